This is an optimization exercise on Yosys and OpenROAD, whose aim is small area and a short achievable clock period, not a production implementation. RTL that was checked went through simulation tests only; none was proved equivalent to the original. Runs are listed by start time; runs that overlapped did not see each other's results, and the first one shown may already differ from the original design. Some runs may be left out. An edit can pass the tests and still lose a function that they never use. Only the layout flow was run in runs 3 to 6; the RTL was not checked for function there.

===== config.mk =====
export PLATFORM = sky130hd
export DESIGN_NAME = rvs192_core
export DESIGN_NICKNAME = rvs192_core
export VERILOG_FILES = /design/flow/design.v
export SDC_FILE = /design/flow/constraint.sdc
export NUM_CORES = 4
export LEC_CHECK = 0
export CAP_MARGIN = 20
export CORE_MARGIN = 2
export CORE_UTILIZATION = 40
export PLACE_DENSITY = 0.6
export SLEW_MARGIN = 20

===== constraint.sdc =====
create_clock -name core_clock -period 12.0 [get_ports {clk}]
set_input_delay 2.4000 -clock core_clock [delete_from_list [all_inputs] [get_ports {clk}]]
set_output_delay 2.4000 -clock core_clock [all_outputs]
set_load 0.01 [all_outputs]

===== design.v =====
package	RVS192_user_parameters;
	parameter	ICACHE_LINE = 128;				 
	parameter	ICACHE_WAY = 2;
	parameter	DCACHE_LINE = 32;				 
	parameter	DCACHE_WAY = 4;
	parameter 	DCACHE_WB_DEPTH = 10;
	parameter	L2_CACHE_LINE = 64;
	parameter 	L2_CACHE_WAY = 8;
	parameter 	L2_CACHE_WB_DEPTH = 16;
	parameter	GSHARE_GPT_INDEX = 5;
	parameter 	LOCAL_LPT_INDEX = 5;
	parameter 	LOCAL_LHT_INDEX = 5;
	parameter 	BTB_INDEX = 3;
	parameter 	BTB_TAG_LENGTH = 30-BTB_INDEX;
endpackage
package	RVS192_package;
	parameter	CACHE_BLOCK_SIZE = 64;
	parameter	GSHARE_HISTORY_LENGTH = 5;
	parameter 	LOCAL_HISTORY_LENGTH = 5;
	parameter 	PC_LENGTH = 32;
	parameter 	INST_LENGTH = 32;	
	parameter	DATA_LENGTH = 32;
	parameter 	CONTROL_LENGTH = 21;
	parameter 	CONTROL_ADDR_LENGTH = 9;
	parameter 	BYTE_OFFSET = 2;
	parameter	WORD_OFFSET = $clog2(CACHE_BLOCK_SIZE/4);
	parameter	MEM_LINE = 2**11;		 
	parameter 	REGISTER_FILE_DEPTH = 32;
endpackage
import RVS192_package::*;
	typedef	enum logic [3:0]	{
		ADD = 4'b0000,
		SUB = 4'b0001,
		LUI = 4'b0010,
		SLL = 4'b0100,
		SRL = 4'b0101,
		SRA = 4'b0110,
		OR = 4'b1000,
		AND = 4'b1001,
		XOR = 4'b1010,
		USC = 4'b1100,
		SC = 4'b1101	
	}	alu_op_type;
	typedef enum logic [1:0]	{
		EQUAL = 2'b00,
		N_EQUAL = 2'b01,
		LT = 2'b10,
		GE = 2'b11
	}	branch_kind_type;
	typedef enum logic [2:0]	{
		B = 3'b000,
		H = 3'b001,
		W = 3'b010,
		BU = 3'b011,
		HU = 3'b100
	}	mem_type;
	typedef enum logic [4:0]	{
		LUI_TYPE = 5'b01101,
		AUIPC_TYPE = 5'b00101,
		JAL_TYPE = 5'b11011,
		JALR_TYPE = 5'b11001,
		B_TYPE = 5'b11000,
		L_TYPE = 5'b00000,
		S_TYPE = 5'b01000,
		I_TYPE = 5'b00100,
		R_TYPE = 5'b01100
	}	op_type;
	typedef struct packed	{
		logic 	[6:0]		imm_op;
		logic 	[4:0]		s2_reg;		
		logic 	[4:0]		s1_reg;
		logic 	[2:0]		op3;
		logic 	[4:0]		des_reg;
		op_type				op5;
		logic 	[1:0]		redundant;
	}	i_extract_type;
	typedef struct packed	{
		logic										wb_sel;
		logic										reg_wen;
	}	control_type_wb;
	typedef struct packed	{
		logic 										cpu_write;
		logic 										cpu_read;	
		mem_type									mem_gen;
		control_type_wb								control_wb;
	}	control_type_mem;
	typedef struct packed	{
		alu_op_type									alu_op;
		logic 										jal;
		logic 										jalr;
		logic 										alu_in1_sel;
		logic 										alu_in2_sel;
		logic 										branch_capture;
		branch_kind_type							branch_kind;
		logic 	[DATA_LENGTH-1:0]					imm_dec;
		control_type_mem							control_mem;
	}	control_type_ex;
		typedef struct packed	{
			logic	[1:0]								GBP_predict;
			logic 	[1:0] 								LBP_predict;
			logic	[1:0]								CPT_predict;
			logic 	[GSHARE_HISTORY_LENGTH-1:0]			GBHR;
			logic 	[LOCAL_HISTORY_LENGTH-1:0]			LBHR;
			logic 										branch_take;
			logic 	[PC_LENGTH-1:0]						target;		 
		}	br_check_type;
		typedef struct packed	{
			logic	[1:0]								GBP_predict_update;
			logic 	[1:0] 								LBP_predict_update;
			logic 	[1:0]								CPT_predict_update;
			logic 	[GSHARE_HISTORY_LENGTH-1:0]			GBHR_old;
			logic 	[LOCAL_HISTORY_LENGTH-1:0]			LBHR_old;	
			logic 										update;
			logic 										wrong;
			logic 										actual;			
		}	br_update_type;
	typedef	struct packed	{
		logic 										update;
		logic 	[INST_LENGTH-1:0]					w1_update;
		logic 	[INST_LENGTH-1:0]					w2_update;
		logic	[ $clog2(CACHE_BLOCK_SIZE/4)-2:0]	addr_update;
	}	cache_update_type;
	typedef struct packed	{
		logic	[PC_LENGTH-1:0]		pc;
		br_check_type 				br_check;
		logic 	[INST_LENGTH-1:0]	inst;
	}	pp_fetch_dec_type;
	typedef struct packed	{
		logic	[PC_LENGTH-1:0]		pc;
		br_check_type 				br_check;	
		logic 	[4:0]				rs1;
		logic 	[4:0]				rs2;	
		logic 	[4:0]				rd;
		logic 	[DATA_LENGTH-1:0]	rs1_out;
		logic 	[DATA_LENGTH-1:0]	rs2_out;
		control_type_ex				control_signals;		
	}	pp_dec_ex_type;
	typedef	struct packed	{
		logic	[4:0]				rd;
		logic 	[DATA_LENGTH-1:0]	alu_out;
		logic 	[DATA_LENGTH-1:0]	rs2_out_fix;
		control_type_mem			control_signals;
	}	pp_ex_mem_type;
	typedef struct packed	{
		logic 	[4:0]				rd;
		logic 	[DATA_LENGTH-1:0]	alu_out;
		logic 	[DATA_LENGTH-1:0]	mem_out;
		control_type_wb				control_signals;
	}	pp_mem_wb_type;
import 	RVS192_package::*;
import	RVS192_user_parameters::*;
module	ALU_RVS192
(
	output	logic	[DATA_LENGTH-1:0]	alu_out,
										add_result,
										target_pc,
	output 	logic						ge,
										eq,
	input 	[DATA_LENGTH-1:0]			branch_cal_out,
										imm_ex,
										pc_ex,
										alu_in1,
										alu_in2,
	input 	alu_op_type					alu_op,
	input 								jal,
										jalr,
										branch_capture
);	
	logic 					 	operate,
								shift_swap,
								sub,
								g_raw;
	logic 	[DATA_LENGTH-1:0]	comp_result,
								shift_result,
								logic_result,
								alu_cal,
								alu_in1_buf,
								alu_in2_buf,
								shift_in,
								shift_out;
	always_comb begin
		sub = 1'b0;
		alu_in1_buf = alu_in1;
		alu_in2_buf = alu_in2;
		if(alu_op == SUB)
		begin
			sub = 1'b1;
			alu_in2_buf = ~alu_in2;
		end
		else if(jalr)
			alu_in2_buf = imm_ex;
		else if(branch_capture || jal)
		begin
			alu_in1_buf = pc_ex;
			alu_in2_buf = imm_ex;
		end		
	end
	assign 	add_result = alu_in1_buf + alu_in2_buf + sub;
	assign 	target_pc = add_result;
	assign 	g_raw = $signed(alu_in1) > $signed(alu_in2) ? 1'b1 : 1'b0; 	 
	assign 	eq = (alu_in1 == alu_in2) ? 1'b1 : 1'b0;
	always_comb begin
		ge = g_raw | eq;
		if(alu_op == USC)
		begin
			if(alu_in1[DATA_LENGTH-1] || alu_in2[DATA_LENGTH-1])
				ge = !g_raw | eq;
		end
	end
	assign	comp_result = (ge||eq) ? '0 : 32'h1;
	always_comb begin
		logic_result = '0;
		case(alu_op)
		OR:		logic_result = alu_in1 | alu_in2;
		AND:	logic_result = alu_in1 & alu_in2;
		XOR:	logic_result = alu_in1 ^ alu_in2;	
		endcase
	end
	assign shift_swap = (alu_op == SLL)	? 1'b1 : 1'b0;
	genvar a;
	generate 
		for(a = 0; a < DATA_LENGTH; a++)
		begin: swap_gen
			assign	shift_in[a] = shift_swap ? alu_in1[DATA_LENGTH-1-a] : alu_in1[a];
			assign 	shift_result[a] = shift_swap ? shift_out[DATA_LENGTH-1-a]: shift_out[a];
		end
	endgenerate	
	always_comb begin
		if(alu_op == SRA)
			shift_out = shift_in >>> alu_in2;
		else 
			shift_out = shift_in >> alu_in2;
	end
	always_comb begin
		case(alu_op[3:2])
		2'b00:	
		begin	
			alu_cal = add_result;
			if(alu_op[1:0] == 2'b10)
				alu_cal = alu_in2;
		end
		2'b01:	alu_cal = shift_result;
		2'b10:	alu_cal = logic_result;
		2'b11:	alu_cal = comp_result;
		endcase
	end
	assign 	alu_out = (jal || jalr) ? branch_cal_out : alu_cal;
endmodule 
import 	RVS192_package::*;
import	RVS192_user_parameters::*;
module	Decoder
(
	output	control_type_ex			control_dec,
	output 	[4:0]					rs1,
									rs2,
									rd,
	input	[INST_LENGTH-1:0]		inst_raw
);
	i_extract_type					inst_union;
	assign 	inst_union = inst_raw;
	always_comb begin
		control_dec.alu_op = ADD;
		control_dec.jal = 1'b0;
		control_dec.jalr = 1'b0;
		control_dec.alu_in1_sel = 1'b0;
		control_dec.alu_in2_sel = 1'b0;
		control_dec.branch_capture = 1'b0;
		control_dec.branch_kind = EQUAL;
		control_dec.imm_dec = 1'b0;
		control_dec.control_mem.cpu_read = 1'b0;
		control_dec.control_mem.cpu_write = 1'b0;
		control_dec.control_mem.mem_gen = W;
		control_dec.control_mem.control_wb.wb_sel = 1'b0;
		control_dec.control_mem.control_wb.reg_wen = 1'b0;
		case (inst_union.op5)
		LUI_TYPE:
		begin	
			control_dec.alu_op = LUI;
			control_dec.alu_in2_sel = 1'b1;
			control_dec.control_mem.control_wb.wb_sel = 1'b1;
			control_dec.control_mem.control_wb.reg_wen = 1'b1;
		end
		AUIPC_TYPE:
		begin
			control_dec.alu_op = ADD;
			control_dec.alu_in1_sel = 1'b1;
			control_dec.alu_in2_sel = 1'b1;
			control_dec.control_mem.control_wb.wb_sel = 1'b1;
			control_dec.control_mem.control_wb.reg_wen = 1'b1;		
		end
		JAL_TYPE:
		begin
			control_dec.alu_op = ADD;
			control_dec.jal = 1'b1;
			control_dec.branch_capture = 1'b1;
			control_dec.alu_in1_sel = 1'b1;
			control_dec.alu_in2_sel = 1'b1;
			control_dec.control_mem.control_wb.wb_sel = 1'b1;
			control_dec.control_mem.control_wb.reg_wen = 1'b1;			
		end
		JALR_TYPE:
		begin
			control_dec.alu_op = ADD;
			control_dec.jalr = 1'b1;
			control_dec.branch_capture = 1'b1;			
			control_dec.alu_in2_sel = 1'b1;
			control_dec.control_mem.control_wb.wb_sel = 1'b1;
			control_dec.control_mem.control_wb.reg_wen = 1'b1;	
		end
		B_TYPE:
		begin
			control_dec.branch_capture = 1'b1;
			control_dec.alu_op = SC;
			case(inst_union.op3)
			3'b000:	control_dec.branch_kind = EQUAL;
			3'b001:	control_dec.branch_kind = N_EQUAL;
			3'b100:	control_dec.branch_kind = LT;
			3'b101:	control_dec.branch_kind = GE;
			3'b110:	
			begin
				control_dec.branch_kind = EQUAL;
				control_dec.alu_op = USC;
			end	
			3'b111:
			begin
				control_dec.branch_kind = EQUAL;
				control_dec.alu_op = USC;
			end
			endcase
		end
		L_TYPE:
		begin
			control_dec.control_mem.cpu_read = 1'b1;
			control_dec.alu_in2_sel = 1'b1;
			control_dec.control_mem.control_wb.reg_wen = 1'b1;
			case(inst_union.op3)
			3'b000:	control_dec.control_mem.mem_gen = B;
			3'b001:	control_dec.control_mem.mem_gen = H;
			3'b010:	control_dec.control_mem.mem_gen = W;
			3'b100:	control_dec.control_mem.mem_gen = BU;
			3'b101:	control_dec.control_mem.mem_gen = HU;
			endcase
		end
		S_TYPE:
		begin
			control_dec.control_mem.cpu_write = 1'b1;
			control_dec.alu_in2_sel = 1'b1;		
			case(inst_union.op3)
			3'b000:	control_dec.control_mem.mem_gen = B;
			3'b001:	control_dec.control_mem.mem_gen = H;
			3'b010:	control_dec.control_mem.mem_gen = W;		
			endcase
		end
		I_TYPE:
		begin
			control_dec.alu_in2_sel = 1'b1;
			control_dec.control_mem.control_wb.wb_sel = 1'b1;
			control_dec.control_mem.control_wb.reg_wen = 1'b1;
			case(inst_union.op3)			
			3'b000:	control_dec.alu_op = ADD;
			3'b010:	control_dec.alu_op = SC;
			3'b011:	control_dec.alu_op = USC;
			3'b100:	control_dec.alu_op = XOR;
			3'b110:	control_dec.alu_op = OR;
			3'b111:	control_dec.alu_op = AND;
			3'b001: control_dec.alu_op = SLL;
			3'b101:
			begin
				if({inst_union.imm_op, inst_union.s2_reg}== 7'b000_0000)
					control_dec.alu_op = SRL;
				else if({inst_union.imm_op, inst_union.s2_reg} == 7'b010_0000)
					control_dec.alu_op = SRA;
			end
			endcase
		end
		R_TYPE:
		begin
			control_dec.control_mem.control_wb.wb_sel = 1'b1;
			control_dec.control_mem.control_wb.reg_wen = 1'b1;
			case(inst_union.op3)
			3'b000:	
			begin
				if({inst_union.imm_op, inst_union.s2_reg} == 7'b010_0000)
					control_dec.alu_op = SUB;
			end
			3'b010:	control_dec.alu_op = SC;
			3'b011:	control_dec.alu_op = USC;
			3'b100:	control_dec.alu_op = XOR;
			3'b110:	control_dec.alu_op = OR;
			3'b111:	control_dec.alu_op = AND;
			3'b001: control_dec.alu_op = SLL;
			3'b101:
			begin
				if({inst_union.imm_op, inst_union.s2_reg}== 7'b000_0000)
					control_dec.alu_op = SRL;
				else if({inst_union.imm_op, inst_union.s2_reg} == 7'b010_0000)
					control_dec.alu_op = SRA;
			end			
			endcase
		end
		endcase
		casez (inst_union.op5)
		I_TYPE, L_TYPE, JALR_TYPE: control_dec.imm_dec = {{20{inst_union[31]}}, inst_union[31:20]};
		S_TYPE:	control_dec.imm_dec = {{20{inst_union[31]}}, inst_union[31:25], inst_union[11:7]};
		B_TYPE: control_dec.imm_dec = {{20{inst_union[31]}}, inst_union[7], inst_union[30:25], inst_union[11:8], 1'b0};
		LUI_TYPE, AUIPC_TYPE: control_dec.imm_dec = {inst_union[31:12], 12'b0};
		JAL_TYPE: control_dec.imm_dec = {{12{inst_union[31]}}, inst_union[19:12], inst_union[20], inst_union[30:21] ,1'b0};
		default: control_dec.imm_dec = '0;
		endcase
	end
	assign 	rs1 = inst_union.s1_reg;
	assign 	rs2 = inst_union.s2_reg;
	assign 	rd = inst_union.des_reg;
endmodule
import 	RVS192_package::*;
import	RVS192_user_parameters::*;
module Forwarding_Unit 
(
	output	logic 	[1:0]	fw_sel_1,
							fw_sel_2,
							mem_fix,
	output					FW_halt,
	input 	[4:0]			rs1_ex,
							rs2_ex,
							rd_mem,
							rd_wb,
	input 					reg_wen_mem,
							reg_wen_wb,
							alu_in1_sel,
							alu_in2_sel,
							wb_mem,
							cpu_write
);
	logic 	halt_op1,
			halt_op2,
			halt_mem;
	always_comb begin															 
		halt_op1 = 1'b0;														 
		fw_sel_1 = {1'b0, alu_in1_sel};											 
		if((rd_mem == rs1_ex) && (rd_mem != '0) && reg_wen_mem && !alu_in1_sel && !wb_mem) 	 
			halt_op1 = 1'b1;
		else if((rd_mem == rs1_ex) && (rd_mem != '0) && reg_wen_mem && !alu_in1_sel && wb_mem)  
			fw_sel_1 = 2'b10;
		else if((rd_wb == rs1_ex) && (rd_wb != '0) && reg_wen_wb && !alu_in1_sel)			 
			fw_sel_1 = 2'b11;
	end
	always_comb begin
		halt_op2 = 1'b0;
		fw_sel_2 = {1'b0, alu_in2_sel};
		if((rd_mem == rs2_ex) && (rd_mem != '0) && reg_wen_mem && !alu_in2_sel && !wb_mem)	 
			halt_op2 = 1'b1;
		else if((rd_mem == rs2_ex) && (rd_mem != '0) && reg_wen_mem && !alu_in2_sel && wb_mem)	 
			fw_sel_2 = 2'b10;
		else if((rd_wb == rs2_ex) && (rd_wb != '0) && reg_wen_wb && !alu_in2_sel)			 
			fw_sel_2 = 2'b11;
	end
	always_comb begin
		mem_fix = 2'b0;	
		halt_mem = 1'b0;
		if(cpu_write && (rd_mem == rs2_ex) && (rd_mem != '0) && reg_wen_mem && !wb_mem)		 
			halt_mem = 1'b1;	
		else if (cpu_write && (rd_mem == rs2_ex) && (rd_mem != '0) && reg_wen_mem && wb_mem)
			mem_fix = 2'b10;																 
		else if(cpu_write && (rd_wb == rs2_ex) && (rd_wb != '0) && reg_wen_wb)
			mem_fix = 2'b01;																 
	end
	assign 	FW_halt = halt_op1 || halt_op2 || halt_mem;
endmodule
import 	RVS192_package::*;
import	RVS192_user_parameters::*;
module DataGen
(
  input  	mem_type					data_type,
  input 	[DATA_LENGTH-1:0]			data_in,
  output 	logic 	[DATA_LENGTH-1:0]	data_out
 );
	always_comb begin
		data_out = '0;
		case(data_type)
        B:  data_out = {{24{data_in[7]}}, data_in[7:0]}; 
        H:  data_out = {{16{data_in[15]}}, data_in[15:0]};
        W:  data_out = data_in;
        BU: data_out = {24'b0, data_in[7:0]};
        HU: data_out = {16'b0, data_in[15:0]};
		endcase
	end
endmodule
import 	RVS192_package::*;
import	RVS192_user_parameters::*;
module Branch_Handling
(
	output 	br_update_type		br_update_ex,
	output 	[PC_LENGTH-1:0]		branch_cal_out,
								actual_pc,
	input 	br_check_type 		br_check_ex,
	input 						ge,
								eq,
								branch_capture,
								non_condition,
	input 	branch_kind_type	branch_kind,							
	input	[DATA_LENGTH-1:0]	imm_ex,
								add_result,
	input 	[PC_LENGTH-1:0]		pc_ex
);
	logic 	condition_check;
	logic 	[1:0]	CPT_check;
	logic 	[PC_LENGTH-1:0]		operand_2;
		assign 	br_update_ex.LBHR_old = br_check_ex.LBHR;	
		assign 	br_update_ex.GBHR_old = br_check_ex.GBHR;
		always_comb begin
			br_update_ex.LBP_predict_update = br_check_ex.LBP_predict;
			if(branch_capture)
			begin
				if(non_condition) 	
					br_update_ex.LBP_predict_update = 2'b11;
				else begin				 
					if((br_check_ex.LBP_predict != 2'b11) && br_update_ex.actual)
						br_update_ex.LBP_predict_update = br_check_ex.LBP_predict + 2'b01;			
					else if((br_check_ex.LBP_predict != 2'b00) && !br_update_ex.actual)				
						br_update_ex.LBP_predict_update = br_check_ex.LBP_predict - 2'b01;
				end		
			end
		end
		always_comb begin
			br_update_ex.GBP_predict_update = br_check_ex.GBP_predict;
			if(branch_capture)
			begin
				if(non_condition)	 
					br_update_ex.GBP_predict_update = 2'b11;		
				else 
				begin       		 
					if((br_check_ex.GBP_predict != 2'b11) && br_update_ex.actual)
						br_update_ex.GBP_predict_update = br_check_ex.GBP_predict + 2'b01;			
					else if((br_check_ex.GBP_predict != 2'b00) && !br_update_ex.actual)				
						br_update_ex.GBP_predict_update = br_check_ex.GBP_predict - 2'b01;
				end
			end
		end		
		always_comb begin
			br_update_ex.CPT_predict_update = br_check_ex.CPT_predict;	
			begin
				if((br_check_ex.CPT_predict != 2'b00)&&(CPT_check == 2'b01))	
					br_update_ex.CPT_predict_update = br_check_ex.CPT_predict - 2'b01;
				else if((br_check_ex.CPT_predict != 2'b11)&&(CPT_check == 2'b10))
					br_update_ex.CPT_predict_update = br_check_ex.CPT_predict + 2'b01;
			end
		end		
	always_comb begin	
		condition_check = 1'b0;
		if(branch_capture && !non_condition)
		begin
			case(branch_kind)
			EQUAL:		condition_check = eq;			
			N_EQUAL:	condition_check = !eq;
			LT:			condition_check = !ge;
			GE:			condition_check = ge;
			endcase  
		end	
	end
	assign 	CPT_check = br_check_ex.CPT_predict ~^ {br_update_ex.actual, br_update_ex.actual};
	assign 	operand_2 = ((br_update_ex.actual)&& ~non_condition) ?	imm_ex : 32'h4;
	assign 	branch_cal_out = pc_ex + operand_2;
	assign 	actual_pc = non_condition ? add_result : branch_cal_out; 
	always_comb begin
		br_update_ex.wrong = 1'b0;
		if(((non_condition || condition_check) ^ br_check_ex.branch_take) && branch_capture)
				br_update_ex.wrong = 1'b1;
		if(br_check_ex.branch_take && br_update_ex.actual && (br_check_ex.target != actual_pc) && branch_capture)
				br_update_ex.wrong = 1'b1;
	end
	assign 	br_update_ex.update = branch_capture;
	assign 	br_update_ex.actual = non_condition || condition_check;
endmodule
import 	RVS192_package::*;
import	RVS192_user_parameters::*;
module	BPU
(
	output	br_check_type	br_check_fetch,
	output 	logic			pc_sel,
							pc_fix,
	output	[PC_LENGTH-1:0]	target_predict,
	input 	br_update_type	br_update_ex,
	input 	[PC_LENGTH-1:0]	pc_ex,
							pc_in,
							target_pc,
	input 					clk,
							rst_n
);
	logic 	[1:0]	byte_index_mem;
	logic 	[PC_LENGTH+BTB_TAG_LENGTH-1:0]	BTB [2**BTB_INDEX-1:0];
	logic 	[2**BTB_INDEX-1:0]	VALID;
	logic 	valid_bit;
	logic 	avail_bit;
	logic 	BTB_hit;
	logic 	[GSHARE_HISTORY_LENGTH-1:0]	GBHR;
	logic	[2**GSHARE_GPT_INDEX-1:0][1:0]	GPT;
	logic 	[GSHARE_GPT_INDEX-1:0]	GPT_index;
	logic 	[GSHARE_GPT_INDEX-1:0]	GPT_index_update;	
	logic	[2**LOCAL_LHT_INDEX-1:0][LOCAL_HISTORY_LENGTH-1:0]	LHT;
	logic 	[2**LOCAL_LPT_INDEX-1:0][1:0]	LPT;
	logic 	[LOCAL_LHT_INDEX-1:0]	LHT_index_update;	
	logic 	[LOCAL_LPT_INDEX-1:0]	LPT_index;	
	logic 	[LOCAL_LPT_INDEX-1:0]	LPT_index_update;
	logic	[2**GSHARE_GPT_INDEX-1:0][1:0]	CPT;
	logic 	[1:0] 	CPT_predict;
	logic 	[GSHARE_GPT_INDEX-1:0]	CPT_index;	
	assign 	byte_index_mem = pc_ex[1:0];
	assign 	GPT_index = pc_in[GSHARE_GPT_INDEX+1:2] ^ GBHR;
	assign	br_check_fetch.GBHR = GBHR;
	assign 	GPT_index_update = pc_ex[GSHARE_GPT_INDEX+1:2] ^ br_update_ex.GBHR_old;
	always_ff @(posedge clk or negedge rst_n)
	begin
		if(!rst_n)
			GPT <= '0;
		else if((byte_index_mem == 2'b0)&&(br_update_ex.update))
			GPT[GPT_index_update] <= br_update_ex.GBP_predict_update;
	end
	assign 	br_check_fetch.GBP_predict = GPT[GPT_index];
	always_ff @(posedge clk or negedge rst_n)
	begin
		if(!rst_n)
			GBHR <= '0;	
		else if((byte_index_mem == 2'b0)&&(br_update_ex.update))
			GBHR <= {br_update_ex.GBHR_old[GSHARE_HISTORY_LENGTH-1:1], br_update_ex.actual};
		else 
			GBHR <= GBHR;
	end
	assign 	LHT_index_update = pc_ex[LOCAL_LHT_INDEX+1:2];	
	assign 	LPT_index = pc_in[LOCAL_LPT_INDEX+1:2] ^ br_check_fetch.LBHR;						 
	assign 	LPT_index_update = pc_ex[LOCAL_LPT_INDEX+1:2] ^ br_update_ex.LBHR_old; 
	always_ff @(posedge clk or negedge rst_n)
	begin
		if(!rst_n)
			LHT <= '0;
		else if((byte_index_mem == 2'b0)&&(br_update_ex.update))
			LHT[LHT_index_update] <= {br_update_ex.LBHR_old[LOCAL_HISTORY_LENGTH-1:1], br_update_ex.actual};
	end
	always_ff @(posedge clk or negedge rst_n)
	begin
		if(!rst_n)
			LPT <= '0;
		else if((byte_index_mem == 2'b00)&&(br_update_ex.update))
			LPT[LPT_index_update] <= br_update_ex.LBP_predict_update;
	end
	assign	br_check_fetch.LBP_predict = LPT[LPT_index];	 
	assign 	br_check_fetch.LBHR = LHT[pc_in[LOCAL_LPT_INDEX+1:2]];
	always_ff @(posedge clk)
	begin
		if((byte_index_mem == 2'b00)&&(br_update_ex.update))
			BTB[pc_ex[BTB_INDEX+1:2]] <= {pc_ex[PC_LENGTH-1:BTB_INDEX+2], target_pc};
	end
	always_ff @(posedge clk or negedge rst_n)
	begin
		if(!rst_n)
			VALID <= '0;
		else if((byte_index_mem == 2'b00)&&(br_update_ex.update))
			VALID[pc_ex[BTB_INDEX+1:2]] <= 1'b1;  
	end
	assign 	target_predict = BTB[pc_in[BTB_INDEX+1:2]][PC_LENGTH-1:0];
	assign 	br_check_fetch.target = target_predict;
	assign	avail_bit = ~|(BTB[pc_in[BTB_INDEX+1:2]][PC_LENGTH+BTB_TAG_LENGTH-1:PC_LENGTH] ^ pc_in[PC_LENGTH-1:BTB_INDEX+2]);
	assign 	valid_bit = VALID[pc_in[BTB_INDEX+1:2]];
	assign	BTB_hit = valid_bit && avail_bit;	
	always_ff @(posedge clk or negedge rst_n)
	begin
		if(!rst_n)
			CPT <= '0;
		else if((byte_index_mem == 2'b0)&&(br_update_ex.update))
			CPT[GPT_index_update] <= br_update_ex.CPT_predict_update;
	end	
	assign 	CPT_index = GPT_index;
	assign 	br_check_fetch.CPT_predict = CPT[CPT_index];
	always_comb begin
		br_check_fetch.branch_take = 1'b0;
		if(BTB_hit)
			br_check_fetch.branch_take = (br_check_fetch.CPT_predict[1]) ? br_check_fetch.GBP_predict[1] : br_check_fetch.LBP_predict[1];
	end
	always_comb begin
		pc_sel = 1'b1;
		if(BTB_hit && br_check_fetch.branch_take)
			pc_sel = 1'b0;
	end
	always_comb begin
		pc_fix = 1'b0;
		if(br_update_ex.wrong)
			pc_fix = 1'b1;
	end
endmodule
import 	RVS192_package::*;
import	RVS192_user_parameters::*;
module	Register_File
(
	output	logic	[DATA_LENGTH-1:0]	rs1_out,
										rs2_out,
	input 	[DATA_LENGTH-1:0]			data_wb,
	input 	[4:0]						rs1,
										rs2,
										rd,
	input		 						reg_wen,
										clk
);
	logic 	[DATA_LENGTH-1:0] register [0:REGISTER_FILE_DEPTH-1];
	always_ff @(posedge clk) begin
		if((reg_wen == 1'b1)&&(rd != 0))
			register[rd] <= data_wb;
		else 
			register[0] <= 32'b0;
	end	
	always_comb begin
		rs1_out = register[rs1];
		rs2_out = register[rs2];
		if((reg_wen == 1'b1)&&(rd != 0)&&(rd == rs1))
			rs1_out = data_wb;
		if((reg_wen == 1'b1)&&(rd != 0)&&(rd == rs2))
			rs2_out = data_wb;
	end
endmodule
import 	RVS192_package::*;
import	RVS192_user_parameters::*;
module 	rvs192_core
(
	input 							clk,
									rst_n,
	output	logic	[PC_LENGTH-1:0]	imem_addr,
	input 			[INST_LENGTH-1:0]	imem_rdata,
	input 							imem_stall,
	output	logic	[DATA_LENGTH-1:0]	dmem_addr,
									dmem_wdata,
	output	logic	[2:0]			dmem_size,
	output	logic					dmem_read,
									dmem_write,
	input 			[DATA_LENGTH-1:0]	dmem_rdata,
	input 							dmem_stall
);
	logic 	[PC_LENGTH-1:0]			pc_in,
									pc_fetch,
									target_predict,
									target_pc,
									actual_pc;
	logic							pc_sel,
									pc_fix,
									FW_halt,
									ICC_halt,
									DCC_halt;
	control_type_ex					raw_control_signals;
	br_update_type					br_update_ex;
	logic	[DATA_LENGTH-1:0]		data_wb;
	logic 	[INST_LENGTH-1:0]		inst;
	logic	[DATA_LENGTH-1:0]		add_result;
	logic							ge,
									eq;
	logic 	[DATA_LENGTH-1:0]		branch_cal_out,
									alu_in1,
									alu_in2,
									data_r,
									data_in;
	logic 	[1:0]					fw_sel_1,
									fw_sel_2,
									mem_fix;
	pp_fetch_dec_type				i_pp_fetch_dec,
									o_pp_fetch_dec;
	pp_dec_ex_type					i_pp_dec_ex,
									o_pp_dec_ex;
	pp_ex_mem_type					i_pp_ex_mem,
									o_pp_ex_mem;
	pp_mem_wb_type					i_pp_mem_wb,
									o_pp_mem_wb;
	logic 							back_halt,
									wrong_dl;
	assign 	imem_addr = pc_fetch;
	assign 	inst = imem_rdata;
	assign 	ICC_halt = imem_stall;
	assign 	dmem_addr = o_pp_ex_mem.alu_out;
	assign 	dmem_wdata = i_pp_mem_wb.mem_out;
	assign 	dmem_size = o_pp_ex_mem.control_signals.mem_gen;
	assign 	dmem_read = o_pp_ex_mem.control_signals.cpu_read;
	assign 	dmem_write = o_pp_ex_mem.control_signals.cpu_write;
	assign 	data_r = dmem_rdata;
	assign 	DCC_halt = dmem_stall && (dmem_read || dmem_write);
	assign 	back_halt = FW_halt || DCC_halt;
	always_ff @(posedge clk or negedge rst_n)
	begin
		if(!rst_n)
			wrong_dl <= 1'b0;
		else if(br_update_ex.wrong && !back_halt)
			wrong_dl <= 1'b1;
		else
			wrong_dl <= 1'b0;
	end
	always_ff @(posedge clk or negedge rst_n)
	begin
		if(!rst_n)
			o_pp_fetch_dec <= '0;
		else if(back_halt)
			o_pp_fetch_dec <= o_pp_fetch_dec;
		else
			o_pp_fetch_dec <= i_pp_fetch_dec;
	end
	always_ff @(posedge clk or negedge rst_n)
	begin
		if(!rst_n)
			o_pp_dec_ex <= '0;
		else if(back_halt)
		begin
			if(o_pp_mem_wb.control_signals.reg_wen && (o_pp_mem_wb.rd != '0) && (o_pp_mem_wb.rd == o_pp_dec_ex.rs1))
				o_pp_dec_ex.rs1_out <= data_wb;
			if(o_pp_mem_wb.control_signals.reg_wen && (o_pp_mem_wb.rd != '0) && (o_pp_mem_wb.rd == o_pp_dec_ex.rs2))
				o_pp_dec_ex.rs2_out <= data_wb;
		end
		else
			o_pp_dec_ex <= i_pp_dec_ex;
	end
	always_ff @(posedge clk or negedge rst_n)
	begin
		if(!rst_n)
			o_pp_ex_mem <= '0;
		else if(DCC_halt)
			o_pp_ex_mem <= o_pp_ex_mem;
		else if(FW_halt)
			o_pp_ex_mem <= '0;
		else
			o_pp_ex_mem <= i_pp_ex_mem;
	end
	always_ff @(posedge clk or negedge rst_n)
	begin
		if(!rst_n)
			o_pp_mem_wb <= '0;
		else
			o_pp_mem_wb <= i_pp_mem_wb;
	end
	BPU	BPU_U
	(
	.br_check_fetch(i_pp_fetch_dec.br_check),
	.pc_sel(pc_sel),
	.pc_fix(pc_fix),
	.target_predict(target_predict),
	.br_update_ex(br_update_ex),
	.pc_ex(o_pp_dec_ex.pc),
	.pc_in(pc_fetch),
	.target_pc(target_pc),
	.clk(clk),
	.rst_n(rst_n)
	);
	always_ff @(posedge clk or negedge rst_n)
	begin
		if(rst_n == 1'b0)
			pc_fetch <= 32'h0000_0ffc;
		else if(back_halt)
			pc_fetch <= pc_fetch;
		else if(pc_fix)
			pc_fetch <= actual_pc;
		else if(ICC_halt)
			pc_fetch <= pc_fetch;
		else
			pc_fetch <= pc_in;
	end
	assign	pc_in = pc_sel ? (pc_fetch + 32'h4) : target_predict;
	assign	i_pp_fetch_dec.pc = pc_fetch;
	assign 	i_pp_fetch_dec.inst = (br_update_ex.wrong || ICC_halt) ? 32'h00007033 : inst;
	assign 	i_pp_dec_ex.pc = o_pp_fetch_dec.pc;
	assign 	i_pp_dec_ex.br_check = o_pp_fetch_dec.br_check;
	Register_File	REG_FILE
	(
	.rs1_out(i_pp_dec_ex.rs1_out),
	.rs2_out(i_pp_dec_ex.rs2_out),
	.data_wb(data_wb),
	.rs1(i_pp_dec_ex.rs1),
	.rs2(i_pp_dec_ex.rs2),
	.rd(o_pp_mem_wb.rd),
	.reg_wen(o_pp_mem_wb.control_signals.reg_wen),
	.clk(clk)
	);
	Decoder	DEC_U
	(
	.control_dec(raw_control_signals),
	.rs1(i_pp_dec_ex.rs1),
	.rs2(i_pp_dec_ex.rs2),
	.rd(i_pp_dec_ex.rd),
	.inst_raw(o_pp_fetch_dec.inst)
	);
	assign 	i_pp_dec_ex.control_signals = (br_update_ex.wrong || wrong_dl) ? '0 : raw_control_signals;
	assign 	i_pp_ex_mem.control_signals = o_pp_dec_ex.control_signals.control_mem;
	assign 	i_pp_ex_mem.rd = o_pp_dec_ex.rd;
	ALU_RVS192	ALU_U
	(
	.alu_out(i_pp_ex_mem.alu_out),
	.add_result(add_result),
	.target_pc(target_pc),
	.ge(ge),
	.eq(eq),
	.branch_cal_out(branch_cal_out),
	.imm_ex(o_pp_dec_ex.control_signals.imm_dec),
	.pc_ex(o_pp_dec_ex.pc),
	.alu_in1(alu_in1),
	.alu_in2(alu_in2),
	.alu_op(o_pp_dec_ex.control_signals.alu_op),
	.jal(o_pp_dec_ex.control_signals.jal),
	.jalr(o_pp_dec_ex.control_signals.jalr),
	.branch_capture(o_pp_dec_ex.control_signals.branch_capture)
	);
	Branch_Handling	BRH_U
	(
	.br_update_ex(br_update_ex),
	.branch_cal_out(branch_cal_out),
	.actual_pc(actual_pc),
	.br_check_ex(o_pp_dec_ex.br_check),
	.ge(ge),
	.eq(eq),
	.branch_capture(o_pp_dec_ex.control_signals.branch_capture),
	.non_condition(o_pp_dec_ex.control_signals.jal || o_pp_dec_ex.control_signals.jalr),
	.branch_kind(o_pp_dec_ex.control_signals.branch_kind),
	.imm_ex(o_pp_dec_ex.control_signals.imm_dec),
	.add_result(add_result),
	.pc_ex(o_pp_dec_ex.pc)
	);
	Forwarding_Unit FW_U
	(
	.fw_sel_1(fw_sel_1),
	.fw_sel_2(fw_sel_2),
	.mem_fix(mem_fix),
	.FW_halt(FW_halt),
	.rs1_ex(o_pp_dec_ex.rs1),
	.rs2_ex(o_pp_dec_ex.rs2),
	.rd_mem(o_pp_ex_mem.rd),
	.rd_wb(o_pp_mem_wb.rd),
	.reg_wen_mem(o_pp_ex_mem.control_signals.control_wb.reg_wen),
	.reg_wen_wb(o_pp_mem_wb.control_signals.reg_wen),
	.alu_in1_sel(o_pp_dec_ex.control_signals.alu_in1_sel),
	.alu_in2_sel(o_pp_dec_ex.control_signals.alu_in2_sel),
	.wb_mem(o_pp_ex_mem.control_signals.control_wb.wb_sel),
	.cpu_write(o_pp_dec_ex.control_signals.control_mem.cpu_write)
	);
	always_comb begin
		alu_in1 = '0;
		case(fw_sel_1)
			2'b00:	alu_in1	= o_pp_dec_ex.rs1_out;
			2'b01:	alu_in1 = o_pp_dec_ex.pc;
			2'b10:	alu_in1 = o_pp_ex_mem.alu_out;
			2'b11:	alu_in1 = data_wb;
		endcase
	end
	always_comb begin
		alu_in2 = '0;
		case(fw_sel_2)
		2'b00:	alu_in2 = o_pp_dec_ex.rs2_out;
		2'b01:	alu_in2 = o_pp_dec_ex.control_signals.imm_dec;
		2'b10:	alu_in2 = o_pp_ex_mem.alu_out;
		2'b11:	alu_in2 = data_wb;
		endcase
	end
	always_comb begin
		i_pp_ex_mem.rs2_out_fix = o_pp_dec_ex.rs2_out;
		if(mem_fix == 2'b01)
			i_pp_ex_mem.rs2_out_fix = data_wb;
		else if(mem_fix == 2'b10)
			i_pp_ex_mem.rs2_out_fix = o_pp_ex_mem.alu_out;
	end
	assign 	i_pp_mem_wb.control_signals = o_pp_ex_mem.control_signals.control_wb;
	assign	i_pp_mem_wb.rd = o_pp_ex_mem.rd;
	assign 	i_pp_mem_wb.alu_out = o_pp_ex_mem.alu_out;
	DataGen	DG_U
	(
	.data_type(o_pp_ex_mem.control_signals.mem_gen),
	.data_in(data_in),
	.data_out(i_pp_mem_wb.mem_out)
	);
	assign 	data_in = o_pp_ex_mem.control_signals.cpu_read ? data_r : o_pp_ex_mem.rs2_out_fix;
	assign data_wb = o_pp_mem_wb.control_signals.wb_sel ? o_pp_mem_wb.alu_out : o_pp_mem_wb.mem_out;
endmodule

===== run.sh =====
#!/bin/bash
# synth_recipe.tcl (not shown) runs the flow's synth.tcl, then flattens the netlist and writes it again
# the make line also repeats each setting of config.mk as NAME=value (left out here)
make -C /OpenROAD-flow-scripts/flow DESIGN_CONFIG=/design/flow/config.mk WORK_HOME=/design/flow/orfs CLKGATE_MAP_FILE= SYNTH_SCRIPT=/design/flow/synth_recipe.tcl finish

==> out/metrics.csv, run 1 <==
stage;metric;value;unit
run_status;status;complete, no violations;
placement;gp_congestion;0.997;
clock_network;clk_pin_slew_worst_paths;0.06;ns
synth;ys_top_cells_by_area;edfxtp_1 38%, dfrtp_1 18%, mux4_2 16%;
global_routing;grt_pass1_vias;81100;
finish;fin_nets;9118;
finish;syn2layout_area_growth;13.2;%
die;die-area;303000;um^2
run;drv_cap;0;
die;core_area;297000;um^2
finish;num-fill-cells;26100;
min_path;hp-start;o_pp_fetch_dec[44]$_DFFE_PN0P_;
clock_network;hold_buffers;0;
clock_network;cts_tree;yes;
global_routing;grt_pass1_wl;613;mm
routing;drt_wl_total;435;mm
sta;tightest_slew;1.26;ns
critical_path;worst_ep_required_time;12.81;ns
sta;finalHoldViolations;0;
die;boundaryPins;169;
clock_network;clock_latency;0.91;ns
synth;async_flop_share;36.7;%
min_path;hold_class;reg2reg;
critical_path;cpPeakStageDelay;0.70;ns
sta;report.final.slew_viol_count;0;
critical_path;cp_max_fo;35;
sta;max_freq;0.0894;GHz
sta;period_share;93.2;%
clock_network;ctsResizeCount;0;
synth;ys_warn_count;10;
finish;final_cell_mix;1496 x edfxtp_1, 1167 x nand2_1, 842 x dfrtp_1;
finish;regArea;66700;um^2
global_routing;grtUsageTotal;28.4;%
critical_path;startpoint;o_pp_ex_mem[72]$_DFFE_PN0N_;
clock_network;cts_sinks;2362;
critical_path;startpoint_type;register;
synth;synth_edf_count;1496;
routing;drt-pass1-iter-count;7;
critical_path;arrival;11.99;ns
sta;period_needed;11.18;ns
global_routing;grt_max_degree;184;
synth;avgSynthCellArea;13.6;um^2
sta;hold_slack;0.438;ns
synth;synth_top_area_share;37.6;%
routing;viasPerCell;6.27;
routing;dr_total_vias;81700;
synth;ys_ff_latch;2362;
critical_path;cpMaxStageDelayCell;or4_1;
synth;synth_nets;9039;
clock_network;cts_buffer_depth;4;
routing;drt_iter0_markers;10400;
clock_network;root_buffer;clkbuf_16;
sta;setup_viol;0;
placement;dp_hpwl;292;mm
die;start_util;40.2;%
global_routing;grt_overflow_total;0;
die;die_h;550;um
synth;netlist_instances;8798;
routing;drc;0;
sta;clock_skew;0.0598;ns
synth;ys_seq_area_share;55.8;%
clock_network;htreeDepth;5;
synth;synth_area_leader_cell;edfxtp_1;
finish;multi_input_area;49700;um^2
finish;mostFrequentLayoutCell;edfxtp_1;
synth;synth_flop_cell;edfxtp_1;
routing;wl_per_cell;33.4;um
synth;syn_area;119000;um^2
die;num_rows;200;
die;fp.dieW;550;um
global_routing;antenna_found_initial;20;
routing;final_antenna_net_count;0;
sta;rsz0062_at_grt;no;
clock_network;cts_buffers;264;
sta;slew-limit-headroom;15.5;%
sta;setup_tns;0;ns
critical_path;critPathKind;reg2reg;
critical_path;endpoint_kind;register;
synth;synth.distinct_cells;100;
clock_network;cts_setup_buffers;0;
placement;port_buffers;166;
finish;layout-drive-gt1-share;21.5;%
critical_path;r2r-start;o_pp_ex_mem[72]$_DFFE_PN0N_;
-- stage by stage --
step | cells | cell area (um^2) | setup slack, ns | util (%)
after floorplan | 8798 | 119000 | 2.30 | -
after global placement | 12500 | 126000 | 0.715 | 42.6
after detailed placement | 12500 | 126000 | 0.687 | 42.6
after CTS | 13000 | 135000 | 0.651 | 45.5
after global routing | 13000 | 135000 | 0.348 | 45.5
final | 13000 | 135000 | 0.816 | 45.5
-- cells in the mapped netlist, drive strengths merged, types with 131 or more instances --
| master | count |
|---|---|
| mux2 | 204 |
| clkbuf | 486 |
| ha | 170 |
| mux4 | 830 |
| nor2 | 357 |
| buf | 238 |
| dfrtp | 856 |
| mux2i | 324 |
| xnor2 | 131 |
| nand2 | 1167 |
| edfxtp | 1496 |
| inv | 163 |
| a21oi | 364 |
| o21ai | 454 |
| a211oi | 183 |
-- path summary, 6_finish.rpt --
path	to	slack, ns	depth (start not counted)
setup / recovery	o_pp_dec_ex[26]$_DFFE_PN0P_	0.82	34
hold / removal	o_pp_dec_ex[141]$_DFFE_PN0P_	0.44	2
setup reg to reg	o_pp_dec_ex[26]$_DFFE_PN0P_	0.82	34
hold reg to reg	o_pp_dec_ex[141]$_DFFE_PN0P_	0.44	2
max in group asynchronous	o_pp_fetch_dec[17]$_DFFE_PN0P_	8.04	4
min in group asynchronous	BPU_U.LHT[53]$_DFFE_PN0P_	1.56	1
-- registers in the layout (all words and copies together), names as in the netlist --
| name | count |
|---|---|
| o_pp_dec_ex | 210 |
| o_pp_ex_mem | 76 |
| BPU_U.LPT | 64 |
| BPU_U.GBHR | 5 |
| pc_fetch | 32 |
| wrong_dl | 1 |
| BPU_U.GPT | 64 |
| REG_FILE.register | 1024 |
| BPU_U.VALID | 8 |
| o_pp_mem_wb | 71 |
| BPU_U.CPT | 64 |
| o_pp_fetch_dec | 111 |
| BPU_U.LHT | 160 |
| BPU_U.BTB | 472 |
-- final cells by class --
cell class                      count  area share (%)
Antenna cell                       11          0.0204
Clock buffer                      351            5.39
Clock inverter                    116           0.965
Inverter                          167           0.465
Multi-Input combinational cell   5545            36.7
Sequential cell                  2362            49.3
Tap cell                         3939            3.64
Timing Repair Buffer              537            3.50
-- critical path: cells and delay by family (launching register included) --
kind                       cells  cell delay [ns]
buffers and inverters          6             1.22
DFF                            1             0.44
adders and majority gates      3             1.02
AOI/OAI and AO/OA             11             3.43
and+or+nand+nor               13             4.76
xor gates and xnor gates       1             0.16
-- cells by family (layout without fill, tap and decap cells) --
logic type | after synthesis | after routing | share of synthesized area (%)
xor+xnor | 211 | 211 | 1.71
compound gates | 1683 | 1683 | 9.31
mux | 1358 | 1358 | 20.3
flops | 2362 | 2362 | 55.8
other cells | 0 | 11 | 0
simple gates | 2120 | 2120 | 7.88
fa+ha+maj | 173 | 173 | 1.83
buf+inv | 891 | 1171 | 3.23
-- per-layer routing --
metal | vias to the layer above | part of all wire [%] | track usage, %
met5 | - | 0.0044 | 0
met4 | 2 | 5.6 | 13.8
met3 | 868 | 7.8 | 4.36
met2 | 3959 | 47 | 45.6
met1 | 42800 | 39 | 37.6
li1 | 34100 | - | -
Power of run 1 is not shown: the default activity estimate is doubtful for this run.
==> run 2: changes to the inputs <==
==> design.v (replaced) <==
package	RVS192_user_parameters;
	parameter	ICACHE_LINE = 128;				 
	parameter	ICACHE_WAY = 2;
	parameter	DCACHE_LINE = 32;				 
	parameter	DCACHE_WAY = 4;
	parameter 	DCACHE_WB_DEPTH = 10;
	parameter	L2_CACHE_LINE = 64;
	parameter 	L2_CACHE_WAY = 8;
	parameter 	L2_CACHE_WB_DEPTH = 16;
	parameter	GSHARE_GPT_INDEX = 5;
	parameter 	LOCAL_LPT_INDEX = 5;
	parameter 	LOCAL_LHT_INDEX = 5;
	parameter 	BTB_INDEX = 3;
	parameter 	BTB_TAG_LENGTH = 30-BTB_INDEX;
endpackage
package	RVS192_package;
	parameter	CACHE_BLOCK_SIZE = 64;
	parameter	GSHARE_HISTORY_LENGTH = 5;
	parameter 	LOCAL_HISTORY_LENGTH = 5;
	parameter 	PC_LENGTH = 32;
	parameter 	INST_LENGTH = 32;	
	parameter	DATA_LENGTH = 32;
	parameter 	CONTROL_LENGTH = 21;
	parameter 	CONTROL_ADDR_LENGTH = 9;
	parameter 	BYTE_OFFSET = 2;
	parameter	WORD_OFFSET = $clog2(CACHE_BLOCK_SIZE/4);
	parameter	MEM_LINE = 2**11;		 
	parameter 	REGISTER_FILE_DEPTH = 32;
endpackage
import RVS192_package::*;
	typedef	enum logic [3:0]	{
		ADD = 4'b0000,
		SUB = 4'b0001,
		LUI = 4'b0010,
		SLL = 4'b0100,
		SRL = 4'b0101,
		SRA = 4'b0110,
		OR = 4'b1000,
		AND = 4'b1001,
		XOR = 4'b1010,
		USC = 4'b1100,
		SC = 4'b1101	
	}	alu_op_type;
	typedef enum logic [1:0]	{
		EQUAL = 2'b00,
		N_EQUAL = 2'b01,
		LT = 2'b10,
		GE = 2'b11
	}	branch_kind_type;
	typedef enum logic [2:0]	{
		B = 3'b000,
		H = 3'b001,
		W = 3'b010,
		BU = 3'b011,
		HU = 3'b100
	}	mem_type;
	typedef enum logic [4:0]	{
		LUI_TYPE = 5'b01101,
		AUIPC_TYPE = 5'b00101,
		JAL_TYPE = 5'b11011,
		JALR_TYPE = 5'b11001,
		B_TYPE = 5'b11000,
		L_TYPE = 5'b00000,
		S_TYPE = 5'b01000,
		I_TYPE = 5'b00100,
		R_TYPE = 5'b01100
	}	op_type;
	typedef struct packed	{
		logic 	[6:0]		imm_op;
		logic 	[4:0]		s2_reg;		
		logic 	[4:0]		s1_reg;
		logic 	[2:0]		op3;
		logic 	[4:0]		des_reg;
		op_type				op5;
		logic 	[1:0]		redundant;
	}	i_extract_type;
	typedef struct packed	{
		logic										wb_sel;
		logic										reg_wen;
	}	control_type_wb;
	typedef struct packed	{
		logic 										cpu_write;
		logic 										cpu_read;	
		mem_type									mem_gen;
		control_type_wb								control_wb;
	}	control_type_mem;
	typedef struct packed	{
		alu_op_type									alu_op;
		logic 										jal;
		logic 										jalr;
		logic 										alu_in1_sel;
		logic 										alu_in2_sel;
		logic 										branch_capture;
		branch_kind_type							branch_kind;
		logic 	[DATA_LENGTH-1:0]					imm_dec;
		control_type_mem							control_mem;
	}	control_type_ex;
		typedef struct packed	{
			logic	[1:0]								GBP_predict;
			logic 	[1:0] 								LBP_predict;
			logic	[1:0]								CPT_predict;
			logic 	[GSHARE_HISTORY_LENGTH-1:0]			GBHR;
			logic 	[LOCAL_HISTORY_LENGTH-1:0]			LBHR;
			logic 										branch_take;
			logic 	[PC_LENGTH-1:0]						target;		 
		}	br_check_type;
		typedef struct packed	{
			logic	[1:0]								GBP_predict_update;
			logic 	[1:0] 								LBP_predict_update;
			logic 	[1:0]								CPT_predict_update;
			logic 	[GSHARE_HISTORY_LENGTH-1:0]			GBHR_old;
			logic 	[LOCAL_HISTORY_LENGTH-1:0]			LBHR_old;	
			logic 										update;
			logic 										wrong;
			logic 										actual;			
		}	br_update_type;
	typedef	struct packed	{
		logic 										update;
		logic 	[INST_LENGTH-1:0]					w1_update;
		logic 	[INST_LENGTH-1:0]					w2_update;
		logic	[ $clog2(CACHE_BLOCK_SIZE/4)-2:0]	addr_update;
	}	cache_update_type;
	typedef struct packed	{
		logic	[PC_LENGTH-1:0]		pc;
		br_check_type 				br_check;
		logic 	[INST_LENGTH-1:0]	inst;
	}	pp_fetch_dec_type;
	typedef struct packed	{
		logic	[PC_LENGTH-1:0]		pc;
		br_check_type 				br_check;	
		logic 	[4:0]				rs1;
		logic 	[4:0]				rs2;	
		logic 	[4:0]				rd;
		logic 	[DATA_LENGTH-1:0]	rs1_out;
		logic 	[DATA_LENGTH-1:0]	rs2_out;
		control_type_ex				control_signals;		
	}	pp_dec_ex_type;
	typedef	struct packed	{
		logic	[4:0]				rd;
		logic 	[DATA_LENGTH-1:0]	alu_out;
		logic 	[DATA_LENGTH-1:0]	rs2_out_fix;
		control_type_mem			control_signals;
	}	pp_ex_mem_type;
	typedef struct packed	{
		logic 	[4:0]				rd;
		logic 	[DATA_LENGTH-1:0]	alu_out;
		logic 	[DATA_LENGTH-1:0]	mem_out;
		control_type_wb				control_signals;
	}	pp_mem_wb_type;
module 	rvs192_core
(
	input 					clk,
							rst_n,
	output	logic	[31:0]	imem_addr,
	input 			[31:0]	imem_rdata,
	input 					imem_stall,
	output	logic	[31:0]	dmem_addr,
							dmem_wdata,
	output	logic	[2:0]	dmem_size,
	output	logic			dmem_read,
							dmem_write,
	input 			[31:0]	dmem_rdata,
	input 					dmem_stall
);
	localparam	[1:0]	S_F = 2'd0, S_E1 = 2'd1, S_M = 2'd2, S_E2 = 2'd3;
	logic	[4:0]	cnt;
	logic	[1:0]	st;
	logic	[31:2]	ir;
	logic	[31:0]	pc, A, D;
	logic			ok, cX, cY, eqf, cond, sgn, rd_f, wr_f;
	logic	[4:0]	shamt;
	logic	[2:0]	sz;
	wire	k0 = (cnt == 5'd0);
	wire	k31 = (cnt == 5'd31);
	wire	k2 = (cnt == 5'd2);
	wire	inF = (st == S_F);
	wire	inE1 = (st == S_E1);
	wire	inM = (st == S_M);
	wire	inE2 = (st == S_E2);
	wire	[4:0]	op = ir[6:2];
	wire	[2:0]	f3 = ir[14:12];
	wire	isLUI = (op == 5'b01101);
	wire	isAUIPC = (op == 5'b00101);
	wire	isJAL = (op == 5'b11011);
	wire	isJALR = (op == 5'b11001);
	wire	isBR = (op == 5'b11000);
	wire	isLD = (op == 5'b00000);
	wire	isST = (op == 5'b01000);
	wire	isOPI = (op == 5'b00100);
	wire	isOP = (op == 5'b01100);
	wire	isALU = isOP || isOPI;
	wire	isSLT = isALU && (f3[2:1] == 2'b01);
	wire	isSLL = isALU && (f3 == 3'b001);
	wire	isCMP = isBR || isSLT;
	wire	imm32 = (ir[31:20] == 12'h020);		 
	logic	[31:0]	imm;
	always_comb begin
		if(isST)
			imm = {{20{ir[31]}}, ir[31:25], ir[11:7]};
		else if(isBR)
			imm = {{20{ir[31]}}, ir[7], ir[30:25], ir[11:8], 1'b0};
		else if(isLUI || isAUIPC)
			imm = {ir[31:12], 12'b0};
		else if(isJAL)
			imm = {{12{ir[31]}}, ir[19:12], ir[20], ir[30:21], 1'b0};
		else
			imm = {{20{ir[31]}}, ir[31:20]};
	end
	wire	immb = imm[cnt];
	logic	[31:0]	q0;
	logic			wbit, rf_we;
	assign	q0[0] = 1'b0;
	genvar g;
	generate
		for(g = 1; g < 32; g++)
		begin: rf
			logic	[31:0]	r;
			always_ff @(posedge clk)
				r <= {(rf_we && (ir[11:7] == g)) ? wbit : r[0], r[31:1]};
			assign	q0[g] = r[0];
		end
	endgenerate
	wire	rs1b = q0[ir[19:15]];
	wire	rs2b = q0[ir[24:20]];
	wire	abit = (isJAL || isAUIPC) ? pc[0] : rs1b;
	wire	bsrc = (isOP || isBR) ? rs2b : immb;
	wire	bx = bsrc ^ isCMP;
	wire	xcin = k0 ? isCMP : cX;
	wire	xs = abit ^ bx ^ xcin;
	wire	xc = (abit & bx) | (abit & xcin) | (bx & xcin);
	wire	eq_all = eqf && (abit == bsrc);
	wire	lt_u = !xc;
	wire	lt_s = !((!abit & bsrc) | (!abit & xcin) | (bsrc & xcin));
	logic	cmpres;
	always_comb begin
		if(isBR)
			case(f3)
			3'b001:	cmpres = !eq_all;
			3'b100:	cmpres = lt_s;
			3'b101:	cmpres = !lt_s;
			default: cmpres = eq_all;
			endcase
		else if(!f3[0])
			cmpres = lt_s;
		else
			cmpres = (abit && bsrc) ? (!lt_u && !eq_all) : lt_u;
	end
	wire	yb = (inE2 && cond) ? immb : k2;
	wire	ycin = k0 ? 1'b0 : cY;
	wire	ys = pc[0] ^ yb ^ ycin;
	wire	yc = (pc[0] & yb) | (pc[0] & ycin) | (yb & ycin);
	logic	alub;
	always_comb begin
		case(f3)
		3'b100:	alub = abit ^ bsrc;
		3'b110:	alub = abit | bsrc;
		3'b111:	alub = abit & bsrc;
		3'b101:	alub = (isOPI && imm32) ? 1'b0 : xs;
		default: alub = xs;
		endcase
	end
	wire	lim8 = (f3[1:0] == 2'b00) && (isLD || !f3[2]);
	wire	lim16 = (f3[1:0] == 2'b01) && (isLD || !f3[2]);
	wire	sgnd = !(isLD && f3[2]);
	wire	ebit = isLD ? D[0] : rs2b;
	wire	hi = (lim8 && (cnt[4:3] != 2'b00)) || (lim16 && cnt[4]);
	wire	extb = hi ? (sgnd && sgn) : ebit;
	logic	[31:0]	drev;
	always_comb begin
		drev[0] = D[0];
		for(int j = 1; j < 32; j++)
			drev[j] = D[32-j];
	end
	wire	sllb = (cnt >= shamt) && !cond && drev[shamt];
	always_comb begin
		rf_we = 1'b0;
		wbit = 1'b0;
		if(inE1)
		begin
			rf_we = isLUI || isAUIPC || isJAL || isJALR || (isALU && !isSLT && !isSLL);
			if(isLUI)
				wbit = immb;
			else if(isAUIPC)
				wbit = xs;
			else if(isJAL || isJALR)
				wbit = ys;
			else
				wbit = alub;
		end
		else if(inE2)
		begin
			rf_we = isLD || isSLT || isSLL;
			if(isLD)
				wbit = extb;
			else if(isSLT)
				wbit = k0 && cond;
			else
				wbit = sllb;
		end
	end
	wire	mdone = k0 ? !dmem_stall : ok;
	wire	mem_next = (inE1 && (isLD || isST)) || (inM && !mdone);
	always_ff @(posedge clk or negedge rst_n)
	begin
		if(!rst_n)
		begin
			cnt <= 5'd0;
			st <= S_F;
			rd_f <= 1'b0;
			wr_f <= 1'b0;
		end
		else
		begin
			cnt <= cnt + 5'd1;
			if(k31)
			begin
				rd_f <= mem_next && isLD;
				wr_f <= mem_next && isST;
				case(st)
				S_F:	st <= ok ? S_E1 : S_F;
				S_E1:	st <= (isLD || isST) ? S_M : ((isBR || isSLT || isSLL) ? S_E2 : S_F);
				S_M:	st <= ok ? (isLD ? S_E2 : S_F) : S_M;
				default: st <= S_F;
				endcase
			end
			else if(k0)
			begin
				rd_f <= 1'b0;
				wr_f <= 1'b0;
			end
		end
	end
	always_ff @(posedge clk)
	begin
		if(k0)
			ok <= inF ? !imem_stall : !dmem_stall;
		if(inF && k0)
			ir <= imem_rdata[31:2];
		cX <= xc;
		cY <= yc;
		eqf <= (k0 || eqf) && (abit == bsrc);
		if(inE1 && isSLL)
			cond <= (!k0 && cond) || ((cnt >= 5'd5) && bsrc);
		else if(inE1 && k31)
			cond <= cmpres;
		if(inE1 && isSLL && (cnt < 5'd5))
			shamt <= {bsrc, shamt[4:1]};
		if((lim8 && cnt == 5'd7) || (lim16 && cnt == 5'd15))
			sgn <= ebit;
		if(inM && k0 && isLD)
			D <= {dmem_rdata[0], dmem_rdata[31:1]};
		else
			D <= {inE1 ? (isST ? extb : rs1b) : D[0], D[31:1]};
		if(f3 == 3'b000)
			sz <= 3'd0;
		else if(f3 == 3'b001)
			sz <= 3'd1;
		else if(isLD && f3 == 3'b100)
			sz <= 3'd3;
		else if(isLD && f3 == 3'b101)
			sz <= 3'd4;
		else
			sz <= 3'd2;
	end
	logic	pcn, an;
	always_comb begin
		pcn = pc[0];
		an = A[0];
		if(inE1)
		begin
			pcn = (isJAL || isJALR) ? xs : (isBR ? pc[0] : ys);
			an = (isLD || isST || isJAL || isJALR) ? xs : ys;
		end
		else if(inM)
			an = mdone ? pc[0] : A[0];
		else if(inE2 && isBR)
		begin
			pcn = ys;
			an = ys;
		end
	end
	always_ff @(posedge clk or negedge rst_n)
	begin
		if(!rst_n)
		begin
			pc <= 32'h0000_0ffc;
			A <= 32'h0000_0ffc;
		end
		else
		begin
			pc <= {pcn, pc[31:1]};
			A <= {an, A[31:1]};
		end
	end
	assign	imem_addr = A;
	assign	dmem_addr = A;
	assign	dmem_wdata = D;
	assign	dmem_size = sz;
	assign	dmem_read = rd_f;
	assign	dmem_write = wr_f;
endmodule
==> run 2 against run 1 <==
  * Hold slack lost 0.12 ns
  * Sequential share of layout area grew 22 points
  * First-iteration DRC count shrank 94%
  * Global-route usage shrank 16 points
  * Via count shrank 85%
  * Register-to-register slack gained 6.1 ns
  * Synthesized area shrank 77%
  * Critical endpoint is now rf[13].r[31]$_DFF_P_
  * Largest cell class unchanged
  * Highest routed layer unchanged
==> out/metrics.csv, run 2 <==
stage;metric;value;unit;change
clock_network;cts_buffer_depth;3;;-1
clock_network;cts_buffers;100;;-62%
routing;drc;0;;unchanged
clock_network;htreeDepth;3;;-2
critical_path;arrival;5.51;ns;-6.48 ns
sta;setup_tns;0;ns;unchanged
global_routing;grt_max_degree;74;;-60%
synth;avgSynthCellArea;16.5;um^2;+22%
routing;wl_per_cell;15.2;um;-55%
synth;syn_area;27600;um^2;-77%
die;start_util;40.3;%;+0.11 points
synth;synth_edf_count;38;;-97%
clock_network;cts_sinks;1141;;-52%
sta;report.final.slew_viol_count;0;;unchanged
sta;clock_skew;0.0220;ns;-0.0378 ns
synth;ys_ff_latch;1141;;-52%
finish;largest_reg_flops;992;;-3.1%
critical_path;endpoint_kind;register;;
die;die_h;266;um;-52%
synth;synth_flop_cell;dfxtp_1;;
clock_network;ctsResizeCount;0;;unchanged
placement;dp_hpwl;27.1;mm;-91%
synth;synth_top_cells_by_count;1030 x dfxtp_1, 81 x nor2_1, 53 x dfrtp_1;;
placement;port_buffers;166;;unchanged
clock_network;cts_setup_buffers;0;;unchanged
routing;final_antenna_net_count;0;;unchanged
sta;max_freq;0.199;GHz;+120%
sta;setup_viol;0;;unchanged
finish;num-fill-cells;5743;;-78%
global_routing;grt_pass1_wl;67.1;mm;-89%
run_status;status;complete, no violations;;
clock_network;cts_tree;yes;;
critical_path;worst_ep_required_time;12.47;ns;-0.34 ns
finish;syn2layout_area_growth;20.5;%;
critical_path;startpoint_type;register;;
routing;viasPerCell;4.30;;-31%
sta;slew-limit-headroom;33.6;%;+18 points
finish;final_cell_mix;1030 x dfxtp_1, 165 x clkdlybuf4s50_1, 101 x clkbuf_16;;
global_routing;grt_overflow_total;0;;unchanged
die;die-area;71000;um^2;-77%
sta;rsz0062_at_grt;no;;
synth;synth_top_area_share;74.8;%;+37 points
synth;synth_area_leader_cell;dfxtp_1;;
run;drv_cap;0;;unchanged
global_routing;antenna_found_initial;3;;-85%
clock_network;clk_pin_slew_worst_paths;0.06;ns;about the same
synth;yosysMostFrequentCell;dfxtp_1;;
routing;drt-pass1-iter-count;5;;-2
synth;ys_warn_count;1;;-9
synth;netlist_instances;1667;;-81%
sta;finalHoldViolations;0;;unchanged
finish;layout-drive-gt1-share;13.5;%;-8.1 points
sta;period_share;42.0;%;-51 points
sta;tightest_slew;0.995;ns;-0.263 ns
critical_path;cp_max_fo;31;;-11%
min_path;hold_class;reg2reg;;
die;num_rows;96;;-52%
routing;dr_total_vias;12200;;-85%
finish;largest_register;rf.r;;
finish;fin_nets;1950;;-79%
placement;gp_congestion;0.797;;-20%
routing;drt_iter0_markers;595;;-94%
routing;drt_wl_total;42.9;mm;-90%
synth;ys_seq_area_share;85.7;%;+30 points
clock_network;root_buffer;clkbuf_16;;
sta;period_needed;5.04;ns;-6.15 ns
global_routing;grtUsageTotal;12.2;%;-16 points
clock_network;clock_latency;0.64;ns;-0.27 ns
clock_network;hold_buffers;0;;unchanged
synth;synth_nets;1751;;-81%
finish;mostFrequentLayoutCell;dfxtp_1;;
synth;synth.distinct_cells;73;;-27%
critical_path;critPathKind;reg2reg;;
die;core_area;68300;um^2;-77%
global_routing;grt_pass1_vias;12300;;-85%
synth;async_flop_share;6.40;%;-30 points
synth;ys_top_cells_by_area;dfxtp_1 75%, dfrtp_1 4.8%, edfxtp_1 4.1%;;
die;fp.dieW;266;um;-52%
die;boundaryPins;169;;unchanged
[run 2: cell types whose count changed in the layout (fill, tap and decap cells not counted), sizes merged, moves of 365 or more]
cell,before,now
edfxtp,1496,38
nand2,1167,38
dfxtp,0,1030
dfrtp,856,53
mux4,830,29
o21ai,454,28
buf,372,7
[run 2: logic make-up (layout without fill, tap and decap cells)]
| logic type | after synthesis | in the layout | share of synthesized area (%) |
|---|---|---|---|
| flip-flops | 1141 | 1141 | 85.7 |
| AND/OR/NAND/NOR | 193 | 193 | 3.60 |
| AO/OA/AOI/OAI | 133 | 133 | 3.33 |
| buffers and inverters | 98 | 377 | 2.02 |
| multiplexers | 83 | 83 | 4.49 |
| adder cells (fa/ha/maj) | 16 | 16 | 0.781 |
| XOR/XNOR | 3 | 3 | 0.0954 |
| other | 0 | 2 | 0 |
[run 2: cell type report]
| cell class | instances | area [um^2] | share of cell area, % |
|---|---|---|---|
| Clock buffer | 146 | 2910 | 8.75 |
| Inverter | 23 | 86.3 | 0.260 |
| Sequential cell | 1141 | 23600 | 71.1 |
| Clock inverter | 36 | 399 | 1.20 |
| Antenna cell | 2 | 5.00 | 0.0151 |
| Tap cell | 882 | 1100 | 3.32 |
| Multi-Input combinational cell | 428 | 3400 | 10.2 |
| Timing Repair Buffer | 172 | 1700 | 5.12 |
[run 2: metal layers]
layer	global-route usage [%]	vias up	part of all wire, %
met5	0	-	0.019
met4	4.28	2	2.3
met3	3.15	77	4.7
met2	18.4	265	43
met1	16.9	5901	50
li1	-	5922	-
[run 2: worst max-delay path, stage by stage, from the launching register on]
cell and delay [ns]:
edfxtp_1 0.68, nand4bb_1 0.70, a211oi_2 0.53, o221ai_1 0.20
o22ai_1 0.38, or3b_1 0.25, nand2_1 0.17, xnor2_1 0.26
fa_1 0.54, o221ai_1 0.23, o211ai_1 0.17, o311ai_4 0.15
buf_4 0.39, a41oi_1 0.18
[run 2: worst paths after layout]
path / from / end / slack [ns] / depth (start not counted)
setup / recovery: ir[2]$_DFFE_PP_ / rf[13].r[31]$_DFF_P_ / 6.96 / 13
hold / removal: rf[28].r[1]$_DFF_P_ / rf[28].r[0]$_DFF_P_ / 0.31 / 0
setup reg to reg: ir[2]$_DFFE_PP_ / rf[13].r[31]$_DFF_P_ / 6.96 / 13
hold reg to reg: rf[28].r[1]$_DFF_P_ / rf[28].r[0]$_DFF_P_ / 0.31 / 0
max in group asynchronous: rst_n / cnt[1]$_DFF_PN0_ / 9.44 / 2
min in group asynchronous: rst_n / A[27]$_DFF_PN0_ / 1.93 / 2
[run 2: per-stage QoR]
step	cell area, um^2	cells	utilization, %	worst slack [ns]	hold WS (ns)
4_1_cts	33200	2828	48.6	6.95	0.314
5_1_grt	33200	2828	48.6	6.67	0.324
3_5_place_dp	29900	2646	43.8	6.99	0.312
6_report	33200	2830	48.6	6.96	0.314
2_1_floorplan	27600	1667	-	8.20	0.310
3_3_place_gp	29900	2646	43.8	6.99	0.310
Power of run 2 is not shown: the default activity estimate is doubtful for this run.
==> run 3: changes to the inputs <==
--- a/design.v
+++ b/design.v
@@ -208,6 +208,8 @@
 	end
-	wire	immb = imm[cnt];
-	logic	[31:0]	q0;
-	logic			wbit, rf_we;
-	assign	q0[0] = 1'b0;
+	logic	immb;
+	always_ff @(posedge clk)
+		immb <= imm[cnt + 5'd1];
+	logic	[31:0]	q1;
+	logic			wbit, rf_we, wbit_d, we_d, rs1b, rs2b;
+	assign	q1[0] = 1'b0;
 	genvar g;
@@ -218,8 +220,13 @@
 			always_ff @(posedge clk)
-				r <= {(rf_we && (ir[11:7] == g)) ? wbit : r[0], r[31:1]};
-			assign	q0[g] = r[0];
+				r <= {r[0], (we_d && (ir[11:7] == g)) ? wbit_d : r[31], r[30:1]};
+			assign	q1[g] = r[1];
 		end
 	endgenerate
-	wire	rs1b = q0[ir[19:15]];
-	wire	rs2b = q0[ir[24:20]];
+	always_ff @(posedge clk)
+	begin
+		rs1b <= q1[ir[19:15]];
+		rs2b <= q1[ir[24:20]];
+		wbit_d <= wbit;
+		we_d <= rf_we;
+	end
 	wire	abit = (isJAL || isAUIPC) ? pc[0] : rs1b;
==> run 3 against run 2 <==
  * Synthesized area shrank 0.16%
  * Sequential cell count grew 5
  * Largest cell class unchanged
  * Non-clock buffer count shrank 2
  * Still clean on timing, DRC and antenna
==> out/metrics.csv, run 3 <==
stage;metric;value;unit;change
run_status;status;complete, no violations;;
synth;synth_top_cells_by_count;1035 x dfxtp_1, 70 x mux2_2, 53 x dfrtp_1;;
sta;slew-limit-headroom;38.6;%;+5.0 points
global_routing;grt_max_degree;74;;unchanged
clock_network;cts_sinks;1146;;+0.44%
finish;largest_register;rf.r;;
die;boundaryPins;169;;unchanged
clock_network;cts_tree;yes;;
global_routing;antenna_found_initial;2;;-1
synth;synth-xor-area-share;0.127;%;+0.032 points
critical_path;reg2reg_slack;8.03;ns;+1.07 ns
synth;synth_area_leader_cell;dfxtp_1;;
clock_network;ctsResizeCount;0;;unchanged
sta;tightest_slew;0.922;ns;-0.0736 ns
synth;avgSynthCellArea;16.8;um^2;+1.8%
synth;ys_top_cells_by_area;dfxtp_1 75%, dfrtp_1 4.8%, edfxtp_1 4.1%;;
synth;synth.distinct_cells;68;;-6.8%
finish;syn2layout_area_growth;21.4;%;
synth;yosysMostFrequentCell;dfxtp_1;;
die;start_util;40.3;%;-0.064 points
sta;period_share;34.7;%;-7.3 points
critical_path;cp_max_fo;5;;-84%
sta;setup_viol;0;;unchanged
clock_network;clock_latency;0.65;ns;about the same
critical_path;worst_ep_required_time;9.60;ns;-2.87 ns
synth;syn_area;27500;um^2;-0.16%
global_routing;grt_overflow_total;0;;unchanged
routing;dr_total_vias;12000;;-1.3%
routing;drc;0;;unchanged
critical_path;worst-path-buf-inv;1;;unchanged
critical_path;endpoint_kind;output port;;
sta;rsz0062_at_grt;no;;
synth;synth_top_area_share;75.3;%;+0.48 points
synth;synth_top_family_by_area;multiplexers;;
synth;yosys.area_share.adder;0.782;%;+0.0012 points
clock_network;clk_pin_slew_worst_paths;0.06;ns;about the same
clock_network;htreeDepth;3;;unchanged
clock_network;hold_buffers;0;;unchanged
sta;report.final.slew_viol_count;0;;unchanged
synth;synth_nets;1719;;-1.8%
die;core_area;68300;um^2;unchanged
critical_path;cpPeakStageDelay;0.61;ns;-0.09 ns
routing;drt-pass1-iter-count;5;;unchanged
global_routing;grt_pass1_vias;12100;;-1.6%
synth;ys_ff_latch;1146;;+0.44%
placement;dp_hpwl;27.1;mm;+0.25%
synth;synthMuxAreaShare;5.66;%;+1.2 points
routing;viasPerCell;4.27;;-0.65%
sta;max_freq;0.240;GHz;+21%
clock_network;cts_buffer_depth;3;;unchanged
finish;layout-drive-gt1-share;15.4;%;+2.0 points
min_path;hold_class;reg2reg;;
synth;ys_warn_count;1;;unchanged
placement;port_buffers;166;;unchanged
sta;finalHoldViolations;0;;unchanged
critical_path;startpoint_type;register;;
finish;largest_reg_flops;992;;unchanged
die;die_h;266;um;about the same
synth;synth_simple_gate_area_share;3.05;%;-0.55 points
die;die-area;70900;um^2;-0.16%
routing;drt_iter0_markers;604;;+1.5%
synth;synth_flop_cell;dfxtp_1;;
global_routing;grtUsageTotal;12.4;%;+0.25 points
critical_path;path_delay_family;buffers and inverters;;
clock_network;root_buffer;clkbuf_16;;
die;num_rows;96;;unchanged
sta;period_needed;4.16;ns;-0.873 ns
finish;fin_nets;1924;;-1.3%
run;drv_cap;0;;unchanged
critical_path;critPathKind;reg2out;;
synth;ys_seq_area_share;86.2;%;+0.50 points
routing;drt_wl_total;43.4;mm;+1.2%
synth;synth_compound_area_share;2.41;%;-0.92 points
routing;wl_per_cell;15.5;um;+2.0%
sta;clock_skew;0.0189;ns;-0.00310 ns
die;fp.dieW;266;um;about the same
critical_path;arrival;1.76;ns;-3.75 ns
clock_network;cts_buffers;102;;+2.0%
critical_path;worstPathCellList;clkdlybuf4s50_1;;
routing;final_antenna_net_count;0;;unchanged
synth;netlist_instances;1635;;-1.9%
finish;mostFrequentLayoutCell;dfxtp_1;;
finish;final_cell_mix;1034 x dfxtp_1, 165 x clkdlybuf4s50_1, 105 x clkbuf_16;;
critical_path;cpMaxStageDelayCell;clkdlybuf4s50_1;;
sta;setup_tns;0;ns;unchanged
global_routing;grt_pass1_wl;67.7;mm;+0.87%
placement;gp_congestion;0.822;;+3.2%
synth;synth_edf_count;38;;unchanged
clock_network;cts_setup_buffers;0;;unchanged
synth;async_flop_share;6.37;%;-0.028 points
[run 3: cell types whose count changed after synthesis, sizes merged, moves of 6 or more]
cell	change
nor2	-42
a31oi	-37
mux2	+36
nor3	+11
buf	-9
nand2	+6
o21ai	-6
[run 3: metal layers]
layer	vias up	global-route usage (%)	part of all wire, %
li1	5820	-	-
met1	5766	17.2	48
met2	316	18.5	43
met3	101	3.14	5.8
met4	0	5.09	3.1
met5	-	0	0
[run 3: through the flow]
stage / hold slack, ns / area [um^2] / util [%] / worst slack [ns] / std cells
global placement: 0.310 / 29900 / 43.8 / 8.05 / 2618
finish: 0.308 / 33400 / 48.9 / 7.84 / 2810
global route: 0.311 / 33400 / 48.8 / 7.69 / 2808
CTS: 0.310 / 33400 / 48.8 / 7.78 / 2808
floorplan: 0.310 / 27500 / - / 8.32 / 1635
detailed placement: 0.312 / 29900 / 43.8 / 8.05 / 2618
[run 3: kinds of logic after synthesis]
family,Yosys count
compound gates,98
xor+xnor,4
fa+ha+maj,16
buf+inv,91
flops,1146
mux,113
simple gates,167
[run 3: final cells by class]
cell class	count	area, um^2
Sequential cell	1146	23700
Clock buffer	149	3030
Inverter	22	82.6
Timing Repair Buffer	170	1690
Clock inverter	41	447
Multi-Input combinational cell	398	3320
Antenna cell	2	5.00
Fill cell	5642	35000
Tap cell	882	1100
[run 3: worst register-to-register path, cell delays in order, from the launching register on]
cell      delay [ns]
dfrtp_1         0.85
inv_1           0.28
ha_1            0.29
nand2_1         0.23
clkinv_1        0.35
a31oi_1         0.29
inv_1           0.10
fa_1            0.47
inv_1           0.09
o21ai_0         0.08
o21ai_0         0.28
o22ai_1         0.12
nor3_1          0.16
o21ai_0         0.12
[run 3: path summary, 6_finish.rpt]
check | cells after the start | endpoint | start
min reg2reg | 0 | rf[13].r[14]$_DFF_P_ | rf[13].r[15]$_DFF_P_
min | 0 | rf[13].r[14]$_DFF_P_ | rf[13].r[15]$_DFF_P_
max in group asynchronous | 2 | pc[1]$_DFF_PN0_ | rst_n
max | 1 | dmem_wdata[0] | D[0]$_DFF_P_
min in group asynchronous | 2 | cnt[0]$_DFF_PN0_ | rst_n
max reg2reg | 13 | cond$_DFFE_PP_ | cnt[0]$_DFF_PN0_
Power of run 3 is not shown: the default activity estimate is doubtful for this run.
==> run 4: changes to the inputs <==
--- a/config.mk
+++ b/config.mk
@@ -10,2 +10,4 @@
 export CORE_UTILIZATION = 40
+export CTS_BUF_LIST = sky130_fd_sc_hd__clkbuf_4 sky130_fd_sc_hd__clkbuf_8
+export CTS_CLUSTER_SIZE = 30
 export PLACE_DENSITY = 0.6
==> run 4 against run 3 <==
  * Hold slack got worse by 0.0053 ns
  * Final cell count rose by 3.2%
  * Fmax is 3.3% lower
  * Still clean
  * Non-clock buffer count unchanged
  * Sequential share of layout area rose by 0.14 points
  * Via count grew 2.4%
  * Count of clock-buffer cells in the layout rose by 103
==> out/metrics.csv, run 4 <==
stage;metric;value;unit;change
global_routing;grt_pass1_wl;68.7;mm;+1.5%
sta;hold_slack;0.303;ns;-0.00534 ns
synth;ys_ff_latch;1146;;unchanged
routing;drt_wl_total;43.9;mm;+1.2%
finish;fin_nets;1985;;+3.2%
routing;viasPerCell;4.24;;-0.70%
critical_path;worstRegToRegCells;13;;unchanged
critical_path;cpPeakStageDelay;0.61;ns;about the same
routing;drt-pass1-iter-count;5;;unchanged
critical_path;r2r-end;cond$_DFFE_PP_;;
critical_path;cp.depth;1;;unchanged
clock_network;cts_tree;yes;;
sta;report.final.slew_viol_count;0;;unchanged
synth;syn_area;27500;um^2;unchanged
clock_network;cts_setup_buffers;0;;unchanged
clock_network;clock_latency;0.79;ns;+0.14 ns
finish;largest_register;rf.r;;
global_routing;grt_max_degree;74;;unchanged
placement;port_buffers;166;;unchanged
synth;synth_area_leader_cell;dfxtp_1;;
die;num_rows;96;;unchanged
die;die_h;266;um;unchanged
critical_path;arrival;1.91;ns;+0.15 ns
finish;largest_reg_flops;992;;unchanged
clock_network;cts_buffer_depth;3;;unchanged
run_status;status;complete, no violations;;
sta;period_needed;4.31;ns;+0.144 ns
clock_network;cts_sinks;1146;;unchanged
finish;fin_util;48.8;%;-0.097 points
sta;max_freq;0.232;GHz;-3.3%
finish;final_cell_mix;1034 x dfxtp_1, 196 x clkbuf_8, 165 x clkdlybuf4s50_1;;
critical_path;startpoint;D[0]$_DFF_P_;;
sta;setup_viol;0;;unchanged
finish;fin_cells;2899;;+3.2%
synth;netlist_instances;1635;;unchanged
synth;ys_top_cells_by_area;dfxtp_1 75%, dfrtp_1 4.8%, edfxtp_1 4.1%;;
synth;ys_seq_area_share;86.2;%;unchanged
critical_path;endpoint_kind;output port;;
critical_path;r2r-start;cnt[0]$_DFF_PN0_;;
critical_path;worstPathCellList;clkdlybuf4s50_1;;
min_path;hold_class;reg2reg;;
routing;drc;0;;unchanged
finish;num-fill-cells;5679;;+0.66%
critical_path;cp_max_fo;5;;unchanged
synth;avgSynthCellArea;16.8;um^2;unchanged
synth;synth_nets;1719;;unchanged
synth;async_flop_share;6.37;%;unchanged
run;drv_cap;0;;unchanged
synth;synth_flop_cell;dfxtp_1;;
global_routing;grtUsageTotal;12.7;%;+0.31 points
clock_network;clk_pin_slew_worst_paths;0.06;ns;about the same
synth;yosysMostFrequentCell;dfxtp_1;;
clock_network;hold_buffers;0;;unchanged
placement;place_inst;2618;;unchanged
sta;tightest_slew;0.924;ns;+0.00180 ns
sta;period_share;35.9;%;+1.2 points
clock_network;cts_buffers;163;;+60%
clock_network;root_buffer;clkbuf_8;;
synth;synth_edf_count;38;;unchanged
finish;mostFrequentLayoutCell;dfxtp_1;;
die;start_util;40.3;%;unchanged
die;die-area;70900;um^2;unchanged
finish;syn2layout_area_growth;21.1;%;
routing;wl_per_cell;15.2;um;-1.9%
synth;ys_warn_count;1;;unchanged
critical_path;critPathKind;reg2out;;
sta;slew-limit-headroom;38.4;%;-0.12 points
synth;synth_top_area_share;75.3;%;unchanged
routing;drt_iter0_markers;553;;-8.4%
sta;setup_tns;0;ns;unchanged
critical_path;cpMaxStageDelayCell;clkdlybuf4s50_1;;
routing;final_antenna_net_count;0;;unchanged
sta;rsz0062_at_grt;no;;
global_routing;grt_pass1_vias;12500;;+3.6%
die;core_area;68300;um^2;unchanged
routing;dr_total_vias;12300;;+2.4%
clock_network;htreeDepth;4;;+1
critical_path;worst-path-buf-inv;1;;unchanged
die;boundaryPins;169;;unchanged
synth;synth.distinct_cells;68;;unchanged
clock_network;ctsResizeCount;0;;unchanged
placement;dp_hpwl;27.1;mm;unchanged
critical_path;reg2reg_slack;7.98;ns;-0.05 ns
critical_path;startpoint_type;register;;
sta;clock_skew;0.0322;ns;+0.0133 ns
finish;layout-drive-gt1-share;20.3;%;+4.9 points
critical_path;crit_end;dmem_wdata[0];;
synth;synth_top_cells_by_count;1035 x dfxtp_1, 70 x mux2_2, 53 x dfrtp_1;;
global_routing;antenna_found_initial;2;;unchanged
global_routing;grt_overflow_total;0;;unchanged
critical_path;worst_ep_required_time;9.60;ns;about the same
sta;finalHoldViolations;0;;unchanged
critical_path;path_delay_family;buffers and inverters;;
die;fp.dieW;266;um;unchanged
placement;gp_congestion;0.822;;unchanged
run 4: cell counts after synthesis:
Identical to the previous run, type by type.
run 4: worst min path at each step:
stage	from	end	slack [ns]	cells past startpoint
CTS	rf[3].r[13]$_DFF_P_	rf[3].r[12]$_DFF_P_	0.29	0
finish	rf[5].r[6]$_DFF_P_	rf[5].r[5]$_DFF_P_	0.30	0
global placement	rf[11].r[4]$_DFF_P_	rf[11].r[3]$_DFF_P_	0.31	0
global route	rf[31].r[12]$_DFF_P_	rf[31].r[11]$_DFF_P_	0.31	0
floorplan	rf[10].r[11]$_DFF_P_	rf[10].r[10]$_DFF_P_	0.31	0
detailed placement	rf[21].r[23]$_DFF_P_	rf[21].r[22]$_DFF_P_	0.31	0
run 4: cells by family (layout without fill, tap and decap cells):
kind of cell,count (synthesis),in the layout,share of synthesized area (%)
muxes,113,113,5.66
AOI/OAI and AO/OA,98,98,2.41
other,0,2,0
adders and majority gates,16,16,0.782
xor gates and xnor gates,4,4,0.127
DFF,1146,1146,86.2
buffers and inverters,91,471,1.79
and+or+nand+nor,167,167,3.05
run 4: final cells by class:
type | instances | area, um^2 | share of cell area, %
Multi-Input combinational cell | 398 | 3320 | 9.96
Timing Repair Buffer | 170 | 1690 | 5.06
Antenna cell | 2 | 5.00 | 0.0150
Clock buffer | 252 | 3120 | 9.36
Sequential cell | 1146 | 23700 | 71.2
Inverter | 22 | 82.6 | 0.248
Tap cell | 882 | 1100 | 3.31
Clock inverter | 27 | 295 | 0.886
run 4: per-layer routing:
metal	up-vias	wire [um]	share of wire (%)	GRT usage, %
met2	339	18900	43	18.5
met1	5892	21200	48	17.1
li1	5962	-	-	-
met5	-	0	0	0
met3	103	2520	5.7	3.71
met4	0	1320	3.0	7.06
run 4: worst register-to-register path, delay by kind of cell, from the launching register on:
family	cells	cell delay (ns)
AO/OA/AOI/OAI	5	0.92
adder cells (fa/ha/maj)	2	0.76
buffers and inverters	4	0.83
flip-flops	1	0.87
AND/OR/NAND/NOR	2	0.39
run 4: through the flow:
stage	cell area, um^2	worst slack (ns)
global placement	29900	8.05
floorplan	27500	8.32
detailed placement	29900	8.05
CTS	33300	7.57
global route	33300	7.62
finish	33300	7.69
Power of run 4 is not shown: the default activity estimate is doubtful for this run.
==> run 5: changes to the inputs <==
--- a/design.v
+++ b/design.v
@@ -172,5 +172,22 @@
 	logic	[2:0]	sz;
-	wire	k0 = (cnt == 5'd0);
-	wire	k31 = (cnt == 5'd31);
-	wire	k2 = (cnt == 5'd2);
+	logic	k0, k31, k2, k7, k15, ge5, ge8, ge16;
+	always_ff @(posedge clk or negedge rst_n)
+	begin
+		if(!rst_n)
+		begin
+			k0 <= 1'b1;
+			{k31, k2, k7, k15, ge5, ge8, ge16} <= '0;
+		end
+		else
+		begin
+			k0 <= (cnt == 5'd31);
+			k31 <= (cnt == 5'd30);
+			k2 <= (cnt == 5'd1);
+			k7 <= (cnt == 5'd6);
+			k15 <= (cnt == 5'd14);
+			ge5 <= (cnt >= 5'd4) && (cnt != 5'd31);
+			ge8 <= (cnt >= 5'd7) && (cnt != 5'd31);
+			ge16 <= (cnt >= 5'd15) && (cnt != 5'd31);
+		end
+	end
 	wire	inF = (st == S_F);
@@ -272,3 +289,3 @@
 	wire	ebit = isLD ? D[0] : rs2b;
-	wire	hi = (lim8 && (cnt[4:3] != 2'b00)) || (lim16 && cnt[4]);
+	wire	hi = (lim8 && ge8) || (lim16 && ge16);
 	wire	extb = hi ? (sgnd && sgn) : ebit;
@@ -349,8 +366,8 @@
 		if(inE1 && isSLL)
-			cond <= (!k0 && cond) || ((cnt >= 5'd5) && bsrc);
+			cond <= (!k0 && cond) || (ge5 && bsrc);
 		else if(inE1 && k31)
 			cond <= cmpres;
-		if(inE1 && isSLL && (cnt < 5'd5))
+		if(inE1 && isSLL && !ge5)
 			shamt <= {bsrc, shamt[4:1]};
-		if((lim8 && cnt == 5'd7) || (lim16 && cnt == 5'd15))
+		if((lim8 && k7) || (lim16 && k15))
 			sgn <= ebit;
@@ -373,3 +390,3 @@
 	always_comb begin
-		pcn = pc[0];
+		pcn = inF ? A[0] : pc[0];
 		an = A[0];
@@ -391,12 +408,8 @@
 		if(!rst_n)
-		begin
-			pc <= 32'h0000_0ffc;
 			A <= 32'h0000_0ffc;
-		end
 		else
-		begin
-			pc <= {pcn, pc[31:1]};
 			A <= {an, A[31:1]};
-		end
 	end
+	always_ff @(posedge clk)
+		pc <= {pcn, pc[31:1]};
 	assign	imem_addr = A;
==> flow/run.sh (new file) <==
#!/bin/bash
# Standard layout (standard.sh: standard synthesis, floorplan, power grid,
# placement, CTS, routing) with two changes:
#  - port buffers are buf_2 cells instead of the default delay buffer;
#  - timing repair aims for setup slack of SETUP_MARGIN ns at the design's
#    clock period, so the repair steps work on the paths that set the achieved
#    period (the constraints themselves are unchanged).
set -euo pipefail
SETUP_MARGIN=${SETUP_MARGIN:-8.5}
bash standard.sh "SETUP_SLACK_MARGIN=${SETUP_MARGIN}" \
  "BUFFER_PORTS_ARGS=-buffer_cell sky130_fd_sc_hd__buf_2" \
  finish > make_finish.log 2>&1
==> standard.sh (new file) <==
#!/bin/bash
# synth_recipe.tcl (not shown) runs the flow's synth.tcl, then flattens the netlist and writes it again
# the make line also repeats each setting of config.mk as NAME=value (left out here)
make -C /OpenROAD-flow-scripts/flow DESIGN_CONFIG=/design/flow/config.mk WORK_HOME=/design/flow/orfs CLKGATE_MAP_FILE= SYNTH_SCRIPT=/design/flow/synth_recipe.tcl "${@:-finish}"
--- a/config.mk
+++ b/config.mk
@@ -10,4 +10,2 @@
 export CORE_UTILIZATION = 40
-export CTS_BUF_LIST = sky130_fd_sc_hd__clkbuf_4 sky130_fd_sc_hd__clkbuf_8
-export CTS_CLUSTER_SIZE = 30
 export PLACE_DENSITY = 0.6
removed: run.sh
==> run 5 against run 4 <==
  * Critical path depth is the same
  * Fmax up 16%
  * Sequential cell count increased by 8
  * Non-clock buffer count increased by 62
  * Register-to-register slack improved by 0.76 ns
  * Wire length fell by 0.69%
  * Via count grew 0.32%
  * Final cell count is 0.93% lower
  * Critical endpoint is now dmem_addr[9]
==> out/metrics.csv, run 5 <==
stage;metric;value;unit;change
run_status;status;complete, no violations;;
synth;async_flop_share;4.25;%;-2.1 points
finish;largest_reg_flops;992;;unchanged
routing;drt_iter0_markers;731;;+32%
routing;drc;0;;unchanged
placement;gp_congestion;0.814;;-1.1%
die;die-area;71000;um^2;about the same
die;fp.dieW;266;um;about the same
sta;slew-limit-headroom;32.0;%;-6.4 points
die;start_util;40.3;%;about the same
critical_path;path_delay_family;flip-flops;;
placement;port_buffers;166;;unchanged
sta;period_share;31.0;%;-4.9 points
sta;finalHoldViolations;0;;unchanged
die;core_area;68300;um^2;unchanged
synth;synth_flop_cell;dfxtp_1;;
clock_network;cts_tree;yes;;
die;num_rows;96;;unchanged
finish;layout-drive-gt1-share;28.3;%;+8.0 points
synth;ys_ff_latch;1154;;+0.70%
routing;dr_total_vias;12300;;+0.32%
clock_network;hold_buffers;0;;unchanged
clock_network;cts_sinks;1154;;+0.70%
placement;dp_hpwl;25.9;mm;-4.7%
clock_network;cts_buffers;103;;-37%
routing;final_antenna_net_count;0;;unchanged
die;boundaryPins;169;;unchanged
routing;drt-pass1-iter-count;5;;unchanged
critical_path;endpoint_kind;output port;;
sta;tightest_slew;1.01;ns;+0.0907 ns
routing;viasPerCell;4.29;;+1.3%
min_path;hold_class;reg2reg;;
critical_path;critPathKind;reg2out;;
synth;ys_top_cells_by_area;dfxtp_1 78%, edfxtp_1 4.1%, dfrtp_1 3.5%;;
finish;mostFrequentLayoutCell;dfxtp_1;;
synth;synth_top_area_share;77.6;%;+2.3 points
critical_path;worst_ep_required_time;9.60;ns;about the same
global_routing;grt_max_degree;50;;-32%
run;drv_cap;0;;unchanged
critical_path;worstPathCellList;buf_6;;
critical_path;cp_max_fo;3;;-2
finish;num-fill-cells;5558;;-2.1%
synth;yosysMostFrequentCell;dfxtp_1;;
clock_network;root_buffer;clkbuf_16;;
sta;max_freq;0.269;GHz;+16%
global_routing;antenna_found_initial;3;;+1
sta;period_needed;3.72;ns;-0.588 ns
synth;ys_seq_area_share;86.2;%;about the same
synth;synth.distinct_cells;61;;-10%
clock_network;htreeDepth;3;;-1
synth;netlist_instances;1630;;-0.31%
critical_path;cpMaxStageDelayCell;dfstp_2;;
global_routing;grt_pass1_vias;12600;;+0.89%
sta;setup_viol;0;;unchanged
synth;synth_area_leader_cell;dfxtp_1;;
routing;drt_wl_total;43.6;mm;-0.69%
critical_path;worst-path-buf-inv;1;;unchanged
sta;clock_skew;0.0602;ns;+0.0280 ns
synth;synth_top_cells_by_count;1067 x dfxtp_1, 70 x mux2_2, 47 x nor2_1;;
synth;synth_nets;1713;;-0.35%
finish;syn2layout_area_growth;22.5;%;
sta;rsz0062_at_grt;yes;;
sta;setup_tns;0;ns;unchanged
synth;ys_warn_count;1;;unchanged
finish;fin_nets;1984;;-0.050%
routing;wl_per_cell;15.2;um;+0.24%
clock_network;clock_latency;0.67;ns;-0.12 ns
global_routing;grt_pass1_wl;68.3;mm;-0.55%
clock_network;cts_buffer_depth;3;;unchanged
finish;largest_register;rf.r;;
global_routing;grtUsageTotal;12.3;%;-0.37 points
synth;syn_area;27500;um^2;about the same
global_routing;grt_overflow_total;0;;unchanged
critical_path;startpoint_type;register;;
finish;final_cell_mix;1032 x dfxtp_1, 104 x clkbuf_16, 100 x buf_2;;
clock_network;clk_pin_slew_worst_paths;0.06;ns;about the same
synth;synth_edf_count;38;;unchanged
synth;avgSynthCellArea;16.9;um^2;+0.39%
critical_path;arrival;1.32;ns;-0.59 ns
sta;report.final.slew_viol_count;0;;unchanged
critical_path;cpPeakStageDelay;0.59;ns;-0.02 ns
die;die_h;266;um;about the same
## run 5: changes by cell type in the layout (fill, tap and decap cells not counted), moves of 11 or more
cell and change:
dfrtp_1 -16, dfxtp_2 +33, clkdlybuf4s50_1 -165, buf_6 +65, bufinv_16 +11, clkbuf_1 +18, clkbuf_16 +104, buf_4 +63
clkbuf_4 -56, clkbuf_8 -181, buf_2 +99
## run 5: final cells by class
class / instances / area, um^2 / share of cell area [%]
inverter: 19 / 71.3 / 0.212
sequential: 1154 / 23800 / 70.6
clock inverter: 55 / 792 / 2.35
tap: 882 / 1100 / 3.27
timing repair buffer: 232 / 1740 / 5.15
antenna: 2 / 5.00 / 0.0148
multi-input combinational: 391 / 3350 / 9.92
clock buffer: 137 / 2880 / 8.53
## run 5: cells by family (layout without fill, tap and decap cells)
logic type	after synthesis	in the layout	share of synthesized area, %
multiplexers	116	116	6.03
AO/OA/AOI/OAI	88	88	2.10
other	0	2	0
buffers and inverters	85	443	1.72
flip-flops	1154	1154	86.2
adder cells (fa/ha/maj)	15	15	0.736
XOR/XNOR	6	6	0.191
AND/OR/NAND/NOR	166	166	3.00
## run 5: metrics by stage
| stage | hold slack, ns | instance area, um^2 | instances | utilization [%] | setup slack, ns |
|---|---|---|---|---|---|
| 2_1_floorplan | 0.310 | 27500 | 1630 | - | 8.77 |
| 3_3_place_gp | 0.310 | 29100 | 2616 | 42.6 | 8.34 |
| 3_5_place_dp | 0.312 | 29100 | 2616 | 42.6 | 8.46 |
| 4_1_cts | 0.278 | 33500 | 2859 | 49.1 | 8.27 |
| 5_1_grt | 0.282 | 33700 | 2870 | 49.3 | 8.25 |
| 6_report | 0.280 | 33700 | 2872 | 49.3 | 8.28 |
## run 5: worst reg2reg max path, delay by kind of cell, from the launching register on
kind	cells	cell delay, ns
buffers and inverters	1	0.20
AND/OR/NAND/NOR	4	0.79
AO/OA/AOI/OAI	3	0.89
adder cells (fa/ha/maj)	1	0.56
flip-flops	1	0.61
## run 5: worst paths after layout
path | start | end | slack [ns] | depth (start not counted)
worst min register to register | rf[14].r[4]$_DFF_P_ | rf[14].r[3]$_DFF_P_ | 0.28 | 0
worst max register to register | ir[6]$_DFFE_PP_ | pc[31]$_DFF_P_ | 8.74 | 9
worst max-delay path | A[9]$_DFF_PN1_ | dmem_addr[9] | 8.28 | 1
max in group asynchronous | rst_n | A[0]$_DFF_PN0_ | 9.73 | 1
worst min-delay path | rf[14].r[4]$_DFF_P_ | rf[14].r[3]$_DFF_P_ | 0.28 | 0
min in group asynchronous | rst_n | A[29]$_DFF_PN0_ | 1.77 | 1
## run 5: routing by layer
metal / vias up / routed length (um) / track usage (%)
met5: - / 0 / 0
met3: 82 / 2510 / 3.02
li1: 5936 / - / -
met4: 0 / 930 / 4.60
met1: 5967 / 20500 / 16.8
met2: 350 / 19700 / 19.2
## run 5: timing repair
action                     in CTS  in global routing
pin swaps                       0                  0
setup endpoints to repair     101                103
gates resized for setup        88                 17
setup buffers                  51                 11
Power of run 5 is not shown: the default activity estimate is doubtful for this run.
==> run 6: changes to the inputs <==
==> run.sh (new file) <==
#!/bin/bash
# synth_recipe.tcl (not shown) runs the flow's synth.tcl, then flattens the netlist and writes it again
# the make line also repeats each setting of config.mk as NAME=value (left out here)
make -C /OpenROAD-flow-scripts/flow DESIGN_CONFIG=/design/flow/config.mk WORK_HOME=/design/flow/orfs CLKGATE_MAP_FILE= SYNTH_SCRIPT=/design/flow/synth_recipe.tcl finish
removed: flow/run.sh
removed: standard.sh
==> run 6 against run 5 <==
  * Still clean
  * Sequential cell count unchanged
  * Register-to-register slack worse by 0.32 ns
  * Wire length decreased by 1.1%
  * Via count fell by 3.0%
  * Die area unchanged
  * Count of clock-buffer cells in the layout up 17
  * Critical path depth is the same
  * First-iteration DRC count decreased by 28%
  * Critical path type unchanged
==> out/metrics.csv, run 6 <==
stage;metric;value;unit;change
min_path;holdPathEnd;rf[18].r[18]$_DFF_P_;;
synth;netlist_instances;1630;;unchanged
sta;rsz0062_at_grt;no;;
sta;slew-limit-headroom;42.5;%;+11 points
min_path;hold_class;reg2reg;;
run_status;status;complete, no violations;;
global_routing;grt_overflow_total;0;;unchanged
critical_path;cp_max_fo;3;;unchanged
routing;drt_wl_total;43.2;mm;-1.1%
die;die-area;71000;um^2;unchanged
finish;largest_reg_flops;992;;unchanged
sta;finalHoldViolations;0;;unchanged
global_routing;antenna_found_initial;3;;unchanged
global_routing;grt_max_degree;50;;unchanged
die;die_h;266;um;unchanged
critical_path;critPathKind;reg2out;;
min_path;hold_depth;0;;unchanged
synth;avgSynthCellArea;16.9;um^2;unchanged
critical_path;worstPathCellList;clkdlybuf4s50_1;;
critical_path;worstRegToRegCells;7;;-2
synth;synth_flop_cell;dfxtp_1;;
synth;synth_nets;1713;;unchanged
global_routing;grt_pass1_vias;12200;;-3.7%
routing;drc;0;;unchanged
finish;layout-drive-gt1-share;15.0;%;-13 points
synth;syn_area;27500;um^2;unchanged
placement;dp_hpwl;26.9;mm;+3.9%
critical_path;cpPeakStageDelay;0.55;ns;-0.04 ns
clock_network;cts_sinks;1154;;unchanged
die;core_area;68300;um^2;unchanged
routing;wl_per_cell;15.4;um;+1.1%
clock_network;hold_buffers;0;;unchanged
sta;report.final.slew_viol_count;0;;unchanged
die;boundaryPins;169;;unchanged
critical_path;worst-path-buf-inv;1;;unchanged
die;num_rows;96;;unchanged
critical_path;reg2reg_slack;8.42;ns;-0.32 ns
run;drv_cap;0;;unchanged
routing;dr_total_vias;12000;;-3.0%
synth;synth_edf_count;38;;unchanged
critical_path;r2r-start;ir[5]$_DFFE_PP_;;
synth;synth_top_cells_by_count;1067 x dfxtp_1, 70 x mux2_2, 47 x nor2_1;;
clock_network;cts_setup_buffers;0;;-100%
sta;setup_viol;0;;unchanged
finish;syn2layout_area_growth;21.3;%;
die;start_util;40.3;%;unchanged
finish;fin_nets;1922;;-3.1%
synth;ys_ff_latch;1154;;unchanged
global_routing;grtUsageTotal;12.2;%;-0.12 points
critical_path;worst_ep_required_time;9.60;ns;about the same
routing;final_antenna_net_count;0;;unchanged
clock_network;clock_latency;0.67;ns;about the same
synth;async_flop_share;4.25;%;unchanged
synth;ys_top_cells_by_area;dfxtp_1 78%, edfxtp_1 4.1%, dfrtp_1 3.5%;;
placement;gp_congestion;0.807;;-0.81%
critical_path;path_delay_family;flip-flops;;
clock_network;clk_pin_slew_worst_paths;0.07;ns;about the same
synth;yosysMostFrequentCell;dfxtp_1;;
sta;setup_tns;0;ns;unchanged
critical_path;arrival;1.75;ns;+0.43 ns
synth;synth_top_area_share;77.6;%;unchanged
clock_network;cts_buffer_depth;3;;unchanged
finish;mostFrequentLayoutCell;dfxtp_1;;
sta;max_freq;0.241;GHz;-10%
clock_network;root_buffer;clkbuf_16;;
die;fp.dieW;266;um;unchanged
finish;largest_register;rf.r;;
sta;tightest_slew;0.850;ns;-0.164 ns
sta;period_needed;4.15;ns;+0.428 ns
routing;drt_iter0_markers;525;;-28%
clock_network;cts_tree;yes;;
sta;clock_skew;0.0434;ns;-0.0169 ns
critical_path;startpoint_type;register;;
min_path;hp-start;rf[18].r[19]$_DFF_P_;;
routing;viasPerCell;4.26;;-0.82%
clock_network;cts_buffers;102;;-0.97%
critical_path;endpoint_kind;output port;;
synth;synth_area_leader_cell;dfxtp_1;;
synth;synth.distinct_cells;61;;unchanged
sta;period_share;34.6;%;+3.6 points
synth;ys_warn_count;1;;unchanged
clock_network;ctsResizeCount;0;;-100%
critical_path;r2r-end;pc[31]$_DFF_P_;;
placement;port_buffers;166;;unchanged
finish;final_cell_mix;1066 x dfxtp_1, 165 x clkdlybuf4s50_1, 103 x clkbuf_16;;
routing;drt-pass1-iter-count;4;;-1
synth;ys_seq_area_share;86.2;%;unchanged
critical_path;cpMaxStageDelayCell;dfstp_2;;
global_routing;grt_pass1_wl;67.3;mm;-1.5%
clock_network;htreeDepth;3;;unchanged
## run 6: worst max-delay path by stage
stage / cells past startpoint / from / end / slack, ns
floorplan: 2 / k0$_DFF_PN1_ / ir[10]$_DFFE_PP_ / 8.77
detailed placement: 11 / ir[5]$_DFFE_PP_ / wbit_d$_DFF_P_ / 8.43
global placement: 11 / ir[5]$_DFFE_PP_ / wbit_d$_DFF_P_ / 8.33
CTS: 1 / A[2]$_DFF_PN1_ / dmem_addr[2] / 7.79
global route: 1 / A[2]$_DFF_PN1_ / dmem_addr[2] / 7.78
finish: 1 / A[2]$_DFF_PN1_ / dmem_addr[2] / 7.85
## run 6: cell families (layout without fill, tap and decap cells)
kind of cell	after synthesis	count (layout)	share of synthesized area, %
buf+inv	85	380	1.72
flops	1154	1154	86.2
fa+ha+maj	15	15	0.736
xor+xnor	6	6	0.191
simple gates	166	166	3.00
mux	116	116	6.03
other cells	0	2	0
compound gates	88	88	2.10
## run 6: through the flow
step                      std cells  area (um^2)  hold slack (ns)  setup slack [ns]  utilization [%]
final                          2809        33400            0.285              7.85             48.9
after global routing           2807        33400            0.293              7.78             48.9
after CTS                      2806        33400            0.292              7.79             48.9
after detailed placement       2616        29900            0.312              8.43             43.8
after global placement         2616        29900            0.310              8.33             43.8
after floorplan                1630        27500            0.310              8.77                -
## run 6: cell type report
type	count	area, um^2
Clock buffer	154	3010
Tap cell	882	1100
Antenna cell	2	5.00
Multi-Input combinational cell	391	3330
Fill cell	5643	34900
Timing Repair Buffer	171	1700
Sequential cell	1154	23700
Inverter	19	71.3
Clock inverter	36	449
## run 6: metal layers
metal / part of all wire [%] / global-route usage, % / up-vias / routed length [um]
met4: 2.7 / 4.78 / 2 / 1160
met2: 44 / 18.5 / 325 / 18900
li1: - / - / 5795 / -
met5: 0.030 / 0 / - / 13
met3: 6.1 / 3.57 / 101 / 2640
met1: 47 / 16.5 / 5742 / 20400
Power of run 6 is not shown: the default activity estimate is doubtful for this run.
==> run 7: changes to the inputs <==
--- a/design.v
+++ b/design.v
@@ -405,3 +405,3 @@
 	end
-	always_ff @(posedge clk or negedge rst_n)
+	always_ff @(posedge clk)
 	begin
==> flow/run.sh (new file) <==
#!/bin/bash
# Standard layout (standard.sh: standard synthesis, floorplan, power grid,
# placement, CTS, routing) with two changes:
#  - port buffers are buf_2 cells instead of the default delay buffer;
#  - timing repair aims for setup slack of SETUP_MARGIN ns at the design's
#    clock period, so the repair steps work on the paths that set the achieved
#    period (the constraints themselves are unchanged).
set -euo pipefail
SETUP_MARGIN=${SETUP_MARGIN:-8.6}
bash standard.sh "SETUP_SLACK_MARGIN=${SETUP_MARGIN}" \
  "BUFFER_PORTS_ARGS=-buffer_cell sky130_fd_sc_hd__buf_2" \
  finish > make_finish.log 2>&1
==> standard.sh (new file) <==
#!/bin/bash
# synth_recipe.tcl (not shown) runs the flow's synth.tcl, then flattens the netlist and writes it again
# the make line also repeats each setting of config.mk as NAME=value (left out here)
make -C /OpenROAD-flow-scripts/flow DESIGN_CONFIG=/design/flow/config.mk WORK_HOME=/design/flow/orfs CLKGATE_MAP_FILE= SYNTH_SCRIPT=/design/flow/synth_recipe.tcl "${@:-finish}"
--- a/config.mk
+++ b/config.mk
@@ -9,4 +9,6 @@
 export CORE_MARGIN = 2
-export CORE_UTILIZATION = 40
-export PLACE_DENSITY = 0.6
+export CORE_UTILIZATION = 70
+export CTS_CLUSTER_DIAMETER = 60
+export CTS_CLUSTER_SIZE = 25
+export PLACE_DENSITY = 0.8
 export SLEW_MARGIN = 20
removed: run.sh
==> run 7 against run 6 <==
  * Still clean on timing, DRC and antenna
  * Die area down 42%
  * Non-clock buffer count is 50 higher
  * Fmax up 16%
  * Sequential cell count unchanged
  * Highest routed layer unchanged
==> out/metrics.csv, run 7 <==
stage;metric;value;unit;change
critical_path;reg2reg_slack;8.74;ns;+0.32 ns
global_routing;antenna_found_initial;3;;unchanged
critical_path;endpoint_kind;output port;;
critical_path;startpoint_type;register;;
finish;syn2layout_area_growth;13.6;%;
synth;ys_top_cells_by_area;dfxtp_1 80%, edfxtp_1 4.1%, mux2_2 3.0%;;
critical_path;cpMaxStageDelayCell;dfrtp_1;;
routing;dr_total_vias;12600;;+5.0%
sta;finalHoldViolations;0;;unchanged
finish;largest_reg_flops;992;;unchanged
finish;fin_nets;1957;;+1.8%
finish;largest_register;rf.r;;
min_path;hp-start;rf[12].r[16]$_DFF_P_;;
critical_path;arrival;1.18;ns;-0.57 ns
sta;fin_ws;8.42;ns;+0.565 ns
critical_path;worstPathCellList;buf_2;;
synth;netlist_instances;1672;;+2.6%
die;die-area;41100;um^2;-42%
routing;viasPerCell;5.22;;+23%
sta;setup_viol;0;;unchanged
die;die_h;203;um;-24%
routing;drt-pass1-iter-count;6;;+2
placement;dp_hpwl;27.6;mm;+2.9%
routing;drc;0;;unchanged
routing;final_antenna_net_count;0;;unchanged
routing;wl_per_cell;21.5;um;+40%
clock_network;clock_latency;0.63;ns;-0.04 ns
placement;gp_congestion;0.865;;+7.2%
finish;num-fill-cells;1862;;-67%
synth;ys_ff_latch;1154;;unchanged
critical_path;worst-path-buf-inv;1;;unchanged
critical_path;r2r-end;wbit_d$_DFF_P_;;
sta;tightest_slew;0.922;ns;+0.0719 ns
run_status;status;complete, no violations;;
synth;synth_top_area_share;79.6;%;+2.1 points
synth;synth_flop_cell;dfxtp_1;;
min_path;hold_depth;0;;unchanged
sta;clock_skew;0.0166;ns;-0.0267 ns
synth;synth_top_cells_by_count;1099 x dfxtp_1, 73 x mux2_2, 42 x nand2_1;;
critical_path;path_delay_family;flip-flops;;
synth;avgSynthCellArea;16.5;um^2;-2.2%
sta;rsz0062_at_grt;yes;;
critical_path;r2r-start;ir[5]$_DFFE_PP_;;
synth;ys_seq_area_share;85.3;%;-0.89 points
min_path;holdPathEnd;rf[12].r[15]$_DFF_P_;;
synth;synth_edf_count;38;;unchanged
global_routing;grt_pass1_wl;77.8;mm;+16%
synth;yosysMostFrequentCell;dfxtp_1;;
finish;layout-drive-gt1-share;24.7;%;+9.7 points
sta;slew-limit-headroom;38.5;%;-4.0 points
clock_network;cts_sinks;1154;;unchanged
synth;async_flop_share;1.47;%;-2.8 points
routing;drt_wl_total;51.8;mm;+20%
clock_network;clk_pin_slew_worst_paths;0.10;ns;+0.03 ns
sta;setup_tns;0;ns;unchanged
clock_network;cts_tree;yes;;
clock_network;cts_buffers;54;;-47%
critical_path;worst_ep_required_time;9.60;ns;about the same
placement;place_ws;8.47;ns;+0.0468 ns
clock_network;htreeDepth;2;;-1
placement;port_buffers;166;;unchanged
global_routing;grt_pass1_vias;13100;;+7.8%
die;boundaryPins;169;;unchanged
sta;max_freq;0.279;GHz;+16%
critical_path;worstRegToRegCells;10;;+3
sta;period_share;29.9;%;-4.7 points
die;core_area;38800;um^2;-43%
min_path;hold_class;reg2reg;;
critical_path;critPathKind;reg2out;;
routing;drt_iter0_markers;797;;+52%
die;fp.dieW;203;um;-24%
synth;synth.distinct_cells;69;;+13%
synth;syn_area;27600;um^2;+0.31%
run;drv_cap;0;;unchanged
critical_path;cp_max_fo;2;;-1
global_routing;grtUsageTotal;25.3;%;+13 points
finish;final_cell_mix;1033 x dfxtp_1, 97 x buf_6, 73 x mux2_2;;
global_routing;grt_overflow_total;0;;unchanged
critical_path;cpPeakStageDelay;0.41;ns;-0.14 ns
die;start_util;71.1;%;+31 points
global_routing;grt_max_degree;50;;unchanged
clock_network;root_buffer;clkbuf_16;;
sta;report.final.slew_viol_count;0;;unchanged
finish;mostFrequentLayoutCell;dfxtp_1;;
die;num_rows;72;;-25%
clock_network;cts_buffer_depth;3;;unchanged
synth;ys_warn_count;1;;unchanged
synth;synth_area_leader_cell;dfxtp_1;;
sta;period_needed;3.58;ns;-0.565 ns
synth;synth_nets;1755;;+2.5%
-- run 7: timing repair --
action / in CTS / in global routing
hold buffers: 0 / 0
endpoints found under the setup margin: 103 / 103
pin swaps: 0 / 0
gates resized for setup: 172 / 20
buffers inserted: 37 / 16
-- run 7: layout make-up --
class	count	area, um^2	share of cell area [%]
sequential	1154	23700	75.6
multi-input combinational	427	3570	11.4
timing repair buffer	221	1860	5.94
clock buffer	61	1400	4.46
tap	518	648	2.07
clock inverter	9	116	0.371
inverter	16	60.1	0.191
antenna	1	2.50	0.00798
-- run 7: how the worst max path moves through the flow --
| stage | start | end | slack [ns] | cells past startpoint |
|---|---|---|---|---|
| floorplan | dmem_stall | A[31]$_SDFF_PN0_ | 8.81 | 5 |
| global placement | ir[6]$_DFFE_PP_ | wbit_d$_DFF_P_ | 8.50 | 10 |
| detailed placement | rst_n | A[31]$_SDFF_PN0_ | 8.47 | 3 |
| CTS | rd_f$_DFFE_PN0P_ | dmem_read | 8.42 | 1 |
| global route | wr_f$_DFFE_PN0P_ | dmem_write | 8.38 | 1 |
| finish | wr_f$_DFFE_PN0P_ | dmem_write | 8.42 | 1 |
-- run 7: kinds of logic after synthesis --
group           after synthesis  synth area share, %
compound gates               94                 2.23
xor+xnor                      4                0.127
fa+ha+maj                    15                0.734
buf+inv                      91                 1.80
flops                      1154                 85.3
mux                         112                 5.75
simple gates                202                 4.04
-- run 7: worst reg2reg max path: stages, from the launching register on --
cell      delay, ns
edfxtp_1       0.68
and3b_1        0.38
nand2_1        0.21
a31oi_1        0.34
inv_1          0.09
fa_1           0.60
nor2b_1        0.21
o221ai_1       0.13
a21oi_1        0.15
a221oi_1       0.09
a41o_1         0.26
-- run 7: layer usage --
| metal | track usage, % | part of all wire [%] | wire length, um | up-vias |
|---|---|---|---|---|
| met5 | 0 | 0.035 | 18 | - |
| met4 | 7.35 | 2.5 | 1290 | 2 |
| met3 | 4.83 | 6.5 | 3350 | 112 |
| met2 | 44.4 | 51 | 26400 | 515 |
| met1 | 32.2 | 40 | 20700 | 6078 |
| li1 | - | - | - | 5862 |
-- run 7: through the flow --
step / hold WS, ns / instances / cell area, um^2 / utilization, %
after detailed placement: 0.312 / 2283 / 28700 / 73.9
final: 0.325 / 2407 / 31400 / 80.8
after global placement: 0.310 / 2283 / 28700 / 73.9
after global routing: 0.332 / 2406 / 31400 / 80.8
after floorplan: 0.310 / 1672 / 27600 / -
after CTS: 0.326 / 2390 / 31200 / 80.3
Power of run 7 is not shown: the default activity estimate is doubtful for this run.
==> run 8: changes to the inputs <==
--- a/config.mk
+++ b/config.mk
@@ -10,4 +10,2 @@
 export CORE_UTILIZATION = 70
-export CTS_CLUSTER_DIAMETER = 60
-export CTS_CLUSTER_SIZE = 25
 export PLACE_DENSITY = 0.8
==> run 8 against run 7 <==
  * Core utilization is 5.7 points higher
  * Sequential share of layout area is 5.0 points lower
  * Non-clock buffer count is 4 higher
  * Critical path type unchanged
  * Register-to-register slack worse by 0.02 ns
  * First-iteration DRC count is 52% higher
  * Final area is 7.1% higher
  * Global-route usage is 4.5 points higher
  * Wire length is 19% higher
  * Sequential cell count stayed put
  * Count of clock-buffer cells in the layout is 76 higher
  * Critical path depth stayed put
==> out/metrics.csv, run 8 <==
stage;metric;value;unit;change
die;boundaryPins;169;;unchanged
routing;final_antenna_net_count;0;;unchanged
synth;synth_nets;1755;;unchanged
placement;port_buffers;166;;unchanged
min_path;hold_class;reg2reg;;
global_routing;grt_max_degree;50;;unchanged
clock_network;root_buffer;clkbuf_16;;
routing;drt_wl_total;61.5;mm;+19%
critical_path;endpoint_kind;output port;;
synth;netlist_instances;1672;;unchanged
synth;ys_seq_area_share;85.3;%;unchanged
die;die-area;41100;um^2;unchanged
finish;fin_nets;2004;;+2.4%
finish;syn2layout_area_growth;21.6;%;
routing;viasPerCell;5.43;;+3.9%
synth;async_flop_share;1.47;%;unchanged
critical_path;cpPeakStageDelay;0.42;ns;about the same
clock_network;cts_buffers;97;;+80%
run;drv_cap;0;;unchanged
routing;dr_total_vias;13700;;+8.9%
clock_network;clk_pin_slew_worst_paths;0.09;ns;about the same
die;fp.dieW;203;um;unchanged
die;num_rows;72;;unchanged
synth;avgSynthCellArea;16.5;um^2;unchanged
die;die_h;203;um;unchanged
clock_network;cts_tree;yes;;
finish;layout-drive-gt1-share;28.7;%;+4.0 points
critical_path;worst-path-buf-inv;1;;unchanged
critical_path;cpMaxStageDelayCell;dfrtp_1;;
sta;period_needed;3.59;ns;+0.00664 ns
synth;synth.distinct_cells;69;;unchanged
global_routing;antenna_found_initial;6;;+3
synth;ys_ff_latch;1154;;unchanged
routing;drc;0;;unchanged
run_status;status;complete, no violations;;
min_path;hold_depth;0;;unchanged
routing;wl_per_cell;24.4;um;+13%
sta;max_freq;0.279;GHz;-0.19%
global_routing;grtUsageTotal;29.8;%;+4.5 points
clock_network;htreeDepth;3;;+1
clock_network;clock_latency;0.64;ns;about the same
synth;synth_flop_cell;dfxtp_1;;
sta;clock_skew;0.0288;ns;+0.0122 ns
synth;yosysMostFrequentCell;dfxtp_1;;
sta;period_share;29.9;%;+0.055 points
finish;largest_reg_flops;992;;unchanged
sta;tightest_slew;1.13;ns;+0.213 ns
sta;setup_viol;0;;unchanged
die;start_util;71.1;%;unchanged
sta;report.final.slew_viol_count;0;;unchanged
finish;largest_register;rf.r;;
synth;synth_edf_count;38;;unchanged
sta;rsz0062_at_grt;yes;;
critical_path;worstPathCellList;buf_2;;
synth;synth_area_leader_cell;dfxtp_1;;
critical_path;path_delay_family;flip-flops;;
placement;gp_congestion;0.865;;unchanged
die;core_area;38800;um^2;unchanged
critical_path;startpoint_type;register;;
critical_path;critPathKind;reg2out;;
critical_path;worst_ep_required_time;9.60;ns;about the same
global_routing;grt_pass1_vias;14500;;+10%
critical_path;arrival;1.19;ns;about the same
finish;mostFrequentLayoutCell;dfxtp_1;;
routing;drt-pass1-iter-count;8;;+2
sta;setup_tns;0;ns;unchanged
synth;ys_top_cells_by_area;dfxtp_1 80%, edfxtp_1 4.1%, mux2_2 3.0%;;
global_routing;grt_overflow_total;0;;unchanged
critical_path;worstRegToRegCells;11;;+1
synth;synth_top_area_share;79.6;%;unchanged
clock_network;cts_sinks;1154;;unchanged
critical_path;cp.depth;1;;unchanged
global_routing;grt_pass1_wl;90.4;mm;+16%
finish;final_cell_mix;1033 x dfxtp_1, 102 x clkbuf_16, 98 x buf_6;;
synth;ys_warn_count;1;;unchanged
synth;syn_area;27600;um^2;unchanged
finish;num-fill-cells;1408;;-24%
placement;dp_hpwl;27.6;mm;unchanged
clock_network;cts_buffer_depth;3;;unchanged
synth;synth_top_cells_by_count;1099 x dfxtp_1, 73 x mux2_2, 42 x nand2_1;;
critical_path;cp_max_fo;2;;unchanged
sta;slew-limit-headroom;24.2;%;-14 points
routing;drt_iter0_markers;1214;;+52%
sta;finalHoldViolations;0;;unchanged
## run 8: area by class of cell
cell class              instances  area, um^2  area share [%]
flip-flops and latches       1154       23700            70.6
multi-input cells             427        3570            10.6
clock buffers                 137        2920            8.70
repair buffers                225        1890            5.62
clock inverters                44         798            2.38
well taps                     518         648            1.93
inverters                      16        60.1           0.179
diodes                          1        2.50         0.00745
## run 8: worst paths after layout
| check | slack [ns] | from | endpoint |
|---|---|---|---|
| worst max-delay path | 8.41 | rd_f$_DFFE_PN0P_ | dmem_read |
| worst min-delay path | 0.31 | rf[6].r[21]$_DFF_P_ | rf[6].r[20]$_DFF_P_ |
| worst max register to register | 8.72 | ir[2]$_DFFE_PP_ | wbit_d$_DFF_P_ |
| worst min register to register | 0.31 | rf[6].r[21]$_DFF_P_ | rf[6].r[20]$_DFF_P_ |
| max in group asynchronous | 9.49 | rst_n | wr_f$_DFFE_PN0P_ |
| min in group asynchronous | 1.92 | rst_n | k2$_DFF_PN0_ |
## run 8: repair_timing
item	in CTS	in global routing
setup endpoints to repair	103	103
hold buffers	0	0
gates resized for setup	172	20
buffers inserted	39	18
## run 8: cell families (layout without fill, tap and decap cells)
family / after synthesis / after routing / synth area share, %
AO/OA/AOI/OAI: 94 / 94 / 2.23
XOR/XNOR: 4 / 4 / 0.127
adder cells (fa/ha/maj): 15 / 15 / 0.734
buffers and inverters: 91 / 422 / 1.80
flip-flops: 1154 / 1154 / 85.3
multiplexers: 112 / 112 / 5.75
other: 0 / 1 / 0
AND/OR/NAND/NOR: 202 / 202 / 4.04
## run 8: routing by layer
| metal | vias to the layer above | global-route usage (%) | wire, um | part of all wire, % |
|---|---|---|---|---|
| met3 | 250 | 6.24 | 4750 | 7.7 |
| met4 | 4 | 11.9 | 2930 | 4.8 |
| li1 | 6016 | - | - | - |
| met2 | 793 | 52.1 | 31300 | 51 |
| met5 | - | 0 | 14 | 0.023 |
| met1 | 6623 | 36.3 | 22500 | 37 |
## run 8: stage by stage
| stage | util (%) | instances | hold WS (ns) | cell area (um^2) | worst slack, ns |
|---|---|---|---|---|---|
| after global placement | 73.9 | 2283 | 0.310 | 28700 | 8.50 |
| after global routing | 86.5 | 2521 | 0.316 | 33600 | 8.39 |
| after CTS | 86.0 | 2503 | 0.308 | 33400 | 8.43 |
| after floorplan | - | 1672 | 0.310 | 27600 | 8.81 |
| final | 86.5 | 2522 | 0.308 | 33600 | 8.41 |
| after detailed placement | 73.9 | 2283 | 0.312 | 28700 | 8.47 |
Power of run 8 is not shown: the default activity estimate is doubtful for this run.
==> run 9: changes to the inputs <==
--- a/flow/run.sh
+++ b/flow/run.sh
@@ -8,5 +8,5 @@
 set -euo pipefail
-SETUP_MARGIN=${SETUP_MARGIN:-8.6}
+SETUP_MARGIN=${SETUP_MARGIN:-8.45}
 bash standard.sh "SETUP_SLACK_MARGIN=${SETUP_MARGIN}" \
-  "BUFFER_PORTS_ARGS=-buffer_cell sky130_fd_sc_hd__buf_2" \
+  "BUFFER_PORTS_ARGS=-buffer_cell sky130_fd_sc_hd__buf_1" \
   finish > make_finish.log 2>&1
--- a/config.mk
+++ b/config.mk
@@ -10,2 +10,4 @@
 export CORE_UTILIZATION = 70
+export CTS_CLUSTER_DIAMETER = 60
+export CTS_CLUSTER_SIZE = 25
 export PLACE_DENSITY = 0.8
==> run 9 against run 8 <==
  * Synthesized area unchanged
  * Final cell count down 5.8%
  * Register-to-register slack worse by 0.18 ns
  * Clock skew down 0.0063 ns
  * Critical path depth unchanged
  * Non-clock buffer count down 38
  * Fmax down 0.11%
  * Still clean
  * Critical path type unchanged
  * Synthesized cell count unchanged
  * Worst setup slack worse by 0.0039 ns
  * Die area unchanged
  * Core utilization down 7.7 points
==> out/metrics.csv, run 9 <==
stage;metric;value;unit;change
routing;drt_iter0_markers;772;;-36%
die;num_rows;72;;unchanged
sta;tightest_slew;1.06;ns;-0.0773 ns
sta;slew-limit-headroom;29.4;%;+5.2 points
synth;syn_area;27600;um^2;unchanged
critical_path;arrival;1.19;ns;about the same
min_path;holdPathEnd;pc[27]$_DFF_P_;;
die;die-area;41100;um^2;unchanged
finish;fin_nets;1923;;-4.0%
routing;dr_total_vias;12100;;-11%
critical_path;critPathKind;reg2out;;
routing;drt_wl_total;48.7;mm;-21%
synth;async_flop_share;1.47;%;unchanged
global_routing;grtUsageTotal;24.0;%;-5.8 points
synth;ys_top_cells_by_area;dfxtp_1 80%, edfxtp_1 4.1%, mux2_2 3.0%;;
sta;period_share;29.9;%;+0.033 points
clock_network;cts_sinks;1154;;unchanged
sta;finalHoldViolations;0;;unchanged
critical_path;startpoint;wr_f$_DFFE_PN0P_;;
clock_network;htreeDepth;2;;-1
global_routing;grt_pass1_wl;74.1;mm;-18%
synth;ys_ff_latch;1154;;unchanged
sta;clock_skew;0.0225;ns;-0.00629 ns
synth;netlist_instances;1672;;unchanged
synth;avgSynthCellArea;16.5;um^2;unchanged
global_routing;grt_max_degree;50;;unchanged
clock_network;clk_pin_slew_worst_paths;0.10;ns;about the same
sta;report.final.slew_viol_count;0;;unchanged
placement;gp_congestion;0.862;;-0.40%
sta;max_freq;0.278;GHz;-0.11%
finish;layout-drive-gt1-share;19.2;%;-9.5 points
routing;drc;0;;unchanged
min_path;hold_depth;0;;unchanged
routing;viasPerCell;5.11;;-5.9%
synth;ys_seq_area_share;85.3;%;unchanged
critical_path;worstPathCellList;buf_2;;
global_routing;antenna_found_initial;3;;-3
die;die_h;203;um;unchanged
clock_network;cts_tree;yes;;
global_routing;grt_pass1_vias;12700;;-12%
critical_path;worst-path-buf-inv;1;;unchanged
finish;largest_reg_flops;992;;unchanged
clock_network;clock_latency;0.63;ns;about the same
critical_path;r2r-end;wbit_d$_DFF_P_;;
critical_path;endpoint_kind;output port;;
routing;wl_per_cell;20.5;um;-16%
synth;synth_edf_count;38;;unchanged
sta;period_needed;3.59;ns;+0.00395 ns
sta;setup_tns;0;ns;unchanged
synth;synth_top_area_share;79.6;%;unchanged
synth;synth_flop_cell;dfxtp_1;;
synth;synth.distinct_cells;69;;unchanged
routing;drt-pass1-iter-count;5;;-3
synth;synth_area_leader_cell;dfxtp_1;;
run_status;status;complete, no violations;;
clock_network;root_buffer;clkbuf_16;;
placement;port_buffers;166;;unchanged
finish;mostFrequentLayoutCell;dfxtp_1;;
placement;dp_hpwl;27.4;mm;-0.89%
die;fp.dieW;203;um;unchanged
critical_path;cp_max_fo;2;;unchanged
routing;final_antenna_net_count;0;;unchanged
run;drv_cap;0;;unchanged
finish;final_cell_mix;1041 x dfxtp_1, 73 x mux2_2, 67 x buf_1;;
clock_network;cts_buffers;54;;-44%
synth;yosysMostFrequentCell;dfxtp_1;;
die;start_util;71.1;%;unchanged
sta;rsz0062_at_grt;yes;;
critical_path;r2r-start;ir[2]$_DFFE_PP_;;
min_path;hp-start;pc[28]$_DFF_P_;;
critical_path;worstRegToRegCells;10;;-1
synth;ys_warn_count;1;;unchanged
synth;synth_nets;1755;;unchanged
critical_path;reg2reg_slack;8.54;ns;-0.18 ns
synth;synth_top_cells_by_count;1099 x dfxtp_1, 73 x mux2_2, 42 x nand2_1;;
die;boundaryPins;169;;unchanged
sta;setup_viol;0;;unchanged
critical_path;cp.depth;1;;unchanged
critical_path;worst_ep_required_time;9.60;ns;about the same
die;core_area;38800;um^2;unchanged
finish;largest_register;rf.r;;
critical_path;path_delay_family;flip-flops;;
critical_path;cpPeakStageDelay;0.41;ns;about the same
critical_path;startpoint_type;register;;
min_path;hold_class;reg2reg;;
clock_network;cts_buffer_depth;3;;unchanged
finish;syn2layout_area_growth;10.8;%;
global_routing;grt_overflow_total;0;;unchanged
critical_path;cpMaxStageDelayCell;dfrtp_1;;
## run 9: changes by cell type in the layout (fill, tap and decap cells not counted), moves of 19 or more
cell,delta
buf_6,-68
buf_1,+67
buf_4,-36
clkbuf_8,-24
bufinv_16,-19
clkbuf_16,-46
## run 9: cells by family after synthesis
group	synth area share, %
flip-flops	85.3
AND/OR/NAND/NOR	4.04
multiplexers	5.75
AO/OA/AOI/OAI	2.23
buffers and inverters	1.80
adder cells (fa/ha/maj)	0.734
XOR/XNOR	0.127
## run 9: how the worst max path moves through the flow
stage | to | slack (ns)
finish | dmem_write | 8.41
global route | dmem_write | 8.38
CTS | dmem_write | 8.41
detailed placement | A[31]$_SDFF_PN0_ | 8.37
global placement | A[31]$_SDFF_PN0_ | 8.44
floorplan | A[31]$_SDFF_PN0_ | 8.81
## run 9: per-stage QoR
stage	cell area [um^2]	worst slack (ns)	util [%]	std cells	hold WS (ns)
2_1_floorplan	27600	8.81	-	1672	0.310
3_3_place_gp	28500	8.44	73.3	2283	0.310
3_5_place_dp	28500	8.37	73.3	2283	0.312
4_1_cts	30400	8.41	78.3	2364	0.326
5_1_grt	30600	8.38	78.8	2373	0.329
6_report	30600	8.41	78.8	2376	0.321
## run 9: cell type report
class | instances | area, um^2
Sequential cell | 1154 | 23700
Multi-Input combinational cell | 427 | 3560
Clock buffer | 64 | 1430
Clock inverter | 7 | 136
Antenna cell | 3 | 7.51
Fill cell | 2021 | 8220
Tap cell | 518 | 648
Timing Repair Buffer | 187 | 1100
Inverter | 16 | 60.1
## run 9: what timing repair did
action / in CTS / in global routing
gates resized for setup: 165 / 39
setup buffers: 10 / 9
endpoints found under the setup margin: 98 / 45
hold buffers: 0 / 0
## run 9: per-layer routing
| layer | part of all wire (%) | wire length, um | track usage [%] |
|---|---|---|---|
| met1 | 42 | 20500 | 31.5 |
| met2 | 50 | 24200 | 41.0 |
| met3 | 5.3 | 2570 | 3.80 |
| met4 | 2.9 | 1410 | 8.39 |
| met5 | 0.023 | 11 | 0 |
Power of run 9 is not shown: the default activity estimate is doubtful for this run.
==> run 10: changes to the inputs <==
--- a/design.v
+++ b/design.v
@@ -172,3 +172,3 @@
 	logic	[2:0]	sz;
-	logic	k0, k31, k2, k7, k15, ge5, ge8, ge16;
+	logic	k0, k31, k2;
 	always_ff @(posedge clk or negedge rst_n)
@@ -178,3 +178,3 @@
 			k0 <= 1'b1;
-			{k31, k2, k7, k15, ge5, ge8, ge16} <= '0;
+			{k31, k2} <= '0;
 		end
@@ -185,9 +185,9 @@
 			k2 <= (cnt == 5'd1);
-			k7 <= (cnt == 5'd6);
-			k15 <= (cnt == 5'd14);
-			ge5 <= (cnt >= 5'd4) && (cnt != 5'd31);
-			ge8 <= (cnt >= 5'd7) && (cnt != 5'd31);
-			ge16 <= (cnt >= 5'd15) && (cnt != 5'd31);
 		end
 	end
+	wire	k7 = (cnt == 5'd7);
+	wire	k15 = (cnt == 5'd15);
+	wire	ge5 = (cnt >= 5'd5);
+	wire	ge8 = cnt[4] || cnt[3];
+	wire	ge16 = cnt[4];
 	wire	inF = (st == S_F);
==> run 10 against run 9 <==
  * First-iteration DRC count grew 18%
  * Critical path depth stayed put
  * Sequential share of layout area about the same
  * Sequential cell count down 5
  * Global-route usage up 0.62 points
  * Synthesized cell count is 0.36% lower
  * Hold slack gained 0.00079 ns
  * Synthesized area down 0.24%
  * Register-to-register slack about the same
==> out/metrics.csv, run 10 <==
stage;metric;value;unit;change
run_status;status;complete, no violations;;
synth;async_flop_share;1.04;%;-0.43 points
synth;synth_flop_cell;dfxtp_1;;
min_path;hold_class;reg2reg;;
sta;setup_tns;0;ns;unchanged
routing;dr_total_vias;12300;;+1.1%
routing;drt-pass1-iter-count;7;;+2
clock_network;htreeDepth;2;;unchanged
sta;slew-limit-headroom;25.9;%;-3.5 points
routing;wl_met2;24.3;mm;+0.51%
sta;report.final.slew_viol_count;0;;unchanged
synth;synth_edf_count;38;;unchanged
synth;synth_top_family_by_area;multiplexers;;
global_routing;grt_overflow_total;0;;unchanged
critical_path;cpPeakStageDelay;0.38;ns;-0.03 ns
synth;synth_top_area_share;79.8;%;+0.19 points
critical_path;worstRegToRegCells;10;;unchanged
critical_path;startpoint_type;register;;
finish;num-fill-cells;1963;;-2.9%
synth;yosysMostFrequentCell;dfxtp_1;;
synth;synthMuxAreaShare;6.20;%;+0.45 points
clock_network;hold_buffers;0;;unchanged
finish;regArea;23500;um^2;-0.55%
synth;ys_top_cells_by_area;dfxtp_1 80%, edfxtp_1 4.1%, mux4_2 2.5%;;
critical_path;path_delay_family;flip-flops;;
sta;clock_skew;0.0249;ns;+0.00238 ns
die;fp.dieW;202;um;-0.12%
critical_path;startpoint;A[19]$_SDFF_PN0_;;
clock_network;cts_buffer_depth;3;;unchanged
routing;viasPerCell;5.17;;+1.2%
routing;top_layer_used;met4;;
synth;ys_ff_latch;1149;;-0.43%
synth;netlist_instances;1666;;-0.36%
critical_path;critPathKind;reg2out;;
run;drv_cap;0;;unchanged
placement;gp_congestion;0.830;;-3.6%
die;die_h;202;um;-0.12%
placement;dp_hpwl;28.4;mm;+3.8%
finish;layout-drive-gt1-share;18.6;%;-0.55 points
critical_path;worst-path-buf-inv;1;;unchanged
synth;synth_simple_gate_area_share;3.90;%;-0.14 points
clock_network;cts_sinks;1149;;-0.43%
synth;syn_area;27600;um^2;-0.24%
global_routing;grtUsageTotal;24.6;%;+0.62 points
clock_network;root_buffer;clkbuf_16;;
die;die-area;41000;um^2;-0.23%
die;core_area;38700;um^2;-0.23%
synth;yosys.area_share.adder;0.736;%;+0.0017 points
synth;synth_nets;1749;;-0.34%
critical_path;cp.depth;1;;unchanged
critical_path;cpMaxStageDelayCell;dfxtp_2;;
synth;avgSynthCellArea;16.5;um^2;+0.12%
synth;synth.distinct_cells;64;;-7.2%
routing;wirelength_met1;20.7;mm;+0.70%
critical_path;endpoint_kind;output port;;
finish;largest_reg_flops;992;;unchanged
finish;final_cell_mix;1040 x dfxtp_1, 68 x buf_1, 68 x buf_2;;
critical_path;reg2reg_slack;8.55;ns;about the same
critical_path;cp_max_fo;3;;+1
clock_network;clk_pin_slew_worst_paths;0.09;ns;about the same
sta;period_needed;3.56;ns;-0.0369 ns
critical_path;worst_ep_required_time;9.60;ns;about the same
finish;fin_nets;1920;;-0.16%
synth;ys_warn_count;1;;unchanged
critical_path;r2r-start;ir[6]$_DFFE_PP_;;
sta;tightest_slew;1.11;ns;+0.0532 ns
routing;drt_iter0_markers;909;;+18%
sta;rsz0062_at_grt;yes;;
synth;synth_area_leader_cell;dfxtp_1;;
clock_network;clock_latency;0.63;ns;about the same
routing;dr_wl_met3;2.82;mm;+9.7%
die;boundaryPins;169;;unchanged
critical_path;arrival;1.16;ns;-0.03 ns
routing;final_antenna_net_count;0;;unchanged
sta;max_freq;0.281;GHz;+1.0%
sta;finalHoldViolations;0;;unchanged
synth;synth_top_cells_by_count;1099 x dfxtp_1, 45 x nand2_1, 39 x mux2_2;;
critical_path;crit_end;dmem_addr[19];;
critical_path;worstPathCellList;buf_2;;
finish;multi_input_area;3640;um^2;+2.2%
global_routing;grt_max_degree;45;;-10%
finish;mostFrequentLayoutCell;dfxtp_1;;
finish;largest_register;rf.r;;
synth;synth_compound_area_share;2.11;%;-0.12 points
die;num_rows;72;;unchanged
placement;port_buffers;166;;unchanged
sta;period_share;29.6;%;-0.31 points
die;start_util;71.1;%;about the same
global_routing;grt_pass1_vias;12800;;+0.92%
synth;ys_seq_area_share;85.1;%;-0.25 points
sta;setup_viol;0;;unchanged
routing;drc;0;;unchanged
clock_network;cts_buffers;53;;-1.9%
critical_path;r2r-end;wbit_d$_DFF_P_;;
global_routing;grt_pass1_wl;75.6;mm;+2.0%
global_routing;antenna_found_initial;1;;-2
routing;drt_wl_total;49.7;mm;+2.2%
synth;synth-xor-area-share;0.159;%;+0.032 points
finish;syn2layout_area_growth;10.5;%;
routing;wl_per_cell;21.0;um;+2.3%
clock_network;cts_tree;yes;;
run 10: layer usage:
metal  vias to the layer above  GRT usage (%)
li1                       5767              -
met4                         0           9.85
met3                       129           4.14
met1                      5939           32.0
met2                       434           41.5
met5                         -              0
run 10: worst min path at each step:
stage	endpoint	start	cells after the start	slack (ns)
final	rf[6].r[28]$_DFF_P_	rf[6].r[29]$_DFF_P_	0	0.32
after global routing	rf[11].r[31]$_DFF_P_	rf[11].r[0]$_DFF_P_	0	0.32
after CTS	rf[11].r[31]$_DFF_P_	rf[11].r[0]$_DFF_P_	0	0.32
after detailed placement	pc[15]$_DFF_P_	pc[16]$_DFF_P_	0	0.31
after global placement	rf[20].r[31]$_DFF_P_	rf[20].r[0]$_DFF_P_	0	0.31
after floorplan	pc[0]$_DFF_P_	pc[1]$_DFF_P_	0	0.31
run 10: through the flow:
| stage | util [%] | hold WS, ns | worst slack (ns) | std cells | instance area, um^2 |
|---|---|---|---|---|---|
| finish | 78.6 | 0.322 | 8.44 | 2373 | 30500 |
| global route | 78.6 | 0.315 | 8.41 | 2369 | 30500 |
| CTS | 78.1 | 0.318 | 8.36 | 2357 | 30300 |
| detailed placement | 73.4 | 0.312 | 8.28 | 2283 | 28400 |
| global placement | 73.4 | 0.310 | 8.26 | 2283 | 28400 |
| floorplan | - | 0.310 | 8.59 | 1666 | 27600 |
run 10: final cells by class:
cell class              count  area share [%]
clock inverters             8           0.476
well taps                 518            2.13
inverters                  23           0.283
repair buffers            185            3.41
diodes                      4          0.0329
flip-flops and latches   1149            77.3
clock buffers              61            4.45
multi-input cells         425            11.9
run 10: cell families after synthesis:
family	count (synthesis)
DFF	1149
and+or+nand+nor	203
adders and majority gates	15
AOI/OAI and AO/OA	89
buffers and inverters	92
muxes	113
xor gates and xnor gates	5
run 10: timing repair:
item | CTS | global route
pin swaps | 0 | 0
setup endpoints to repair | 99 | 51
resized for setup | 158 | 40
setup buffers | 5 | 12
Power of run 10 is not shown: the default activity estimate is doubtful for this run.
==> run 11: changes to the inputs <==
--- a/config.mk
+++ b/config.mk
@@ -7,2 +7,3 @@
 export LEC_CHECK = 0
+export ABC_AREA = 1
 export CAP_MARGIN = 20
==> run 11 against run 10 <==
  * Wire length increased by 20%
  * Via count increased by 17%
  * Still clean
  * First-iteration DRC count grew 57%
  * Non-clock buffer count rose by 12
  * Worst setup slack worse by 0.030 ns
==> out/metrics.csv, run 11 <==
stage;metric;value;unit;change
placement;gp_congestion;0.926;;+12%
critical_path;startpoint_type;register;;
sta;max_freq;0.279;GHz;-0.83%
routing;drt_iter0_markers;1427;;+57%
sta;rsz0062_at_grt;yes;;
finish;largest_reg_flops;992;;unchanged
synth;netlist_instances;1913;;+15%
clock_network;cts_sinks;1149;;unchanged
synth;syn_area;27500;um^2;-0.21%
clock_network;cts_tree;yes;;
synth;synth_area_leader_cell;dfxtp_1;;
sta;period_needed;3.59;ns;+0.0297 ns
clock_network;cts_buffer_depth;3;;unchanged
synth;yosysMostFrequentCell;dfxtp_1;;
sta;setup_viol;0;;unchanged
sta;tightest_slew;0.915;ns;-0.195 ns
routing;dr_total_vias;14300;;+17%
routing;drc;0;;unchanged
clock_network;hold_buffers;0;;unchanged
sta;period_share;29.9;%;+0.25 points
synth;ys_top_cells_by_area;dfxtp_1 80%, edfxtp_1 4.1%, nand2_1 2.8%;;
finish;layout-drive-gt1-share;14.8;%;-3.8 points
synth;ys_warn_count;1;;unchanged
die;boundaryPins;169;;unchanged
finish;syn2layout_area_growth;11.5;%;
global_routing;grt_pass1_vias;14700;;+15%
routing;drt-pass1-iter-count;8;;+1
critical_path;cp_max_fo;2;;-1
critical_path;arrival;1.19;ns;+0.03 ns
finish;mostFrequentLayoutCell;dfxtp_1;;
global_routing;grtUsageTotal;29.4;%;+4.8 points
die;die_h;202;um;-0.10%
clock_network;clk_pin_slew_worst_paths;0.11;ns;+0.02 ns
synth;ys_seq_area_share;85.2;%;+0.18 points
clock_network;cts_buffers;55;;+3.8%
sta;setup_tns;0;ns;unchanged
synth;synth_top_cells_by_count;1099 x dfxtp_1, 203 x nand2_1, 102 x inv_1;;
die;start_util;71.0;%;-0.15 points
synth;synth_top_area_share;80.0;%;+0.17 points
global_routing;grt_max_degree;35;;-22%
synth;avgSynthCellArea;14.4;um^2;-13%
critical_path;worst_ep_required_time;9.60;ns;about the same
critical_path;worstPathCellList;buf_2;;
global_routing;grt_pass1_wl;89.3;mm;+18%
die;core_area;38700;um^2;unchanged
synth;synth.distinct_cells;46;;-28%
critical_path;cpMaxStageDelayCell;dfrtp_1;;
placement;dp_hpwl;33.7;mm;+19%
finish;final_cell_mix;1036 x dfxtp_1, 203 x nand2_1, 102 x inv_1;;
global_routing;grt_overflow_total;0;;unchanged
run;drv_cap;0;;unchanged
critical_path;worst-path-buf-inv;1;;unchanged
routing;drt_wl_total;59.6;mm;+20%
die;num_rows;72;;unchanged
routing;viasPerCell;5.40;;+4.4%
critical_path;path_delay_family;flip-flops;;
sta;clock_skew;0.0403;ns;+0.0154 ns
critical_path;critPathKind;reg2out;;
routing;wl_per_cell;22.5;um;+7.4%
critical_path;cpPeakStageDelay;0.40;ns;+0.02 ns
finish;largest_register;rf.r;;
die;die-area;40900;um^2;-0.21%
sta;finalHoldViolations;0;;unchanged
synth;synth_flop_cell;dfxtp_1;;
global_routing;antenna_found_initial;9;;+8
clock_network;root_buffer;clkbuf_16;;
run_status;status;complete, no violations;;
synth;synth_nets;1996;;+14%
die;fp.dieW;202;um;-0.10%
synth;async_flop_share;1.04;%;unchanged
synth;synth_edf_count;38;;unchanged
clock_network;htreeDepth;2;;unchanged
sta;report.final.slew_viol_count;0;;unchanged
critical_path;endpoint_kind;output port;;
sta;slew-limit-headroom;38.9;%;+13 points
finish;fin_nets;2195;;+14%
routing;final_antenna_net_count;0;;unchanged
placement;port_buffers;166;;unchanged
synth;ys_ff_latch;1149;;unchanged
clock_network;clock_latency;0.66;ns;+0.03 ns
min_path;hold_class;reg2reg;;
-- run 11: cell type report --
cell class                      instances  area [um^2]
Antenna cell                            2         5.00
Clock buffer                           61         1400
Clock inverter                         13          176
Fill cell                            1922         8080
Inverter                              106          398
Multi-Input combinational cell        603         3310
Sequential cell                      1149        23500
Tap cell                              518          648
Timing Repair Buffer                  197         1180
-- run 11: stage by stage --
stage | std cells | hold WS, ns | instance area, um^2 | setup WS [ns] | utilization (%)
6_report | 2649 | 0.314 | 30700 | 8.41 | 79.2
5_1_grt | 2647 | 0.314 | 30700 | 8.38 | 79.1
4_1_cts | 2635 | 0.317 | 30400 | 8.40 | 78.5
3_5_place_dp | 2545 | 0.312 | 28400 | 8.46 | 73.4
3_3_place_gp | 2545 | 0.310 | 28400 | 8.49 | 73.4
2_1_floorplan | 1913 | 0.310 | 27500 | 8.70 | -
-- run 11: logic make-up (layout without fill, tap and decap cells) --
family,count (synthesis),in the layout,share of synthesized area (%)
compound gates,160,160,3.36
xor+xnor,2,2,0.0637
fa+ha+maj,15,15,0.737
buf+inv,161,377,2.76
flops,1149,1149,85.2
mux,34,34,1.76
other cells,0,2,0
simple gates,392,392,6.07
-- run 11: path summary, 6_finish.rpt --
path	startpoint	to	slack (ns)	cells after the start
max reg2reg	ir[20]$_DFFE_PP_	rs2b$_DFF_P_	9.10	7
min in group asynchronous	rst_n	cnt[3]$_DFF_PN0_	1.81	2
max	wr_f$_DFFE_PN0P_	dmem_write	8.41	1
max in group asynchronous	rst_n	k0$_DFF_PN1_	9.85	2
min	rf[12].r[14]$_DFF_P_	rf[12].r[13]$_DFF_P_	0.31	0
min reg2reg	rf[12].r[14]$_DFF_P_	rf[12].r[13]$_DFF_P_	0.31	0
-- run 11: repair_timing --
action | 4_1_cts | 5_1_grt
endpoints found under the setup margin | 98 | 50
resized for setup | 175 | 38
setup buffers | 16 | 12
-- run 11: metal layers --
metal  share of wire, %  up-vias  global-route usage (%)
met4                5.3        6                    13.2
li1                   -     6430                       -
met5              0.069        -                       0
met2                 48      800                    49.2
met1                 39     6799                    36.8
met3                7.7      259                    6.71
Power of run 11 is not shown: the default activity estimate is doubtful for this run.
==> run 12: changes to the inputs <==
--- a/config.mk
+++ b/config.mk
@@ -7,9 +7,8 @@
 export LEC_CHECK = 0
-export ABC_AREA = 1
 export CAP_MARGIN = 20
 export CORE_MARGIN = 2
-export CORE_UTILIZATION = 70
+export CORE_UTILIZATION = 85
 export CTS_CLUSTER_DIAMETER = 60
 export CTS_CLUSTER_SIZE = 25
-export PLACE_DENSITY = 0.8
+export PLACE_DENSITY = 0.9
 export SLEW_MARGIN = 20
==> run 12 against run 11 <==
  * The run now fails in 3_5_place_dp
  * Synthesized area rose by 0.21%
  * Synthesized cell count fell by 13%
==> out/metrics.csv, run 12 <==
stage;metric;value;unit;change
synth;synth.distinct_cells;64;;+39%
synth;avgSynthCellArea;16.5;um^2;+15%
synth;synth_top_area_share;79.8;%;-0.17 points
die;start_util;86.9;%;+16 points
synth;async_flop_share;1.04;%;unchanged
synth;yosysMostFrequentCell;dfxtp_1;;
synth;ys_ff_latch;1149;;unchanged
synth;synth_edf_count;38;;unchanged
synth;ys_warn_count;1;;unchanged
placement;gp_congestion;0.882;;-4.7%
synth;ys_seq_area_share;85.1;%;-0.18 points
synth;netlist_instances;1666;;-13%
run_status;stop_stage;3_5_place_dp;;
synth;synth_flop_cell;dfxtp_1;;
synth;ys_top_cells_by_area;dfxtp_1 80%, edfxtp_1 4.1%, mux4_2 2.5%;;
synth;syn_area;27600;um^2;+0.21%
synth;synth_top_cells_by_count;1099 x dfxtp_1, 45 x nand2_1, 39 x mux2_2;;
die;die_h;184;um;-9.0%
die;fp.dieW;184;um;-9.0%
run_status;status;aborted with a tool error;;
die;num_rows;65;;-9.7%
synth;synth_area_leader_cell;dfxtp_1;;
placement;dp_hpwl;44.8;mm;+33%
run_status;firstError;[ERROR DPL-0033] detailed placement checks failed during check placement.;;
synth;synth_nets;1749;;-12%
die;boundaryPins;169;;unchanged
placement;port_buffers;166;;unchanged
[run 12: changes by cell type after synthesis, sizes merged, moves of 14 or more]
cell / delta
clkbuf: +14
nand3: -50
and2: +21
a21oi: -14
mux4: +31
mux2: +36
nor2: -54
o21ai: -57
nand2b: +21
inv: -80
nand2: -162
[run 12: logic make-up after synthesis]
logic type / Yosys count / share of synthesized area [%]
xor+xnor: 5 / 0.159
buf+inv: 92 / 1.83
simple gates: 203 / 3.90
flops: 1149 / 85.1
fa+ha+maj: 15 / 0.736
compound gates: 89 / 2.11
mux: 113 / 6.20
[run 12: worst max-delay path by stage]
| stage | startpoint | end | slack, ns |
|---|---|---|---|
| floorplan | k0$_DFF_PN1_ | ir[10]$_DFFE_PP_ | 8.59 |
| global placement | ir[4]$_DFFE_PP_ | wbit_d$_DFF_P_ | 7.97 |
[run 12: through the flow]
step	cells	setup slack (ns)	area [um^2]	hold slack (ns)
2_1_floorplan	1666	8.59	27600	0.310
3_3_place_gp	2167	7.97	28300	0.310
==> run 13: changes to the inputs <==
==> flow/run.sh (replaced) <==
#!/bin/bash
# Standard layout (standard.sh: standard synthesis, floorplan, power grid,
# placement, CTS, routing) with these changes:
#  - port buffers are buf_1 cells instead of the default delay buffer;
#  - timing repair aims for setup slack of SETUP_MARGIN ns at the design's
#    clock period, so the repair steps work on the paths that set the achieved
#    period (the constraints themselves are unchanged);
#  - clock tree: clustered sinks, clkbuf_8 sink buffers, no dummy loads.
set -euo pipefail
SETUP_MARGIN=${SETUP_MARGIN:-8.45}
CTS="-sink_clustering_enable -repair_clock_nets -sink_clustering_size 20 -sink_clustering_max_diameter 50"
CTS="$CTS -dont_use_dummy_load -root_buf sky130_fd_sc_hd__clkbuf_16 -sink_clustering_buffer sky130_fd_sc_hd__clkbuf_8"
CTS="$CTS -buf_list {sky130_fd_sc_hd__clkbuf_8 sky130_fd_sc_hd__clkbuf_16}"
bash standard.sh "SETUP_SLACK_MARGIN=${SETUP_MARGIN}" \
  "BUFFER_PORTS_ARGS=-buffer_cell sky130_fd_sc_hd__buf_1" \
  "CTS_ARGS=${CTS}" \
  finish > make_finish.log 2>&1
--- a/config.mk
+++ b/config.mk
@@ -9,6 +9,6 @@
 export CORE_MARGIN = 2
-export CORE_UTILIZATION = 85
+export CORE_UTILIZATION = 70
 export CTS_CLUSTER_DIAMETER = 60
 export CTS_CLUSTER_SIZE = 25
-export PLACE_DENSITY = 0.9
+export PLACE_DENSITY = 0.8
 export SLEW_MARGIN = 20
==> run 13 against run 12 <==
  * The run now finishes clean
  * Synthesized cell count stayed put
  * Synthesized area did not move
==> out/metrics.csv, run 13 <==
stage;metric;value;unit;change
synth;synth_nets;1749;;unchanged
synth;yosysMostFrequentCell;dfxtp_1;;
finish;fin_cells;2363;;
finish;largest_register;rf.r;;
routing;drt-pass1-iter-count;5;;
sta;finalHoldViolations;0;;
placement;port_buffers;166;;unchanged
synth;synth.distinct_cells;64;;unchanged
critical_path;cpPeakStageDelay;0.39;ns;
global_routing;grt_pass1_vias;12200;;
clock_network;cts_buffers;70;;
synth;ys_seq_area_share;85.1;%;unchanged
die;num_rows;72;;+11%
critical_path;critPathKind;reg2out;;
sta;setup_tns;0;ns;
sta;period_needed;3.51;ns;
routing;drt_iter0_markers;739;;
critical_path;worst-path-buf-inv;1;;
synth;avgSynthCellArea;16.5;um^2;unchanged
clock_network;htreeDepth;3;;
synth;synth_top_cells_by_count;1099 x dfxtp_1, 45 x nand2_1, 39 x mux2_2;;
synth;synth_area_leader_cell;dfxtp_1;;
finish;layout-drive-gt1-share;14.3;%;
synth;ys_ff_latch;1149;;unchanged
routing;final_antenna_net_count;0;;
sta;period_share;29.2;%;
critical_path;startpoint_type;register;;
synth;syn_area;27600;um^2;unchanged
global_routing;grt_max_degree;45;;
synth;ys_warn_count;1;;unchanged
clock_network;cts_sinks;1149;;
sta;max_freq;0.285;GHz;
min_path;hold_class;reg2reg;;
placement;place_inst;2283;;
critical_path;path_delay_family;flip-flops;;
clock_network;cts_buffer_depth;3;;
critical_path;worstRegToRegCells;9;;
sta;setup_viol;0;;
global_routing;use_met1;28.6;%;
critical_path;cp_max_fo;3;;
critical_path;startpoint;A[13]$_SDFF_PN0_;;
run;drv_cap;0;;
global_routing;antenna_found_initial;1;;
placement;gp_congestion;0.830;;-5.9%
critical_path;cpMaxStageDelayCell;dfxtp_2;;
clock_network;clk_pin_slew_worst_paths;0.11;ns;
sta;tightest_slew;1.05;ns;
min_path;hp-start;rf[11].r[0]$_DFF_P_;;
global_routing;grtUsageTotal;21.8;%;
die;die_h;202;um;+10%
finish;fin_util;76.7;%;
synth;synth_flop_cell;dfxtp_1;;
synth;synth_top_area_share;79.8;%;unchanged
die;core_area;38700;um^2;
clock_network;cts_tree;yes;;
critical_path;arrival;1.11;ns;
die;boundaryPins;169;;unchanged
routing;wl_per_cell;18.5;um;
sta;rsz0062_at_grt;yes;;
critical_path;endpoint_kind;output port;;
finish;num-fill-cells;2123;;
critical_path;worst_ep_required_time;9.60;ns;
synth;netlist_instances;1666;;unchanged
synth;async_flop_share;1.04;%;unchanged
finish;syn2layout_area_growth;7.80;%;
finish;final_cell_mix;1077 x dfxtp_1, 109 x buf_1, 61 x clkbuf_8;;
die;start_util;71.1;%;-16 points
placement;dp_hpwl;28.4;mm;-37%
routing;drc;0;;
finish;fin_nets;1925;;
routing;drt_wl_total;43.7;mm;
clock_network;clock_latency;0.58;ns;
clock_network;hold_buffers;0;;
routing;dr_total_vias;11900;;
global_routing;met3_usage;5.14;%;
min_path;hold_depth;0;;
global_routing;top_usage_layer;met2;;
finish;largest_reg_flops;992;;
global_routing;grt_overflow_total;0;;
die;die-area;41000;um^2;
global_routing;grt_pass1_wl;67.4;mm;
sta;slew-limit-headroom;30.0;%;
critical_path;worstPathCellList;buf_2;;
min_path;holdPathEnd;rf[11].r[31]$_DFF_P_;;
global_routing;gr-usage-met2;35.1;%;
synth;synth_edf_count;38;;unchanged
clock_network;root_buffer;clkbuf_16;;
finish;mostFrequentLayoutCell;dfxtp_1;;
synth;ys_top_cells_by_area;dfxtp_1 80%, edfxtp_1 4.1%, mux4_2 2.5%;;
critical_path;reg2reg_slack;8.54;ns;
routing;viasPerCell;5.02;;
die;fp.dieW;202;um;+10%
sta;clock_skew;0.0723;ns;
critical_path;r2r-start;ir[3]$_DFFE_PP_;;
critical_path;r2r-end;wbit_d$_DFF_P_;;
sta;report.final.slew_viol_count;0;;
run_status;status;complete, no violations;;
-- run 13: cell counts after synthesis --
No cell type changed its count.
-- run 13: metal layers --
layer | share of wire [%] | vias to the layer above
li1 | - | 5745
met1 | 44 | 5607
met2 | 46 | 378
met5 | 0 | -
met4 | 4.4 | 0
met3 | 5.7 | 122
-- run 13: final cells by class --
class / instances / area [um^2] / area share [%]
Multi-Input combinational cell: 425 / 3640 / 12.2
Timing Repair Buffer: 173 / 774 / 2.61
Inverter: 23 / 86.3 / 0.291
Tap cell: 518 / 648 / 2.18
Sequential cell: 1149 / 23500 / 79.0
Clock buffer: 70 / 1060 / 3.58
Antenna cell: 5 / 12.5 / 0.0421
-- run 13: stage by stage --
| stage | setup WS, ns | cell area, um^2 | hold WS [ns] |
|---|---|---|---|
| after floorplan | 8.59 | 27600 | 0.310 |
| after global placement | 8.26 | 28400 | 0.310 |
| after detailed placement | 8.28 | 28400 | 0.312 |
| after CTS | 8.40 | 29600 | 0.267 |
| after global routing | 8.43 | 29700 | 0.271 |
| final | 8.49 | 29700 | 0.276 |
-- run 13: worst max-delay path by stage --
stage	end	slack, ns	cells past startpoint
2_1_floorplan	ir[10]$_DFFE_PP_	8.59	3
3_3_place_gp	wbit_d$_DFF_P_	8.26	10
3_5_place_dp	wbit_d$_DFF_P_	8.28	10
4_1_cts	imem_addr[0]	8.40	1
5_1_grt	wbit_d$_DFF_P_	8.43	10
6_report	imem_addr[13]	8.49	1
-- run 13: cell families after synthesis --
logic type,share of synthesized area [%]
AOI/OAI and AO/OA,2.11
xor gates and xnor gates,0.159
adders and majority gates,0.736
buffers and inverters,1.83
DFF,85.1
muxes,6.20
and+or+nand+nor,3.90
-- run 13: what timing repair did --
| item | 4_1_cts | 5_1_grt |
|---|---|---|
| gates resized for setup | 39 | 54 |
| setup buffers | 1 | 4 |
| endpoints found under the setup margin | 34 | 49 |
Power of run 13 is not shown: the default activity estimate is doubtful for this run.
==> run 14: changes to the inputs <==
--- a/flow/run.sh
+++ b/flow/run.sh
@@ -15,3 +15,3 @@
   "BUFFER_PORTS_ARGS=-buffer_cell sky130_fd_sc_hd__buf_1" \
-  "CTS_ARGS=${CTS}" \
+  "CTS_ARGS=${CTS}" "RECOVER_POWER=100" \
   finish > make_finish.log 2>&1
==> run 14 against run 13 <==
  * Now fails the layout checks on max-capacitance violations, max-slew violations
  * Core utilization shrank 0.61 points
  * Hold slack got worse by 0.0023 ns
  * Final cell count is essentially flat
  * Worst setup slack lost 0.27 ns
  * Global-route usage did not move
  * Clock skew is 0.0038 ns higher
  * Sequential cell count unchanged
  * First-iteration DRC count down 7.6%
  * Die area unchanged
  * Register-to-register slack got worse by 0.27 ns
  * Critical endpoint is now A[31]$_SDFF_PN0_
  * Largest cell class unchanged
==> out/metrics.csv, run 14 <==
stage;metric;value;unit;change
run_status;status;finished with violations;;
run_status;so.violations;max-capacitance violations, max-slew violations;;
clock_network;root_buffer;clkbuf_16;;
critical_path;critPathKind;in2reg;;
die;core_area;38700;um^2;unchanged
finish;syn2layout_area_growth;6.94;%;
clock_network;htreeDepth;3;;unchanged
routing;final_antenna_net_count;0;;unchanged
synth;ys_seq_area_share;85.1;%;unchanged
global_routing;grt_pass1_vias;12200;;unchanged
sta;max_freq;0.265;GHz;-7.1%
routing;drc;0;;unchanged
die;fp.dieW;202;um;unchanged
synth;syn_area;27600;um^2;unchanged
placement;gp_congestion;0.830;;unchanged
synth;netlist_instances;1666;;unchanged
placement;port_buffers;166;;unchanged
finish;layout-drive-gt1-share;7.72;%;-6.6 points
synth;synth.distinct_cells;64;;unchanged
sta;rsz0062_at_grt;yes;;
critical_path;worst_ep_required_time;12.48;ns;+2.88 ns
sta;setup_viol;0;;unchanged
clock_network;hold_buffers;0;;unchanged
routing;wl_per_cell;18.5;um;about the same
die;boundaryPins;169;;unchanged
finish;largest_reg_flops;992;;unchanged
routing;drt_wl_total;43.7;mm;about the same
clock_network;clock_latency;0.59;ns;about the same
placement;place_area;28400;um^2;unchanged
clock_network;cts_sinks;1149;;unchanged
run;drv_cap;2;;+2
finish;mostFrequentLayoutCell;dfxtp_1;;
synth;yosysMostFrequentCell;dfxtp_1;;
global_routing;grt_overflow_total;0;;unchanged
routing;drt_iter0_markers;683;;-7.6%
critical_path;worstPathCellList;buf_1 -> clkbuf_1 -> o21ai_0 -> a31oi_1;;
die;start_util;71.1;%;unchanged
global_routing;grt_max_degree;45;;unchanged
critical_path;cpMaxStageDelayCell;clkbuf_1;;
clock_network;clk_pin_slew_worst_paths;0.11;ns;about the same
sta;slew-limit-headroom;-36.4;%;-66 points
critical_path;path_delay_family;buffers and inverters;;
critical_path;cp_max_fo;44;;+41
sta;report.final.slew_viol_count;59;;+59
finish;fin_area;29500;um^2;-0.79%
die;num_rows;72;;unchanged
finish;fin_nets;1925;;unchanged
sta;tightest_slew;2.03;ns;+0.982 ns
critical_path;endpoint_kind;register;;
sta;period_share;31.5;%;+2.2 points
critical_path;cpPeakStageDelay;1.26;ns;+0.87 ns
routing;viasPerCell;5.03;;+0.35%
synth;synth_flop_cell;dfxtp_1;;
finish;largest_register;rf.r;;
sta;period_needed;3.78;ns;+0.267 ns
sta;clock_skew;0.0762;ns;+0.00385 ns
synth;synth_nets;1749;;unchanged
min_path;hold_class;reg2reg;;
synth;synth_area_leader_cell;dfxtp_1;;
sta;setup_tns;0;ns;unchanged
synth;avgSynthCellArea;16.5;um^2;unchanged
synth;synth_top_area_share;79.8;%;unchanged
clock_network;cts_tree;yes;;
sta;fin_ws;8.22;ns;-0.267 ns
critical_path;startpoint_type;input pin;;
global_routing;grtUsageTotal;21.8;%;unchanged
routing;drt-pass1-iter-count;8;;+3
synth;synth_top_cells_by_count;1099 x dfxtp_1, 45 x nand2_1, 39 x mux2_2;;
sta;finalHoldViolations;0;;unchanged
global_routing;antenna_found_initial;1;;unchanged
clock_network;cts_buffers;70;;unchanged
critical_path;worst-path-buf-inv;2;;+1
finish;final_cell_mix;1099 x dfxtp_1, 109 x buf_1, 61 x clkbuf_8;;
placement;place_ws;8.28;ns;unchanged
placement;dp_hpwl;28.4;mm;unchanged
synth;ys_top_cells_by_area;dfxtp_1 80%, edfxtp_1 4.1%, mux4_2 2.5%;;
global_routing;grt_pass1_wl;67.4;mm;unchanged
clock_network;cts_buffer_depth;3;;unchanged
routing;dr_total_vias;11900;;+0.27%
synth;ys_ff_latch;1149;;unchanged
synth;async_flop_share;1.04;%;unchanged
die;die_h;202;um;unchanged
critical_path;arrival;4.25;ns;+3.14 ns
synth;ys_warn_count;1;;unchanged
synth;synth_edf_count;38;;unchanged
die;die-area;41000;um^2;unchanged
run 14: cell types whose count changed in the layout (fill, tap and decap cells not counted), moves of 18 or more:
cell,change
dfxtp_1,+22
mux2_2,-25
dfxtp_2,-18
clkbuf_2,-20
mux2_4,-28
clkbuf_1,+40
mux2_1,+53
run 14: cell families (layout without fill, tap and decap cells):
family | count (synthesis) | after routing | synth area share (%)
DFF | 1149 | 1149 | 85.1
and+or+nand+nor | 203 | 203 | 3.90
muxes | 113 | 113 | 6.20
buffers and inverters | 92 | 266 | 1.83
AOI/OAI and AO/OA | 89 | 89 | 2.11
adders and majority gates | 15 | 15 | 0.736
xor gates and xnor gates | 5 | 5 | 0.159
other | 0 | 3 | 0
run 14: worst register-to-register path, cell delays in order, from the launching register on:
cell and delay, ns:
dfstp_1 0.76, inv_1 0.22, nor3_1 1.56, clkbuf_1 0.85
run 14: area by class of cell:
type | instances | area, um^2
fill | 2209 | 9270
tap | 518 | 648
antenna | 3 | 7.51
sequential | 1149 | 23400
inverter | 23 | 86.3
timing repair buffer | 173 | 711
clock buffer | 70 | 1060
multi-input combinational | 425 | 3510
run 14: path summary, 6_finish.rpt:
kind / start / end / slack, ns / cells past startpoint
max in group asynchronous: rst_n / cnt[4]$_DFF_PN0_ / 8.54 / 2
worst max-delay path: rst_n / A[31]$_SDFF_PN0_ / 8.22 / 4
worst max register to register: k0$_DFF_PN1_ / ir[21]$_DFFE_PP_ / 8.27 / 3
worst min-delay path: rf[11].r[0]$_DFF_P_ / rf[11].r[31]$_DFF_P_ / 0.27 / 0
worst min register to register: rf[11].r[0]$_DFF_P_ / rf[11].r[31]$_DFF_P_ / 0.27 / 0
min in group asynchronous: rst_n / k2$_DFF_PN0_ / 2.38 / 2
run 14: metal layers:
layer	up-vias	GRT usage (%)	part of all wire, %
met5	-	0	0
met1	5639	28.6	44
li1	5742	-	-
met4	0	9.28	4.2
met3	118	5.14	5.8
met2	385	35.1	46
run 14: what timing repair did:
action / 4_1_cts / 5_1_grt
setup endpoints to repair: 34 / 49
resized for setup: 39 / 54
buffers inserted: 1 / 4
run 14: per-stage QoR:
stage	utilization, %	hold slack, ns	std cells
global route	76.1	0.271	2358
floorplan	-	0.310	1666
finish	76.1	0.273	2361
CTS	76.3	0.267	2354
global placement	73.4	0.310	2283
detailed placement	73.4	0.312	2283
Power of run 14 is not shown: the default activity estimate is doubtful for this run.
==> run 15: changes to the inputs <==
--- a/design.v
+++ b/design.v
@@ -291,9 +291,5 @@
 	wire	extb = hi ? (sgnd && sgn) : ebit;
-	logic	[31:0]	drev;
-	always_comb begin
-		drev[0] = D[0];
-		for(int j = 1; j < 32; j++)
-			drev[j] = D[32-j];
-	end
-	wire	sllb = (cnt >= shamt) && !cond && drev[shamt];
+	logic	pb;
+	wire	shiftnow = (shamt != 5'd0);
+	wire	sllb = shiftnow ? (!k0 && pb) : D[0];
 	always_comb begin
@@ -321,3 +317,3 @@
 			else
-				wbit = sllb;
+				wbit = !cond && sllb;
 		end
@@ -346,3 +342,3 @@
 				S_M:	st <= ok ? (isLD ? S_E2 : S_F) : S_M;
-				default: st <= S_F;
+				default: st <= (isSLL && !cond && (shamt > 5'd1)) ? S_E2 : S_F;
 				endcase
@@ -371,2 +367,5 @@
 			shamt <= {bsrc, shamt[4:1]};
+		else if(inE2 && isSLL && k31)
+			shamt <= shamt - 5'd1;
+		pb <= D[0];
 		if((lim8 && k7) || (lim16 && k15))
@@ -376,3 +375,3 @@
 		else
-			D <= {inE1 ? (isST ? extb : rs1b) : D[0], D[31:1]};
+			D <= {inE1 ? (isST ? extb : rs1b) : ((inE2 && isSLL) ? sllb : D[0]), D[31:1]};
 		if(f3 == 3'b000)
--- a/flow/run.sh
+++ b/flow/run.sh
@@ -15,3 +15,3 @@
   "BUFFER_PORTS_ARGS=-buffer_cell sky130_fd_sc_hd__buf_1" \
-  "CTS_ARGS=${CTS}" "RECOVER_POWER=100" \
+  "CTS_ARGS=${CTS}" \
   finish > make_finish.log 2>&1
==> run 15 against run 14 <==
  * The run now finishes clean
  * Synthesized area shrank 0.92%
  * Non-clock buffer count down 3
  * Hold slack better by 0.0075 ns
  * Synthesized cell count fell by 1.0%
  * Via count fell by 2.2%
  * Sequential share of layout area rose by 0.52 points
  * Sequential cell count rose by 1
  * Wire length fell by 4.3%
  * Final area decreased by 0.48%
  * Critical path depth down 3
  * Die area down 0.91%
  * Count of clock-buffer cells in the layout stayed put
==> out/metrics.csv, run 15 <==
stage;metric;value;unit;change
run_status;status;complete, no violations;;
global_routing;met3_usage;3.77;%;-1.4 points
die;fp.dieW;201;um;-0.45%
sta;finalHoldViolations;0;;unchanged
die;start_util;70.8;%;-0.33 points
die;num_rows;72;;unchanged
sta;tightest_slew;1.10;ns;-0.929 ns
global_routing;antenna_found_initial;2;;+1
sta;period_needed;3.51;ns;-0.261 ns
sta;rsz0062_at_grt;yes;;
clock_network;cts_sinks;1150;;+0.087%
sta;slew-limit-headroom;26.5;%;+63 points
global_routing;gr-usage-met2;35.0;%;-0.091 points
synth;synth_area_leader_cell;dfxtp_1;;
critical_path;endpoint_kind;output port;;
routing;dr_total_vias;11600;;-2.2%
die;die_h;201;um;-0.45%
synth;synth_top_area_share;80.7;%;+0.82 points
sta;setup_tns;0;ns;unchanged
finish;mostFrequentLayoutCell;dfxtp_1;;
critical_path;cpMaxStageDelayCell;dfxtp_1;;
finish;largest_register;rf.r;;
global_routing;grtUsageTotal;21.0;%;-0.73 points
sta;setup_viol;0;;unchanged
sta;period_share;29.3;%;-2.2 points
synth;ys_warn_count;1;;unchanged
routing;drt-pass1-iter-count;5;;-3
synth;ys_ff_latch;1150;;+0.087%
die;core_area;38600;um^2;-0.47%
finish;regArea;23500;um^2;+0.17%
critical_path;worst_ep_required_time;9.60;ns;-2.88 ns
routing;wl_per_cell;17.9;um;-3.5%
finish;final_cell_mix;1089 x dfxtp_1, 135 x buf_1, 67 x mux2_2;;
clock_network;cts_buffers;70;;unchanged
finish;largest_reg_flops;992;;unchanged
finish;num-fill-cells;2129;;-3.6%
die;boundaryPins;169;;unchanged
routing;drt_iter0_markers;579;;-15%
synth;ys_seq_area_share;85.9;%;+0.86 points
synth;synth_flop_cell;dfxtp_1;;
critical_path;arrival;1.11;ns;-3.14 ns
critical_path;path_delay_family;flip-flops;;
finish;fin_cells;2341;;-0.85%
synth;async_flop_share;1.04;%;about the same
finish;layout-drive-gt1-share;11.9;%;+4.2 points
synth;netlist_instances;1649;;-1.0%
synth;yosysMostFrequentCell;dfxtp_1;;
min_path;hold_class;reg2reg;;
global_routing;grt_pass1_vias;11900;;-2.0%
placement;gp_congestion;0.830;;unchanged
critical_path;cp_max_fo;3;;-93%
clock_network;clock_latency;0.59;ns;about the same
routing;drt_wl_total;41.8;mm;-4.3%
global_routing;top_usage_layer;met2;;
routing;viasPerCell;4.97;;-1.3%
critical_path;worstPathCellList;clkbuf_2;;
routing;drc;0;;unchanged
synth;synth_nets;1729;;-1.1%
critical_path;cpPeakStageDelay;0.38;ns;-0.88 ns
synth;avgSynthCellArea;16.6;um^2;about the same
sta;max_freq;0.285;GHz;+7.4%
clock_network;htreeDepth;3;;unchanged
die;die-area;40600;um^2;-0.91%
critical_path;startpoint_type;register;;
finish;multi_input_area;3360;um^2;-4.2%
clock_network;cts_buffer_depth;3;;unchanged
routing;final_antenna_net_count;0;;unchanged
critical_path;worst-path-buf-inv;1;;-1
clock_network;root_buffer;clkbuf_16;;
synth;ys_top_cells_by_area;dfxtp_1 81%, edfxtp_1 4.2%, mux2_2 2.8%;;
clock_network;clk_pin_slew_worst_paths;0.11;ns;about the same
finish;fin_nets;1904;;-1.1%
placement;port_buffers;166;;unchanged
synth;synth_top_cells_by_count;1100 x dfxtp_1, 67 x mux2_2, 43 x nand2_1;;
placement;place_inst;2269;;-0.61%
clock_network;cts_tree;yes;;
placement;dp_hpwl;27.0;mm;-5.1%
synth;synth_edf_count;38;;unchanged
global_routing;grt_pass1_wl;64.9;mm;-3.7%
synth;synth.distinct_cells;73;;+14%
finish;syn2layout_area_growth;7.41;%;
synth;syn_area;27300;um^2;-0.92%
run;drv_cap;0;;-2
global_routing;grt_overflow_total;0;;unchanged
global_routing;use_met1;28.0;%;-0.61 points
sta;report.final.slew_viol_count;0;;-100%
critical_path;critPathKind;reg2out;;
global_routing;grt_max_degree;45;;unchanged
clock_network;hold_buffers;0;;unchanged
sta;clock_skew;0.0600;ns;-0.0162 ns
==> run 15: changes by cell type in the layout (fill, tap and decap cells not counted), sizes merged, moves of 4 or more <==
cell    before  now
o21ai       22   17
buf        122  149
mux4        31   23
nand2b      21   17
nor2        38   43
a211oi       6    1
nand4        3    8
clkbuf     121   91
a21oi       19   24
==> run 15: repair_timing <==
action,4_1_cts,5_1_grt
endpoints found under the setup margin,21,28
gates cloned,0,0
gates resized for setup,18,26
buffers inserted,0,1
pin swaps,0,0
==> run 15: cell type report <==
| class | count | area share [%] |
|---|---|---|
| Antenna cell | 1 | 0.00853 |
| Clock buffer | 70 | 3.63 |
| Inverter | 20 | 0.256 |
| Multi-Input combinational cell | 412 | 11.5 |
| Sequential cell | 1150 | 80.1 |
| Tap cell | 518 | 2.21 |
| Timing Repair Buffer | 170 | 2.36 |
==> run 15: routing by layer <==
metal / share of wire [%] / vias up
met2: 48 / 335
met1: 45 / 5541
met5: 0 / -
met4: 2.5 / 0
li1: - / 5667
met3: 4.9 / 82
==> run 15: path summary, 6_finish.rpt <==
kind	startpoint	end	slack, ns	cells after the start
worst max-delay path	A[25]$_SDFF_PN0_	imem_addr[25]	8.49	1
worst min-delay path	rf[20].r[0]$_DFF_P_	rf[20].r[31]$_DFF_P_	0.28	0
worst max register to register	ir[2]$_DFFE_PP_	cond$_DFFE_PP_	8.88	10
worst min register to register	rf[20].r[0]$_DFF_P_	rf[20].r[31]$_DFF_P_	0.28	0
max in group asynchronous	rst_n	k0$_DFF_PN1_	9.76	2
min in group asynchronous	rst_n	cnt[2]$_DFF_PN0_	1.85	2
==> run 15: metrics by stage <==
stage | worst slack, ns | area (um^2) | util, % | hold WS (ns)
2_1_floorplan | 8.59 | 27300 | - | 0.310
3_3_place_gp | 8.68 | 28200 | 73.1 | 0.310
3_5_place_dp | 8.75 | 28200 | 73.1 | 0.312
4_1_cts | 8.43 | 29300 | 76.0 | 0.271
5_1_grt | 8.43 | 29300 | 76.1 | 0.285
6_report | 8.49 | 29300 | 76.1 | 0.281
==> run 15: kinds of logic (layout without fill, tap and decap cells) <==
kind of cell             after synthesis  count (layout)  synth area share, %
AO/OA/AOI/OAI                         86              86                 2.08
XOR/XNOR                               6               6                0.192
adder cells (fa/ha/maj)               12              12                0.605
buffers and inverters                 87             260                 1.76
flip-flops                          1150            1150                 85.9
multiplexers                         105             105                 5.31
other                                  0               1                    0
AND/OR/NAND/NOR                      203             203                 4.11
Power of run 15 is not shown: the default activity estimate is doubtful for this run.
==> run 16: changes to the inputs <==
--- a/flow/run.sh
+++ b/flow/run.sh
@@ -9,3 +9,3 @@
 set -euo pipefail
-SETUP_MARGIN=${SETUP_MARGIN:-8.45}
+SETUP_MARGIN=${SETUP_MARGIN:-8.35}
 CTS="-sink_clustering_enable -repair_clock_nets -sink_clustering_size 20 -sink_clustering_max_diameter 50"
==> run 16 against run 15 <==
  * Sequential cell count unchanged
  * Wire length decreased by 0.48%
  * Critical path depth unchanged
  * First-iteration DRC count decreased by 1.4%
  * Synthesized cell count unchanged
  * Still clean
  * Hold slack improved by 0.0037 ns
  * Via count decreased by 0.15%
  * Global-route usage about the same
  * Largest cell class unchanged
==> out/metrics.csv, run 16 <==
stage;metric;value;unit;change
die;fp.dieW;201;um;unchanged
clock_network;clk_pin_slew_worst_paths;0.11;ns;about the same
synth;synth.distinct_cells;73;;unchanged
clock_network;cts_sinks;1150;;unchanged
sta;period_share;29.8;%;+0.47 points
placement;dp_hpwl;27.0;mm;unchanged
synth;synth_top_cells_by_count;1100 x dfxtp_1, 67 x mux2_2, 43 x nand2_1;;
finish;fin_area;29300;um^2;-0.21%
routing;drt_wl_total;41.6;mm;-0.48%
die;die_h;201;um;unchanged
global_routing;grtUsageTotal;21.0;%;about the same
sta;setup_viol;0;;unchanged
global_routing;grt_pass1_wl;64.8;mm;about the same
synth;ys_top_cells_by_area;dfxtp_1 81%, edfxtp_1 4.2%, mux2_2 2.8%;;
clock_network;hold_buffers;0;;unchanged
sta;report.final.slew_viol_count;0;;unchanged
sta;period_needed;3.57;ns;+0.0566 ns
die;start_util;70.8;%;unchanged
critical_path;critPathKind;reg2out;;
min_path;hold_depth;0;;unchanged
critical_path;cp.depth;1;;unchanged
routing;final_antenna_net_count;0;;unchanged
finish;largest_register;rf.r;;
global_routing;antenna_found_initial;2;;unchanged
sta;slew-limit-headroom;27.8;%;+1.4 points
synth;ys_warn_count;1;;unchanged
synth;netlist_instances;1649;;unchanged
routing;drc;0;;unchanged
critical_path;path_delay_family;flip-flops;;
clock_network;cts_buffers;70;;unchanged
placement;place_area;28200;um^2;unchanged
critical_path;arrival;1.17;ns;+0.06 ns
sta;finalHoldViolations;0;;unchanged
synth;synth_top_area_share;80.7;%;unchanged
synth;synth_edf_count;38;;unchanged
critical_path;cp_max_fo;3;;unchanged
critical_path;cpPeakStageDelay;0.42;ns;+0.04 ns
clock_network;cts_tree;yes;;
critical_path;worst_ep_required_time;9.60;ns;about the same
die;core_area;38600;um^2;unchanged
finish;layout-drive-gt1-share;9.67;%;-2.2 points
critical_path;endpoint_kind;output port;;
run_status;status;complete, no violations;;
critical_path;r2r-start;ir[6]$_DFFE_PP_;;
synth;syn_area;27300;um^2;unchanged
min_path;hold_class;reg2reg;;
clock_network;htreeDepth;3;;unchanged
sta;tightest_slew;1.08;ns;-0.0202 ns
synth;yosysMostFrequentCell;dfxtp_1;;
die;num_rows;72;;unchanged
routing;wl_per_cell;17.8;um;-0.44%
synth;async_flop_share;1.04;%;unchanged
placement;gp_congestion;0.830;;unchanged
critical_path;worstPathCellList;buf_1;;
synth;avgSynthCellArea;16.6;um^2;unchanged
synth;synth_flop_cell;dfxtp_1;;
finish;fin_nets;1903;;-0.053%
synth;ys_seq_area_share;85.9;%;unchanged
synth;synth_area_leader_cell;dfxtp_1;;
finish;final_cell_mix;1098 x dfxtp_1, 166 x buf_1, 67 x mux2_2;;
sta;clock_skew;0.0570;ns;-0.00295 ns
global_routing;grt_pass1_vias;11900;;-0.14%
clock_network;cts_buffer_depth;3;;unchanged
clock_network;cts_setup_buffers;0;;unchanged
die;boundaryPins;169;;unchanged
critical_path;worstRegToRegCells;9;;-1
synth;synth_nets;1729;;unchanged
finish;syn2layout_area_growth;7.19;%;
sta;rsz0062_at_grt;no;;
global_routing;grt_max_degree;45;;unchanged
die;die-area;40600;um^2;unchanged
routing;drt_iter0_markers;571;;-1.4%
synth;ys_ff_latch;1150;;unchanged
routing;viasPerCell;4.96;;-0.11%
critical_path;startpoint;A[3]$_SDFF_PN1_;;
clock_network;root_buffer;clkbuf_16;;
sta;setup_tns;0;ns;unchanged
sta;max_freq;0.280;GHz;-1.6%
routing;dr_total_vias;11600;;-0.15%
critical_path;worst-path-buf-inv;1;;unchanged
run;drv_cap;0;;unchanged
finish;mostFrequentLayoutCell;dfxtp_1;;
min_path;hp-start;rf[20].r[0]$_DFF_P_;;
global_routing;grt_overflow_total;0;;unchanged
finish;largest_reg_flops;992;;unchanged
placement;port_buffers;166;;unchanged
critical_path;startpoint_type;register;;
critical_path;cpMaxStageDelayCell;dfxtp_1;;
routing;drt-pass1-iter-count;5;;unchanged
clock_network;clock_latency;0.58;ns;about the same
==> run 16: cell families after synthesis <==
| group | synth area share [%] |
|---|---|
| flip-flops | 85.9 |
| AND/OR/NAND/NOR | 4.11 |
| multiplexers | 5.31 |
| buffers and inverters | 1.76 |
| AO/OA/AOI/OAI | 2.08 |
| adder cells (fa/ha/maj) | 0.605 |
| XOR/XNOR | 0.192 |
==> run 16: routing by layer <==
metal / GRT usage [%] / up-vias / share of wire, % / wire [um]
li1: - / 5663 / - / -
met1: 28.0 / 5523 / 45 / 18700
met5: 0 / - / 0 / 0
met4: 7.83 / 0 / 2.5 / 1060
met2: 34.9 / 339 / 48 / 19800
met3: 3.81 / 82 / 4.9 / 2040
==> run 16: final timing paths <==
check                                             to  slack, ns
worst max-delay path                    imem_addr[3]       8.43
worst min-delay path            rf[20].r[31]$_DFF_P_       0.28
worst max register to register        cond$_DFFE_PP_       8.88
worst min register to register  rf[20].r[31]$_DFF_P_       0.28
max in group asynchronous               k0$_DFF_PN1_       9.77
min in group asynchronous           cnt[1]$_DFF_PN0_       1.85
==> run 16: what timing repair did <==
item / CTS / global route
resized for setup: 1 / 1
gates cloned: 0 / 0
setup endpoints to repair: 2 / 1
==> run 16: per-stage QoR <==
step           hold WS, ns  cells  worst slack (ns)  util [%]
2_1_floorplan        0.310   1649              8.59         -
3_3_place_gp         0.310   2269              8.68      73.1
3_5_place_dp         0.312   2269              8.75      73.1
4_1_cts              0.271   2339              8.38      75.9
5_1_grt              0.285   2339              8.37      75.9
6_report             0.285   2340              8.43      75.9
==> run 16: area by class of cell <==
cell class / instances / area [um^2]
well taps: 518 / 648
inverters: 20 / 75.1
clock buffers: 70 / 1060
fillers: 2146 / 9290
flip-flops and latches: 1150 / 23500
repair buffers: 169 / 646
multi-input cells: 412 / 3360
diodes: 1 / 2.50
Power of run 16 is not shown: the default activity estimate is doubtful for this run.
==> run 17: changes to the inputs <==
--- a/flow/run.sh
+++ b/flow/run.sh
@@ -9,3 +9,3 @@
 set -euo pipefail
-SETUP_MARGIN=${SETUP_MARGIN:-8.35}
+SETUP_MARGIN=${SETUP_MARGIN:-8.45}
 CTS="-sink_clustering_enable -repair_clock_nets -sink_clustering_size 20 -sink_clustering_max_diameter 50"
--- a/config.mk
+++ b/config.mk
@@ -9,6 +9,6 @@
 export CORE_MARGIN = 2
-export CORE_UTILIZATION = 70
+export CORE_UTILIZATION = 75
 export CTS_CLUSTER_DIAMETER = 60
 export CTS_CLUSTER_SIZE = 25
-export PLACE_DENSITY = 0.8
+export PLACE_DENSITY = 0.85
 export SLEW_MARGIN = 20
==> run 17 against run 16 <==
  * Global-route usage grew 6.0 points
  * Sequential cell count unchanged
  * Register-to-register slack barely moved
  * Still clean on timing, DRC and antenna
  * Critical path depth unchanged
  * Fmax grew 1.5%
  * Synthesized cell count stayed put
  * Worst setup slack better by 0.053 ns
  * Hold slack got worse by 0.024 ns
  * Non-clock buffer count is 2 higher
  * Synthesized area stayed put
  * Core utilization is 6.0 points higher
==> out/metrics.csv, run 17 <==
stage;metric;value;unit;change
critical_path;worst-path-buf-inv;1;;unchanged
die;boundaryPins;169;;unchanged
routing;viasPerCell;5.32;;+7.4%
clock_network;cts_buffers;70;;unchanged
synth;netlist_instances;1649;;unchanged
synth;ys_warn_count;1;;unchanged
clock_network;cts_sinks;1150;;unchanged
run;drv_cap;0;;unchanged
clock_network;clk_pin_slew_worst_paths;0.11;ns;about the same
routing;wl_per_cell;21.8;um;+23%
routing;final_antenna_net_count;0;;unchanged
sta;finalHoldViolations;0;;unchanged
finish;num-fill-cells;1559;;-27%
routing;drt-pass1-iter-count;7;;+2
min_path;hold_class;reg2reg;;
critical_path;cp_max_fo;3;;unchanged
finish;largest_register;rf.r;;
finish;syn2layout_area_growth;7.15;%;about the same
global_routing;grt_max_degree;45;;unchanged
clock_network;clock_latency;0.57;ns;about the same
routing;drt_wl_total;49.8;mm;+20%
finish;layout-drive-gt1-share;11.2;%;+1.5 points
finish;final_cell_mix;1089 x dfxtp_1, 149 x buf_1, 67 x mux2_2;;
placement;gp_congestion;0.831;;about the same
synth;syn_area;27300;um^2;unchanged
synth;synth.distinct_cells;73;;unchanged
sta;rsz0062_at_grt;yes;;
synth;synth_flop_cell;dfxtp_1;;
die;fp.dieW;195;um;-3.3%
die;num_rows;69;;-4.2%
synth;async_flop_share;1.04;%;unchanged
synth;ys_ff_latch;1150;;unchanged
sta;slew-limit-headroom;41.4;%;+14 points
synth;synth_top_area_share;80.7;%;unchanged
sta;period_share;29.3;%;-0.44 points
routing;dr_total_vias;12200;;+4.9%
critical_path;worstPathCellList;buf_1;;
synth;ys_top_cells_by_area;dfxtp_1 81%, edfxtp_1 4.2%, mux2_2 2.8%;;
synth;synth_nets;1729;;unchanged
global_routing;grt_pass1_wl;75.9;mm;+17%
die;die-area;37900;um^2;-6.5%
synth;yosysMostFrequentCell;dfxtp_1;;
placement;dp_hpwl;30.4;mm;+13%
routing;drt_iter0_markers;597;;+4.6%
critical_path;arrival;1.12;ns;-0.05 ns
finish;multi_input_area;3360;um^2;unchanged
sta;setup_tns;0;ns;unchanged
clock_network;htreeDepth;3;;unchanged
synth;synth_edf_count;38;;unchanged
routing;drc;0;;unchanged
die;die_h;195;um;-3.3%
die;core_area;35700;um^2;-7.3%
global_routing;grt_pass1_vias;12900;;+8.1%
critical_path;worst_ep_required_time;9.60;ns;about the same
critical_path;path_delay_family;flip-flops;;
synth;synth_area_leader_cell;dfxtp_1;;
critical_path;cpPeakStageDelay;0.38;ns;-0.04 ns
finish;fin_nets;1905;;+0.11%
sta;period_needed;3.52;ns;-0.0534 ns
clock_network;cts_buffer_depth;3;;unchanged
synth;synth_top_cells_by_count;1100 x dfxtp_1, 67 x mux2_2, 43 x nand2_1;;
critical_path;endpoint_kind;output port;;
critical_path;critPathKind;reg2out;;
critical_path;cpMaxStageDelayCell;dfxtp_1;;
global_routing;antenna_found_initial;4;;+2
sta;setup_viol;0;;unchanged
sta;tightest_slew;0.877;ns;-0.205 ns
clock_network;root_buffer;clkbuf_16;;
finish;regArea;23500;um^2;about the same
critical_path;startpoint_type;register;;
global_routing;grt_overflow_total;0;;unchanged
synth;ys_seq_area_share;85.9;%;unchanged
sta;clock_skew;0.0649;ns;+0.00791 ns
sta;report.final.slew_viol_count;0;;unchanged
sta;max_freq;0.284;GHz;+1.5%
die;start_util;76.4;%;+5.6 points
clock_network;cts_tree;yes;;
global_routing;grtUsageTotal;27.0;%;+6.0 points
placement;port_buffers;166;;unchanged
finish;mostFrequentLayoutCell;dfxtp_1;;
run_status;status;complete, no violations;;
finish;largest_reg_flops;992;;unchanged
synth;avgSynthCellArea;16.6;um^2;unchanged
run 17: cell type report:
cell class	count	area share, %
Multi-Input combinational cell	412	11.5
Clock buffer	70	3.64
Sequential cell	1150	80.3
Timing Repair Buffer	171	2.34
Tap cell	461	1.97
Antenna cell	3	0.0257
Inverter	20	0.257
run 17: metrics by stage:
stage | area [um^2] | hold slack, ns | setup WS, ns | cells | utilization [%]
finish | 29300 | 0.261 | 8.48 | 2287 | 81.9
CTS | 29200 | 0.255 | 8.45 | 2284 | 81.8
global route | 29200 | 0.252 | 8.44 | 2284 | 81.8
global placement | 28100 | 0.310 | 8.67 | 2213 | 78.7
floorplan | 27300 | 0.310 | 8.59 | 1649 | -
detailed placement | 28100 | 0.312 | 8.68 | 2213 | 78.7
run 17: routing by layer:
layer | vias to the layer above | part of all wire (%) | track usage [%]
met5 | - | 0.026 | 0
met4 | 2 | 4.4 | 12.0
met3 | 143 | 5.8 | 5.17
met2 | 500 | 50 | 47.0
met1 | 5862 | 40 | 33.2
li1 | 5671 | - | -
run 17: cell families after synthesis:
family	count (synthesis)	synth area share (%)
simple gates	203	4.11
fa+ha+maj	12	0.605
compound gates	86	2.08
mux	105	5.31
xor+xnor	6	0.192
flops	1150	85.9
buf+inv	87	1.76
run 17: timing repair:
action	4_1_cts	5_1_grt
pin swaps	0	0
hold endpoints to repair	0	0
buffers inserted	1	0
hold buffers	0	0
gates cloned	0	0
gates resized for setup	11	20
setup endpoints to repair	15	21
run 17: path summary, 6_finish.rpt:
kind                            depth (start not counted)  slack (ns)              from                to
worst min-delay path                                    0        0.26     pc[6]$_DFF_P_     pc[5]$_DFF_P_
worst min register to register                          0        0.26     pc[6]$_DFF_P_     pc[5]$_DFF_P_
worst max-delay path                                    1        8.48  A[16]$_SDFF_PN0_     dmem_addr[16]
worst max register to register                          9        8.88   ir[6]$_DFFE_PP_    pc[31]$_DFF_P_
min in group asynchronous                               2        1.84             rst_n  cnt[0]$_DFF_PN0_
max in group asynchronous                               2        9.77             rst_n      k0$_DFF_PN1_
Power of run 17 is not shown: the default activity estimate is doubtful for this run.
==> run 18: changes to the inputs <==
--- a/config.mk
+++ b/config.mk
@@ -7,8 +7,7 @@
 export LEC_CHECK = 0
+export ABC_AREA = 1
 export CAP_MARGIN = 20
 export CORE_MARGIN = 2
-export CORE_UTILIZATION = 75
-export CTS_CLUSTER_DIAMETER = 60
-export CTS_CLUSTER_SIZE = 25
-export PLACE_DENSITY = 0.85
+export CORE_UTILIZATION = 70
+export PLACE_DENSITY = 0.8
 export SLEW_MARGIN = 20
==> run 18 against run 17 <==
  * Synthesized cell count grew 18%
  * Via count grew 7.6%
  * Wire length shrank 3.6%
  * Still clean
  * Global-route usage shrank 2.6 points
  * Critical path depth is the same
==> out/metrics.csv, run 18 <==
stage;metric;value;unit;change
finish;mostFrequentLayoutCell;dfxtp_1;;
routing;drt_wl_total;48.0;mm;-3.6%
routing;drc;0;;unchanged
clock_network;cts_tree;yes;;
clock_network;root_buffer;clkbuf_16;;
global_routing;grt_pass1_wl;75.3;mm;-0.74%
sta;period_share;29.3;%;about the same
synth;ys_ff_latch;1150;;unchanged
sta;finalHoldViolations;0;;unchanged
clock_network;cts_buffer_depth;3;;unchanged
sta;slew-limit-headroom;42.3;%;+0.97 points
synth;synth.distinct_cells;45;;-38%
synth;netlist_instances;1952;;+18%
synth;avgSynthCellArea;14.0;um^2;-16%
sta;rsz0062_at_grt;yes;;
run_status;status;complete, no violations;;
die;fp.dieW;201;um;+3.4%
clock_network;clk_pin_slew_worst_paths;0.11;ns;about the same
min_path;hold_class;reg2reg;;
placement;gp_congestion;0.887;;+6.8%
finish;layout-drive-gt1-share;6.29;%;-4.9 points
min_path;hp-start;rf[11].r[27]$_DFF_P_;;
run;drv_cap;0;;unchanged
finish;largest_reg_flops;992;;unchanged
sta;setup_tns;0;ns;unchanged
global_routing;grt_overflow_total;0;;unchanged
critical_path;cp_max_fo;3;;unchanged
critical_path;worst-path-buf-inv;1;;unchanged
critical_path;cpMaxStageDelayCell;dfxtp_1;;
synth;ys_warn_count;1;;unchanged
clock_network;htreeDepth;3;;unchanged
synth;synth_area_leader_cell;dfxtp_1;;
critical_path;startpoint_type;register;;
clock_network;hold_buffers;0;;unchanged
critical_path;startpoint;A[18]$_SDFF_PN0_;;
critical_path;endpoint_kind;output port;;
die;boundaryPins;169;;unchanged
synth;synth_flop_cell;dfxtp_1;;
finish;fin_util;76.0;%;-5.8 points
critical_path;worstPathCellList;clkbuf_2;;
die;num_rows;72;;+4.3%
synth;synth_top_cells_by_count;1100 x dfxtp_1, 278 x nand2_1, 95 x inv_1;;
critical_path;path_delay_family;flip-flops;;
sta;max_freq;0.284;GHz;about the same
die;core_area;38600;um^2;+7.9%
finish;syn2layout_area_growth;7.39;%;
sta;report.final.slew_viol_count;0;;unchanged
placement;dp_hpwl;30.7;mm;+0.83%
synth;yosysMostFrequentCell;dfxtp_1;;
critical_path;critPathKind;reg2out;;
clock_network;clock_latency;0.59;ns;+0.02 ns
critical_path;cpPeakStageDelay;0.39;ns;about the same
synth;syn_area;27300;um^2;about the same
die;die-area;40600;um^2;+6.9%
routing;wl_per_cell;18.1;um;-17%
clock_network;cts_setup_buffers;0;;-1
global_routing;grt_pass1_vias;13600;;+5.4%
sta;period_needed;3.52;ns;+0.00242 ns
synth;ys_seq_area_share;86.0;%;about the same
synth;synth_edf_count;38;;unchanged
routing;drt-pass1-iter-count;5;;-2
critical_path;r2r-start;cnt[0]$_DFF_PN0_;;
sta;tightest_slew;0.864;ns;-0.0125 ns
sta;clock_skew;0.0543;ns;-0.0106 ns
routing;final_antenna_net_count;0;;unchanged
global_routing;grt_max_degree;35;;-22%
die;die_h;201;um;+3.4%
clock_network;cts_buffers;69;;-1.4%
sta;setup_viol;0;;unchanged
routing;drt_iter0_markers;895;;+50%
routing;viasPerCell;4.94;;-7.2%
synth;ys_top_cells_by_area;dfxtp_1 81%, edfxtp_1 4.2%, nand2_1 3.8%;;
critical_path;arrival;1.12;ns;about the same
placement;port_buffers;166;;unchanged
critical_path;worst_ep_required_time;9.60;ns;about the same
finish;final_cell_mix;1090 x dfxtp_1, 278 x nand2_1, 144 x buf_1;;
synth;synth_top_area_share;80.7;%;about the same
global_routing;grtUsageTotal;24.4;%;-2.6 points
routing;dr_total_vias;13100;;+7.6%
finish;fin_nets;2214;;+16%
clock_network;cts_sinks;1150;;unchanged
global_routing;antenna_found_initial;2;;-2
synth;async_flop_share;1.04;%;unchanged
die;start_util;70.8;%;-5.6 points
synth;synth_nets;2032;;+18%
finish;largest_register;rf.r;;
==> run 18: changes by cell type after synthesis, moves of 9 or more <==
cell	delta
nand2_1	+235
inv_1	+76
o21ai_0	+73
mux2_2	-67
nor2_1	+46
nand3_1	+28
and2_1	-22
mux4_2	-21
nand2b_1	-17
a21oi_1	+15
or2_2	+12
mux2i_1	-9
==> run 18: cell type report <==
| class | count | area [um^2] |
|---|---|---|
| Sequential cell | 1150 | 23500 |
| Fill cell | 2171 | 9250 |
| Multi-Input combinational cell | 643 | 3070 |
| Clock buffer | 69 | 1050 |
| Timing Repair Buffer | 169 | 673 |
| Tap cell | 518 | 648 |
| Inverter | 101 | 379 |
| Antenna cell | 3 | 7.51 |
==> run 18: worst paths after layout <==
check / endpoint / slack (ns) / cells past startpoint
max in group asynchronous: k0$_DFF_PN1_ / 9.83 / 2
hold / removal: rf[11].r[26]$_DFF_P_ / 0.30 / 0
setup / recovery: imem_addr[18] / 8.48 / 1
hold reg to reg: rf[11].r[26]$_DFF_P_ / 0.30 / 0
setup reg to reg: immb$_DFF_P_ / 9.00 / 14
min in group asynchronous: cnt[0]$_DFF_PN0_ / 1.83 / 2
==> run 18: timing repair <==
| action | CTS | global route |
|---|---|---|
| cloned | 0 | 0 |
| pin swaps | 0 | 0 |
| gates resized for setup | 5 | 28 |
| setup endpoints to repair | 9 | 27 |
==> run 18: routing by layer <==
metal  wire (um)  vias up  track usage (%)
met4        1480        0             8.88
met3        2080       92             3.63
met2       23400      366             41.2
met5           0        -                0
met1       21100     6225             32.5
li1            -     6422                -
==> run 18: kinds of logic (layout without fill, tap and decap cells) <==
logic type               after synthesis  after routing  share of synthesized area, %
flip-flops                          1150           1150                          86.0
AND/OR/NAND/NOR                      456            456                          6.95
AO/OA/AOI/OAI                        169            169                          3.48
buffers and inverters                159            339                          2.79
adder cells (fa/ha/maj)               12             12                         0.605
XOR/XNOR                               4              4                         0.128
multiplexers                           2              2                        0.0734
other                                  0              3                             0
==> run 18: through the flow <==
stage,std cells,hold WS (ns),worst slack (ns),cell area (um^2)
2_1_floorplan,1952,0.310,8.66,27300
3_3_place_gp,2581,0.310,8.55,28200
3_5_place_dp,2581,0.312,8.49,28200
4_1_cts,2650,0.300,8.45,29300
5_1_grt,2650,0.291,8.44,29300
6_report,2653,0.300,8.48,29300
Power of run 18 is not shown: the default activity estimate is doubtful for this run.
==> run 19: changes to the inputs <==
--- a/flow/run.sh
+++ b/flow/run.sh
@@ -10,3 +10,3 @@
 SETUP_MARGIN=${SETUP_MARGIN:-8.45}
-CTS="-sink_clustering_enable -repair_clock_nets -sink_clustering_size 20 -sink_clustering_max_diameter 50"
+CTS="-sink_clustering_enable -repair_clock_nets -sink_clustering_size 22 -sink_clustering_max_diameter 55"
 CTS="$CTS -dont_use_dummy_load -root_buf sky130_fd_sc_hd__clkbuf_16 -sink_clustering_buffer sky130_fd_sc_hd__clkbuf_8"
--- a/config.mk
+++ b/config.mk
@@ -7,3 +7,2 @@
 export LEC_CHECK = 0
-export ABC_AREA = 1
 export CAP_MARGIN = 20
==> run 19 against run 18 <==
  * Critical endpoint is now dmem_read
  * Fmax about the same
  * Non-clock buffer count up 4
  * Still clean
  * Global-route usage down 3.9 points
  * Critical path depth unchanged
  * Worst setup slack about the same
  * Highest routed layer unchanged
  * Hold slack worse by 0.020 ns
  * Die area about the same
==> out/metrics.csv, run 19 <==
stage;metric;value;unit;change
run_status;status;complete, no violations;;
global_routing;grt_pass1_vias;11600;;-15%
routing;viasPerCell;4.96;;+0.43%
critical_path;cpPeakStageDelay;0.41;ns;+0.02 ns
global_routing;grt_pass1_wl;63.6;mm;-16%
sta;period_needed;3.52;ns;+0.000180 ns
die;start_util;70.8;%;about the same
routing;drt_wl_total;41.5;mm;-14%
global_routing;antenna_found_initial;2;;unchanged
critical_path;worstPathCellList;buf_2;;
synth;synth_top_cells_by_count;1100 x dfxtp_1, 67 x mux2_2, 43 x nand2_1;;
synth;yosysMostFrequentCell;dfxtp_1;;
synth;synth.distinct_cells;73;;+62%
clock_network;root_buffer;clkbuf_16;;
clock_network;htreeDepth;2;;-1
sta;setup_tns;0;ns;unchanged
die;boundaryPins;169;;unchanged
routing;drt-pass1-iter-count;8;;+3
synth;synth_edf_count;38;;unchanged
global_routing;grt_overflow_total;0;;unchanged
synth;ys_ff_latch;1150;;unchanged
finish;layout-drive-gt1-share;14.8;%;+8.5 points
synth;ys_warn_count;1;;unchanged
synth;async_flop_share;1.04;%;unchanged
routing;wl_per_cell;17.8;um;-1.8%
clock_network;cts_sinks;1150;;unchanged
synth;synth_top_area_share;80.7;%;about the same
die;core_area;38600;um^2;unchanged
sta;rsz0062_at_grt;yes;;
clock_network;clk_pin_slew_worst_paths;0.11;ns;about the same
critical_path;arrival;1.12;ns;about the same
synth;ys_seq_area_share;85.9;%;about the same
die;fp.dieW;201;um;about the same
sta;finalHoldViolations;0;;unchanged
routing;drt_iter0_markers;603;;-33%
finish;final_cell_mix;1073 x dfxtp_1, 92 x buf_1, 67 x mux2_2;;
placement;gp_congestion;0.830;;-6.4%
finish;largest_register;rf.r;;
synth;syn_area;27300;um^2;about the same
critical_path;startpoint_type;register;;
synth;synth_flop_cell;dfxtp_1;;
placement;port_buffers;166;;unchanged
finish;num-fill-cells;2120;;-2.3%
critical_path;critPathKind;reg2out;;
sta;setup_viol;0;;unchanged
synth;ys_top_cells_by_area;dfxtp_1 81%, edfxtp_1 4.2%, mux2_2 2.8%;;
sta;clock_skew;0.0529;ns;-0.00141 ns
die;num_rows;72;;unchanged
sta;tightest_slew;1.08;ns;+0.219 ns
routing;drc;0;;unchanged
sta;report.final.slew_viol_count;0;;unchanged
finish;largest_reg_flops;992;;unchanged
global_routing;grtUsageTotal;20.6;%;-3.9 points
finish;fin_nets;1897;;-14%
clock_network;clock_latency;0.58;ns;about the same
routing;dr_total_vias;11600;;-12%
critical_path;cpMaxStageDelayCell;dfrtp_1;;
critical_path;path_delay_family;flip-flops;;
synth;synth_area_leader_cell;dfxtp_1;;
run;drv_cap;0;;unchanged
sta;max_freq;0.284;GHz;about the same
clock_network;cts_buffers;60;;-13%
global_routing;grt_max_degree;45;;+29%
critical_path;worst-path-buf-inv;1;;unchanged
clock_network;cts_tree;yes;;
die;die-area;40600;um^2;about the same
critical_path;endpoint_kind;output port;;
sta;period_share;29.3;%;about the same
synth;avgSynthCellArea;16.6;um^2;+18%
clock_network;cts_buffer_depth;3;;unchanged
synth;netlist_instances;1649;;-16%
synth;synth_nets;1729;;-15%
routing;final_antenna_net_count;0;;unchanged
finish;mostFrequentLayoutCell;dfxtp_1;;
placement;dp_hpwl;27.0;mm;-12%
min_path;hold_class;reg2reg;;
sta;slew-limit-headroom;27.7;%;-15 points
critical_path;worst_ep_required_time;9.60;ns;about the same
die;die_h;201;um;about the same
critical_path;cp_max_fo;2;;-1
finish;syn2layout_area_growth;7.24;%;
-- run 19: cell types whose count changed after synthesis, moves of 15 or more --
| cell | previous run | this run |
|---|---|---|
| nand2_1 | 278 | 43 |
| inv_1 | 95 | 19 |
| o21ai_0 | 88 | 15 |
| mux2_2 | 0 | 67 |
| nor2_1 | 88 | 42 |
| nand3_1 | 47 | 19 |
| and2_1 | 0 | 22 |
| mux4_2 | 0 | 21 |
| nand2b_1 | 0 | 17 |
| a21oi_1 | 38 | 23 |
-- run 19: cell type report --
class | instances | area (um^2) | area share [%]
multi-input combinational | 412 | 3360 | 11.5
antenna | 3 | 7.51 | 0.0256
sequential | 1150 | 23500 | 80.3
tap | 518 | 648 | 2.21
clock buffer | 60 | 882 | 3.01
timing repair buffer | 173 | 796 | 2.72
inverter | 20 | 75.1 | 0.256
-- run 19: worst paths after layout --
path	start	end	slack (ns)	cells past startpoint
hold / removal	rf[20].r[11]$_DFF_P_	rf[20].r[10]$_DFF_P_	0.28	0
min in group asynchronous	rst_n	wr_f$_DFFE_PN0P_	1.85	2
max in group asynchronous	rst_n	k0$_DFF_PN1_	9.79	2
setup / recovery	rd_f$_DFFE_PN0P_	dmem_read	8.48	1
setup reg to reg	ir[2]$_DFFE_PP_	cond$_DFFE_PP_	8.95	10
hold reg to reg	rf[20].r[11]$_DFF_P_	rf[20].r[10]$_DFF_P_	0.28	0
-- run 19: timing repair --
| item | CTS | global route |
|---|---|---|
| endpoints found under the hold margin | 0 | 0 |
| resized for setup | 48 | 62 |
| endpoints found under the setup margin | 46 | 67 |
| setup buffers | 3 | 1 |
| hold buffers | 0 | 0 |
-- run 19: cells by family (layout without fill, tap and decap cells) --
family / Yosys count / in the layout / share of synthesized area (%)
AOI/OAI and AO/OA: 86 / 86 / 2.08
xor gates and xnor gates: 6 / 6 / 0.192
adders and majority gates: 12 / 12 / 0.605
buffers and inverters: 87 / 253 / 1.76
DFF: 1150 / 1150 / 85.9
muxes: 105 / 105 / 5.31
other: 0 / 3 / 0
and+or+nand+nor: 203 / 203 / 4.11
-- run 19: routing by layer --
layer  GRT usage (%)  part of all wire (%)
met5               0                     0
met4            7.25                   2.5
met3            3.56                   5.0
met2            33.9                    47
met1            27.9                    45
-- run 19: stage by stage --
step           utilization, %  setup slack, ns  hold WS, ns  std cells  cell area, um^2
6_report                 75.9             8.48        0.280       2336            29300
5_1_grt                  75.9             8.43        0.265       2333            29300
4_1_cts                  75.7             8.42        0.277       2332            29200
3_5_place_dp             73.1             8.75        0.312       2269            28200
3_3_place_gp             73.1             8.68        0.310       2269            28200
2_1_floorplan               -             8.59        0.310       1649            27300
Power of run 19 is not shown: the default activity estimate is doubtful for this run.
==> run 20: changes to the inputs <==
--- a/flow/run.sh
+++ b/flow/run.sh
@@ -9,4 +9,4 @@
 set -euo pipefail
-SETUP_MARGIN=${SETUP_MARGIN:-8.45}
-CTS="-sink_clustering_enable -repair_clock_nets -sink_clustering_size 22 -sink_clustering_max_diameter 55"
+SETUP_MARGIN=${SETUP_MARGIN:-8.52}
+CTS="-sink_clustering_enable -repair_clock_nets -sink_clustering_size 20 -sink_clustering_max_diameter 50"
 CTS="$CTS -dont_use_dummy_load -root_buf sky130_fd_sc_hd__clkbuf_16 -sink_clustering_buffer sky130_fd_sc_hd__clkbuf_8"
@@ -15,3 +15,3 @@
   "BUFFER_PORTS_ARGS=-buffer_cell sky130_fd_sc_hd__buf_1" \
-  "CTS_ARGS=${CTS}" \
+  "CTS_ARGS=${CTS}" "SETUP_MOVE_SEQUENCE=sizeup,swap" \
   finish > make_finish.log 2>&1
--- a/config.mk
+++ b/config.mk
@@ -10,2 +10,4 @@
 export CORE_UTILIZATION = 70
+export CTS_CLUSTER_DIAMETER = 60
+export CTS_CLUSTER_SIZE = 25
 export PLACE_DENSITY = 0.8
==> run 20 against run 19 <==
  * Critical path type unchanged
  * Largest cell class unchanged
  * Register-to-register slack lost 0.10 ns
  * Critical endpoint is now imem_addr[0]
  * First-iteration DRC count shrank 7.8%
  * Non-clock buffer count shrank 4
  * Die area is the same
  * Highest routed layer unchanged
  * Sequential cell count is the same
  * Via count grew 1.4%
  * Final cell count grew 0.17%
  * Sequential share of layout area shrank 1.3 points
  * Worst setup slack gained 0.0095 ns
  * Core utilization grew 1.5 points
==> out/metrics.csv, run 20 <==
stage;metric;value;unit;change
critical_path;critPathKind;reg2out;;
clock_network;cts_buffer_depth;3;;unchanged
synth;avgSynthCellArea;16.6;um^2;unchanged
die;fp.dieW;201;um;unchanged
global_routing;grt_max_degree;45;;unchanged
synth;syn_area;27300;um^2;unchanged
synth;synth-xor-area-share;0.192;%;unchanged
die;boundaryPins;169;;unchanged
routing;drt-pass1-iter-count;5;;-3
synth;async_flop_share;1.04;%;unchanged
synth;ys_top_cells_by_area;dfxtp_1 81%, edfxtp_1 4.2%, mux2_2 2.8%;;
clock_network;clock_latency;0.59;ns;about the same
global_routing;grt_overflow_total;0;;unchanged
clock_network;root_buffer;clkbuf_16;;
sta;slew-limit-headroom;27.7;%;+0.047 points
finish;syn2layout_area_growth;9.35;%;
synth;ys_ff_latch;1150;;unchanged
finish;largest_register;rf.r;;
sta;rsz0062_at_grt;yes;;
sta;max_freq;0.285;GHz;+0.27%
critical_path;cpMaxStageDelayCell;dfxtp_4;;
finish;num-fill-cells;2024;;-4.5%
critical_path;worstPathCellList;buf_6;;
die;core_area;38600;um^2;unchanged
clock_network;hold_buffers;0;;unchanged
critical_path;path_delay_family;flip-flops;;
clock_network;cts_tree;yes;;
clock_network;cts_buffers;70;;+17%
synth;yosysMostFrequentCell;dfxtp_1;;
die;start_util;70.8;%;unchanged
sta;tightest_slew;1.08;ns;-0.000703 ns
placement;place_inst;2269;;unchanged
die;num_rows;72;;unchanged
synth;synth_nets;1729;;unchanged
routing;viasPerCell;5.02;;+1.2%
placement;dp_hpwl;27.0;mm;unchanged
sta;setup_tns;0;ns;unchanged
critical_path;cp_max_fo;4;;+2
synth;netlist_instances;1649;;unchanged
run_status;status;complete, no violations;;
global_routing;grtUsageTotal;21.8;%;+1.2 points
synth;ys_seq_area_share;85.9;%;unchanged
finish;fin_nets;1903;;+0.32%
synth;synth_compound_area_share;2.08;%;unchanged
critical_path;cpPeakStageDelay;0.41;ns;about the same
critical_path;arrival;1.11;ns;about the same
clock_network;htreeDepth;3;;+1
finish;fin_cells;2340;;+0.17%
routing;drt_iter0_markers;556;;-7.8%
finish;largest_reg_flops;992;;unchanged
routing;wl_per_cell;19.0;um;+6.7%
synth;synthMuxAreaShare;5.31;%;unchanged
sta;report.final.slew_viol_count;0;;unchanged
synth;yosys.area_share.adder;0.605;%;unchanged
global_routing;grt_pass1_vias;12100;;+4.5%
sta;clock_skew;0.0632;ns;+0.0103 ns
finish;multi_input_area;3360;um^2;unchanged
critical_path;worst-path-buf-inv;1;;unchanged
sta;period_needed;3.51;ns;-0.00955 ns
synth;synth_flop_cell;dfxtp_1;;
placement;gp_congestion;0.830;;unchanged
critical_path;endpoint_kind;output port;;
finish;mostFrequentLayoutCell;dfxtp_1;;
synth;synth_top_area_share;80.7;%;unchanged
clock_network;cts_sinks;1150;;unchanged
synth;synth_area_leader_cell;dfxtp_1;;
critical_path;worst_ep_required_time;9.60;ns;about the same
sta;finalHoldViolations;0;;unchanged
die;die-area;40600;um^2;unchanged
synth;synth.distinct_cells;73;;unchanged
finish;final_cell_mix;1055 x dfxtp_1, 70 x buf_1, 67 x mux2_2;;
sta;setup_viol;0;;unchanged
finish;regArea;23600;um^2;+0.26%
placement;port_buffers;166;;unchanged
routing;drt_wl_total;44.4;mm;+6.9%
die;die_h;201;um;unchanged
run;drv_cap;0;;unchanged
synth;synth_edf_count;38;;unchanged
synth;ys_warn_count;1;;unchanged
sta;period_share;29.3;%;-0.080 points
synth;synth_top_family_by_area;multiplexers;;
synth;synth_simple_gate_area_share;4.11;%;unchanged
routing;dr_total_vias;11800;;+1.4%
global_routing;antenna_found_initial;2;;unchanged
min_path;hold_class;reg2reg;;
routing;drc;0;;unchanged
clock_network;clk_pin_slew_worst_paths;0.11;ns;about the same
critical_path;startpoint_type;register;;
finish;layout-drive-gt1-share;17.3;%;+2.5 points
clock_network;cts_setup_buffers;0;;-3
global_routing;grt_pass1_wl;67.1;mm;+5.4%
synth;synth_top_cells_by_count;1100 x dfxtp_1, 67 x mux2_2, 43 x nand2_1;;
routing;final_antenna_net_count;0;;unchanged
run 20: cell counts after synthesis:
Identical to the previous run, type by type.
run 20: routing by layer:
layer | routed length (um) | up-vias | GRT usage (%)
met5 | 0 | - | 0
met3 | 2310 | 84 | 4.28
li1 | - | 5668 | -
met2 | 21600 | 356 | 36.9
met4 | 1120 | 0 | 7.93
met1 | 19300 | 5645 | 28.2
run 20: cell type report:
class | instances | share of cell area [%]
sequential | 1150 | 78.9
multi-input combinational | 412 | 11.3
timing repair buffer | 169 | 3.80
clock buffer | 70 | 3.57
tap | 518 | 2.17
inverter | 20 | 0.251
antenna | 1 | 0.00838
run 20: timing repair:
| item | in CTS | in global routing |
|---|---|---|
| resized for setup | 158 | 63 |
| endpoints found under the setup margin | 83 | 86 |
| endpoints found under the hold margin | 0 | 0 |
run 20: logic make-up after synthesis:
family | count (synthesis)
fa+ha+maj | 12
flops | 1150
buf+inv | 87
simple gates | 203
compound gates | 86
xor+xnor | 6
mux | 105
run 20: path summary, 6_finish.rpt:
| check | from | to | slack (ns) | cells past startpoint |
|---|---|---|---|---|
| min in group asynchronous | rst_n | cnt[2]$_DFF_PN0_ | 1.88 | 2 |
| worst max-delay path | A[0]$_SDFF_PN0_ | imem_addr[0] | 8.49 | 1 |
| worst max register to register | ir[6]$_DFFE_PP_ | cond$_DFFE_PP_ | 8.85 | 9 |
| max in group asynchronous | rst_n | k0$_DFF_PN1_ | 9.72 | 2 |
| worst min register to register | rf[20].r[0]$_DFF_P_ | rf[20].r[31]$_DFF_P_ | 0.29 | 0 |
| worst min-delay path | rf[20].r[0]$_DFF_P_ | rf[20].r[31]$_DFF_P_ | 0.29 | 0 |
run 20: stage by stage:
step	hold slack [ns]	area [um^2]	worst slack (ns)	util, %
finish	0.289	29900	8.49	77.4
global route	0.291	29900	8.45	77.4
CTS	0.271	29600	8.47	76.9
detailed placement	0.312	28200	8.75	73.1
global placement	0.310	28200	8.68	73.1
floorplan	0.310	27300	8.59	-
Power of run 20 is not shown: the default activity estimate is doubtful for this run.
==> run 21: changes to the inputs <==
--- a/flow/run.sh
+++ b/flow/run.sh
@@ -9,3 +9,3 @@
 set -euo pipefail
-SETUP_MARGIN=${SETUP_MARGIN:-8.52}
+SETUP_MARGIN=${SETUP_MARGIN:-8.6}
 CTS="-sink_clustering_enable -repair_clock_nets -sink_clustering_size 20 -sink_clustering_max_diameter 50"
==> run 21 against run 20 <==
  * Still clean
  * Global-route usage fell by 0.14 points
  * Synthesized area did not move
  * Fmax fell by 0.75%
  * Critical path depth did not move
  * Sequential cell count did not move
  * Worst setup slack got worse by 0.026 ns
  * Highest routed layer unchanged
==> out/metrics.csv, run 21 <==
stage;metric;value;unit;change
global_routing;grt_pass1_wl;66.8;mm;-0.44%
routing;viasPerCell;5.02;;about the same
synth;avgSynthCellArea;16.6;um^2;unchanged
global_routing;grt_overflow_total;0;;unchanged
synth;synth_top_cells_by_count;1100 x dfxtp_1, 67 x mux2_2, 43 x nand2_1;;
die;die-area;40600;um^2;unchanged
routing;dr_total_vias;11700;;-0.043%
critical_path;critPathKind;reg2out;;
die;fp.dieW;201;um;unchanged
synth;synth.distinct_cells;73;;unchanged
sta;finalHoldViolations;0;;unchanged
sta;rsz0062_at_grt;yes;;
finish;final_cell_mix;1034 x dfxtp_1, 98 x buf_6, 67 x mux2_2;;
placement;dp_hpwl;26.3;mm;-2.4%
sta;period_needed;3.54;ns;+0.0264 ns
sta;setup_viol;0;;unchanged
global_routing;grtUsageTotal;21.6;%;-0.14 points
critical_path;worstPathCellList;buf_2;;
routing;drt_wl_total;43.5;mm;-1.9%
sta;report.final.slew_viol_count;0;;unchanged
die;core_area;38600;um^2;unchanged
die;num_rows;72;;unchanged
clock_network;cts_tree;yes;;
synth;synth_top_area_share;80.7;%;unchanged
global_routing;antenna_found_initial;2;;unchanged
global_routing;grt_max_degree;45;;unchanged
synth;ys_ff_latch;1150;;unchanged
routing;drc;0;;unchanged
finish;mostFrequentLayoutCell;dfxtp_1;;
finish;num-fill-cells;2003;;-1.0%
critical_path;worst-path-buf-inv;1;;unchanged
finish;largest_register;rf.r;;
global_routing;grt_pass1_vias;11900;;-1.5%
critical_path;cpPeakStageDelay;0.41;ns;about the same
critical_path;endpoint_kind;output port;;
synth;synth_edf_count;38;;unchanged
routing;drt-pass1-iter-count;5;;unchanged
clock_network;hold_buffers;0;;unchanged
synth;syn_area;27300;um^2;unchanged
critical_path;cp_max_fo;2;;-2
sta;tightest_slew;1.08;ns;-0.00529 ns
routing;wl_per_cell;18.6;um;-1.9%
sta;period_share;29.5;%;+0.22 points
die;boundaryPins;169;;unchanged
die;start_util;70.8;%;unchanged
critical_path;startpoint_type;register;;
min_path;hold_class;reg2reg;;
placement;port_buffers;166;;unchanged
synth;ys_warn_count;1;;unchanged
finish;layout-drive-gt1-share;18.7;%;+1.4 points
synth;ys_top_cells_by_area;dfxtp_1 81%, edfxtp_1 4.2%, mux2_2 2.8%;;
clock_network;cts_buffers;70;;unchanged
critical_path;arrival;1.14;ns;+0.03 ns
synth;async_flop_share;1.04;%;unchanged
clock_network;cts_buffer_depth;3;;unchanged
synth;synth_nets;1729;;unchanged
sta;clock_skew;0.0775;ns;+0.0143 ns
sta;setup_tns;0;ns;unchanged
run_status;status;complete, no violations;;
finish;regArea;23600;um^2;about the same
synth;netlist_instances;1649;;unchanged
synth;ys_seq_area_share;85.9;%;unchanged
critical_path;cpMaxStageDelayCell;dfrtp_1;;
synth;synth_flop_cell;dfxtp_1;;
clock_network;clk_pin_slew_worst_paths;0.12;ns;about the same
finish;multi_input_area;3370;um^2;+0.19%
clock_network;root_buffer;clkbuf_16;;
routing;final_antenna_net_count;0;;unchanged
routing;drt_iter0_markers;638;;+15%
run;drv_cap;0;;unchanged
synth;synth_area_leader_cell;dfxtp_1;;
placement;gp_congestion;0.866;;+4.3%
clock_network;cts_sinks;1150;;unchanged
critical_path;path_delay_family;flip-flops;;
sta;slew-limit-headroom;28.1;%;+0.35 points
finish;syn2layout_area_growth;10.3;%;
synth;yosysMostFrequentCell;dfxtp_1;;
finish;largest_reg_flops;992;;unchanged
finish;fin_nets;1903;;unchanged
clock_network;htreeDepth;3;;unchanged
critical_path;worst_ep_required_time;9.60;ns;about the same
die;die_h;201;um;unchanged
sta;max_freq;0.283;GHz;-0.75%
clock_network;clock_latency;0.59;ns;about the same
finish;num_antenna_cells;0;;-1
-- run 21: cell counts after synthesis --
Identical to the previous run, type by type.
-- run 21: per-layer routing --
layer | GRT usage (%) | share of wire [%]
met1 | 28.7 | 44
met5 | 0 | 0
met2 | 36.1 | 49
met4 | 7.77 | 2.4
met3 | 3.97 | 5.3
-- run 21: cells by family (layout without fill, tap and decap cells) --
family | after synthesis | after routing | share of synthesized area, %
simple gates | 203 | 203 | 4.11
compound gates | 86 | 86 | 2.08
xor+xnor | 6 | 6 | 0.192
buf+inv | 87 | 259 | 1.76
flops | 1150 | 1150 | 85.9
mux | 105 | 105 | 5.31
fa+ha+maj | 12 | 12 | 0.605
-- run 21: path summary, 6_finish.rpt --
kind,endpoint,slack [ns],cells past startpoint,start
worst min register to register,rf[10].r[20]$_DFF_P_,0.30,0,rf[10].r[21]$_DFF_P_
worst max register to register,cond$_DFFE_PP_,8.86,10,ir[2]$_DFFE_PP_
max in group asynchronous,cnt[1]$_DFF_PN0_,9.77,2,rst_n
worst min-delay path,rf[10].r[20]$_DFF_P_,0.30,0,rf[10].r[21]$_DFF_P_
min in group asynchronous,rd_f$_DFFE_PN0P_,1.86,2,rst_n
worst max-delay path,dmem_read,8.46,1,rd_f$_DFFE_PN0P_
-- run 21: worst reg2reg max path: cells and delay by family (launching register included) --
| family | cells | cell delay [ns] |
|---|---|---|
| AOI/OAI and AO/OA | 2 | 0.42 |
| adders and majority gates | 1 | 0.34 |
| buffers and inverters | 1 | 0.10 |
| DFF | 1 | 0.66 |
| muxes | 2 | 0.45 |
| and+or+nand+nor | 4 | 0.88 |
-- run 21: stage by stage --
| stage | util (%) | hold WS [ns] | area, um^2 | worst slack (ns) | std cells |
|---|---|---|---|---|---|
| 5_1_grt | 78.1 | 0.308 | 30100 | 8.43 | 2339 |
| 3_5_place_dp | 73.1 | 0.312 | 28200 | 8.65 | 2269 |
| 3_3_place_gp | 73.1 | 0.310 | 28200 | 8.71 | 2269 |
| 4_1_cts | 78.1 | 0.304 | 30100 | 8.46 | 2339 |
| 6_report | 78.1 | 0.301 | 30100 | 8.46 | 2339 |
| 2_1_floorplan | - | 0.310 | 27300 | 8.91 | 1649 |
-- run 21: final cells by class --
type	instances	share of cell area, %
inverter	20	0.249
sequential	1150	78.3
tap	518	2.15
multi-input combinational	412	11.2
clock buffer	70	3.54
timing repair buffer	169	4.60
-- run 21: repair_timing --
item / CTS / global route
setup endpoints to repair: 101 / 101
gates resized for setup: 272 / 8
buffers inserted: 0 / 0
cloned: 0 / 0
Power of run 21 is not shown: the default activity estimate is doubtful for this run.

[afterwards: timing with drivers on the ports]
The results above use ideal ports. As a check the final layouts listed here were re-extracted and re-timed, cells and wires unchanged. Step 1: set_driving_cell puts a clkbuf_16 on clk and a buf_2 on each other input, an assumption about the parent block. Step 2 moves the port delays by t, midway between the first and last clock arrival at a register: inputs arrive t later, outputs are due t later. That takes back most of the time a late clock gives input paths. Slacks: ideal ports / drivers / drivers and shift; pairs: ideal ports / drivers.
| run | shift t [ns] | setup WS [ns] | latest minus earliest clock arrival (ns) |
|---|---|---|---|
| run 1 | 0.978 | 0.816 / 0.816 / 0.816 | 0.066 / 0.065 |
| run 2 | 0.687 | 6.964 / 6.964 / 6.964 | 0.026 / 0.026 |
| run 3 | 0.691 | 7.837 / 7.783 / 8.032 | 0.024 / 0.023 |
| run 4 | 0.821 | 7.693 / 7.642 / 7.984 | 0.038 / 0.039 |
| run 5 | 0.688 | 8.281 / 8.230 / 8.668 | 0.069 / 0.069 |
| run 6 | 0.699 | 7.853 / 7.800 / 8.406 | 0.047 / 0.046 |
| run 7 | 0.680 | 8.418 / 8.360 / 8.334 | 0.019 / 0.019 |
| run 8 | 0.683 | 8.411 / 8.355 / 8.092 | 0.037 / 0.036 |
| run 9 | 0.678 | 8.407 / 8.353 / 8.388 | 0.023 / 0.024 |
| run 10 | 0.673 | 8.444 / 8.390 / 8.531 | 0.025 / 0.025 |
| run 11 | 0.699 | 8.414 / 8.356 / 8.391 | 0.047 / 0.047 |
| run 13 | 0.599 | 8.492 / 8.440 / 8.538 | 0.079 / 0.078 |
| run 14 | 0.602 | 8.225 / 8.255 / 7.653 | 0.078 / 0.078 |
| run 15 | 0.611 | 8.486 / 8.430 / 8.703 | 0.061 / 0.061 |
| run 16 | 0.609 | 8.429 / 8.373 / 8.701 | 0.059 / 0.059 |
| run 17 | 0.601 | 8.483 / 8.429 / 8.659 | 0.082 / 0.082 |
| run 18 | 0.622 | 8.480 / 8.421 / 8.483 | 0.056 / 0.056 |
| run 19 | 0.622 | 8.480 / 8.424 / 8.729 | 0.070 / 0.070 |
| run 20 | 0.615 | 8.490 / 8.434 / 8.663 | 0.070 / 0.070 |
| run 21 | 0.604 | 8.463 / 8.410 / 8.539 | 0.082 / 0.082 |
For run 14, which loses most, drivers alone change the setup slack by +0.030 ns; drivers and shift together by -0.572 ns.
